Source: an optimization exercise on an open RTL-to-GDS flow (aim: small area and a short achievable clock period). Production flows keep margins and buffers that such runs may drop. At most, simulation tests tie the RTL to the original design; equivalence was not proved. Order is by start time. A run may have started before the one above it ended, and the first run may already hold edits. Some runs may be left out. An edit can pass the tests and still lose a function that they never use. Only the layout flow was run in runs 3 to 6; the RTL was not checked for function there.

## flow/constraint.sdc

```tcl
create_clock -name core_clock -period 5.0 [get_ports {clk}]
set_input_delay 1.0000 -clock core_clock [delete_from_list [all_inputs] [get_ports {clk}]]
set_output_delay 1.0000 -clock core_clock [all_outputs]
set_load 0.01 [all_outputs]
```

## flow/run.sh

```bash
#!/bin/bash
# synth_recipe.tcl (not shown) runs the flow's synth.tcl, then flattens the netlist and writes it again
# the make line also repeats each setting of config.mk as NAME=value (left out here)
make -C /OpenROAD-flow-scripts/flow DESIGN_CONFIG=/design/flow/config.mk WORK_HOME=/design/flow/orfs CLKGATE_MAP_FILE= SYNTH_SCRIPT=/design/flow/synth_recipe.tcl finish
```

## flow/config.mk

```make
export PLATFORM = sky130hd
export DESIGN_NAME = sobel_mod
export DESIGN_NICKNAME = sobel_mod
export VERILOG_FILES = /design/flow/design.v
export SDC_FILE = /design/flow/constraint.sdc
export NUM_CORES = 4
export LEC_CHECK = 0
export CAP_MARGIN = 20
export CORE_MARGIN = 2
export CORE_UTILIZATION = 40
export SLEW_MARGIN = 20
```

## flow/design.v

```verilog
`timescale 1ps/1ps
module fifo_single_line_buffer (
    input clk,
    input rst,
    input we_i,
    input [7:0] data_i,
    output [7:0] data_o,
    output done_o
);
    parameter DEPTH = 128;
    reg [7:0] mem [DEPTH - 1: 0];
    reg [9:0] wr_pointer;  
    reg [9:0] rd_pointer;
    reg [9:0] iCounter;
    assign done_o = (iCounter == DEPTH) ? 1'b1 : 1'b0;
    assign data_o = mem[rd_pointer];
    always @(posedge clk) begin
        if(rst) begin
            iCounter <= 10'b0;
        end else begin
            if(we_i == 1'b1) begin
                iCounter <= (iCounter == DEPTH ) ? iCounter : iCounter + 10'b1;
            end
        end
    end
    always @(posedge clk) begin
        if(rst) begin
            wr_pointer <= 10'b0;
        end else begin
            if(we_i == 1'b1) begin
                mem[wr_pointer] <= data_i;
                wr_pointer <= (wr_pointer == DEPTH - 1) ? 0 : wr_pointer + 10'b1;
            end
        end
    end
    always @(posedge clk) begin
        if(rst) begin
            rd_pointer <= 10'b0;
        end else begin
            if(iCounter == DEPTH) begin
                rd_pointer <= (rd_pointer == DEPTH - 1) ? 0 : rd_pointer + 10'b1;
            end
        end
    end
endmodule
`timescale 1ps/1ps
module fifo_double_line_buffer (
    input clk,
    input rst,
    input we_i,
    input [7:0] data_i,
    output [7:0] data0_o,
    output [7:0] data1_o,
    output [7:0] data2_o,
    output done_o
);
wire [7:0] fifo1_data, fifo2_data;
wire fifo1_done, fifo2_done;
assign data0_o = data_i;
assign data1_o = fifo1_data;
assign data2_o = fifo2_data;
assign done_o = fifo1_done;
fifo_single_line_buffer FIFO_SINGLE_LINE_BUFFER_01 (
    .clk(clk),
    .rst(rst),
    .we_i(we_i),
    .data_i(data_i),
    .data_o(fifo1_data),
    .done_o(fifo1_done)
);
fifo_single_line_buffer FIFO_SINGLE_LINE_BUFFER_02 (
    .clk(clk),
    .rst(rst),
    .we_i(fifo1_done),
    .data_i(fifo1_data),
    .data_o(fifo2_data),
    .done_o(fifo2_done)
);
endmodule
`timescale 1ps/1ps
module sobel_data_modulate (
    input clk,
    input rst,
    input [7:0] d0_i,  
    input [7:0] d1_i,  
    input [7:0] d2_i,  
    input done_i,
    output reg [7:0] d0_o,
    output reg [7:0] d1_o,
    output reg [7:0] d2_o,
    output reg [7:0] d3_o,
    output reg [7:0] d4_o,
    output reg [7:0] d5_o,
    output reg [7:0] d6_o,
    output reg [7:0] d7_o,
    output reg [7:0] d8_o,
    output done_o
);
localparam ROWS = 128;
localparam COLS = 128;
reg [9:0] iRows, iCols;
reg [7:0] data0, data1, data2, data3, data4, data5, data6, data7, data8;
reg [7:0] iCounter;
assign done_o = (iCounter == 2) ? 1'b1 : 1'b0;
always @(posedge clk) begin
    if(rst) begin
        iRows <= 10'b0;
        iCols <= 10'b0;
    end else begin
        if(done_o == 1'b1) begin
            iCols <= (iCols == COLS - 1) ? 0 : iCols + 1;
            if(iCols == COLS - 1) 
                iRows <= (iRows == ROWS - 1) ? 0 : iRows + 1;
        end
    end
end
always @(*) begin
    d0_o = 0; d1_o = 0; d2_o = 0;
    d3_o = 0; d4_o = 0; d5_o = 0;
    d6_o = 0; d7_o = 0; d8_o = 0;
    if(rst) begin
        d0_o = 0;
        d1_o = 0;
        d2_o = 0;
        d3_o = 0;
        d4_o = 0;
        d5_o = 0;
        d6_o = 0;
        d7_o = 0;
        d8_o = 0;
    end else begin
        if(done_o == 1'b1) begin
            if(iRows == 0 && iCols == 0) begin
                d0_o = 0;
                d1_o = 0;
                d2_o = 0;
                d3_o = 0;
                d4_o = data4;
                d5_o = data5;
                d6_o = 0;
                d7_o = data7;
                d8_o = data8;
            end else if(iRows == 0 && iCols > 0 && iCols < COLS - 1) begin
                d0_o = 0;
                d1_o = 0;
                d2_o = 0;
                d3_o = data3;
                d4_o = data4;
                d5_o = data5;
                d6_o = data6;
                d7_o = data7;
                d8_o = data8;
            end else if(iRows == 0 && iCols == COLS - 1) begin
                d0_o = 0;
                d1_o = 0;
                d2_o = 0;
                d3_o = data3;
                d4_o = data4;
                d5_o = 0;
                d6_o = data6;
                d7_o = data7;
                d8_o = 0;
            end else if(iRows > 0 && iRows < ROWS - 1 && iCols == 0) begin
                d0_o = 0;
                d1_o = data1;
                d2_o = data2;
                d3_o = 0;
                d4_o = data4;
                d5_o = data5;
                d6_o = 0;
                d7_o = data7;
                d8_o = data8;
            end else if(iRows > 0 && iRows < ROWS - 1 && iCols > 0 && iCols < COLS - 1) begin
                d0_o = data0;
                d1_o = data1;
                d2_o = data2;
                d3_o = data3;
                d4_o = data4;
                d5_o = data5;
                d6_o = data6;
                d7_o = data7;
                d8_o = data8;
            end else if(iRows > 0 && iRows < ROWS - 1 && iCols == COLS - 1) begin
                d0_o = data0;
                d1_o = data1;
                d2_o = 0;
                d3_o = data3;
                d4_o = data4;
                d5_o = 0;
                d6_o = data6;
                d7_o = data7;
                d8_o = 0;
            end else if(iRows == ROWS - 1 && iCols == 0) begin
                d0_o = 0;
                d1_o = data1;
                d2_o = data2;
                d3_o = 0;
                d4_o = data4;
                d5_o = data5;
                d6_o = 0;
                d7_o = 0;
                d8_o = 0;
            end else if(iRows == ROWS - 1 && iCols > 0 && iCols < COLS - 1) begin
                d0_o = data0;
                d1_o = data1;
                d2_o = data2;
                d3_o = data3;
                d4_o = data4;
                d5_o = data5;
                d6_o = 0;
                d7_o = 0;
                d8_o = 0;
            end else if(iRows == ROWS - 1 && iCols == COLS - 1) begin
                d0_o = data0;
                d1_o = data1;
                d2_o = 0;
                d3_o = data3;
                d4_o = data4;
                d5_o = 0;
                d6_o = 0;
                d7_o = 0;
                d8_o = 0;
            end
        end
    end
end
always @(posedge clk) begin
    if(rst) begin
        iCounter <= 8'b0;
    end else begin
        if(done_i == 1'b1) begin
            iCounter <= (iCounter == 2) ? iCounter : iCounter + 8'b1;
        end
    end
end
always @(posedge clk) begin
    if(rst) begin
        data0 <= 8'b0;
        data1 <= 8'b0;
        data2 <= 8'b0;
        data3 <= 8'b0;
        data4 <= 8'b0;
        data5 <= 8'b0;
        data6 <= 8'b0;
        data7 <= 8'b0;
        data8 <= 8'b0;
    end else begin
        if(done_i == 1'b1) begin
            data0 <= data1;
            data1 <= data2;
            data2 <= d2_i;
            data3 <= data4;
            data4 <= data5;
            data5 <= d1_i;
            data6 <= data7;
            data7 <= data8;
            data8 <= d0_i;
        end
    end
end
endmodule
`timescale 1ps/1ps
module sobel_data_buffer (
    input clk,
    input rst,
    input [7:0] grayscale_i,
    input done_i,
    output [7:0] d0_o,
    output [7:0] d1_o,
    output [7:0] d2_o,
    output [7:0] d3_o,
    output [7:0] d4_o,
    output [7:0] d5_o,
    output [7:0] d6_o,
    output [7:0] d7_o,
    output [7:0] d8_o,
    output done_o
);
wire [7:0] double_line_buffer_data0;
wire [7:0] double_line_buffer_data1;
wire [7:0] double_line_buffer_data2;
wire double_line_buffer_done;
fifo_double_line_buffer FIFO_DOUBLE_LINE_BUFFER (
    .clk(clk),
    .rst(rst),
    .we_i(done_i),
    .data_i(grayscale_i),
    .data0_o(double_line_buffer_data0),
    .data1_o(double_line_buffer_data1),
    .data2_o(double_line_buffer_data2),
    .done_o(double_line_buffer_done)
);
sobel_data_modulate SOBEL_DATA_MODULATE(
    .clk(clk),
    .rst(rst),
    .d0_i(double_line_buffer_data0), 
    .d1_i(double_line_buffer_data1),
    .d2_i(double_line_buffer_data2),
    .done_i(double_line_buffer_done),
    .d0_o(d0_o),
    .d1_o(d1_o),
    .d2_o(d2_o),
    .d3_o(d3_o),
    .d4_o(d4_o),
    .d5_o(d5_o),
    .d6_o(d6_o),
    .d7_o(d7_o),
    .d8_o(d8_o),
    .done_o(done_o)
);
endmodule
`timescale 1ps/1ps
module sobel_calc (
    input clk,
    input rst,
    input [7:0] d0_i,
    input [7:0] d1_i,
    input [7:0] d2_i,
    input [7:0] d3_i,
    input [7:0] d4_i,
    input [7:0] d5_i,
    input [7:0] d6_i,
    input [7:0] d7_i,
    input [7:0] d8_i,
    input done_i,
    output reg [7:0] grayscale_o,
    output done_o
);
reg [9:0] gx_p;  
reg [9:0] gx_n;  
reg [9:0] gx_d;  
reg [9:0] gy_p;  
reg [9:0] gy_n;  
reg [9:0] gy_d;  
reg [9:0] g_sum;  
reg [3:0] done_shift;
localparam THRESHOLD = 60;
always @(posedge clk) begin
    if(rst) begin
        gx_p <= 0;
        gx_n <= 0;
    end else begin
        gx_p <= d6_i + (d3_i << 1) + d0_i;
        gx_n <= d8_i + (d5_i << 1) + d2_i;
    end
end
always @(posedge clk) begin
    if(rst) begin
        gy_p <= 0;
        gy_n <= 0;
    end else begin
        gy_p <= d0_i + (d1_i << 1) + d2_i;
        gy_n <= d6_i + (d7_i << 1) + d8_i;
    end
end
always @(posedge clk) begin
    if(rst) begin
        gx_d <= 0;
        gy_d <= 0;
    end else begin
        gx_d <= (gx_p >= gx_n) ? (gx_p - gx_n) : (gx_n - gx_p);
        gy_d <= (gy_p >= gy_n) ? (gy_p - gy_n) : (gy_n - gy_p);
    end
end
always @(posedge clk) begin
    if(rst) begin
        g_sum <= 0;
    end else begin
        g_sum <= gx_d + gy_d;
    end
end
always @(posedge clk) begin
    if(rst) begin
        grayscale_o <= 0;
    end else begin
        grayscale_o <=(g_sum >= THRESHOLD) ? 8'd255 : g_sum[7:0];
    end
end
always @(posedge clk) begin
    if(rst) begin
        done_shift <= 0;
    end else begin
        done_shift <= {done_shift[2:0], done_i};
    end
end
assign done_o = done_shift[3];
endmodule
`timescale 1ps/1ps
module sobel_kernel(
    input clk,
    input rst,
    input [7:0] grayscale_i,
    input done_i,
    output [7:0] grayscale_o,
    output done_o
);
wire [7:0]  d0, d1, d2,
            d3, d4, d5,
            d6, d7, d8;
wire sobel_data_buffer_done;
sobel_data_buffer SOBEL_DATA_BUFFER(
    .clk(clk),
    .rst(rst),
    .grayscale_i(grayscale_i),
    .done_i(done_i),
    .d0_o(d0),
    .d1_o(d1),
    .d2_o(d2),
    .d3_o(d3),
    .d4_o(d4),
    .d5_o(d5),
    .d6_o(d6),
    .d7_o(d7),
    .d8_o(d8),
    .done_o(sobel_data_buffer_done)
);
sobel_calc SOBEL_CALC (
    .clk(clk),
    .rst(rst),
    .d0_i(d0),
    .d1_i(d1),
    .d2_i(d2),
    .d3_i(d3),
    .d4_i(d4),
    .d5_i(d5),
    .d6_i(d6),
    .d7_i(d7),
    .d8_i(d8),
    .done_i(sobel_data_buffer_done),
    .grayscale_o(grayscale_o),
    .done_o(done_o)
);
endmodule
`timescale 1ps/1ps
module rgb_to_grayscale(
    input clk,
    input rst,
    input [7:0] red_i,
    input [7:0] green_i,
    input [7:0] blue_i,
    input cam_done_i,
    output reg [7:0] grayscale_o,
    output reg done_o
);
reg [15:0] count;
    always @(posedge clk) begin
        if(rst) begin
            count <= 12'b0;
            done_o <= 1'b0;
            grayscale_o <= 7'b0;
        end else begin
            count <= count + 1;
            if(cam_done_i == 1'b1) begin
                grayscale_o <= (red_i >> 2) + (red_i >> 5) + 
                                (green_i >> 1) + (green_i >> 4) +
                                (blue_i >> 4) + (blue_i >> 5);
                done_o <= 1'b1;
            end else begin
                grayscale_o <= 8'b0;
                done_o <= 1'b0;
                count <= 12'b0;
            end
        end
    end
endmodule
`timescale 1ps/1ps
module grayscale_to_rgb (
    input clk,
    input rst,
    input [7:0] grayscale_i,
    input done_i,
    output reg [7:0] red_o,
    output reg [7:0] green_o,
    output reg [7:0] blue_o,
    output reg done_o
);
always @(posedge clk) begin
    if(rst) begin
        red_o <= 8'b0;
        green_o <= 8'b0;
        blue_o <= 8'b0;
        done_o <= 8'b0;
    end else begin
        if(done_i) begin
            red_o <= grayscale_i;
            green_o <= grayscale_i;
            blue_o <= grayscale_i;
        end
        done_o <= done_i;
    end
end
endmodule
`timescale 1ps/1ps
module sobel_mod (
    input clk,
    input rst,
    input [7:0] cam_red_i,
    input [7:0] cam_green_i,
    input [7:0] cam_blue_i,
    input cam_done_i,
    output reg [7:0] sobel_red_o,
    output reg [7:0] sobel_green_o,
    output reg [7:0] sobel_blue_o,
    output reg sobel_done_o
);
wire [7:0] sobel_grayscale_i;
wire sobel_grayscale_i_done;
wire [7:0] sobel_grayscale_o;
wire sobel_grayscale_o_done;
rgb_to_grayscale RGB_TO_GRAYSCALE(
    .clk(clk),
    .rst(rst),
    .red_i(cam_red_i),
    .green_i(cam_green_i),
    .blue_i(cam_blue_i),
    .cam_done_i(cam_done_i),
    .grayscale_o(sobel_grayscale_i),
    .done_o(sobel_grayscale_i_done)
);
sobel_kernel SOBEL_KERNEL(
    .clk(clk),
    .rst(rst),
    .grayscale_i(sobel_grayscale_i),
    .done_i(sobel_grayscale_i_done),
    .grayscale_o(sobel_grayscale_o),
    .done_o(sobel_grayscale_o_done)
);
grayscale_to_rgb GRAYSCALE_TO_RGB(
    .clk(clk),
    .rst(rst),
    .grayscale_i(sobel_grayscale_o),
    .done_i(sobel_grayscale_o_done),
    .red_o(sobel_red_o),
    .green_o(sobel_green_o),
    .blue_o(sobel_blue_o),
    .done_o(sobel_done_o)
);
endmodule
```

==> results of run 1 <==
cell type report:
class | instances | area (sq um)
Antenna cell | 1 | 2.50
Clock buffer | 285 | 6040
Clock inverter | 152 | 1650
Sequential cell | 2315 | 66900
Multi-Input combinational cell | 2872 | 25000
Fill cell | 20000 | 127000
Tap cell | 3132 | 3920
Inverter | 128 | 480
Timing Repair Buffer | 244 | 2230
cells in the final DEF (no fill, tap or decap), types with 11 or more instances in the layout:
master / synthesis / final
dfxtp_1: 267 / 254
fa_1: 49 / 49
o221ai_1: 17 / 17
a41oi_1: 32 / 32
edfxtp_1: 2048 / 2048
nand2_1: 289 / 285
ha_1: 116 / 116
o21ai_0: 55 / 55
clkinv_1: 0 / 48
a21oi_1: 138 / 138
clkinv_2: 0 / 43
nand3_1: 70 / 69
o22ai_1: 77 / 77
buf_12: 0 / 23
and2_1: 52 / 51
xor2_1: 78 / 78
clkdlybuf4s50_1: 0 / 43
clkbuf_16: 0 / 232
bufinv_16: 0 / 27
and3_1: 28 / 19
a21o_1: 33 / 33
nor2_1: 490 / 486
a22oi_1: 183 / 183
nand4_1: 40 / 40
nor3_1: 37 / 37
a211oi_1: 42 / 42
inv_1: 128 / 128
buf_4: 50 / 177
mux2i_1: 430 / 430
xnor2_1: 45 / 45
clkinvlp_4: 0 / 11
clkbuf_1: 106 / 49
nor2b_1: 58 / 56
dfxtp_4: 0 / 12
nor4_1: 38 / 37
nand2b_1: 27 / 27
mux4_2: 318 / 318
cell families (layout without fill, tap and decap cells):
kind of cell               Yosys count  in the layout  synth area share [%]
other                                0              1                     0
buffers and inverters              414            809                  2.05
xor gates and xnor gates           123            123                  1.15
adders and majority gates          165            165                  2.60
muxes                              750            750                  12.3
and+or+nand+nor                   1185           1185                  5.84
AOI/OAI and AO/OA                  649            649                  4.74
DFF                               2315           2315                  71.4
worst min-delay path by stage:
stage                                                startpoint                               endpoint
after floorplan           SOBEL_KERNEL.SOBEL_CALC.done_shift[0]  SOBEL_KERNEL.SOBEL_CALC.done_shift[1]
after global placement                                flip-flop                              flip-flop
after detailed placement                              flip-flop                              flip-flop
after CTS                                                   rst  SOBEL_KERNEL.SOBEL_CALC.done_shift[0]
after global routing                                        rst  SOBEL_KERNEL.SOBEL_CALC.done_shift[0]
final                                                 flip-flop                              flip-flop
synthesized netlist by cell type, types with 9 or more instances:
| library cell | number |
|---|---|
| o21ai_0 | 55 |
| nand2b_1 | 27 |
| edfxtp_1 | 2048 |
| and2_1 | 52 |
| mux4_2 | 318 |
| nand2_1 | 289 |
| o221ai_1 | 17 |
| a41oi_1 | 32 |
| a21o_1 | 33 |
| nand4_1 | 40 |
| and3_1 | 28 |
| a221oi_1 | 9 |
| nor3b_1 | 10 |
| buf_4 | 50 |
| inv_1 | 128 |
| xnor2_1 | 45 |
| xor2_1 | 78 |
| clkbuf_1 | 106 |
| dfxtp_1 | 267 |
| a22oi_1 | 183 |
| nor2b_1 | 58 |
| o22ai_1 | 77 |
| ha_1 | 116 |
| nor2_1 | 490 |
| nand3_1 | 70 |
| fa_1 | 49 |
| buf_2 | 119 |
| a21oi_1 | 138 |
| nor4_1 | 38 |
| nor3_1 | 37 |
| mux2i_1 | 430 |
| a211oi_1 | 42 |
stage by stage:
stage / setup TNS [ns] / setup WS [ns] / std cells / hold WS [ns] / utilization (%)
2_1_floorplan: 0 / 0.381 / 5601 / 0.414 / -
3_3_place_gp: -0.642 / -0.423 / 8691 / 0.438 / 42.3
4_1_cts: 0 / 0.268 / 9128 / 0.426 / 45.6
3_5_place_dp: -0.518 / -0.348 / 8691 / 0.445 / 42.3
6_report: 0 / 0.444 / 9129 / 0.436 / 45.6
5_1_grt: 0 / 0.0244 / 9129 / 0.443 / 45.6
critical path, delay by kind of cell (launching register included):
family | cells | cell delay (ns)
and+or+nand+nor | 9 | 1.52
DFF | 1 | 0.38
AOI/OAI and AO/OA | 5 | 1.03
buffers and inverters | 1 | 0.20
adders and majority gates | 4 | 1.26
per-layer routing:
layer | up-vias | global-route usage [%]
met4 | 4 | 6.40
met3 | 404 | 3.07
met5 | - | 0
met1 | 26100 | 25.8
li1 | 22200 | -
met2 | 1638 | 30.7
repair_timing:
item / in CTS / in global routing
resized for setup: 0 / 1
hold buffers: 0 / 0
setup endpoints to repair: 0 / 2
endpoints found under the hold margin: 0 / 0
==> impl_metrics.json, run 1 <==
{
  "status": "finished clean",
  "relSlewSlack_pct": 24.3,
  "avgSynthCellArea_sq_um": 16.7,
  "skew_ns": 0.0753,
  "die_w_um": 488,
  "grt_pass1_wl_mm": 336,
  "cts.sinks": 2315,
  "synth_top_area_share_pct": 65.7,
  "hold_violations": 0,
  "worstMarginPinSlew_ns": 1.13,
  "hold_class": "flip-flop to flip-flop",
  "layout.nets": 5985,
  "routed-wl-met3_mm": 14.0,
  "synthArstFlopShare_pct": 0,
  "cp_slowest_cell": "fa_1",
  "grt.total_usage_pct": 18.9,
  "rsz0062_at_grt": "no",
  "arrival_ns": 5.27,
  "netlist_top_cells_area": "edfxtp_1 (66%), mux4_2 (7.6%), dfxtp_1 (5.7%), mux2i_1 (4.6%), nor2_1 (2.0%)",
  "cap_violations": 0,
  "startpoint_type": "flip-flop",
  "cts_root_buf": "clkbuf_16",
  "wl_met2_mm": 109,
  "numCtsBuffers": 232,
  "first_pass_iters": 6,
  "crit_required_ns": 5.71,
  "crit_end": "SOBEL_KERNEL.SOBEL_CALC.gx_n[9]",
  "drc": 0,
  "rows": 177,
  "placed_area_sq_um": 98500,
  "clk_pin_slew_worst_paths_ns": 0.06,
  "drt-met1-wl_mm": 95.7,
  "dpl.hpwl_mm": 142,
  "cts.htree.levels": 4,
  "cts_setup_buffers": 0,
  "ys_seq_area_share_pct": 71.4,
  "synth_area_sq_um": 93700,
  "synth-edff-count": 2048,
  "syn_inst": 5601,
  "routed.top_layer": "met5",
  "port-buffer-count": 44,
  "final_antenna_net_count": 0,
  "synthFlopType": "edfxtp_1",
  "cp-end-kind": "flip-flop",
  "overflow": 0,
  "fp.dieArea_sq_um": 238000,
  "io_pins": 52,
  "worst-r2r-setup-slack_ns": 0.44,
  "vias_per_cell": 5.52,
  "drtIter0Drc": 4628,
  "drive_gt1_share_pct": 15.3,
  "r2r_cells": 19,
  "cpPeakStageDelay_ns": 0.46,
  "final_max_slew_viol_count": 0,
  "gp_congestion": 0.843,
  "period_needed_ns": 4.56,
  "wl_per_cell_um": 24.8,
  "synth_seq_cells": 2315,
  "grt_pass1_vias": 50700,
  "area.growth.synth_to_final_pct": 13.4,
  "fmax_mhz": 220,
  "finalSetupViolCount": 0,
  "holdPathStages": 2,
  "yosys.area.top_type": "edfxtp_1",
  "synth_nets": 5793,
  "cts_tree": "yes",
  "ys_types": 73,
  "crit_type": "flip-flop to flip-flop",
  "antenna_found_initial": 3,
  "critPathMaxFanout": 8,
  "die_h_um": 488,
  "floorplan.initialDensity_pct": 40.2,
  "wirelength_mm": 227,
  "vias": 50400,
  "path_cells": "ha_1, or4b_1, nor4_2, and2b_1, nand2_2, a21o_1, nor4_4, buf_4, and2_1, fa_1, ha_1, fa_1, a21o_1, a21oi_1, nor2b_1, o21ai_0, nand2b_1, a211oi_1, nor3_1",
  "ys_warn_count": 5,
  "clock_latency_ns": 0.89,
  "grt_max_degree": 130,
  "core_area_sq_um": 233000,
  "r2r_end": "SOBEL_KERNEL.SOBEL_CALC.gx_n[9]",
  "period_share_pct": 91.1,
  "fin_area_sq_um": 106000,
  "clock_path_buffers": 3
}
Power of run 1 is not shown: the default activity estimate is doubtful for this run.
==> run 2, diff against run 1 <==
==> flow/design.v (replaced) <==
`timescale 1ps/1ps
module sobel_mod (
    input clk,
    input rst,
    input [7:0] cam_red_i,
    input [7:0] cam_green_i,
    input [7:0] cam_blue_i,
    input cam_done_i,
    output [7:0] sobel_red_o,
    output [7:0] sobel_green_o,
    output [7:0] sobel_blue_o,
    output sobel_done_o
);
localparam THRESHOLD = 60;
reg  [7:0]  g0;       
reg         gv;       
reg  [13:0] cnt;      
reg         armed;    
always @(posedge clk) begin
    g0 <= (cam_red_i >> 2) + (cam_red_i >> 5) +
          (cam_green_i >> 1) + (cam_green_i >> 4) +
          (cam_blue_i >> 4) + (cam_blue_i >> 5);
    gv <= ~rst & cam_done_i;
    cnt <= gv ? cnt + 14'd1 : 14'd0;
    armed <= ~rst & (armed | (gv & (cnt == 14'd129)));
end
reg [2047:0] line;
always @(posedge clk)
    line <= {line[2039:0], g0};
wire [7:0] mid = line[127*8 +: 8];   
wire [7:0] top = line[255*8 +: 8];   
wire [6:0] row = cnt[13:7];
wire [6:0] col = cnt[6:0];
wire go0 = gv & (armed | (cnt == 14'd129));
wire [7:0] top_m = (row == 7'd1) ? 8'd0 : top;
wire [7:0] bot_m = (row == 7'd0) ? 8'd0 : g0;
reg  [9:0] vB;    
reg  [8:0] dyB;   
reg        c0B;   
reg        go1;
always @(posedge clk) begin
    vB  <= {2'b00, top_m} + {1'b0, mid, 1'b0} + {2'b00, bot_m};
    dyB <= {1'b0, top_m} - {1'b0, bot_m};
    c0B <= (col == 7'd0);
end
reg  [9:0]  vD;    
reg  [9:0]  vL;    
reg  [8:0]  dyD;   
reg  [10:0] P;     
reg  signed [10:0] gxr, gyr;
reg         go2;
wire [9:0] vR  = c0B ? 10'd0 : vB;
wire [8:0] dyR = c0B ? 9'd0  : dyB;
always @(posedge clk) begin
    vD  <= vB;
    vL  <= c0B ? 10'd0 : vD;
    dyD <= dyB;
    P   <= (c0B ? 11'd0 : {{2{dyD[8]}}, dyD}) + {dyB[8], dyB, 1'b0};
    gxr <= {1'b0, vL} - {1'b0, vR};
    gyr <= P + {{2{dyR[8]}}, dyR};
end
reg [9:0] s;
reg       go3;
wire [9:0] gxa = gxr[10] ? -gxr[9:0] : gxr[9:0];
wire [9:0] gya = gyr[10] ? -gyr[9:0] : gyr[9:0];
always @(posedge clk)
    s <= gxa + gya;
reg [7:0] outp;
reg       go4;
always @(posedge clk)
    outp <= (s >= THRESHOLD) ? 8'd255 : s[7:0];
always @(posedge clk) begin
    if (rst) begin
        go1 <= 1'b0;
        go2 <= 1'b0;
        go3 <= 1'b0;
        go4 <= 1'b0;
    end else begin
        go1 <= go0;
        go2 <= go1;
        go3 <= go2;
        go4 <= go3;
    end
end
assign sobel_red_o   = outp;
assign sobel_green_o = outp;
assign sobel_blue_o  = outp;
assign sobel_done_o  = go4;
endmodule
==> run 2 against run 1 <==
  * Utilization is 2.3 points higher
  * Global-route usage is 10 points lower
  * Via count is 65% lower
  * Fmax is 6.6% higher
==> impl_metrics.json, run 2 <==
{
  "crit_family": "adder cells",
  "hold_class": "flip-flop to flip-flop",
  "synthTopCellsByCount": "dfxtp_1 (2171), inv_1 (84), ha_1 (71)",
  "cts_tree": "yes",
  "placed_cells": 4304,
  "vias_per_cell": 3.76,
  "cp_slowest_cell": "clkdlybuf4s50_1",
  "rows": 126,
  "cts_setup_buffers": 0,
  "gp_congestion": 0.741,
  "grt_pass1_wl_mm": 87.3,
  "io_pins": 52,
  "fp.dieArea_sq_um": 122000,
  "first_pass_iters": 4,
  "skew_ns": 0.0429,
  "final_common_cell": "dfxtp_1",
  "startpoint": "cam_red_i[7]",
  "hold_violations": 0,
  "area.growth.synth_to_final_pct": 18.5,
  "crit_type": "input port to flip-flop",
  "cpPeakStageDelay_ns": 0.77,
  "clock_latency_ns": 0.75,
  "finalSetupViolCount": 0,
  "critPathMostFrequentCell": "inv_1",
  "mostFrequentLayoutCells": "dfxtp_1 (2171), clkbuf_16 (190), inv_1 (84)",
  "ys_seq_area_share_pct": 91.0,
  "overflow": 0,
  "crit_cells": 14,
  "yosys.area.top_type": "dfxtp_1",
  "ys_warn_count": 1,
  "synth-edff-count": 0,
  "crit_end": "g0[7]",
  "port-buffer-count": 44,
  "antenna_cells": 0,
  "rsz0062_at_grt": "no",
  "cap_violations": 0,
  "die_w_um": 350,
  "period_share_pct": 85.5,
  "critPathMaxFanout": 2,
  "cp_num_buf_inv": 5,
  "postCtsHoldBufs": 0,
  "final_antenna_net_count": 0,
  "numCtsBuffers": 190,
  "avgSynthCellArea_sq_um": 17.4,
  "regMostFlops": "line",
  "drtIter0Drc": 716,
  "worstMarginPinSlew_ns": 0.804,
  "wl_per_cell_um": 11.1,
  "synth_nets": 2872,
  "fmax_mhz": 234,
  "grt_pass1_vias": 17500,
  "clock_path_buffers": 3,
  "startpoint_type": "input port",
  "period_needed_ns": 4.27,
  "netlist_top_cells_area": "dfxtp_1 (91%), ha_1 (1.9%), fa_1 (1.2%), xnor2_1 (0.97%), inv_1 (0.66%)",
  "path_cells": "clkdlybuf4s50_1, inv_1, fa_1, inv_1, fa_1, inv_1, fa_1, inv_1, ha_1, a21o_1, a21oi_1, o21bai_1, a21oi_1, xnor2_1",
  "hold_ws_ns": 0.285,
  "largest_reg_flops": 2048,
  "drc": 0,
  "cts_root_buf": "clkbuf_16",
  "r2r_end": "vB[8]",
  "synth_top_area_share_pct": 91.0,
  "biggestRegsByFlops": "line (2048), cnt (14), gyr (11)",
  "antenna_found_initial": 1,
  "drive_gt1_share_pct": 10.7,
  "dpl.hpwl_mm": 26.4,
  "final_cells": 4655,
  "status": "finished clean",
  "final_max_slew_viol_count": 0,
  "crit_required_ns": 5.67,
  "r2r_start": "cnt[8]",
  "clk_pin_slew_worst_paths_ns": 0.06,
  "grt_max_degree": 24,
  "cts-resized-gates": 0,
  "worst-r2r-setup-slack_ns": 1.73,
  "layout.nets": 3087,
  "vias": 17500,
  "cts.htree.levels": 4,
  "cts.sinks": 2171,
  "arrival_ns": 4.94,
  "synth_seq_cells": 2171,
  "floorplan.initialDensity_pct": 40.4,
  "synthArstFlopShare_pct": 0,
  "ys_types": 54,
  "grt.total_usage_pct": 8.84,
  "synthFlopType": "dfxtp_1",
  "wirelength_mm": 51.8,
  "cp-end-kind": "flip-flop",
  "synth_area_sq_um": 47800,
  "synth.most_common_cell": "dfxtp_1",
  "r2r_cells": 10,
  "core_area_sq_um": 118000,
  "relSlewSlack_pct": 46.3,
  "syn_inst": 2746,
  "die_h_um": 350
}
==> run 2: changes by cell type in the layout (fill, tap and decap cells not counted), moves of 48 or more <==
cell,before,now
mux4_2,318,0
nand2_1,285,39
dfxtp_1,254,2171
a22oi_1,183,0
clkinv_1,48,0
nand3_1,69,14
mux2i_1,430,2
buf_4,177,1
o22ai_1,77,0
xor2_1,78,18
edfxtp_1,2048,0
nor2_1,486,29
a21oi_1,138,24
==> run 2: through the flow <==
stage	cell area [sq um]	worst slack, ns	util (%)	setup TNS, ns
2_1_floorplan	47800	1.17	-	0
3_3_place_gp	50000	-0.102	42.3	-0.190
3_5_place_dp	50000	-0.130	42.3	-0.223
4_1_cts	56600	0.700	47.9	0
5_1_grt	56600	0.514	47.9	0
6_report	56600	0.725	47.9	0
==> run 2: worst min-delay path by stage <==
stage	from	end	cells after the start
floorplan	line[992]	line[1000]	0
global placement	line[998]	line[1006]	0
CTS	line[410]	line[418]	0
finish	line[426]	line[434]	0
detailed placement	line[1073]	line[1081]	0
global route	line[707]	line[715]	0
==> run 2: area by class of cell <==
type                            instances  area, sq um
Multi-Input combinational cell        468         3840
Clock inverter                         85         1180
Inverter                               84          315
Sequential cell                      2171        43500
Tap cell                             1536         1920
Clock buffer                          265         5460
Fill cell                            9871        61600
Timing Repair Buffer                   46          453
==> run 2: cells by family (layout without fill, tap and decap cells) <==
| logic type | Yosys count | count (layout) | synth area share (%) |
|---|---|---|---|
| xor gates and xnor gates | 71 | 71 | 1.30 |
| AOI/OAI and AO/OA | 98 | 98 | 1.42 |
| and+or+nand+nor | 198 | 198 | 2.25 |
| muxes | 2 | 2 | 0.0419 |
| adders and majority gates | 99 | 99 | 3.03 |
| DFF | 2171 | 2171 | 91.0 |
| buffers and inverters | 107 | 480 | 0.982 |
==> run 2: routing by layer <==
layer | global-route usage, % | vias up | wire [um]
met1 | 13.1 | 8072 | 28500
met4 | 4.43 | 0 | 1530
met5 | 0 | - | 0
met3 | 2.94 | 126 | 2850
met2 | 11.3 | 270 | 18800
li1 | - | 9040 | -
Power of run 2 is not shown: the default activity estimate is doubtful for this run.
==> run 3, diff against run 2 <==
--- a/flow/design.v
+++ b/flow/design.v
@@ -12,28 +12,42 @@
     output sobel_done_o
 );
 localparam THRESHOLD = 60;
-reg  [7:0]  g0;       
-reg         gv;       
+reg  [6:0]  ga;       
+reg  [7:0]  gb;       
+reg  [4:0]  gc;       
+reg         iv;       
 reg  [13:0] cnt;      
 reg         armed;    
 always @(posedge clk) begin
-    g0 <= (cam_red_i >> 2) + (cam_red_i >> 5) +
-          (cam_green_i >> 1) + (cam_green_i >> 4) +
-          (cam_blue_i >> 4) + (cam_blue_i >> 5);
-    gv <= ~rst & cam_done_i;
-    cnt <= gv ? cnt + 14'd1 : 14'd0;
-    armed <= ~rst & (armed | (gv & (cnt == 14'd129)));
+    ga <= {2'b00, cam_red_i[7:2]} + {4'b0000, cam_red_i[7:5]};
+    gb <= {1'b0, cam_green_i[7:1]} + {4'b0000, cam_green_i[7:4]};
+    gc <= {1'b0, cam_blue_i[7:4]} + {2'b00, cam_blue_i[7:5]};
+    iv <= ~rst & cam_done_i;
+    cnt <= iv ? cnt + 14'd1 : 14'd0;
+    armed <= ~rst & (armed | (iv & (cnt == 14'd129)));
+end
+reg  [7:0]  g0;       
+reg         r0G;      
+reg         r1G;      
+reg         c0G;      
+reg         goG;      
+always @(posedge clk) begin
+    g0  <= {1'b0, ga} + gb + {3'b000, gc};
+    r0G <= (cnt[13:7] == 7'd0);
+    r1G <= (cnt[13:7] == 7'd1);
+    c0G <= (cnt[6:0] == 7'd0);
+end
+always @(posedge clk) begin
+    if (rst) goG <= 1'b0;
+    else     goG <= iv & (armed | (cnt == 14'd129));
 end
 reg [2047:0] line;
 always @(posedge clk)
     line <= {line[2039:0], g0};
 wire [7:0] mid = line[127*8 +: 8];   
 wire [7:0] top = line[255*8 +: 8];   
-wire [6:0] row = cnt[13:7];
-wire [6:0] col = cnt[6:0];
-wire go0 = gv & (armed | (cnt == 14'd129));
-wire [7:0] top_m = (row == 7'd1) ? 8'd0 : top;
-wire [7:0] bot_m = (row == 7'd0) ? 8'd0 : g0;
+wire [7:0] top_m = r1G ? 8'd0 : top;
+wire [7:0] bot_m = r0G ? 8'd0 : g0;
 reg  [9:0] vB;    
 reg  [8:0] dyB;   
 reg        c0B;   
@@ -41,7 +55,7 @@
 always @(posedge clk) begin
     vB  <= {2'b00, top_m} + {1'b0, mid, 1'b0} + {2'b00, bot_m};
     dyB <= {1'b0, top_m} - {1'b0, bot_m};
-    c0B <= (col == 7'd0);
+    c0B <= c0G;
 end
 reg  [9:0]  vD;    
 reg  [9:0]  vL;    
@@ -61,10 +75,12 @@
 end
 reg [9:0] s;
 reg       go3;
-wire [9:0] gxa = gxr[10] ? -gxr[9:0] : gxr[9:0];
-wire [9:0] gya = gyr[10] ? -gyr[9:0] : gyr[9:0];
+wire       sx = gxr[10];
+wire       sy = gyr[10];
+wire [9:0] gxi = gxr[9:0] ^ {10{sx}};
+wire [9:0] gyi = gyr[9:0] ^ {10{sy}};
 always @(posedge clk)
-    s <= gxa + gya;
+    s <= gxi + gyi + {9'd0, sx} + {9'd0, sy};
 reg [7:0] outp;
 reg       go4;
 always @(posedge clk)
@@ -76,7 +92,7 @@
         go3 <= 1'b0;
         go4 <= 1'b0;
     end else begin
-        go1 <= go0;
+        go1 <= goG;
         go2 <= go1;
         go3 <= go2;
         go4 <= go3;
--- a/flow/config.mk
+++ b/flow/config.mk
@@ -7,5 +7,6 @@
 export LEC_CHECK = 0
 export CAP_MARGIN = 20
 export CORE_MARGIN = 2
-export CORE_UTILIZATION = 40
+export CORE_UTILIZATION = 60
+export SETUP_SLACK_MARGIN = 2.7
 export SLEW_MARGIN = 20
==> run 3 against run 2 <==
  * First-iteration DRC count decreased by 32%
  * Clock skew rose by 0.0057 ns
  * Still clean on timing, DRC and antenna
  * Utilization increased by 23 points
  * Critical path depth shrank 5
  * Cell area is 0.15% higher
  * Routed wire length rose by 3.4%
  * Synthesized cell count up 1.7%
  * Clock-buffer cell count up 6
  * Fmax grew 80%
  * Area after synthesis up 1.5%
  * Hold slack better by 0.0017 ns
==> impl_metrics.json, run 3 <==
{
  "drc": 0,
  "worst-r2r-setup-slack_ns": 2.62,
  "vias": 17900,
  "layout.nets": 3150,
  "vias_per_cell": 4.24,
  "die_w_um": 288,
  "skew_ns": 0.0487,
  "yosys.area.top_type": "dfxtp_1",
  "synthArstFlopShare_pct": 0,
  "fp.dieArea_sq_um": 83100,
  "netlist_top_cells_area": "dfxtp_1 (91%), ha_1 (2.2%), xnor2_1 (0.99%), xor2_1 (0.76%), fa_1 (0.70%)",
  "wl_per_cell_um": 12.7,
  "mostFrequentLayoutCells": "dfxtp_1 (2183), clkbuf_16 (186), ha_1 (82)",
  "crit_end": "vB[8]",
  "startpoint_type": "flip-flop",
  "cts_root_buf": "clkbuf_16",
  "placed_cells": 3874,
  "syn_inst": 2794,
  "postCtsHoldBufs": 0,
  "grt_pass1_wl_mm": 90.4,
  "largest_reg_flops": 2048,
  "grt_pass1_vias": 18700,
  "ys_warn_count": 1,
  "avgSynthCellArea_sq_um": 17.4,
  "final_cells": 4229,
  "biggestRegsByFlops": "line (2048), cnt (14), gyr (11)",
  "clk_pin_slew_worst_paths_ns": 0.06,
  "gp_congestion": 0.798,
  "floorplan.initialDensity_pct": 60.4,
  "cts_tree": "yes",
  "regMostFlops": "line",
  "rows": 104,
  "post-route-util_pct": 70.6,
  "cap_violations": 0,
  "fmax_mhz": 420,
  "startpoint": "r1G",
  "overflow": 0,
  "numCtsBuffers": 185,
  "synthTopCellsByCount": "dfxtp_1 (2196), ha_1 (87), inv_1 (67)",
  "cts.htree.levels": 4,
  "dpl.hpwl_mm": 27.2,
  "r2r_cells": 9,
  "final_antenna_net_count": 0,
  "hold_class": "flip-flop to flip-flop",
  "r2r_start": "r1G",
  "clock_path_buffers": 3,
  "critPathMaxFanout": 3,
  "crit_type": "flip-flop to flip-flop",
  "synthFlopType": "dfxtp_1",
  "synth_area_sq_um": 48500,
  "status": "finished clean",
  "hold_ws_ns": 0.286,
  "finalSetupViolCount": 0,
  "synth_seq_cells": 2196,
  "period_share_pct": 47.6,
  "tns_ns": 0,
  "die_h_um": 288,
  "wirelength_mm": 53.5,
  "port-buffer-count": 44,
  "synth.most_common_cell": "dfxtp_1",
  "clock_latency_ns": 0.74,
  "period_needed_ns": 2.38,
  "synth_nets": 2925,
  "area.growth.synth_to_final_pct": 17.0,
  "hold_violations": 0,
  "first_pass_iters": 4,
  "arrival_ns": 2.96,
  "io_pins": 52,
  "synth_top_area_share_pct": 90.7,
  "worstMarginPinSlew_ns": 0.903,
  "final_common_cell": "dfxtp_1",
  "final_max_slew_viol_count": 0,
  "crit_required_ns": 5.58,
  "drive_gt1_share_pct": 12.8,
  "r2r_end": "vB[8]",
  "antenna_found_initial": 1,
  "drtIter0Drc": 488,
  "core_area_sq_um": 80300,
  "ys_seq_area_share_pct": 90.7,
  "synth-edff-count": 0,
  "grt_max_degree": 19,
  "cts.sinks": 2196,
  "relSlewSlack_pct": 39.3,
  "cp-end-kind": "flip-flop",
  "rsz0062_at_grt": "yes",
  "ys_types": 61,
  "grt.total_usage_pct": 13.4
}
[run 3: changes by cell type after synthesis, sizes merged, moves of 5 or more]
cell	previous run	this run
nand2	40	25
nor2b	42	48
a21o	14	19
inv	84	67
and2	23	12
dfxtp	2171	2196
nand2b	21	28
fa	28	17
ha	71	87
xor2	18	42
[run 3: critical path, cell delays in order, from the launching register on]
cell and delay [ns]:
dfxtp_4 0.36, and2b_2 0.22, xor2_1 0.14, ha_1 0.36, ha_1 0.32, a21o_1 0.17
a21oi_2 0.18, o21ai_2 0.10, o41ai_2 0.25, xnor2_1 0.12
[run 3: how the worst min path moves through the flow]
stage | from | to | slack (ns) | cells past startpoint
finish | line[1044] | line[1052] | 0.29 | 0
global route | line[1044] | line[1052] | 0.30 | 0
CTS | line[1044] | line[1052] | 0.29 | 0
detailed placement | line[1362] | line[1370] | 0.31 | 0
global placement | line[1296] | line[1304] | 0.31 | 0
floorplan | c0G | c0B | 0.31 | 0
[run 3: timing repair]
item / CTS / global route
pin swaps: 10 / 10
setup buffers: 13 / 4
hold endpoints to repair: 0 / 0
setup endpoints to repair: 50 / 22
resized for setup: 140 / 27
cloned: 1 / 0
[run 3: cell type report]
type | count | area [sq um]
Fill cell | 5120 | 23600
Multi-Input combinational cell | 506 | 4310
Clock inverter | 64 | 877
Timing Repair Buffer | 63 | 499
Inverter | 67 | 251
Clock buffer | 271 | 5450
Tap cell | 1060 | 1330
Antenna cell | 2 | 5.00
Sequential cell | 2196 | 44000
[run 3: layer usage]
metal | up-vias | wire length, um | global-route usage [%]
met3 | 145 | 2270 | 3.82
met2 | 261 | 22200 | 19.3
met4 | 0 | 1590 | 6.15
met1 | 8295 | 27500 | 18.7
met5 | - | 0 | 0
li1 | 9231 | - | -
[run 3: metrics by stage]
stage | setup slack [ns] | instance area [sq um]
final | 2.62 | 56700
after detailed placement | 2.09 | 50100
after global placement | 2.15 | 50100
after floorplan | 2.70 | 48500
after CTS | 2.59 | 56600
after global routing | 2.50 | 56700
[run 3: cells by family after synthesis]
kind of cell	count (synthesis)	synth area share, %
xor+xnor	98	1.79
buf+inv	92	0.846
simple gates	187	2.13
fa+ha+maj	104	2.95
compound gates	116	1.60
flops	2196	90.7
mux	1	0.0232
Power of run 3 is not shown: the default activity estimate is doubtful for this run.
==> run 4, diff against run 3 <==
--- a/flow/config.mk
+++ b/flow/config.mk
@@ -8,5 +8,6 @@
 export CAP_MARGIN = 20
 export CORE_MARGIN = 2
 export CORE_UTILIZATION = 60
+export CTS_BUF_LIST = sky130_fd_sc_hd__clkbuf_8 sky130_fd_sc_hd__clkbuf_4
 export SETUP_SLACK_MARGIN = 2.7
 export SLEW_MARGIN = 20
==> run 4 against run 3 <==
  * Still clean
  * Non-clock buffer count fell by 1
  * First-iteration DRC count fell by 3.7%
  * Global-route usage rose by 0.21 points
  * Routed wire length rose by 1.3%
  * Worst setup slack got worse by 0.043 ns
  * Register-to-register slack got worse by 0.04 ns
  * Critical endpoint unchanged
  * Largest cell class unchanged
  * Highest routed layer unchanged
==> impl_metrics.json, run 4 <==
{
  "final_antenna_net_count": 0,
  "relSlewSlack_pct": 38.3,
  "final_common_cell": "dfxtp_1",
  "synthArstFlopShare_pct": 0,
  "mostFrequentLayoutCells": "dfxtp_1 (2182), clkbuf_8 (388), clkbuf_4 (91)",
  "grt.total_usage_pct": 13.6,
  "period_share_pct": 48.5,
  "biggestRegsByFlops": "line (2048), cnt (14), gyr (11)",
  "period_needed_ns": 2.42,
  "clock_path_buffers": 4,
  "path_cells": "and2b_2, xor2_1, ha_1, ha_1, a21o_1, a21oi_2, o21ai_1, o41ai_2, xnor2_1",
  "crit_type": "flip-flop to flip-flop",
  "vias": 18800,
  "largest_reg_flops": 2048,
  "crit_end": "vB[8]",
  "cts_tree": "yes",
  "drc": 0,
  "clk_pin_slew_worst_paths_ns": 0.06,
  "ys_types": 61,
  "postCtsHoldBufs": 0,
  "rows": 104,
  "netlist_top_cells_area": "dfxtp_1 (91%), ha_1 (2.2%), xnor2_1 (0.99%), xor2_1 (0.76%), fa_1 (0.70%)",
  "fmax_mhz": 413,
  "clock_latency_ns": 0.87,
  "cts.sinks": 2196,
  "cp-end-kind": "flip-flop",
  "synth_nets": 2925,
  "synth_area_sq_um": 48500,
  "synthTopCellsByCount": "dfxtp_1 (2196), ha_1 (87), inv_1 (67)",
  "yosys.area.top_type": "dfxtp_1",
  "synth-edff-count": 0,
  "cpPeakStageDelay_ns": 0.35,
  "post-route-util_pct": 71.0,
  "io_pins": 52,
  "cp_slowest_cell": "dfxtp_4",
  "synthFlopType": "dfxtp_1",
  "floorplan.initialDensity_pct": 60.4,
  "core_area_sq_um": 80300,
  "synth_top_area_share_pct": 90.7,
  "r2r_end": "vB[8]",
  "finalSetupViolCount": 0,
  "grt_pass1_vias": 19900,
  "arrival_ns": 3.15,
  "final-seq-area_sq_um": 44000,
  "layout.nets": 3284,
  "final_max_slew_viol_count": 0,
  "cts.htree.levels": 5,
  "die_w_um": 288,
  "wirelength_mm": 54.2,
  "startpoint_type": "flip-flop",
  "syn_inst": 2794,
  "critPathMaxFanout": 3,
  "rsz0062_at_grt": "yes",
  "multi_input_area_sq_um": 4310,
  "hold_violations": 0,
  "drive_gt1_share_pct": 19.1,
  "crit_required_ns": 5.72,
  "ys_warn_count": 1,
  "worstMarginPinSlew_ns": 0.917,
  "synth_seq_cells": 2196,
  "fp.dieArea_sq_um": 83100,
  "critPathMostFrequentCell": "ha_1",
  "nFillCells": 5176,
  "die_h_um": 288,
  "first_pass_iters": 4,
  "antenna_found_initial": 2,
  "avgSynthCellArea_sq_um": 17.4,
  "area.growth.synth_to_final_pct": 17.6,
  "tns_ns": 0,
  "skew_ns": 0.103,
  "dpl.hpwl_mm": 27.2,
  "r2r_cells": 9,
  "cap_violations": 0,
  "grt_pass1_wl_mm": 92.7,
  "status": "finished clean",
  "numCtsBuffers": 320,
  "port-buffer-count": 44,
  "r2r_start": "r1G",
  "synth.most_common_cell": "dfxtp_1",
  "cts_root_buf": "clkbuf_8",
  "startpoint": "r1G",
  "ys_seq_area_share_pct": 90.7,
  "overflow": 0,
  "gp_congestion": 0.798,
  "grt_max_degree": 19,
  "hold_class": "flip-flop to flip-flop",
  "wl_per_cell_um": 12.2,
  "worst-r2r-setup-slack_ns": 2.58,
  "regMostFlops": "line",
  "drtIter0Drc": 470,
  "vias_per_cell": 4.23
}
-- run 4: cell types whose count changed in the layout (fill, tap and decap cells not counted), moves of 5 or more --
cell       previous run  this run
clkbuf_1             37         0
clkinv_16             9         0
buf_2                25         1
dfxtp_2               8         1
bufinv_16            11         5
clkinv_2             35        40
buf_6                 1        26
dfxtp_4               5        13
clkbuf_8             48       388
clkbuf_16           186         0
clkbuf_4              0        91
-- run 4: how the worst min path moves through the flow --
stage	depth (start not counted)	slack (ns)	to	start
floorplan	0	0.31	c0B	c0G
global placement	0	0.31	line[1304]	line[1296]
detailed placement	0	0.31	line[1370]	line[1362]
CTS	0	0.26	line[1999]	line[1991]
global route	0	0.26	line[1342]	line[1334]
finish	0	0.27	line[1999]	line[1991]
-- run 4: critical path: cells and delay by family (launching register included) --
kind / cells / cell delay, ns
AOI/OAI and AO/OA: 4 / 0.71
DFF: 1 / 0.35
adders and majority gates: 2 / 0.67
and+or+nand+nor: 1 / 0.25
xor gates and xnor gates: 2 / 0.31
-- run 4: repair_timing --
item / in CTS / in global routing
pin swaps: 8 / 14
gates resized for setup: 145 / 55
gates cloned: 1 / 0
endpoints found under the setup margin: 50 / 46
setup buffers: 6 / 10
-- run 4: through the flow --
step / hold slack, ns / cell area (sq um) / instances / worst slack [ns]
2_1_floorplan: 0.310 / 48500 / 2794 / 2.70
3_3_place_gp: 0.311 / 50100 / 3874 / 2.15
6_report: 0.266 / 57000 / 4429 / 2.58
5_1_grt: 0.259 / 57000 / 4428 / 2.46
4_1_cts: 0.257 / 56700 / 4416 / 2.55
3_5_place_dp: 0.312 / 50100 / 3874 / 2.09
-- run 4: cell families (layout without fill, tap and decap cells) --
| kind of cell | Yosys count | count (layout) | share of synthesized area (%) |
|---|---|---|---|
| AOI/OAI and AO/OA | 116 | 116 | 1.60 |
| muxes | 1 | 1 | 0.0232 |
| adders and majority gates | 104 | 104 | 2.95 |
| other | 0 | 3 | 0 |
| DFF | 2196 | 2196 | 90.7 |
| xor gates and xnor gates | 98 | 98 | 1.79 |
| and+or+nand+nor | 187 | 187 | 2.13 |
| buffers and inverters | 92 | 664 | 0.846 |
-- run 4: area by class of cell --
class / count / share of cell area [%]
Sequential cell: 2196 / 77.2
Clock inverter: 56 / 0.814
Antenna cell: 3 / 0.0132
Inverter: 67 / 0.441
Timing Repair Buffer: 62 / 1.13
Clock buffer: 479 / 10.6
Multi-Input combinational cell: 506 / 7.55
Tap cell: 1060 / 2.33
-- run 4: layer usage --
layer	share of wire, %	up-vias	track usage [%]
li1	-	9539	-
met1	51	8704	18.6
met2	42	329	19.1
met3	4.0	178	3.83
met4	3.6	0	8.39
met5	0	-	0
Power of run 4 is not shown: the default activity estimate is doubtful for this run.
==> run 5, diff against run 4 <==
--- a/flow/config.mk
+++ b/flow/config.mk
@@ -8,6 +8,8 @@
 export CAP_MARGIN = 20
 export CORE_MARGIN = 2
 export CORE_UTILIZATION = 60
-export CTS_BUF_LIST = sky130_fd_sc_hd__clkbuf_8 sky130_fd_sc_hd__clkbuf_4
+export CTS_BUF_LIST = sky130_fd_sc_hd__clkbuf_8
+export CTS_CLUSTER_DIAMETER = 50
+export CTS_CLUSTER_SIZE = 24
 export SETUP_SLACK_MARGIN = 2.7
 export SLEW_MARGIN = 20
==> run 5 against run 4 <==
  * Highest routed layer unchanged
  * Register-to-register slack about the same
  * Clock-buffer cell count down 329
  * Fmax up 0.18%
  * Via count down 6.7%
  * Die area unchanged
  * Routed wire length down 6.5%
  * Sequential share of layout area up 4.8 points
  * Global-route usage down 0.98 points
  * Largest cell class unchanged
  * Synthesized cell count unchanged
  * Non-clock buffer count up 3
  * Critical path type unchanged
  * First-iteration DRC count up 15%
  * Sequential cell count unchanged
==> impl_metrics.json, run 5 <==
{
  "rsz0062_at_grt": "yes",
  "floorplan.initialDensity_pct": 60.4,
  "syn_inst": 2794,
  "skew_ns": 0.0648,
  "die_w_um": 288,
  "cts.htree.levels": 4,
  "muxShareOfSynthArea_pct": 0.0232,
  "biggestRegsByFlops": "line (2048), cnt (14), gyr (11)",
  "antenna_found_initial": 3,
  "core_area_sq_um": 80300,
  "synth_top_area_share_pct": 90.7,
  "synthArstFlopShare_pct": 0,
  "post-route-util_pct": 66.9,
  "drtIter0Drc": 539,
  "synth_seq_cells": 2196,
  "grt_pass1_vias": 17700,
  "status": "finished clean",
  "synthTopCellsByCount": "dfxtp_1 (2196), ha_1 (87), inv_1 (67)",
  "synth-edff-count": 0,
  "synth_area_sq_um": 48500,
  "grt.total_usage_pct": 12.6,
  "synthFlopType": "dfxtp_1",
  "dpl.hpwl_mm": 27.2,
  "ys_warn_count": 1,
  "drive_gt1_share_pct": 11.6,
  "wl_per_cell_um": 12.3,
  "synth-compound-area-share_pct": 1.60,
  "worstMarginPinSlew_ns": 0.905,
  "ys_seq_area_share_pct": 90.7,
  "hold_violations": 0,
  "cts_tree": "yes",
  "arrival_ns": 3.10,
  "cts_root_buf": "clkbuf_8",
  "period_needed_ns": 2.42,
  "first_pass_iters": 4,
  "hold_class": "flip-flop to flip-flop",
  "die_h_um": 288,
  "synth_adder_area_share_pct": 2.95,
  "critPathMostFrequentCell": "ha_1",
  "cap_violations": 0,
  "numCtsBuffers": 136,
  "tns_ns": 0,
  "yosys.area.top_type": "dfxtp_1",
  "cp_slowest_cell": "dfxtp_4",
  "mostFrequentLayoutCells": "dfxtp_1 (2182), clkbuf_8 (150), inv_1 (81)",
  "crit_required_ns": 5.68,
  "netlist_top_cells_area": "dfxtp_1 (91%), ha_1 (2.2%), xnor2_1 (0.99%), xor2_1 (0.76%), fa_1 (0.70%)",
  "final_common_cell": "dfxtp_1",
  "largest_reg_flops": 2048,
  "vias": 17500,
  "fmax_mhz": 413,
  "area.growth.synth_to_final_pct": 10.7,
  "critPathMaxFanout": 3,
  "dp_slack_ns": 2.09,
  "gp_congestion": 0.798,
  "cpPeakStageDelay_ns": 0.37,
  "layout.nets": 3103,
  "wirelength_mm": 50.7,
  "grt_pass1_wl_mm": 85.5,
  "grt_max_degree": 25,
  "synth_top_family_by_area": "adder cells",
  "startpoint_type": "flip-flop",
  "clock_path_buffers": 3,
  "clock_latency_ns": 0.80,
  "synth.most_common_cell": "dfxtp_1",
  "synth_simple_gate_area_share_pct": 2.13,
  "rows": 104,
  "ys_types": 61,
  "io_pins": 52,
  "avgSynthCellArea_sq_um": 17.4,
  "cp-end-kind": "flip-flop",
  "cp_num_buf_inv": 0,
  "crit_family": "compound AO/OA/AOI/OAI gates",
  "path_cells": "and2b_2, xor2_1, ha_1, ha_1, a21o_1, a21oi_2, o21ai_2, o41ai_2, xnor2_1",
  "drc": 0,
  "period_share_pct": 48.4,
  "final_antenna_net_count": 0,
  "fin_ws_ns": 2.58,
  "synth-xor-area-share_pct": 1.79,
  "vias_per_cell": 4.23,
  "synth_nets": 2925,
  "cts.sinks": 2196,
  "overflow": 0,
  "clk_pin_slew_worst_paths_ns": 0.12,
  "final_max_slew_viol_count": 0,
  "fp.dieArea_sq_um": 83100,
  "nFillCells": 5478,
  "relSlewSlack_pct": 39.1,
  "port-buffer-count": 44,
  "crit_type": "flip-flop to flip-flop",
  "regMostFlops": "line",
  "finalSetupViolCount": 0
}
run 5: final timing paths:
kind,to,from,slack (ns),depth (start not counted)
worst min register to register,line[1095],line[1087],0.28,0
worst min-delay path,line[1095],line[1087],0.28,0
worst max register to register,vB[8],r1G,2.58,9
worst max-delay path,vB[8],r1G,2.58,9
run 5: cell families (layout without fill, tap and decap cells):
logic type                 count (synthesis)  after routing
buffers and inverters                     92            376
muxes                                      1              1
adders and majority gates                104            104
and+or+nand+nor                          187            187
other                                      0              2
xor gates and xnor gates                  98             98
DFF                                     2196           2196
AOI/OAI and AO/OA                        116            116
run 5: per-layer routing:
| metal | share of wire (%) | track usage (%) | vias up |
|---|---|---|---|
| met2 | 40 | 17.9 | 223 |
| met4 | 2.5 | 5.40 | 0 |
| met1 | 53 | 18.3 | 8081 |
| met5 | 0 | 0 | - |
| li1 | - | - | 9086 |
| met3 | 4.3 | 3.36 | 104 |
run 5: what timing repair did:
action                                  4_1_cts  5_1_grt
setup buffers                                12        7
resized for setup                           167       49
endpoints found under the setup margin       50       47
pin swaps                                     6       21
cloned                                        1        0
hold buffers                                  0        0
run 5: layout make-up:
| cell class | count | area (sq um) | share of cell area, % |
|---|---|---|---|
| sequential | 2196 | 44000 | 82.0 |
| clock inverter | 94 | 942 | 1.75 |
| tap | 1060 | 1330 | 2.47 |
| timing repair buffer | 65 | 674 | 1.26 |
| antenna | 2 | 5.00 | 0.00932 |
| inverter | 67 | 251 | 0.468 |
| clock buffer | 150 | 2060 | 3.84 |
| multi-input combinational | 506 | 4420 | 8.23 |
run 5: through the flow:
step / std cells / hold WS (ns) / cell area, sq um
2_1_floorplan: 2794 / 0.310 / 48500
3_3_place_gp: 3874 / 0.311 / 50100
3_5_place_dp: 3874 / 0.312 / 50100
4_1_cts: 4131 / 0.276 / 53400
5_1_grt: 4139 / 0.273 / 53700
6_report: 4140 / 0.281 / 53700
Power of run 5 is not shown: the default activity estimate is doubtful for this run.
==> run 6, diff against run 5 <==
--- a/flow/config.mk
+++ b/flow/config.mk
@@ -8,8 +8,7 @@
 export CAP_MARGIN = 20
 export CORE_MARGIN = 2
 export CORE_UTILIZATION = 60
-export CTS_BUF_LIST = sky130_fd_sc_hd__clkbuf_8
-export CTS_CLUSTER_DIAMETER = 50
-export CTS_CLUSTER_SIZE = 24
+export CTS_CLUSTER_DIAMETER = 60
+export CTS_CLUSTER_SIZE = 30
 export SETUP_SLACK_MARGIN = 2.7
 export SLEW_MARGIN = 20
==> run 6 against run 5 <==
  * Hold slack better by 0.032 ns
  * Area after synthesis stayed put
  * Global-route usage is 0.22 points lower
  * Register-to-register slack hardly changed
  * Die area stayed put
  * Critical path type unchanged
  * Critical endpoint unchanged
==> impl_metrics.json, run 6 <==
{
  "regMostFlops": "line",
  "die_h_um": 288,
  "overflow": 0,
  "r2r_start": "r1G",
  "holdPathStages": 0,
  "hold_ws_ns": 0.312,
  "port-buffer-count": 44,
  "grt_pass1_wl_mm": 84.7,
  "cts_root_buf": "clkbuf_16",
  "area.growth.synth_to_final_pct": 11.3,
  "core_area_sq_um": 80300,
  "placed_cells": 3874,
  "startpoint_type": "flip-flop",
  "fp.dieArea_sq_um": 83100,
  "period_share_pct": 48.6,
  "die_w_um": 288,
  "ys_warn_count": 1,
  "drive_gt1_share_pct": 9.35,
  "ys_seq_area_share_pct": 90.7,
  "biggestRegsByFlops": "line (2048), cnt (14), gyr (11)",
  "io_pins": 52,
  "gp_congestion": 0.798,
  "cts.htree.levels": 3,
  "avgSynthCellArea_sq_um": 17.4,
  "clock_latency_ns": 0.67,
  "vias_per_cell": 4.25,
  "final_antenna_net_count": 0,
  "post-route-util_pct": 67.2,
  "relSlewSlack_pct": 37.9,
  "clock_path_buffers": 3,
  "crit_type": "flip-flop to flip-flop",
  "skew_ns": 0.0274,
  "worstMarginPinSlew_ns": 0.923,
  "cp-end-kind": "flip-flop",
  "first_pass_iters": 4,
  "r2r_cells": 9,
  "cpPeakStageDelay_ns": 0.37,
  "postCtsHoldBufs": 0,
  "worst-r2r-setup-slack_ns": 2.57,
  "grt_max_degree": 31,
  "rsz0062_at_grt": "yes",
  "final_max_slew_viol_count": 0,
  "cp_slowest_cell": "dfxtp_4",
  "cts_tree": "yes",
  "syn_inst": 2794,
  "yosys.area.top_type": "dfxtp_1",
  "ys_types": 61,
  "cap_violations": 0,
  "hold_class": "flip-flop to flip-flop",
  "holdPathEnd": "line[410]",
  "vias": 17200,
  "path_cells": "and2b_2, xor2_1, ha_1, ha_1, a21o_1, a21oi_2, o21ai_2, o41ai_2, xnor2_1",
  "status": "finished clean",
  "drtIter0Drc": 562,
  "rows": 104,
  "layout.nets": 3065,
  "cts.sinks": 2196,
  "final_cells": 4056,
  "grt_pass1_vias": 17300,
  "grt.total_usage_pct": 12.4,
  "nFillCells": 5408,
  "drc": 0,
  "fmax_mhz": 411,
  "final_common_cell": "dfxtp_1",
  "r2r_end": "vB[8]",
  "period_needed_ns": 2.43,
  "synth_seq_cells": 2196,
  "min_from": "line[402]",
  "synth_top_area_share_pct": 90.7,
  "largest_reg_flops": 2048,
  "wl_per_cell_um": 12.4,
  "wirelength_mm": 50.4,
  "antenna_found_initial": 1,
  "synth.most_common_cell": "dfxtp_1",
  "critPathMaxFanout": 3,
  "clk_pin_slew_worst_paths_ns": 0.10,
  "numCtsBuffers": 99,
  "arrival_ns": 2.97,
  "netlist_top_cells_area": "dfxtp_1 (91%), ha_1 (2.2%), xnor2_1 (0.99%), xor2_1 (0.76%), fa_1 (0.70%)",
  "synthTopCellsByCount": "dfxtp_1 (2196), ha_1 (87), inv_1 (67)",
  "hold_violations": 0,
  "synthFlopType": "dfxtp_1",
  "critPathMostFrequentCell": "ha_1",
  "synth-edff-count": 0,
  "synthArstFlopShare_pct": 0,
  "synth_nets": 2925,
  "floorplan.initialDensity_pct": 60.4,
  "mostFrequentLayoutCells": "dfxtp_1 (2183), clkbuf_16 (101), ha_1 (79)",
  "synth_area_sq_um": 48500,
  "crit_required_ns": 5.54,
  "tns_ns": 0,
  "finalSetupViolCount": 0,
  "dpl.hpwl_mm": 27.2
}
-- run 6: metrics by stage --
stage	area [sq um]	worst slack [ns]
floorplan	48500	2.70
global placement	50100	2.15
detailed placement	50100	2.09
CTS	53700	2.53
global route	54000	2.46
finish	54000	2.57
-- run 6: kinds of logic after synthesis --
logic type | Yosys count | synth area share [%]
adders and majority gates | 104 | 2.95
xor gates and xnor gates | 98 | 1.79
buffers and inverters | 92 | 0.846
and+or+nand+nor | 187 | 2.13
muxes | 1 | 0.0232
DFF | 2196 | 90.7
AOI/OAI and AO/OA | 116 | 1.60
-- run 6: worst max path at each step --
stage	startpoint	end	cells past startpoint
finish	r1G	vB[8]	9
global route	r1G	vB[8]	9
CTS	r1G	vB[8]	9
detailed placement	r1G	vB[8]	10
global placement	r1G	vB[8]	9
floorplan	gxr[10]	s[6]	11
-- run 6: per-layer routing --
layer | up-vias | GRT usage [%] | wire (um)
met5 | - | 0 | 0
met4 | 0 | 4.97 | 1420
met3 | 101 | 2.45 | 1770
met2 | 178 | 17.8 | 20200
met1 | 7989 | 18.4 | 27100
li1 | 8974 | - | -
-- run 6: layout make-up --
cell class                      instances  area [sq um]  area share, %
Antenna cell                            1          2.50        0.00464
Clock buffer                          104          2560           4.74
Clock inverter                         58           860           1.59
Inverter                               67           251          0.466
Multi-Input combinational cell        506          4390           8.13
Sequential cell                      2196         44000           81.5
Tap cell                             1060          1330           2.46
Timing Repair Buffer                   64           599           1.11
-- run 6: critical path: cells and delay by family (launching register included) --
family	cells	cell delay (ns)
AO/OA/AOI/OAI	4	0.77
adder cells (fa/ha/maj)	2	0.66
XOR/XNOR	2	0.27
flip-flops	1	0.37
AND/OR/NAND/NOR	1	0.25
-- run 6: what timing repair did --
action                                  in CTS  in global routing
buffers inserted                            11                  7
resized for setup                          103                 58
endpoints found under the setup margin      49                 42
gates cloned                                 1                  0
pin swaps                                    7                 27
Power of run 6 is not shown: the default activity estimate is doubtful for this run.
==> run 7, diff against run 6 <==
--- a/flow/design.v
+++ b/flow/design.v
@@ -46,6 +46,12 @@
     line <= {line[2039:0], g0};
 wire [7:0] mid = line[127*8 +: 8];   
 wire [7:0] top = line[255*8 +: 8];   
+wire       r1I  = (cnt[13:7] == 7'd1);           
+wire [7:0] topn = line[254*8 +: 8];
+wire [7:0] midn = line[126*8 +: 8];
+reg  [9:0] pt;
+always @(posedge clk)
+    pt <= {2'b00, r1I ? 8'd0 : topn} + {1'b0, midn, 1'b0};
 wire [7:0] top_m = r1G ? 8'd0 : top;
 wire [7:0] bot_m = r0G ? 8'd0 : g0;
 reg  [9:0] vB;    
@@ -53,7 +59,7 @@
 reg        c0B;   
 reg        go1;
 always @(posedge clk) begin
-    vB  <= {2'b00, top_m} + {1'b0, mid, 1'b0} + {2'b00, bot_m};
+    vB  <= pt + {2'b00, bot_m};
     dyB <= {1'b0, top_m} - {1'b0, bot_m};
     c0B <= c0G;
 end
@@ -61,7 +67,8 @@
 reg  [9:0]  vL;    
 reg  [8:0]  dyD;   
 reg  [10:0] P;     
-reg  signed [10:0] gxr, gyr;
+reg  [9:0]  gxa;   
+reg  [10:0] gyr;   
 reg         go2;
 wire [9:0] vR  = c0B ? 10'd0 : vB;
 wire [8:0] dyR = c0B ? 9'd0  : dyB;
@@ -70,17 +77,16 @@
     vL  <= c0B ? 10'd0 : vD;
     dyD <= dyB;
     P   <= (c0B ? 11'd0 : {{2{dyD[8]}}, dyD}) + {dyB[8], dyB, 1'b0};
-    gxr <= {1'b0, vL} - {1'b0, vR};
+    gxa <= (vL >= vR) ? vL - vR : vR - vL;
     gyr <= P + {{2{dyR[8]}}, dyR};
 end
 reg [9:0] s;
 reg       go3;
-wire       sx = gxr[10];
-wire       sy = gyr[10];
-wire [9:0] gxi = gxr[9:0] ^ {10{sx}};
+wire       sy  = gyr[10];
 wire [9:0] gyi = gyr[9:0] ^ {10{sy}};
+wire [10:0] ssum = {gxa, 1'b1} + {gyi, sy};
 always @(posedge clk)
-    s <= gxi + gyi + {9'd0, sx} + {9'd0, sy};
+    s <= ssum[10:1];
 reg [7:0] outp;
 reg       go4;
 always @(posedge clk)
==> run 7 against run 6 <==
  * Still clean
  * Critical path depth increased by 3
  * Synthesized cell count increased by 2.3%
  * Die area increased by 1.2%
  * Clock skew decreased by 0.0057 ns
  * Routed wire length increased by 10%
  * Critical path type unchanged
==> impl_metrics.json, run 7 <==
{
  "status": "finished clean",
  "relSlewSlack_pct": 45.7,
  "yosys.area.top_type": "dfxtp_1",
  "synth_seq_cells": 2209,
  "die_w_um": 290,
  "startpoint_type": "flip-flop",
  "dpl.hpwl_mm": 29.8,
  "grt_max_degree": 31,
  "core_area_sq_um": 80700,
  "rows": 104,
  "critPathMaxFanout": 8,
  "cp-end-kind": "flip-flop",
  "ys_warn_count": 1,
  "fp.dieArea_sq_um": 84100,
  "cts_root_buf": "clkbuf_16",
  "drc": 0,
  "crit_type": "flip-flop to flip-flop",
  "cap_violations": 0,
  "clock_latency_ns": 0.68,
  "grt_pass1_vias": 18800,
  "synth_nets": 2995,
  "tns_ns": 0,
  "vias_per_cell": 4.34,
  "wl_per_cell_um": 13.4,
  "layout.nets": 3168,
  "cpPeakStageDelay_ns": 0.40,
  "syn_inst": 2859,
  "period_needed_ns": 2.49,
  "hold_ws_ns": 0.311,
  "synthTopCellsByCount": "dfxtp_1 (2209), ha_1 (93), inv_1 (66)",
  "drtIter0Drc": 658,
  "floorplan.initialDensity_pct": 60.8,
  "worstMarginPinSlew_ns": 0.808,
  "clock_path_buffers": 3,
  "final_common_cell": "dfxtp_1",
  "cts.htree.levels": 3,
  "path_cells": "buf_6, buf_12, nand2b_4, inv_4, fa_2, nand3b_1, a21o_1, a31oi_4, a21boi_4, buf_12, mux2i_4, xor2_1",
  "die_h_um": 290,
  "port-buffer-count": 44,
  "largest_reg_flops": 2048,
  "cts_tree": "yes",
  "overflow": 0,
  "final_max_slew_viol_count": 0,
  "period_share_pct": 49.8,
  "arrival_ns": 3.06,
  "ys_types": 58,
  "final_antenna_net_count": 0,
  "synth_top_area_share_pct": 90.2,
  "gp_congestion": 0.741,
  "biggestRegsByFlops": "line (2048), cnt (14)",
  "ys_seq_area_share_pct": 90.2,
  "vias": 18100,
  "synth.most_common_cell": "dfxtp_1",
  "first_pass_iters": 6,
  "area.growth.synth_to_final_pct": 12.3,
  "hold_class": "flip-flop to flip-flop",
  "numCtsBuffers": 103,
  "mostFrequentLayoutCells": "dfxtp_1 (2191), clkbuf_16 (104), ha_1 (79)",
  "io_pins": 52,
  "drive_gt1_share_pct": 10.8,
  "rsz0062_at_grt": "yes",
  "nFillCells": 5390,
  "fmax_mhz": 401,
  "finalSetupViolCount": 0,
  "cp_slowest_cell": "dfxtp_4",
  "crit_required_ns": 5.56,
  "crit_family": "compound AO/OA/AOI/OAI gates",
  "synthFlopType": "dfxtp_1",
  "antenna_found_initial": 1,
  "synth_area_sq_um": 49100,
  "skew_ns": 0.0217,
  "synthArstFlopShare_pct": 0,
  "regMostFlops": "line",
  "wirelength_mm": 55.6,
  "clk_pin_slew_worst_paths_ns": 0.10,
  "cts.sinks": 2209,
  "synth-edff-count": 0,
  "antenna_cells": 0,
  "grt.total_usage_pct": 13.6,
  "hold_violations": 0,
  "critPathMostFrequentCell": "buf_12",
  "netlist_top_cells_area": "dfxtp_1 (90%), ha_1 (2.4%), xnor2_1 (1.0%), nor2b_1 (0.69%), fa_1 (0.65%)",
  "grt_pass1_wl_mm": 94.1,
  "avgSynthCellArea_sq_um": 17.2,
  "cp_num_buf_inv": 4
}
==> run 7: worst paths after layout <==
path               end  slack, ns  startpoint  depth (start not counted)
max             gxa[2]       2.51         c0B                         12
min          line[433]       0.31   line[425]                          0
max reg2reg     gxa[2]       2.51         c0B                         12
min reg2reg  line[433]       0.31   line[425]                          0
==> run 7: kinds of logic (layout without fill, tap and decap cells) <==
group           after synthesis  after routing  share of synthesized area, %
compound gates              135            135                          1.82
buf+inv                      93            331                         0.847
simple gates                217            217                          2.42
xor+xnor                     87             87                          1.55
flops                      2209           2209                          90.2
fa+ha+maj                   109            109                          3.03
mux                           9              9                         0.184
==> run 7: per-layer routing <==
layer  vias up  global-route usage [%]  routed length, um
met2       183                    20.8              23600
met5         -                       0                  0
met4         0                    5.82               2100
met1      8451                    19.2              28300
met3       118                    2.47               1590
li1       9308                       -                  -
==> run 7: worst register-to-register path, stage by stage, from the launching register on <==
cell	delay, ns
dfxtp_4	0.40
buf_6	0.11
buf_12	0.09
nand2b_4	0.14
inv_4	0.04
fa_2	0.36
nand3b_1	0.20
a21o_1	0.23
a31oi_4	0.23
a21boi_4	0.09
buf_12	0.16
mux2i_4	0.18
xor2_1	0.16
==> run 7: stage by stage <==
step / cell area, sq um / instances / worst slack (ns) / util, %
finish: 55100 / 4157 / 2.51 / 68.3
global route: 55100 / 4157 / 2.44 / 68.3
CTS: 54800 / 4136 / 2.50 / 67.9
detailed placement: 50700 / 3936 / 1.63 / 62.8
global placement: 50700 / 3936 / 1.62 / 62.8
floorplan: 49100 / 2859 / 2.40 / -
==> run 7: layout make-up <==
type                       instances  area [sq um]  area share, %
timing repair buffer              95           880           1.60
clock inverter                    63           926           1.68
clock buffer                     107          2620           4.76
multi-input combinational        557          4800           8.71
inverter                          66           255          0.464
sequential                      2209         44300           80.4
tap                             1060          1330           2.41
==> run 7: timing repair <==
item                       4_1_cts  5_1_grt
setup endpoints to repair       55       44
resized for setup              151       38
hold buffers                     0        0
pin swaps                       28       32
buffers inserted                30       21
Power of run 7 is not shown: the default activity estimate is doubtful for this run.
==> run 8, diff against run 7 <==
--- a/flow/design.v
+++ b/flow/design.v
@@ -18,12 +18,15 @@
 reg         iv;       
 reg  [13:0] cnt;      
 reg         armed;    
+reg         r1I;      
 always @(posedge clk) begin
     ga <= {2'b00, cam_red_i[7:2]} + {4'b0000, cam_red_i[7:5]};
     gb <= {1'b0, cam_green_i[7:1]} + {4'b0000, cam_green_i[7:4]};
     gc <= {1'b0, cam_blue_i[7:4]} + {2'b00, cam_blue_i[7:5]};
     iv <= ~rst & cam_done_i;
     cnt <= iv ? cnt + 14'd1 : 14'd0;
+    r1I <= iv & (((cnt[13:7] == 7'd1) & (cnt[6:0] != 7'd127)) |
+                 ((cnt[13:7] == 7'd0) & (cnt[6:0] == 7'd127)));
     armed <= ~rst & (armed | (iv & (cnt == 14'd129)));
 end
 reg  [7:0]  g0;       
@@ -34,7 +37,7 @@
 always @(posedge clk) begin
     g0  <= {1'b0, ga} + gb + {3'b000, gc};
     r0G <= (cnt[13:7] == 7'd0);
-    r1G <= (cnt[13:7] == 7'd1);
+    r1G <= r1I;
     c0G <= (cnt[6:0] == 7'd0);
 end
 always @(posedge clk) begin
@@ -46,7 +49,6 @@
     line <= {line[2039:0], g0};
 wire [7:0] mid = line[127*8 +: 8];   
 wire [7:0] top = line[255*8 +: 8];   
-wire       r1I  = (cnt[13:7] == 7'd1);           
 wire [7:0] topn = line[254*8 +: 8];
 wire [7:0] midn = line[126*8 +: 8];
 reg  [9:0] pt;
@@ -67,7 +69,7 @@
 reg  [9:0]  vL;    
 reg  [8:0]  dyD;   
 reg  [10:0] P;     
-reg  [9:0]  gxa;   
+reg  [10:0] gxr;   
 reg  [10:0] gyr;   
 reg         go2;
 wire [9:0] vR  = c0B ? 10'd0 : vB;
@@ -77,16 +79,22 @@
     vL  <= c0B ? 10'd0 : vD;
     dyD <= dyB;
     P   <= (c0B ? 11'd0 : {{2{dyD[8]}}, dyD}) + {dyB[8], dyB, 1'b0};
-    gxa <= (vL >= vR) ? vL - vR : vR - vL;
+    gxr <= {1'b0, vL} - {1'b0, vR};
     gyr <= P + {{2{dyR[8]}}, dyR};
 end
-reg [9:0] s;
+reg [9:0] s1;      
+reg       sx1;     
 reg       go3;
+wire       sx  = gxr[10];
 wire       sy  = gyr[10];
+wire [9:0] gxi = gxr[9:0] ^ {10{sx}};
 wire [9:0] gyi = gyr[9:0] ^ {10{sy}};
-wire [10:0] ssum = {gxa, 1'b1} + {gyi, sy};
-always @(posedge clk)
-    s <= ssum[10:1];
+wire [10:0] ssum = {gxi, 1'b1} + {gyi, sy};
+always @(posedge clk) begin
+    s1  <= ssum[10:1];
+    sx1 <= sx;
+end
+wire [9:0] s = s1 + {9'd0, sx1};    
 reg [7:0] outp;
 reg       go4;
 always @(posedge clk)
==> run 8 against run 7 <==
  * Area after synthesis increased by 0.20%
  * Global-route usage decreased by 0.70 points
  * Critical path depth decreased by 11
  * First-iteration DRC count decreased by 13%
  * Critical endpoint is now sobel_blue_o[2]
  * Final cell count decreased by 1.2%
  * Non-clock buffer count decreased by 44
  * Clock-buffer cell count increased by 2
  * Die area increased by 0.20%
  * Via count decreased by 1.2%
  * Still clean
  * Worst setup slack improved by 0.26 ns
==> impl_metrics.json, run 8 <==
{
  "status": "finished clean",
  "rows": 104,
  "wirelength_mm": 52.9,
  "arrival_ns": 1.23,
  "synthTopCellsByCount": "dfxtp_1 (2212), ha_1 (83), nor2b_1 (62)",
  "grt_pass1_wl_mm": 89.9,
  "synthArstFlopShare_pct": 0,
  "vias_per_cell": 4.34,
  "busiest_layer": "met1",
  "area.growth.synth_to_final_pct": 10.7,
  "largest_reg_flops": 2048,
  "critPathMaxFanout": 3,
  "synth_seq_cells": 2212,
  "antenna_found_initial": 4,
  "vias": 17800,
  "nFillCells": 5446,
  "synth.most_common_cell": "dfxtp_1",
  "drtIter0Drc": 574,
  "synth_top_area_share_pct": 90.1,
  "floorplan.initialDensity_pct": 60.8,
  "cts.htree.levels": 3,
  "drive_gt1_share_pct": 8.23,
  "layout.nets": 3109,
  "period_share_pct": 44.7,
  "ys_seq_area_share_pct": 90.1,
  "cp_num_buf_inv": 1,
  "crit_type": "flip-flop to output port",
  "r2r_start": "c0B",
  "cts_tree": "yes",
  "final-seq-area_sq_um": 44300,
  "regMostFlops": "line",
  "final_antenna_net_count": 0,
  "port-buffer-count": 44,
  "path_cells": "clkdlybuf4s15_2",
  "synth_nets": 2984,
  "hold_violations": 0,
  "cpPeakStageDelay_ns": 0.35,
  "netlist_top_cells_area": "dfxtp_1 (90%), ha_1 (2.1%), xnor2_1 (1.0%), xor2_1 (0.89%), nor2b_1 (0.79%)",
  "worstMarginPinSlew_ns": 0.549,
  "synth_area_sq_um": 49200,
  "synth-edff-count": 0,
  "numCtsBuffers": 101,
  "io_pins": 52,
  "grt_max_degree": 31,
  "cts_root_buf": "clkbuf_16",
  "mostFrequentLayoutCells": "dfxtp_1 (2196), clkbuf_16 (102), ha_1 (82)",
  "multi_input_area_sq_um": 4560,
  "overflow": 0,
  "hold_class": "flip-flop to flip-flop",
  "period_needed_ns": 2.23,
  "relSlewSlack_pct": 63.3,
  "grt.total_usage_pct": 12.9,
  "startpoint": "outp[2]",
  "cp_slowest_cell": "dfxtp_2",
  "clock_latency_ns": 0.67,
  "syn_inst": 2860,
  "crit_family": "flip-flops",
  "dpl.hpwl_mm": 29.1,
  "ys_types": 64,
  "die_h_um": 290,
  "die_w_um": 290,
  "gp_congestion": 0.749,
  "clk_pin_slew_worst_paths_ns": 0.10,
  "cap_violations": 0,
  "synthFlopType": "dfxtp_1",
  "use_met3_pct": 2.65,
  "avgSynthCellArea_sq_um": 17.2,
  "grt_pass1_vias": 17900,
  "ys_warn_count": 1,
  "startpoint_type": "flip-flop",
  "cp-end-kind": "output port",
  "final_max_slew_viol_count": 0,
  "fmax_mhz": 448,
  "final_common_cell": "dfxtp_1",
  "cts.sinks": 2212,
  "finalSetupViolCount": 0,
  "crit_required_ns": 4.00,
  "rsz0062_at_grt": "yes",
  "clock_path_buffers": 3,
  "use_met2_pct": 18.0,
  "fp.dieArea_sq_um": 84200,
  "met1_usage_pct": 20.0,
  "drc": 0,
  "skew_ns": 0.0300,
  "tns_ns": 0,
  "first_pass_iters": 4,
  "biggestRegsByFlops": "line (2048), cnt (14)",
  "min_from": "line[1485]",
  "core_area_sq_um": 80800,
  "wl_per_cell_um": 12.9,
  "yosys.area.top_type": "dfxtp_1"
}
run 8: cell count changes after synthesis, moves of 5 or more:
cell	delta
and2_1	-7
ha_1	-10
inv_1	-16
mux2i_1	-9
nor2b_1	+8
o21ai_1	+5
xor2_1	+19
run 8: layer usage:
| metal | routed length [um] | vias up |
|---|---|---|
| met1 | 29000 | 8351 |
| met2 | 20800 | 148 |
| met5 | 0 | - |
| met3 | 1640 | 115 |
| met4 | 1490 | 0 |
| li1 | - | 9235 |
run 8: final timing paths:
check / slack, ns / cells past startpoint / endpoint
min: 0.32 / 0 / line[1493]
max: 2.77 / 1 / sobel_blue_o[2]
max reg2reg: 2.79 / 10 / gxr[10]
min reg2reg: 0.32 / 0 / line[1493]
run 8: metrics by stage:
stage	setup WS, ns	instance area (sq um)	util, %	hold WS (ns)	std cells
after floorplan	2.73	49200	-	0.310	2860
after global placement	2.10	50700	62.8	0.311	3935
after detailed placement	1.98	50700	62.8	0.312	3935
after CTS	2.67	54400	67.3	0.306	4104
after global routing	2.65	54400	67.3	0.319	4108
final	2.77	54400	67.3	0.317	4109
run 8: repair_timing:
item | in CTS | in global routing
pin swaps | 1 | 11
setup endpoints to repair | 56 | 34
setup buffers | 3 | 4
hold buffers | 0 | 0
resized for setup | 91 | 38
run 8: final cells by class:
type                    count  share of cell area [%]
multi-input cells         567                    8.38
repair buffers             51                   0.858
diodes                      1                 0.00460
clock buffers             109                    4.81
clock inverters            57                    1.69
well taps                1060                    2.44
inverters                  52                   0.359
flip-flops and latches   2212                    81.5
run 8: logic make-up after synthesis:
logic type	share of synthesized area, %
AO/OA/AOI/OAI	2.09
XOR/XNOR	1.91
adder cells (fa/ha/maj)	2.68
buffers and inverters	0.789
flip-flops	90.1
AND/OR/NAND/NOR	2.44
Power of run 8 is not shown: the default activity estimate is doubtful for this run.
==> run 9, diff against run 8 <==
--- a/flow/config.mk
+++ b/flow/config.mk
@@ -10,5 +10,5 @@
 export CORE_UTILIZATION = 60
 export CTS_CLUSTER_DIAMETER = 60
 export CTS_CLUSTER_SIZE = 30
-export SETUP_SLACK_MARGIN = 2.7
+export SETUP_SLACK_MARGIN = 3.0
 export SLEW_MARGIN = 20
==> run 9 against run 8 <==
  * Final cell count increased by 0.58%
  * Die area is the same
  * Hold slack lost 0.00054 ns
  * Largest cell class unchanged
  * Non-clock buffer count increased by 38
  * Critical path type unchanged
  * Routed wire length rose by 1.4%
  * Critical path depth is the same
  * Synthesized cell count did not move
==> impl_metrics.json, run 9 <==
{
  "hold_class": "flip-flop to flip-flop",
  "first_pass_iters": 5,
  "postCtsHoldBufs": 0,
  "final_max_slew_viol_count": 0,
  "fmax_mhz": 465,
  "synthTopCellsByCount": "dfxtp_1 (2212), ha_1 (83), nor2b_1 (62)",
  "met1_usage_pct": 19.4,
  "rows": 104,
  "cp-end-kind": "output port",
  "grt_pass1_vias": 18200,
  "syn_inst": 2860,
  "use_met3_pct": 2.82,
  "worstMarginPinSlew_ns": 0.494,
  "clk_pin_slew_worst_paths_ns": 0.10,
  "finalSetupViolCount": 0,
  "biggestRegsByFlops": "line (2048), cnt (14)",
  "area.growth.synth_to_final_pct": 12.1,
  "crit_end": "sobel_green_o[5]",
  "crit_family": "flip-flops",
  "largest_reg_flops": 2048,
  "avgSynthCellArea_sq_um": 17.2,
  "cts.htree.levels": 3,
  "cts_tree": "yes",
  "tns_ns": 0,
  "use_met2_pct": 18.4,
  "drtIter0Drc": 523,
  "cp_num_buf_inv": 1,
  "vias": 18000,
  "final_antenna_net_count": 0,
  "synth_nets": 2984,
  "busiest_layer": "met1",
  "synth-edff-count": 0,
  "synth.most_common_cell": "dfxtp_1",
  "cap_violations": 0,
  "synth_area_sq_um": 49200,
  "skew_ns": 0.0228,
  "period_share_pct": 43.0,
  "drc": 0,
  "startpoint": "outp[5]",
  "grt_max_degree": 31,
  "io_pins": 52,
  "drive_gt1_share_pct": 12.2,
  "critPathMaxFanout": 3,
  "crit_type": "flip-flop to output port",
  "period_needed_ns": 2.15,
  "gp_congestion": 0.778,
  "netlist_top_cells_area": "dfxtp_1 (90%), ha_1 (2.1%), xnor2_1 (1.0%), xor2_1 (0.89%), nor2b_1 (0.79%)",
  "antenna_found_initial": 1,
  "ys_seq_area_share_pct": 90.1,
  "ys_warn_count": 1,
  "cts_root_buf": "clkbuf_16",
  "clock_path_buffers": 3,
  "hold_violations": 0,
  "dpl.hpwl_mm": 28.5,
  "die_w_um": 290,
  "clock_latency_ns": 0.67,
  "cpPeakStageDelay_ns": 0.37,
  "wl_per_cell_um": 13.0,
  "crit_cells": 1,
  "nFillCells": 5379,
  "wirelength_mm": 53.7,
  "fp.dieArea_sq_um": 84200,
  "crit_required_ns": 4.00,
  "path_cells": "buf_6",
  "layout.nets": 3143,
  "post-route-util_pct": 68.2,
  "floorplan.initialDensity_pct": 60.8,
  "synth_top_area_share_pct": 90.1,
  "rsz0062_at_grt": "yes",
  "synthFlopType": "dfxtp_1",
  "final_common_cell": "dfxtp_1",
  "overflow": 0,
  "grt.total_usage_pct": 12.9,
  "startpoint_type": "flip-flop",
  "yosys.area.top_type": "dfxtp_1",
  "mostFrequentLayoutCells": "dfxtp_1 (2188), clkbuf_16 (100), ha_1 (63)",
  "cts.sinks": 2212,
  "regMostFlops": "line",
  "cp_slowest_cell": "dfxtp_4",
  "ys_types": 64,
  "grt_pass1_wl_mm": 90.2,
  "r2r_cells": 10,
  "relSlewSlack_pct": 67.0,
  "r2r_start": "ga[1]",
  "die_h_um": 290,
  "synth_seq_cells": 2212,
  "worst-r2r-setup-slack_ns": 2.88,
  "core_area_sq_um": 80800,
  "r2r_end": "g0[7]",
  "status": "finished clean",
  "numCtsBuffers": 97,
  "port-buffer-count": 44,
  "vias_per_cell": 4.35,
  "arrival_ns": 1.15,
  "synthArstFlopShare_pct": 0
}
-- run 9: changes by cell type in the layout (fill, tap and decap cells not counted), sizes merged --
cell | previous run | this run
buf | 15 | 70
dlygate4sd2 | 0 | 1
dlymetal6s2s | 0 | 2
clkbuf | 113 | 103
clkdlybuf4s15 | 13 | 0
clkdlybuf4s50 | 19 | 16
clkinvlp | 4 | 1
inv | 85 | 78
bufinv | 7 | 6
clkinv | 13 | 16
-- run 9: stage by stage --
stage	setup slack (ns)	hold slack [ns]	area, sq um	cells
after floorplan	2.75	0.310	49300	2860
after global placement	2.14	0.310	50800	3935
after CTS	2.79	0.317	54600	4115
final	2.85	0.317	55100	4133
after global routing	2.76	0.316	55100	4132
after detailed placement	2.09	0.312	50800	3935
-- run 9: layer usage --
layer  vias up  part of all wire (%)  routed length, um
met5         -                     0                  0
met4         0                   2.8               1530
met3       123                   3.2               1710
met2       146                    41              21800
met1      8439                    53              28600
li1       9280                     -                  -
-- run 9: final cells by class --
cell class / instances / area (sq um) / share of cell area, %
Sequential cell: 2212 / 44300 / 80.5
Multi-Input combinational cell: 567 / 5130 / 9.31
Clock buffer: 103 / 2530 / 4.60
Tap cell: 1060 / 1330 / 2.41
Timing Repair Buffer: 89 / 808 / 1.47
Clock inverter: 49 / 749 / 1.36
Inverter: 52 / 195 / 0.354
Antenna cell: 1 / 2.50 / 0.00454
-- run 9: worst min path at each step --
stage	start	endpoint	slack (ns)	cells after the start
after global routing	line[1963]	line[1971]	0.32	0
after floorplan	c0G	c0B	0.31	0
after global placement	line[587]	line[595]	0.31	0
final	line[1902]	line[1910]	0.32	0
after detailed placement	line[1030]	line[1038]	0.31	0
after CTS	line[1963]	line[1971]	0.32	0
-- run 9: cells by family after synthesis --
kind of cell	Yosys count	synth area share, %
simple gates	213	2.44
flops	2212	90.1
fa+ha+maj	97	2.68
compound gates	150	2.09
buf+inv	81	0.789
xor+xnor	107	1.91
-- run 9: what timing repair did --
action,CTS,global route
gates resized for setup,202,78
pin swaps,44,58
endpoints found under the setup margin,74,58
buffers inserted,28,17
Power of run 9 is not shown: the default activity estimate is doubtful for this run.
==> run 10, diff against run 9 <==
==> flow/flow/run.sh (new file) <==
#!/bin/bash
# The standard layout (standard.sh), with clock tree synthesis told
# to cluster up to 30 sinks per leaf buffer and to add no dummy loads.
set -euo pipefail
export CTS_ARGS="-sink_clustering_enable -repair_clock_nets -sink_clustering_size 30 -sink_clustering_max_diameter 60 -dont_use_dummy_load"
bash standard.sh > standard_flow.log 2>&1
==> flow/standard.sh (new file) <==
#!/bin/bash
# synth_recipe.tcl (not shown) runs the flow's synth.tcl, then flattens the netlist and writes it again
# the make line also repeats each setting of config.mk as NAME=value (left out here)
make -C /OpenROAD-flow-scripts/flow DESIGN_CONFIG=/design/flow/config.mk WORK_HOME=/design/flow/orfs CLKGATE_MAP_FILE= SYNTH_SCRIPT=/design/flow/synth_recipe.tcl "${@:-finish}"
removed: flow/run.sh
==> run 10 against run 9 <==
  * Synthesized cell count is the same
  * Critical path type is now flip-flop to flip-flop
  * Register-to-register slack worse by 0.04 ns
  * Clock skew grew 0.031 ns
  * Utilization is 1.1 points lower
  * Final cell count fell by 1.5%
  * Non-clock buffer count shrank 5
  * Routed wire length shrank 1.6%
  * Fmax decreased by 0.36%
  * Critical path depth up 9
  * Via count down 0.65%
  * Cell area is 1.6% lower
==> impl_metrics.json, run 10 <==
{
  "synth-edff-count": 0,
  "crit_type": "flip-flop to flip-flop",
  "crit_required_ns": 5.49,
  "first_pass_iters": 4,
  "grt_pass1_vias": 18100,
  "synthArstFlopShare_pct": 0,
  "rsz0062_at_grt": "yes",
  "final_max_slew_viol_count": 0,
  "cpPeakStageDelay_ns": 0.39,
  "syn_inst": 2860,
  "core_area_sq_um": 80800,
  "critPathMaxFanout": 7,
  "numCtsBuffers": 97,
  "startpoint_type": "flip-flop",
  "synth_seq_cells": 2212,
  "final_antenna_net_count": 0,
  "die_w_um": 290,
  "synth_area_sq_um": 49200,
  "cts_tree": "yes",
  "cap_violations": 0,
  "period_needed_ns": 2.16,
  "vias": 17900,
  "grt_pass1_wl_mm": 89.4,
  "drtIter0Drc": 561,
  "skew_ns": 0.0541,
  "r2r_cells": 10,
  "arrival_ns": 2.64,
  "critPathMostFrequentCell": "a21o_1",
  "clk_pin_slew_worst_paths_ns": 0.10,
  "worstMarginPinSlew_ns": 0.469,
  "die_h_um": 290,
  "grt.total_usage_pct": 12.8,
  "avgSynthCellArea_sq_um": 17.2,
  "routed.top_layer": "met4",
  "status": "finished clean",
  "mostFrequentLayoutCells": "dfxtp_1 (2188), clkbuf_16 (97), ha_1 (64)",
  "crit_family": "compound AO/OA/AOI/OAI gates",
  "cts.htree.levels": 3,
  "cp_slowest_cell": "dfxtp_4",
  "synthFlopType": "dfxtp_1",
  "largest_reg_flops": 2048,
  "holdPathStages": 0,
  "fp.dieArea_sq_um": 84200,
  "area.growth.synth_to_final_pct": 10.2,
  "synth_nets": 2984,
  "routed-wl-met3_mm": 1.75,
  "drt-met1-wl_mm": 28.3,
  "cp-end-kind": "flip-flop",
  "rows": 104,
  "nFillCells": 5473,
  "wl_met2_mm": 21.1,
  "cts.sinks": 2212,
  "tns_ns": 0,
  "fmax_mhz": 464,
  "ys_types": 64,
  "ys_seq_area_share_pct": 90.1,
  "hold_class": "flip-flop to flip-flop",
  "antenna_cells": 0,
  "synthTopCellsByCount": "dfxtp_1 (2212), ha_1 (83), nor2b_1 (62)",
  "biggestRegsByFlops": "line (2048), cnt (14)",
  "vias_per_cell": 4.39,
  "ys_warn_count": 1,
  "floorplan.initialDensity_pct": 60.8,
  "gp_congestion": 0.778,
  "finalSetupViolCount": 0,
  "drc": 0,
  "wirelength_mm": 52.8,
  "dpl.hpwl_mm": 28.5,
  "grt_max_degree": 31,
  "period_share_pct": 43.1,
  "final_common_cell": "dfxtp_1",
  "layout.nets": 3138,
  "drive_gt1_share_pct": 10.2,
  "hold_violations": 0,
  "regMostFlops": "line",
  "wl_per_cell_um": 13.0,
  "port-buffer-count": 44,
  "yosys.area.top_type": "dfxtp_1",
  "clock_latency_ns": 0.65,
  "clock_path_buffers": 3,
  "io_pins": 52,
  "cts_root_buf": "clkbuf_16",
  "crit_cells": 10,
  "antenna_found_initial": 1,
  "relSlewSlack_pct": 68.7,
  "netlist_top_cells_area": "dfxtp_1 (90%), ha_1 (2.1%), xnor2_1 (1.0%), xor2_1 (0.89%), nor2b_1 (0.79%)",
  "path_cells": "nor2b_2, ha_2, inv_2, fa_2, a21o_1, a21o_1, a21o_1, a21oi_2, a21oi_2, xor2_1",
  "cp_num_buf_inv": 1,
  "overflow": 0,
  "synth_top_area_share_pct": 90.1,
  "synth.most_common_cell": "dfxtp_1"
}
==> run 10: repair_timing <==
item,in CTS,in global routing
hold buffers,0,0
endpoints found under the setup margin,75,58
pin swaps,33,49
gates resized for setup,206,70
setup buffers,28,12
cloned,0,0
==> run 10: final cells by class <==
class	instances	area (sq um)	share of cell area [%]
inverters	52	195	0.360
well taps	1060	1330	2.45
multi-input cells	567	5090	9.39
clock buffers	97	2430	4.48
flip-flops and latches	2212	44300	81.9
repair buffers	84	795	1.47
==> run 10: worst paths after layout <==
| kind | to | slack (ns) | startpoint |
|---|---|---|---|
| worst max-delay path | gxr[8] | 2.84 | c0B |
| worst min-delay path | line[1877] | 0.29 | line[1869] |
| worst max register to register | gxr[8] | 2.84 | c0B |
| worst min register to register | line[1877] | 0.29 | line[1869] |
==> run 10: cell families (layout without fill, tap and decap cells) <==
kind of cell             Yosys count  in the layout  share of synthesized area, %
flip-flops                      2212           2212                          90.1
AND/OR/NAND/NOR                  213            213                          2.44
AO/OA/AOI/OAI                    150            150                          2.09
XOR/XNOR                         107            107                          1.91
adder cells (fa/ha/maj)           97             97                          2.68
buffers and inverters             81            233                         0.789
==> run 10: per-layer routing <==
layer	GRT usage (%)	up-vias
met4	4.73	0
met5	0	-
met1	19.3	8398
met3	2.87	123
met2	18.1	148
li1	-	9202
==> run 10: metrics by stage <==
stage / worst slack, ns / utilization (%) / cells / hold WS, ns / instance area (sq um)
2_1_floorplan: 2.75 / - / 2860 / 0.310 / 49300
3_3_place_gp: 2.14 / 62.9 / 3935 / 0.310 / 50800
3_5_place_dp: 2.09 / 62.9 / 3935 / 0.312 / 50800
4_1_cts: 2.81 / 66.5 / 4060 / 0.285 / 53800
5_1_grt: 2.73 / 67.0 / 4072 / 0.287 / 54200
6_report: 2.84 / 67.0 / 4072 / 0.286 / 54200
Power of run 10 is not shown: the default activity estimate is doubtful for this run.
==> run 11, diff against run 10 <==
==> flow/flow/run.sh (replaced) <==
#!/bin/bash
# The standard layout (standard.sh), with clock tree synthesis told
# to cluster up to 34 sinks per leaf buffer and to add no dummy loads.
set -euo pipefail
export CTS_ARGS="-sink_clustering_enable -repair_clock_nets -sink_clustering_size 34 -sink_clustering_max_diameter 60 -dont_use_dummy_load"
bash standard.sh > standard_flow.log 2>&1
==> run 11 against run 10 <==
  * Still clean on timing, DRC and antenna
  * Sequential cell count unchanged
  * Clock-buffer cell count decreased by 2
  * Final cell count unchanged
  * Die area unchanged
  * Register-to-register slack improved by 0.02 ns
  * Clock skew increased by 0.042 ns
  * First-iteration DRC count increased by 5.2%
  * Global-route usage about the same
  * Critical endpoint unchanged
  * Highest routed layer unchanged
==> impl_metrics.json, run 11 <==
{
  "grt_max_degree": 35,
  "status": "finished clean",
  "rows": 104,
  "mostFrequentLayoutCells": "dfxtp_1 (2188), clkbuf_16 (95), ha_1 (65)",
  "rsz0062_at_grt": "yes",
  "final_antenna_net_count": 0,
  "finalSetupViolCount": 0,
  "grt.total_usage_pct": 12.7,
  "tns_ns": 0,
  "dpl.hpwl_mm": 28.5,
  "ys_seq_area_share_pct": 90.1,
  "min_from": "line[1963]",
  "die_w_um": 290,
  "gp_congestion": 0.778,
  "final_common_cell": "dfxtp_1",
  "vias_per_cell": 4.38,
  "worstMarginPinSlew_ns": 0.491,
  "ys_types": 64,
  "fin_ws_ns": 2.87,
  "crit_required_ns": 5.50,
  "floorplan.initialDensity_pct": 60.8,
  "io_pins": 52,
  "numCtsBuffers": 95,
  "cp-end-kind": "flip-flop",
  "relSlewSlack_pct": 67.2,
  "layout.nets": 3137,
  "ys_warn_count": 1,
  "fmax_mhz": 469,
  "r2r_start": "c0B",
  "avgSynthCellArea_sq_um": 17.2,
  "grt_pass1_vias": 18000,
  "die_h_um": 290,
  "final_max_slew_viol_count": 0,
  "cts_tree": "yes",
  "synthArstFlopShare_pct": 0,
  "clk_pin_slew_worst_paths_ns": 0.11,
  "wl_per_cell_um": 13.0,
  "largest_reg_flops": 2048,
  "drc": 0,
  "hold_class": "flip-flop to flip-flop",
  "synthFlopType": "dfxtp_1",
  "vias": 17800,
  "nFillCells": 5507,
  "post-route-util_pct": 66.9,
  "synth-edff-count": 0,
  "crit_type": "flip-flop to flip-flop",
  "period_needed_ns": 2.13,
  "synth_top_area_share_pct": 90.1,
  "cts.sinks": 2212,
  "cts.htree.levels": 3,
  "multi_input_area_sq_um": 5010,
  "regMostFlops": "line",
  "period_share_pct": 42.7,
  "critPathMaxFanout": 6,
  "final-seq-area_sq_um": 44400,
  "synth_nets": 2984,
  "synth_area_sq_um": 49200,
  "biggestRegsByFlops": "line (2048), cnt (14)",
  "hold_violations": 0,
  "first_pass_iters": 4,
  "skew_ns": 0.0956,
  "wirelength_mm": 52.8,
  "antenna_found_initial": 1,
  "area.growth.synth_to_final_pct": 10.0,
  "cap_violations": 0,
  "dp_slack_ns": 2.09,
  "synthTopCellsByCount": "dfxtp_1 (2212), ha_1 (83), nor2b_1 (62)",
  "synth_seq_cells": 2212,
  "arrival_ns": 2.63,
  "core_area_sq_um": 80800,
  "synth.most_common_cell": "dfxtp_1",
  "drtIter0Drc": 590,
  "cts_root_buf": "clkbuf_16",
  "startpoint_type": "flip-flop",
  "syn_inst": 2860,
  "port-buffer-count": 44,
  "netlist_top_cells_area": "dfxtp_1 (90%), ha_1 (2.1%), xnor2_1 (1.0%), xor2_1 (0.89%), nor2b_1 (0.79%)",
  "overflow": 0,
  "drive_gt1_share_pct": 10.0,
  "yosys.area.top_type": "dfxtp_1",
  "clock_path_buffers": 3,
  "grt_pass1_wl_mm": 89.3,
  "startpoint": "c0B",
  "clock_latency_ns": 0.67,
  "fp.dieArea_sq_um": 84200
}
-- run 11: cells by family (layout without fill, tap and decap cells) --
family,Yosys count,in the layout,synth area share (%)
compound gates,150,150,2.09
other cells,0,1,0
fa+ha+maj,97,97,2.68
simple gates,213,213,2.44
buf+inv,81,232,0.789
xor+xnor,107,107,1.91
flops,2212,2212,90.1
-- run 11: layout make-up --
type | instances | share of cell area [%]
Clock buffer | 95 | 4.40
Inverter | 52 | 0.361
Sequential cell | 2212 | 82.0
Antenna cell | 1 | 0.00463
Multi-Input combinational cell | 567 | 9.28
Timing Repair Buffer | 85 | 1.47
Tap cell | 1060 | 2.45
-- run 11: routing by layer --
layer / wire [um] / up-vias / track usage [%]
li1: - / 9203 / -
met1: 28400 / 8342 / 19.4
met2: 20900 / 142 / 18.0
met3: 1670 / 137 / 2.78
met4: 1820 / 0 / 4.62
met5: 0 / - / 0
-- run 11: path summary, 6_finish.rpt --
kind | slack, ns | cells past startpoint | endpoint
max | 2.87 | 10 | gxr[8]
min | 0.23 | 0 | line[1971]
max reg2reg | 2.87 | 10 | gxr[8]
min reg2reg | 0.23 | 0 | line[1971]
-- run 11: through the flow --
step	hold slack, ns	area [sq um]	std cells
after floorplan	0.310	49300	2860
after global placement	0.310	50800	3935
after detailed placement	0.312	50800	3935
after CTS	0.223	53700	4057
after global routing	0.221	54100	4071
final	0.229	54100	4072
-- run 11: critical path, cell delays in order (launching register included) --
cell and delay (ns):
dfxtp_4 0.39, nor2b_2 0.13, ha_2 0.19, inv_2 0.04
fa_2 0.35, a21o_1 0.16, a21o_1 0.16, a21o_1 0.16
a21oi_2 0.17, a21oi_2 0.09, xor2_1 0.15
-- run 11: what timing repair did --
item / 4_1_cts / 5_1_grt
endpoints found under the setup margin: 76 / 58
hold endpoints to repair: 0 / 0
cloned: 0 / 0
gates resized for setup: 207 / 65
pin swaps: 38 / 34
hold buffers: 0 / 0
buffers inserted: 27 / 14
Power of run 11 is not shown: the default activity estimate is doubtful for this run.
==> run 12, diff against run 11 <==
--- a/flow/config.mk
+++ b/flow/config.mk
@@ -5,10 +5,9 @@
 export SDC_FILE = /design/flow/constraint.sdc
 export NUM_CORES = 4
 export LEC_CHECK = 0
+export ABC_AREA = 1
 export CAP_MARGIN = 20
 export CORE_MARGIN = 2
 export CORE_UTILIZATION = 60
-export CTS_CLUSTER_DIAMETER = 60
-export CTS_CLUSTER_SIZE = 30
 export SETUP_SLACK_MARGIN = 3.0
 export SLEW_MARGIN = 20
==> run 12 against run 11 <==
  * Critical endpoint is now sobel_red_o[0]
  * Routed wire length is 4.2% higher
  * Sequential share of layout area shrank 0.48 points
  * Register-to-register slack improved by 0.11 ns
  * Worst setup slack worse by 0.0077 ns
  * Largest cell class unchanged
==> impl_metrics.json, run 12 <==
{
  "die_w_um": 291,
  "final_common_cell": "dfxtp_1",
  "hold_ws_ns": 0.247,
  "critPathMaxFanout": 3,
  "cap_violations": 0,
  "floorplan.initialDensity_pct": 60.5,
  "syn_inst": 3104,
  "numCtsBuffers": 103,
  "wirelength_mm": 55.0,
  "fp.dieArea_sq_um": 84800,
  "crit_required_ns": 4.00,
  "cp_num_buf_inv": 1,
  "synth_area_sq_um": 49500,
  "first_pass_iters": 5,
  "synth_seq_cells": 2212,
  "grt_max_degree": 35,
  "avgSynthCellArea_sq_um": 16.0,
  "grt_pass1_vias": 19000,
  "io_pins": 52,
  "finalSetupViolCount": 0,
  "antenna_found_initial": 0,
  "core_area_sq_um": 81800,
  "cts.sinks": 2212,
  "rsz0062_at_grt": "yes",
  "grt_pass1_wl_mm": 93.2,
  "synthTopCellsByCount": "dfxtp_1 (2212), nand2_1 (188), inv_1 (179)",
  "hold_class": "flip-flop to flip-flop",
  "area.growth.synth_to_final_pct": 9.75,
  "final_antenna_net_count": 0,
  "skew_ns": 0.0776,
  "synth_top_area_share_pct": 89.4,
  "vias": 19000,
  "period_needed_ns": 2.14,
  "hold_violations": 0,
  "largest_reg_flops": 2048,
  "cp-end-kind": "output port",
  "synthArstFlopShare_pct": 0,
  "biggestRegsByFlops": "line (2048), cnt (14)",
  "antenna_cells": 0,
  "final_max_slew_viol_count": 0,
  "relSlewSlack_pct": 71.3,
  "synthFlopType": "dfxtp_1",
  "layout.nets": 3372,
  "die_h_um": 291,
  "cp_slowest_cell": "dfxtp_4",
  "worstMarginPinSlew_ns": 0.426,
  "period_share_pct": 42.8,
  "drtIter0Drc": 780,
  "regMostFlops": "line",
  "port-buffer-count": 44,
  "grt.total_usage_pct": 13.3,
  "synth.most_common_cell": "dfxtp_1",
  "ys_warn_count": 1,
  "crit_type": "flip-flop to output port",
  "mostFrequentLayoutCells": "dfxtp_1 (2196), nand2_1 (179), inv_1 (174)",
  "status": "finished clean",
  "clock_latency_ns": 0.66,
  "crit_family": "flip-flops",
  "synth-edff-count": 0,
  "drc": 0,
  "drive_gt1_share_pct": 7.58,
  "ys_seq_area_share_pct": 89.4,
  "startpoint_type": "flip-flop",
  "cts.htree.levels": 3,
  "wl_per_cell_um": 12.7,
  "clk_pin_slew_worst_paths_ns": 0.11,
  "rows": 105,
  "ys_types": 40,
  "path_cells": "buf_6",
  "synth_nets": 3228,
  "cts_root_buf": "clkbuf_16",
  "cts_tree": "yes",
  "arrival_ns": 1.14,
  "netlist_top_cells_area": "dfxtp_1 (89%), ha_1 (2.1%), nand2_1 (1.4%), inv_1 (1.4%), xor2_1 (1.2%)",
  "dpl.hpwl_mm": 31.6,
  "fmax_mhz": 467,
  "nFillCells": 5652,
  "yosys.area.top_type": "dfxtp_1",
  "clock_path_buffers": 3,
  "gp_congestion": 0.802,
  "vias_per_cell": 4.39,
  "tns_ns": 0,
  "overflow": 0,
  "cpPeakStageDelay_ns": 0.37
}
==> run 12: final cells by class <==
| cell class | count | area [sq um] | area share [%] |
|---|---|---|---|
| multi-input combinational | 684 | 4730 | 8.70 |
| timing repair buffer | 66 | 691 | 1.27 |
| sequential | 2212 | 44300 | 81.6 |
| inverter | 181 | 686 | 1.26 |
| tap | 1070 | 1340 | 2.46 |
| clock buffer | 103 | 2580 | 4.74 |
==> run 12: through the flow <==
| stage | cell area [sq um] | setup slack (ns) | util (%) | instances |
|---|---|---|---|---|
| 3_3_place_gp | 51100 | 2.37 | 62.5 | 4192 |
| 5_1_grt | 54300 | 2.79 | 66.4 | 4316 |
| 6_report | 54300 | 2.86 | 66.4 | 4316 |
| 2_1_floorplan | 49500 | 2.98 | - | 3104 |
| 3_5_place_dp | 51100 | 2.35 | 62.5 | 4192 |
| 4_1_cts | 53900 | 2.80 | 65.9 | 4302 |
==> run 12: final timing paths <==
path	start	end	slack (ns)	cells past startpoint
worst max register to register	ga[1]	g0[7]	2.98	11
worst max-delay path	outp[0]	sobel_red_o[0]	2.86	1
worst min register to register	line[1151]	line[1159]	0.25	0
worst min-delay path	line[1151]	line[1159]	0.25	0
==> run 12: timing repair <==
item                       CTS  global route
pin swaps                    8            30
setup endpoints to repair   52            57
cloned                       1             1
hold endpoints to repair     0             0
hold buffers                 0             0
resized for setup          160            77
setup buffers                6            13
==> run 12: layer usage <==
layer  track usage [%]  vias up  share of wire (%)
met5                 0        -                  0
met4              4.26        0                2.1
met3              2.92       93                3.8
met2              19.6      204                 42
met1              19.7     8878                 52
li1                  -     9792                  -
==> run 12: logic make-up after synthesis <==
logic type	count (synthesis)	share of synthesized area [%]
adders and majority gates	97	2.66
xor gates and xnor gates	81	1.43
and+or+nand+nor	407	3.63
DFF	2212	89.4
AOI/OAI and AO/OA	99	1.11
buffers and inverters	208	1.73
Power of run 12 is not shown: the default activity estimate is doubtful for this run.
==> run 13, diff against run 12 <==
--- a/flow/config.mk
+++ b/flow/config.mk
@@ -9,5 +9,5 @@
 export CAP_MARGIN = 20
 export CORE_MARGIN = 2
 export CORE_UTILIZATION = 60
-export SETUP_SLACK_MARGIN = 3.0
+export SETUP_SLACK_MARGIN = 2.88
 export SLEW_MARGIN = 20
==> run 13 against run 12 <==
  * Still clean on timing, DRC and antenna
  * Clock-buffer cell count decreased by 4
  * Via count decreased by 1.7%
  * Utilization decreased by 0.67 points
  * Register-to-register slack got worse by 0.02 ns
  * First-iteration DRC count decreased by 12%
  * Synthesized cell count unchanged
==> impl_metrics.json, run 13 <==
{
  "final_common_cell": "dfxtp_1",
  "io_pins": 52,
  "synth_area_sq_um": 49500,
  "fp.dieArea_sq_um": 84800,
  "cts.htree.levels": 3,
  "period_share_pct": 43.1,
  "clock_path_buffers": 3,
  "critPathMaxFanout": 3,
  "grt_pass1_vias": 19000,
  "cts.sinks": 2212,
  "path_cells": "buf_2",
  "wl_per_cell_um": 13.0,
  "overflow": 0,
  "drive_gt1_share_pct": 5.60,
  "layout.nets": 3356,
  "die_w_um": 291,
  "rows": 105,
  "yosys.area.top_type": "dfxtp_1",
  "port-buffer-count": 44,
  "vias": 18600,
  "synth_seq_cells": 2212,
  "startpoint_type": "flip-flop",
  "antenna_cells": 0,
  "period_needed_ns": 2.15,
  "r2r_start": "ga[1]",
  "worstMarginPinSlew_ns": 0.438,
  "synth_nets": 3228,
  "avgSynthCellArea_sq_um": 16.0,
  "synth-edff-count": 0,
  "floorplan.initialDensity_pct": 60.5,
  "relSlewSlack_pct": 70.5,
  "synth.most_common_cell": "dfxtp_1",
  "netlist_top_cells_area": "dfxtp_1 (89%), ha_1 (2.1%), nand2_1 (1.4%), inv_1 (1.4%), xor2_1 (1.2%)",
  "fmax_mhz": 464,
  "die_h_um": 291,
  "startpoint": "outp[4]",
  "grt_max_degree": 35,
  "holdPathEnd": "line[579]",
  "wirelength_mm": 55.8,
  "min_from": "line[571]",
  "largest_reg_flops": 2048,
  "cp-end-kind": "output port",
  "ys_warn_count": 1,
  "drtIter0Drc": 687,
  "tns_ns": 0,
  "clk_pin_slew_worst_paths_ns": 0.11,
  "grt_pass1_wl_mm": 94.8,
  "ys_types": 40,
  "biggestRegsByFlops": "line (2048), cnt (14)",
  "status": "finished clean",
  "crit_required_ns": 4.00,
  "multi_input_area_sq_um": 4450,
  "cp_num_buf_inv": 1,
  "synthArstFlopShare_pct": 0,
  "nFillCells": 5736,
  "hold_class": "flip-flop to flip-flop",
  "postCtsHoldBufs": 0,
  "crit_family": "flip-flops",
  "hold_violations": 0,
  "numCtsBuffers": 99,
  "skew_ns": 0.0828,
  "r2r_end": "g0[7]",
  "final_max_slew_viol_count": 0,
  "synthTopCellsByCount": "dfxtp_1 (2212), nand2_1 (188), inv_1 (179)",
  "antenna_found_initial": 0,
  "r2r_cells": 10,
  "cap_violations": 0,
  "drc": 0,
  "grt.total_usage_pct": 13.6,
  "final_antenna_net_count": 0,
  "holdPathStages": 0,
  "regMostFlops": "line",
  "crit_type": "flip-flop to output port",
  "synth_top_area_share_pct": 89.4,
  "core_area_sq_um": 81800,
  "vias_per_cell": 4.33,
  "syn_inst": 3104,
  "dpl.hpwl_mm": 32.8,
  "first_pass_iters": 5,
  "area.growth.synth_to_final_pct": 8.63,
  "worst-r2r-setup-slack_ns": 2.96,
  "ys_seq_area_share_pct": 89.4,
  "arrival_ns": 1.15,
  "clock_latency_ns": 0.70,
  "cts_root_buf": "clkbuf_16",
  "cpPeakStageDelay_ns": 0.36,
  "mostFrequentLayoutCells": "dfxtp_1 (2199), nand2_1 (188), inv_1 (177)",
  "gp_congestion": 0.760,
  "cp_slowest_cell": "dfxtp_2",
  "rsz0062_at_grt": "yes",
  "final-seq-area_sq_um": 44300,
  "finalSetupViolCount": 0,
  "synthFlopType": "dfxtp_1",
  "cts_tree": "yes"
}
## run 13: cell counts after synthesis
No cell type changed its count.
## run 13: cell type report
cell class              count  area share (%)
repair buffers             54           0.991
flip-flops and latches   2212            82.4
clock buffers              99            4.61
well taps                1070            2.49
multi-input cells         684            8.26
inverters                 181            1.27
## run 13: per-layer routing
layer	vias up	global-route usage (%)	part of all wire, %
met3	94	2.79	3.4
met1	8642	20.1	52
li1	9746	-	-
met2	154	20.4	42
met4	0	4.07	2.4
met5	-	0	0
## run 13: worst max path at each step
stage | end | slack, ns | depth (start not counted)
after floorplan | ga[4] | 2.89 | 6
after global placement | ga[4] | 2.25 | 7
after detailed placement | ga[4] | 2.20 | 7
after CTS | sobel_blue_o[4] | 2.80 | 1
after global routing | sobel_green_o[5] | 2.77 | 1
final | sobel_red_o[4] | 2.85 | 1
## run 13: repair_timing
action,CTS,global route
gates resized for setup,141,26
endpoints found under the setup margin,43,41
buffers inserted,3,5
pin swaps,1,5
cloned,0,1
## run 13: logic make-up (layout without fill, tap and decap cells)
logic type               count (synthesis)  count (layout)  share of synthesized area [%]
flip-flops                            2212            2212                           89.4
AND/OR/NAND/NOR                        407             407                           3.63
buffers and inverters                  208             334                           1.73
AO/OA/AOI/OAI                           99              99                           1.11
adder cells (fa/ha/maj)                 97              97                           2.66
XOR/XNOR                                81              81                           1.43
## run 13: metrics by stage
step           util [%]  cells  cell area [sq um]  hold WS (ns)  worst slack [ns]
6_report           65.7   4300              53800         0.241              2.85
5_1_grt            65.7   4300              53800         0.244              2.77
4_1_cts            65.6   4294              53700         0.244              2.80
3_5_place_dp       62.5   4192              51100         0.312              2.20
3_3_place_gp       62.5   4192              51100         0.310              2.25
2_1_floorplan         -   3104              49500         0.310              2.89
## run 13: worst register-to-register path: stages, from the launching register on
cell and delay [ns]:
dfxtp_1 0.33, fa_1 0.54, ha_2 0.18, inv_1 0.05, fa_2 0.35, o21ai_2 0.19, nand2_1 0.07, nand2_1 0.06
a21oi_1 0.07, nand2_1 0.07, nand2_1 0.04
Power of run 13 is not shown: the default activity estimate is doubtful for this run.
==> run 14, diff against run 13 <==
==> flow/flow/run.sh (replaced) <==
#!/bin/bash
# The standard layout (standard.sh), with clock tree synthesis told
# to use clkbuf_16 for the tree, clkbuf_8 for the leaf buffers (up to 20
# sinks each) and to add no dummy loads.
set -euo pipefail
export CTS_ARGS="-sink_clustering_enable -repair_clock_nets -sink_clustering_size 20 -sink_clustering_max_diameter 50 -dont_use_dummy_load -root_buf sky130_fd_sc_hd__clkbuf_16 -tree_buf sky130_fd_sc_hd__clkbuf_16 -sink_clustering_buffer sky130_fd_sc_hd__clkbuf_8 -buf_list {sky130_fd_sc_hd__clkbuf_16 sky130_fd_sc_hd__clkbuf_8}"
bash standard.sh > standard_flow.log 2>&1
--- a/flow/config.mk
+++ b/flow/config.mk
@@ -9,5 +9,5 @@
 export CAP_MARGIN = 20
 export CORE_MARGIN = 2
 export CORE_UTILIZATION = 60
-export SETUP_SLACK_MARGIN = 2.88
+export SETUP_SLACK_MARGIN = 3.0
 export SLEW_MARGIN = 20
==> run 14 against run 13 <==
  * Still clean on timing, DRC and antenna
  * Hold slack improved by 0.020 ns
  * Critical path depth unchanged
  * Sequential cell count unchanged
  * Global-route usage decreased by 0.14 points
  * Fmax decreased by 0.73%
  * Via count increased by 2.8%
  * Synthesized cell count unchanged
  * Sequential share of layout area decreased by 0.22 points
  * Die area unchanged
  * Register-to-register slack improved by 0.02 ns
  * Non-clock buffer count increased by 16
==> impl_metrics.json, run 14 <==
{
  "status": "finished clean",
  "drive_gt1_share_pct": 9.01,
  "first_pass_iters": 5,
  "tns_ns": 0,
  "cts_tree": "yes",
  "cp-end-kind": "output port",
  "area.growth.synth_to_final_pct": 8.95,
  "mostFrequentLayoutCells": "dfxtp_1 (2195), nand2_1 (176), inv_1 (172)",
  "final_max_slew_viol_count": 0,
  "cp_slowest_cell": "dfxtp_4",
  "hold_violations": 0,
  "synth.most_common_cell": "dfxtp_1",
  "cpPeakStageDelay_ns": 0.37,
  "synthFlopType": "dfxtp_1",
  "dpl.hpwl_mm": 31.6,
  "ys_seq_area_share_pct": 89.4,
  "crit_type": "flip-flop to output port",
  "crit_required_ns": 4.00,
  "final_antenna_net_count": 0,
  "overflow": 0,
  "synthArstFlopShare_pct": 0,
  "grt_max_degree": 21,
  "cts.sinks": 2212,
  "die_h_um": 291,
  "synth-edff-count": 0,
  "die_w_um": 291,
  "critPathMaxFanout": 3,
  "path_cells": "buf_6",
  "finalSetupViolCount": 0,
  "drtIter0Drc": 770,
  "cap_violations": 0,
  "synthTopCellsByCount": "dfxtp_1 (2212), nand2_1 (188), inv_1 (179)",
  "gp_congestion": 0.802,
  "floorplan.initialDensity_pct": 60.5,
  "grt_pass1_wl_mm": 93.4,
  "layout.nets": 3413,
  "drc": 0,
  "antenna_cells": 0,
  "clock_latency_ns": 0.68,
  "relSlewSlack_pct": 74.4,
  "worstMarginPinSlew_ns": 0.380,
  "netlist_top_cells_area": "dfxtp_1 (89%), ha_1 (2.1%), nand2_1 (1.4%), inv_1 (1.4%), xor2_1 (1.2%)",
  "cp_num_buf_inv": 1,
  "post-route-util_pct": 65.9,
  "rsz0062_at_grt": "yes",
  "rows": 105,
  "arrival_ns": 1.17,
  "vias_per_cell": 4.40,
  "clk_pin_slew_worst_paths_ns": 0.10,
  "wirelength_mm": 55.2,
  "fmax_mhz": 461,
  "synth_top_area_share_pct": 89.4,
  "grt_pass1_vias": 19200,
  "startpoint_type": "flip-flop",
  "core_area_sq_um": 81800,
  "synth_seq_cells": 2212,
  "biggestRegsByFlops": "line (2048), cnt (14)",
  "final_common_cell": "dfxtp_1",
  "period_needed_ns": 2.17,
  "ys_types": 40,
  "cts_root_buf": "clkbuf_16",
  "skew_ns": 0.0674,
  "io_pins": 52,
  "period_share_pct": 43.4,
  "numCtsBuffers": 140,
  "clock_path_buffers": 3,
  "largest_reg_flops": 2048,
  "grt.total_usage_pct": 13.5,
  "cts.htree.levels": 4,
  "regMostFlops": "line",
  "syn_inst": 3104,
  "vias": 19200,
  "antenna_found_initial": 0,
  "synth_area_sq_um": 49500,
  "hold_class": "flip-flop to flip-flop",
  "fp.dieArea_sq_um": 84800,
  "avgSynthCellArea_sq_um": 16.0,
  "yosys.area.top_type": "dfxtp_1",
  "ys_warn_count": 1,
  "crit_family": "flip-flops",
  "wl_per_cell_um": 12.7,
  "synth_nets": 3228,
  "port-buffer-count": 44
}
==> run 14: cell counts after synthesis <==
Identical to the previous run, type by type.
==> run 14: timing repair <==
action	4_1_cts	5_1_grt
pin swaps	8	29
buffers inserted	8	16
cloned	1	0
endpoints found under the hold margin	0	0
gates resized for setup	162	90
setup endpoints to repair	52	55
hold buffers	0	0
==> run 14: logic make-up (layout without fill, tap and decap cells) <==
| kind of cell | Yosys count | count (layout) | synth area share [%] |
|---|---|---|---|
| AO/OA/AOI/OAI | 99 | 99 | 1.11 |
| XOR/XNOR | 81 | 81 | 1.43 |
| adder cells (fa/ha/maj) | 97 | 97 | 2.66 |
| buffers and inverters | 208 | 391 | 1.73 |
| flip-flops | 2212 | 2212 | 89.4 |
| AND/OR/NAND/NOR | 407 | 407 | 3.63 |
==> run 14: layer usage <==
metal	up-vias	wire length, um	global-route usage (%)
met1	8946	28800	19.5
met4	0	1690	5.57
met2	224	22700	19.4
li1	9845	-	-
met5	-	0	0
met3	140	2030	3.31
==> run 14: through the flow <==
| step | setup WS [ns] | hold slack [ns] | instances | cell area (sq um) |
|---|---|---|---|---|
| after floorplan | 2.98 | 0.310 | 3104 | 49500 |
| after global placement | 2.37 | 0.310 | 4192 | 51100 |
| after detailed placement | 2.35 | 0.312 | 4192 | 51100 |
| after CTS | 2.76 | 0.257 | 4341 | 53400 |
| after global routing | 2.76 | 0.270 | 4357 | 54000 |
| final | 2.83 | 0.261 | 4357 | 54000 |
==> run 14: worst paths after layout <==
kind                    end  startpoint  cells past startpoint  slack (ns)
max reg2reg           g0[7]       ga[1]                     11        2.98
max          sobel_red_o[0]     outp[0]                      1        2.83
min reg2reg      line[1159]  line[1151]                      0        0.26
min              line[1159]  line[1151]                      0        0.26
==> run 14: worst register-to-register path: stages, from the launching register on <==
cell and delay (ns):
dfxtp_2 0.34, fa_1 0.55, ha_2 0.19, inv_2 0.04
fa_2 0.35, o21ai_2 0.17, nand2_1 0.07, nand2_1 0.07
a21oi_2 0.06, inv_1 0.05, nand2_1 0.04, nand2_1 0.05
==> run 14: cell type report <==
class,instances,area (sq um)
sequential,2212,44300
fill,5741,27900
multi-input combinational,684,4760
clock buffer,140,2120
tap,1070,1340
timing repair buffer,70,713
inverter,181,688
Power of run 14 is not shown: the default activity estimate is doubtful for this run.
==> run 15, diff against run 14 <==
--- a/flow/design.v
+++ b/flow/design.v
@@ -77,8 +77,8 @@
 always @(posedge clk) begin
     vD  <= vB;
     vL  <= c0B ? 10'd0 : vD;
-    dyD <= dyB;
-    P   <= (c0B ? 11'd0 : {{2{dyD[8]}}, dyD}) + {dyB[8], dyB, 1'b0};
+    dyD <= c0G ? 9'd0 : dyB;    
+    P   <= {{2{dyD[8]}}, dyD} + {dyB[8], dyB, 1'b0};
     gxr <= {1'b0, vL} - {1'b0, vR};
     gyr <= P + {{2{dyR[8]}}, dyR};
 end
==> flow/flow/run.sh (replaced) <==
#!/bin/bash
# The standard layout (standard.sh), with clock tree synthesis told
# to cluster up to 34 sinks per leaf buffer and to add no dummy loads.
set -euo pipefail
export CTS_ARGS="-sink_clustering_enable -repair_clock_nets -sink_clustering_size 34 -sink_clustering_max_diameter 60 -dont_use_dummy_load"
bash standard.sh > standard_flow.log 2>&1
--- a/flow/config.mk
+++ b/flow/config.mk
@@ -9,5 +9,5 @@
 export CAP_MARGIN = 20
 export CORE_MARGIN = 2
 export CORE_UTILIZATION = 60
-export SETUP_SLACK_MARGIN = 3.0
+export SETUP_SLACK_MARGIN = 2.88
 export SLEW_MARGIN = 20
==> run 15 against run 14 <==
  * Highest routed layer unchanged
  * Still clean on timing, DRC and antenna
  * Synthesized cell count down 0.87%
  * Non-clock buffer count down 22
  * Routed wire length down 1.4%
  * Die area down 0.27%
==> impl_metrics.json, run 15 <==
{
  "die_w_um": 291,
  "grt_max_degree": 35,
  "placed_cells": 4166,
  "placed_area_sq_um": 51000,
  "floorplan.initialDensity_pct": 60.3,
  "area.growth.synth_to_final_pct": 8.29,
  "clock_latency_ns": 0.66,
  "synthArstFlopShare_pct": 0,
  "clk_pin_slew_worst_paths_ns": 0.11,
  "status": "finished clean",
  "synth.most_common_cell": "dfxtp_1",
  "numCtsBuffers": 97,
  "cap_violations": 0,
  "synth-edff-count": 0,
  "antenna_cells": 0,
  "netlist_top_cells_area": "dfxtp_1 (90%), ha_1 (2.1%), nand2_1 (1.4%), inv_1 (1.2%), xor2_1 (1.2%)",
  "regMostFlops": "line",
  "layout.nets": 3322,
  "fin_ws_ns": 2.87,
  "antenna_found_initial": 1,
  "wl_per_cell_um": 12.8,
  "finalSetupViolCount": 0,
  "crit_family": "flip-flops",
  "synthTopCellsByCount": "dfxtp_1 (2212), nand2_1 (189), inv_1 (156)",
  "synthFlopType": "dfxtp_1",
  "fin_area_sq_um": 53500,
  "final_antenna_net_count": 0,
  "postCtsHoldBufs": 0,
  "min_from": "line[1118]",
  "syn_inst": 3077,
  "ys_types": 36,
  "final_common_cell": "dfxtp_1",
  "vias": 18600,
  "hold_class": "flip-flop to flip-flop",
  "synth_nets": 3200,
  "synth_top_family_by_area": "simple AND/OR/NAND/NOR gates",
  "synth_simple_gate_area_share_pct": 3.58,
  "crit_type": "flip-flop to output port",
  "crit_required_ns": 4.00,
  "cts_root_buf": "clkbuf_16",
  "drtIter0Drc": 809,
  "drive_gt1_share_pct": 5.25,
  "biggestRegsByFlops": "line (2048), cnt (14)",
  "cts.htree.levels": 3,
  "synth_top_area_share_pct": 89.7,
  "ys_seq_area_share_pct": 89.7,
  "synth_seq_cells": 2212,
  "clock_path_buffers": 3,
  "period_needed_ns": 2.13,
  "grt.total_usage_pct": 13.3,
  "fmax_mhz": 470,
  "vias_per_cell": 4.36,
  "mostFrequentLayoutCells": "dfxtp_1 (2197), nand2_1 (189), inv_1 (155)",
  "dpl.hpwl_mm": 31.1,
  "cts.sinks": 2212,
  "synth_area_sq_um": 49400,
  "path_cells": "buf_2",
  "period_share_pct": 42.6,
  "startpoint": "outp[4]",
  "cp_slowest_cell": "dfxtp_2",
  "relSlewSlack_pct": 70.3,
  "cts_tree": "yes",
  "cp_num_buf_inv": 1,
  "startpoint_type": "flip-flop",
  "grt_pass1_vias": 18800,
  "final_max_slew_viol_count": 0,
  "worstMarginPinSlew_ns": 0.441,
  "grt_pass1_wl_mm": 93.5,
  "io_pins": 52,
  "r2r_start": "gb[4]",
  "gp_congestion": 0.767,
  "arrival_ns": 1.13,
  "core_area_sq_um": 81800,
  "synth_adder_area_share_pct": 2.63,
  "overflow": 0,
  "drc": 0,
  "hold_violations": 0,
  "cpPeakStageDelay_ns": 0.36,
  "first_pass_iters": 4,
  "cp-end-kind": "output port",
  "largest_reg_flops": 2048,
  "port-buffer-count": 44,
  "final_cells": 4267,
  "die_h_um": 291,
  "rsz0062_at_grt": "yes",
  "tns_ns": 0,
  "fp.dieArea_sq_um": 84600,
  "dp_slack_ns": 2.28,
  "skew_ns": 0.0760,
  "synth-compound-area-share_pct": 1.09,
  "wirelength_mm": 54.5,
  "rows": 105,
  "critPathMaxFanout": 3,
  "ys_warn_count": 1,
  "yosys.area.top_type": "dfxtp_1",
  "muxShareOfSynthArea_pct": 0,
  "avgSynthCellArea_sq_um": 16.0,
  "synth-xor-area-share_pct": 1.47
}
[run 15: cell types whose count changed in the layout (fill, tap and decap cells not counted), sizes merged, moves of 3 or more]
cell	previous run	this run
inv	180	158
o21ai	25	19
nand3	78	74
a211oi	5	2
buf	51	29
a21oi	55	61
clkbuf	140	97
xnor2	14	18
nor3	20	14
nor2	87	94
[run 15: area by class of cell]
type / instances / area (sq um)
Sequential cell: 2212 / 44300
Fill cell: 5768 / 28400
Multi-Input combinational cell: 680 / 4350
Clock buffer: 97 / 2430
Tap cell: 1070 / 1340
Inverter: 160 / 602
Timing Repair Buffer: 48 / 445
[run 15: per-stage QoR]
stage,util [%],hold WS [ns]
finish,65.3,0.269
global route,65.3,0.277
CTS,65.3,0.271
detailed placement,62.3,0.312
global placement,62.3,0.310
floorplan,-,0.310
[run 15: repair_timing]
action                     4_1_cts  5_1_grt
setup endpoints to repair       44       41
gates resized for setup        130       18
buffers inserted                 1        3
pin swaps                        1        6
[run 15: layer usage]
layer  wire length, um  share of wire, %  track usage (%)
met1             29100                53             20.1
met2             22200                41             19.4
met3              2060               3.8             2.55
met4              1130               2.1             4.33
met5                 0                 0                0
[run 15: final timing paths]
check,endpoint,slack [ns],cells past startpoint
setup / recovery,sobel_green_o[4],2.87,1
hold / removal,line[1126],0.27,0
setup reg to reg,g0[7],2.91,10
hold reg to reg,line[1126],0.27,0
[run 15: kinds of logic after synthesis]
group | after synthesis
buffers and inverters | 185
adders and majority gates | 96
xor gates and xnor gates | 83
AOI/OAI and AO/OA | 98
and+or+nand+nor | 403
DFF | 2212
Power of run 15 is not shown: the default activity estimate is doubtful for this run.
==> run 16, diff against run 15 <==
==> flow/flow/run.sh (replaced) <==
#!/bin/bash
# The standard layout (standard.sh), with clock tree synthesis told
# to use clkbuf_16 for the tree, clkbuf_8 for the leaf buffers (up to 20
# sinks each) and to add no dummy loads.
set -euo pipefail
export CTS_ARGS="-sink_clustering_enable -repair_clock_nets -sink_clustering_size 20 -sink_clustering_max_diameter 50 -dont_use_dummy_load -root_buf sky130_fd_sc_hd__clkbuf_16 -tree_buf sky130_fd_sc_hd__clkbuf_16 -sink_clustering_buffer sky130_fd_sc_hd__clkbuf_8 -buf_list {sky130_fd_sc_hd__clkbuf_16 sky130_fd_sc_hd__clkbuf_8}"
bash standard.sh > standard_flow.log 2>&1
==> run 16 against run 15 <==
  * Cell area decreased by 0.74%
  * Worst setup slack got worse by 0.043 ns
  * First-iteration DRC count decreased by 12%
  * Area after synthesis unchanged
  * Register-to-register slack improved by 0.07 ns
  * Sequential cell count unchanged
  * Clock skew increased by 0.016 ns
  * Non-clock buffer count decreased by 2
==> impl_metrics.json, run 16 <==
{
  "grt_max_degree": 22,
  "ys_seq_area_share_pct": 89.7,
  "avgSynthCellArea_sq_um": 16.0,
  "port-buffer-count": 44,
  "io_pins": 52,
  "crit_family": "flip-flops",
  "cp-end-kind": "output port",
  "first_pass_iters": 5,
  "drtIter0Drc": 713,
  "antenna_found_initial": 2,
  "rsz0062_at_grt": "yes",
  "core_area_sq_um": 81800,
  "nFillCells": 5831,
  "synth_seq_cells": 2212,
  "netlist_top_cells_area": "dfxtp_1 (90%), ha_1 (2.1%), nand2_1 (1.4%), inv_1 (1.2%), xor2_1 (1.2%)",
  "path_cells": "buf_6",
  "final_max_slew_viol_count": 0,
  "cts_tree": "yes",
  "r2r_start": "gb[4]",
  "rows": 105,
  "tns_ns": 0,
  "critPathMaxFanout": 3,
  "drive_gt1_share_pct": 6.30,
  "synth.most_common_cell": "dfxtp_1",
  "ys_warn_count": 1,
  "cp_slowest_cell": "dfxtp_4",
  "cap_violations": 0,
  "relSlewSlack_pct": 74.2,
  "regMostFlops": "line",
  "arrival_ns": 1.17,
  "skew_ns": 0.0917,
  "vias_per_cell": 4.37,
  "vias": 18800,
  "floorplan.initialDensity_pct": 60.3,
  "wl_per_cell_um": 12.7,
  "syn_inst": 3077,
  "synthFlopType": "dfxtp_1",
  "crit_required_ns": 4.00,
  "grt_pass1_wl_mm": 94.2,
  "hold_class": "flip-flop to flip-flop",
  "startpoint_type": "flip-flop",
  "cpPeakStageDelay_ns": 0.37,
  "cts.sinks": 2212,
  "min_from": "line[3]",
  "synth-edff-count": 0,
  "synth_nets": 3200,
  "dpl.hpwl_mm": 31.1,
  "area.growth.synth_to_final_pct": 7.49,
  "grt.total_usage_pct": 13.5,
  "yosys.area.top_type": "dfxtp_1",
  "synthTopCellsByCount": "dfxtp_1 (2212), nand2_1 (189), inv_1 (156)",
  "clock_path_buffers": 3,
  "synthArstFlopShare_pct": 0,
  "finalSetupViolCount": 0,
  "period_needed_ns": 2.17,
  "status": "finished clean",
  "final_common_cell": "dfxtp_1",
  "hold_violations": 0,
  "drc": 0,
  "cts_root_buf": "clkbuf_16",
  "crit_type": "flip-flop to output port",
  "postCtsHoldBufs": 0,
  "cts.htree.levels": 4,
  "cp_num_buf_inv": 1,
  "mostFrequentLayoutCells": "dfxtp_1 (2198), nand2_1 (189), inv_1 (156)",
  "fp.dieArea_sq_um": 84600,
  "startpoint": "outp[0]",
  "overflow": 0,
  "synth_area_sq_um": 49400,
  "numCtsBuffers": 139,
  "fmax_mhz": 460,
  "clk_pin_slew_worst_paths_ns": 0.10,
  "biggestRegsByFlops": "line (2048), cnt (14)",
  "largest_reg_flops": 2048,
  "die_h_um": 291,
  "final_antenna_net_count": 0,
  "ys_types": 36,
  "worstMarginPinSlew_ns": 0.385,
  "period_share_pct": 43.4,
  "wirelength_mm": 54.5,
  "antenna_cells": 0,
  "layout.nets": 3362,
  "gp_congestion": 0.767,
  "grt_pass1_vias": 19200,
  "clock_latency_ns": 0.70,
  "die_w_um": 291,
  "synth_top_area_share_pct": 89.7
}
==> run 16: cell counts after synthesis <==
No cell type changed its count.
==> run 16: cells by family (layout without fill, tap and decap cells) <==
logic type	Yosys count	count (layout)	synth area share [%]
DFF	2212	2212	89.7
and+or+nand+nor	403	403	3.58
buffers and inverters	185	345	1.56
AOI/OAI and AO/OA	98	98	1.09
adders and majority gates	96	96	2.63
xor gates and xnor gates	83	83	1.47
==> run 16: final cells by class <==
type                            instances  area (sq um)  share of cell area (%)
Multi-Input combinational cell        680          4340                    8.18
Tap cell                             1070          1340                    2.52
Sequential cell                      2212         44300                    83.5
Timing Repair Buffer                   46           384                   0.724
Inverter                              160           602                    1.13
Clock buffer                          139          2100                    3.96
==> run 16: worst paths after layout <==
kind                                         end  slack (ns)  depth (start not counted)
worst max register to register             g0[7]        2.98                         10
worst max-delay path            sobel_green_o[0]        2.83                          1
worst min-delay path                    line[11]        0.28                          0
worst min register to register          line[11]        0.28                          0
==> run 16: metrics by stage <==
stage	instances	util [%]	setup WS (ns)	hold slack, ns	area, sq um
finish	4307	64.9	2.83	0.277	53100
global route	4307	64.9	2.75	0.272	53100
floorplan	3077	-	2.89	0.310	49400
detailed placement	4166	62.3	2.28	0.312	51000
global placement	4166	62.3	2.27	0.310	51000
CTS	4305	64.8	2.76	0.278	53000
==> run 16: timing repair <==
action	CTS	global route
resized for setup	118	16
gates cloned	0	0
setup buffers	0	2
pin swaps	0	1
setup endpoints to repair	45	43
==> run 16: metal layers <==
metal	vias up	GRT usage [%]	routed length, um
met4	0	5.90	1650
li1	9733	-	-
met2	253	19.2	21900
met3	133	3.01	2140
met1	8714	20.0	28800
met5	-	0	0
Power of run 16 is not shown: the default activity estimate is doubtful for this run.
==> run 17, diff against run 16 <==
==> flow/flow/run.sh (replaced) <==
#!/bin/bash
# The standard layout (standard.sh), with clock tree synthesis told
# to cluster up to 34 sinks per leaf buffer and to add no dummy loads.
set -euo pipefail
export CTS_ARGS="-sink_clustering_enable -repair_clock_nets -sink_clustering_size 34 -sink_clustering_max_diameter 60 -dont_use_dummy_load"
bash standard.sh > standard_flow.log 2>&1
--- a/flow/config.mk
+++ b/flow/config.mk
@@ -9,5 +9,5 @@
 export CAP_MARGIN = 20
 export CORE_MARGIN = 2
 export CORE_UTILIZATION = 60
-export SETUP_SLACK_MARGIN = 2.88
+export SETUP_SLACK_MARGIN = 2.95
 export SLEW_MARGIN = 20
==> run 17 against run 16 <==
  * Fmax increased by 1.5%
  * Cell area is 0.96% higher
  * Clock-buffer cell count fell by 39
  * First-iteration DRC count grew 5.2%
  * Via count decreased by 1.5%
  * Routed wire length decreased by 1.3%
  * Utilization increased by 0.63 points
  * Critical path type unchanged
==> impl_metrics.json, run 17 <==
{
  "overflow": 0,
  "cts.htree.levels": 3,
  "crit_family": "flip-flops",
  "r2r_end": "g0[7]",
  "core_area_sq_um": 81800,
  "crit_required_ns": 4.00,
  "final_common_cell": "dfxtp_1",
  "holdPathEnd": "line[1992]",
  "io_pins": 52,
  "die_h_um": 291,
  "die_w_um": 291,
  "vias_per_cell": 4.34,
  "synth_nets": 3200,
  "crit_type": "flip-flop to output port",
  "final_max_slew_viol_count": 0,
  "largest_reg_flops": 2048,
  "port-buffer-count": 44,
  "relSlewSlack_pct": 69.0,
  "synth-edff-count": 0,
  "synth_seq_cells": 2212,
  "final_antenna_net_count": 0,
  "synth_top_area_share_pct": 89.7,
  "synth.most_common_cell": "dfxtp_1",
  "first_pass_iters": 4,
  "vias": 18600,
  "yosys.area.top_type": "dfxtp_1",
  "wirelength_mm": 53.8,
  "drc": 0,
  "grt_pass1_vias": 18700,
  "period_needed_ns": 2.14,
  "layout.nets": 3323,
  "cp-end-kind": "output port",
  "wl_per_cell_um": 12.6,
  "avgSynthCellArea_sq_um": 16.0,
  "gp_congestion": 0.767,
  "critPathMaxFanout": 3,
  "cts.sinks": 2212,
  "startpoint_type": "flip-flop",
  "multi_input_area_sq_um": 4380,
  "cts_root_buf": "clkbuf_16",
  "finalSetupViolCount": 0,
  "clock_latency_ns": 0.67,
  "rows": 105,
  "regMostFlops": "line",
  "clock_path_buffers": 3,
  "ys_seq_area_share_pct": 89.7,
  "tns_ns": 0,
  "drive_gt1_share_pct": 5.50,
  "worst-r2r-setup-slack_ns": 2.95,
  "ys_warn_count": 1,
  "antenna_found_initial": 1,
  "hold_violations": 0,
  "hold_class": "flip-flop to flip-flop",
  "netlist_top_cells_area": "dfxtp_1 (90%), ha_1 (2.1%), nand2_1 (1.4%), inv_1 (1.2%), xor2_1 (1.2%)",
  "cpPeakStageDelay_ns": 0.35,
  "area.growth.synth_to_final_pct": 8.53,
  "skew_ns": 0.0756,
  "nFillCells": 5722,
  "grt_max_degree": 35,
  "r2r_cells": 10,
  "biggestRegsByFlops": "line (2048), cnt (14)",
  "floorplan.initialDensity_pct": 60.3,
  "dpl.hpwl_mm": 30.8,
  "arrival_ns": 1.14,
  "fmax_mhz": 467,
  "rsz0062_at_grt": "yes",
  "clk_pin_slew_worst_paths_ns": 0.11,
  "r2r_start": "gb[1]",
  "ys_types": 36,
  "grt_pass1_wl_mm": 92.2,
  "mostFrequentLayoutCells": "dfxtp_1 (2195), nand2_1 (189), inv_1 (155)",
  "holdPathStages": 0,
  "drtIter0Drc": 750,
  "worstMarginPinSlew_ns": 0.465,
  "fp.dieArea_sq_um": 84600,
  "cp_slowest_cell": "dfxtp_2",
  "final-seq-area_sq_um": 44300,
  "cp_num_buf_inv": 1,
  "grt.total_usage_pct": 13.2,
  "cap_violations": 0,
  "syn_inst": 3077,
  "min_from": "line[1984]",
  "path_cells": "buf_2",
  "synthArstFlopShare_pct": 0,
  "synth_area_sq_um": 49400,
  "synthFlopType": "dfxtp_1",
  "numCtsBuffers": 100,
  "status": "finished clean",
  "synthTopCellsByCount": "dfxtp_1 (2212), nand2_1 (189), inv_1 (156)",
  "period_share_pct": 42.8,
  "cts_tree": "yes"
}
run 17: metal layers:
| metal | share of wire, % | global-route usage (%) | vias to the layer above |
|---|---|---|---|
| met2 | 41 | 19.1 | 183 |
| li1 | - | - | 9673 |
| met1 | 53 | 19.8 | 8589 |
| met3 | 3.4 | 2.72 | 106 |
| met4 | 2.8 | 4.35 | 0 |
| met5 | 0 | 0 | - |
run 17: logic make-up after synthesis:
| kind of cell | Yosys count | synth area share, % |
|---|---|---|
| flops | 2212 | 89.7 |
| simple gates | 403 | 3.58 |
| buf+inv | 185 | 1.56 |
| compound gates | 98 | 1.09 |
| fa+ha+maj | 96 | 2.63 |
| xor+xnor | 83 | 1.47 |
run 17: final cells by class:
cell class / count / share of cell area, %
sequential: 2212 / 82.7
multi-input combinational: 680 / 8.18
clock buffer: 100 / 4.67
tap: 1070 / 2.50
inverter: 160 / 1.12
timing repair buffer: 46 / 0.815
antenna: 2 / 0.00934
run 17: through the flow:
step                hold WS, ns  std cells  area, sq um  util (%)  setup WS (ns)
finish                    0.253       4270        53600      65.5           2.86
global route              0.247       4268        53600      65.5           2.78
CTS                       0.258       4267        53500      65.4           2.79
detailed placement        0.312       4166        51000      62.3           2.35
global placement          0.310       4166        51000      62.3           2.35
floorplan                 0.310       3077        49400         -           2.95
run 17: worst max path at each step:
stage | from | to | slack, ns | cells after the start
floorplan | cam_red_i[2] | ga[4] | 2.95 | 6
global placement | cam_red_i[5] | ga[4] | 2.35 | 7
detailed placement | cam_red_i[5] | ga[4] | 2.35 | 7
CTS | outp[1] | sobel_green_o[1] | 2.79 | 1
global route | outp[5] | sobel_green_o[5] | 2.78 | 1
finish | outp[5] | sobel_green_o[5] | 2.86 | 1
run 17: repair_timing:
action / in CTS / in global routing
setup buffers: 1 / 1
gates cloned: 0 / 0
hold buffers: 0 / 0
hold endpoints to repair: 0 / 0
gates resized for setup: 135 / 22
setup endpoints to repair: 46 / 48
pin swaps: 1 / 0
Power of run 17 is not shown: the default activity estimate is doubtful for this run.
==> run 18, diff against run 17 <==
--- a/flow/config.mk
+++ b/flow/config.mk
@@ -5,7 +5,7 @@
 export SDC_FILE = /design/flow/constraint.sdc
 export NUM_CORES = 4
 export LEC_CHECK = 0
-export ABC_AREA = 1
+export ABC_CLOCK_PERIOD_IN_PS = 1800
 export CAP_MARGIN = 20
 export CORE_MARGIN = 2
 export CORE_UTILIZATION = 60
==> run 18 against run 17 <==
  * Still clean on timing, DRC and antenna
  * Critical endpoint is now g0[7]
  * Fmax is 0.61% lower
  * Die area is 0.35% lower
  * Utilization is 0.92 points higher
  * Via count is 2.4% lower
  * Critical path depth is 9 higher
==> impl_metrics.json, run 18 <==
{
  "synth-edff-count": 0,
  "crit_family": "adder cells",
  "vias_per_cell": 4.41,
  "cts.htree.levels": 3,
  "arrival_ns": 2.66,
  "hold_violations": 0,
  "cp-end-kind": "flip-flop",
  "cts_tree": "yes",
  "clock_latency_ns": 0.67,
  "ys_types": 62,
  "numCtsBuffers": 100,
  "die_h_um": 290,
  "final_common_cell": "dfxtp_1",
  "final_cells": 4106,
  "startpoint_type": "flip-flop",
  "worstMarginPinSlew_ns": 0.431,
  "area.growth.synth_to_final_pct": 10.1,
  "fmax_mhz": 464,
  "multi_input_area_sq_um": 4990,
  "gp_congestion": 0.764,
  "synth.most_common_cell": "dfxtp_1",
  "nFillCells": 5579,
  "cp_slowest_cell": "fa_1",
  "synthFlopType": "dfxtp_1",
  "critPathMaxFanout": 2,
  "period_needed_ns": 2.15,
  "skew_ns": 0.0938,
  "dp_slack_ns": 2.22,
  "final-seq-area_sq_um": 44400,
  "fp.dieArea_sq_um": 84300,
  "synth_area_sq_um": 49200,
  "grt_max_degree": 35,
  "io_pins": 52,
  "hold_class": "flip-flop to flip-flop",
  "clock_path_buffers": 3,
  "antenna_cells": 0,
  "vias": 18100,
  "ys_seq_area_share_pct": 90.0,
  "core_area_sq_um": 81600,
  "rows": 105,
  "placed_cells": 3963,
  "cts_root_buf": "clkbuf_16",
  "hold_ws_ns": 0.256,
  "clk_pin_slew_worst_paths_ns": 0.11,
  "wl_per_cell_um": 13.2,
  "period_share_pct": 43.1,
  "netlist_top_cells_area": "dfxtp_1 (90%), ha_1 (2.1%), xnor2_1 (0.94%), xor2_1 (0.87%), nor2b_1 (0.83%)",
  "mostFrequentLayoutCells": "dfxtp_1 (2186), clkbuf_16 (100), ha_1 (73)",
  "fin_ws_ns": 2.85,
  "wirelength_mm": 54.1,
  "regMostFlops": "line",
  "crit_type": "flip-flop to flip-flop",
  "crit_required_ns": 5.50,
  "first_pass_iters": 5,
  "synthArstFlopShare_pct": 0,
  "die_w_um": 290,
  "tns_ns": 0,
  "drc": 0,
  "grt_pass1_vias": 18300,
  "drive_gt1_share_pct": 9.35,
  "overflow": 0,
  "drtIter0Drc": 635,
  "avgSynthCellArea_sq_um": 17.1,
  "floorplan.initialDensity_pct": 60.3,
  "synth_seq_cells": 2212,
  "antenna_found_initial": 2,
  "cpPeakStageDelay_ns": 0.54,
  "biggestRegsByFlops": "line (2048), cnt (14)",
  "postCtsHoldBufs": 0,
  "status": "finished clean",
  "rsz0062_at_grt": "yes",
  "grt.total_usage_pct": 13.1,
  "synth_top_area_share_pct": 90.0,
  "finalSetupViolCount": 0,
  "final_antenna_net_count": 0,
  "final_max_slew_viol_count": 0,
  "path_cells": "fa_1, ha_2, inv_2, fa_2, inv_2, a21oi_2, o21bai_1, a21o_1, a21oi_2, xnor2_1",
  "synthTopCellsByCount": "dfxtp_1 (2212), ha_1 (83), nor2b_1 (65)",
  "synth_nets": 3002,
  "cp_num_buf_inv": 2,
  "cap_violations": 0,
  "ys_warn_count": 1,
  "port-buffer-count": 44,
  "yosys.area.top_type": "dfxtp_1",
  "grt_pass1_wl_mm": 91.3,
  "dpl.hpwl_mm": 29.6,
  "relSlewSlack_pct": 71.2,
  "cts.sinks": 2212,
  "syn_inst": 2879,
  "layout.nets": 3161,
  "largest_reg_flops": 2048
}
[run 18: cell count changes after synthesis, moves of 15 or more]
cell,previous run,this run
nand2_1,189,26
inv_1,156,49
nor2b_1,0,65
nand3_1,70,14
nor2_1,88,39
xnor2_1,18,53
nand2b_1,0,23
a21o_1,4,24
a21oi_1,61,45
and2_1,0,16
xor2_1,65,49
nand4_1,20,5
[run 18: through the flow]
| stage | utilization (%) | area [sq um] |
|---|---|---|
| after CTS | 65.8 | 53700 |
| final | 66.4 | 54200 |
| after floorplan | - | 49300 |
| after detailed placement | 62.3 | 50800 |
| after global placement | 62.3 | 50800 |
| after global routing | 66.4 | 54200 |
[run 18: cell type report]
type	instances	area share [%]
tap	1070	2.47
inverter	49	0.339
multi-input combinational	588	9.21
timing repair buffer	87	1.49
clock buffer	100	4.62
sequential	2212	81.9
[run 18: kinds of logic after synthesis]
kind of cell / count (synthesis) / synth area share (%)
compound gates: 152 / 2.03
xor+xnor: 103 / 1.85
fa+ha+maj: 97 / 2.66
buf+inv: 79 / 0.753
flops: 2212 / 90.0
mux: 8 / 0.168
simple gates: 228 / 2.55
[run 18: layer usage]
layer,up-vias,wire [um],GRT usage [%]
li1,9290,-,-
met1,8537,28400,19.5
met5,-,0,0
met4,0,1390,4.74
met2,167,22100,19.0
met3,107,2160,2.77
[run 18: final timing paths]
| check | startpoint | endpoint | slack (ns) | depth (start not counted) |
|---|---|---|---|---|
| worst min-delay path | line[1435] | line[1443] | 0.26 | 0 |
| worst max register to register | gb[1] | g0[7] | 2.85 | 10 |
| worst min register to register | line[1435] | line[1443] | 0.26 | 0 |
| worst max-delay path | gb[1] | g0[7] | 2.85 | 10 |
[run 18: repair_timing]
| action | 4_1_cts | 5_1_grt |
|---|---|---|
| gates resized for setup | 199 | 69 |
| setup buffers | 23 | 20 |
| setup endpoints to repair | 61 | 60 |
| pin swaps | 41 | 45 |
Power of run 18 is not shown: the default activity estimate is doubtful for this run.

[re-timing with driven ports]
The results above use ideal ports. As a check the final layouts listed here were re-extracted and re-timed, cells and wires unchanged. Step 1: set_driving_cell puts a clkbuf_16 on clk and a buf_2 on each other input, an assumption about the parent block. Step 2 times the ports against the registers' clock, not the clock port: input delays grow and output delays shrink by t, the midpoint of the rising clock arrivals with the driver on. Three values: ideal ports, drivers, drivers and shift; two values: the first two.
| run | t (ns) | slack for setup (ns) | worst slew at a driven data input, ns | pins driven straight from the clock port |
|---|---|---|---|---|
| run 1 | 0.947 | 0.444 / 0.444 / -0.280 | 0.24 | 1 |
| run 2 | 0.793 | 0.725 / 0.764 / -0.029 | 0.14 | 1 |
| run 3 | 0.792 | 2.619 / 2.619 / 2.100 | 0.03 | 1 |
| run 4 | 0.891 | 2.576 / 2.576 / 2.104 | 0.04 | 1 |
| run 5 | 0.832 | 2.581 / 2.581 / 2.105 | 0.04 | 1 |
| run 6 | 0.712 | 2.568 / 2.568 / 2.114 | 0.04 | 1 |
| run 7 | 0.726 | 2.508 / 2.508 / 2.178 | 0.04 | 1 |
| run 8 | 0.722 | 2.766 / 2.708 / 2.181 | 0.04 | 1 |
| run 9 | 0.719 | 2.851 / 2.792 / 2.391 | 0.04 | 1 |
| run 10 | 0.689 | 2.843 / 2.843 / 2.398 | 0.04 | 1 |
| run 11 | 0.680 | 2.866 / 2.855 / 2.387 | 0.04 | 1 |
| run 12 | 0.696 | 2.859 / 2.800 / 2.415 | 0.04 | 1 |
| run 13 | 0.703 | 2.847 / 2.787 / 2.300 | 0.04 | 1 |
| run 14 | 0.710 | 2.831 / 2.773 / 2.426 | 0.04 | 1 |
| run 15 | 0.693 | 2.871 / 2.806 / 2.303 | 0.04 | 1 |
| run 16 | 0.718 | 2.828 / 2.764 / 2.295 | 0.04 | 1 |
| run 17 | 0.700 | 2.859 / 2.794 / 2.342 | 0.05 | 1 |
| run 18 | 0.680 | 2.846 / 2.831 / 2.391 | 0.04 | 1 |
Met with ideal ports but missed after step 2: setup timing in run 1 and run 2. For run 2, which loses most, drivers alone change the setup slack by +0.039 ns; drivers and shift together by -0.754 ns.
